This design comes from an exercise in tuning for small area and a short achievable clock period on the open sky130 flow, not from production work. RTL that was checked went through simulation tests only; none was proved equivalent to the original. Runs are listed by start time; runs that overlapped did not see each other's results, and the first one shown may already differ from the original design. Not every run is shown, and edits may drop behaviour that the tests do not exercise. The RTL of runs 2, 3, 6 and 8 to 10 was laid out without a check of its function. Power is estimated from default activity; no workload was simulated.

`flow/design.v`:
```
`timescale 1ns / 1ps
module ID(
    input [31:0] instr,
    output reg [6:0] op,
    output reg [2:0] fun,
    output reg [4:0] rs2,
    output reg [4:0] rs1,
    output reg [4:0] rd,
    output reg [31:0] outIns  
    );
always @(*)
begin
    op <= {instr[6:0]};
    fun <= {instr[14:12]};
    rs2 <= {instr[24:20]};
    rs1 <= {instr[19:15]};
    rd <= {instr[11:7]};
    outIns <= instr;
end
endmodule
`timescale 1ns / 1ps
module controller(
    input [6:0] op,   
    input [2:0] fun,   
    output reg Branch,
    output reg Jump,
    output reg ALUAsrc,
    output reg[1:0] ALUBsrc,
    output reg[3:0] ALUctr,
    output reg MemtoReg,
    output reg RegWr,
    output reg MemWr,
    output reg[2:0] ExtOp
    );
    reg Rtype;
    reg Itype;
    reg lui;
    reg load;
    reg store;
    reg Btype;
    reg Jtype;
always @ (*)
begin
    Rtype = ~op[6] && op[5] && op[4] && ~op[3] && ~op[2] && op[1] && op[0];
    Itype = ~op[6] && ~op[5] && op[4] && ~op[3] && ~op[2] && op[1] && op[0];
    lui = ~op[6] && op[5] && op[4] && ~op[3] && op[2] && op[1] && op[0];
    load = ~op[6] && ~op[5] && ~op[4] && ~op[3] && ~op[2] && op[1] && op[0];
    store = ~op[6] && op[5] && ~op[4] && ~op[3] && ~op[2] && op[1] && op[0];
    Btype = op[6] && op[5] && ~op[4] && ~op[3] && ~op[2] && op[1] && op[0];
    Jtype = op[6] && op[5] && ~op[4] && op[3] && op[2] && op[1] && op[0];
end
always @ (*)
begin
    RegWr <= Rtype || Itype || lui || load || Jtype;
    MemWr <= store;
    MemtoReg <= load;
    ALUctr <= {{lui || Btype}, {((Rtype || Itype) && fun[2]) || lui}, {((Rtype || Itype) && fun[1]) || lui}, {((Rtype || Itype) && fun[0]) || lui}};
    ALUBsrc <= {{Itype || lui || load || store}, {Jtype}};
    ExtOp <= {{Jtype}, {store || Btype}, {lui || Btype}};
    Branch <= Btype;
    Jump <= Jtype;
    ALUAsrc <= Jtype;
end
endmodule
`timescale 1ns / 1ps
module extender(
    input [31:0] instr,
    input [2:0] ExtOp,
    output reg[31:0] imm
    );
reg[31:0] imms[0:4];   
always @ (*)
begin
    imms[0] <= {{20{instr[31]}}, instr[31:20]};   
    imms[1] <= {instr[31:12], 12'b0};   
    imms[2] <= {{20{instr[31]}}, instr[31:25], instr[11:7]};   
    imms[3] <= {{20{instr[31]}}, instr[7], instr[30:25], instr[11:8], 1'b0};   
    imms[4] <= {{12{instr[31]}}, instr[19:12], instr[20], instr[30:21], 1'b0};   
end
always @ (*)
begin
    if(ExtOp <= 4 )
        imm <= imms[ExtOp]; 
    else
        imm <= 32'b0;
end
endmodule
`timescale 1ns / 1ps
module register_set_32(
    input rst_n,   
    input clk,   
    input [4:0] waddr,   
    input [31:0] wdata,   
    input we,   
    input [4:0] raddr1,   
    output reg[31:0] rdata1,   
    input [4:0] raddr2,   
    output reg[31:0] rdata2   
    );
reg[31:0] mem_r[0:31];   
always @ (posedge clk) 
begin
    if(rst_n)   
       begin
            if((waddr != 5'b0) && (we))   
                mem_r[waddr] <= wdata;    
       end
end
always @(*)      
begin   
    if(~rst_n)   
        rdata1 <= 32'b0;
    else
        if(raddr1 == 5'b0)   
            rdata1 <= 32'b0;
        else
            rdata1 <= mem_r[raddr1];
end
always @(*)
begin
    if(~rst_n)   
        rdata2 <= 32'b0;
    else
        if(raddr2 == 5'b0)   
            rdata2 <= 32'b0;
        else
            rdata2 <= mem_r[raddr2];
end
endmodule
`timescale 1ns / 1ps
module MUX2in(
        input  select,   
        input [31:0] in0,
        input [31:0] in1,
        output reg[31:0] out
        );
    always @(*) begin
        if(select == 1'b0)
            out <= in0;
        else
            out <= in1;
    end
endmodule
`timescale 1ns / 1ps
module MUX(
    input [1:0] select,   
    input [31:0] in0,
    input [31:0] in1,
    input [31:0] in2,
    input [31:0] in3,
    output reg[31:0] out
    );
always @(*) begin
    if(select == 2'b00)
        out = in0;
    else
        if(select == 2'b01)
            out = 32'h00000004;   
        else
            if(select == 2'b10)
                out = in2;
            else
                out = in3;
end
endmodule
`timescale 1ns / 1ps
module ALU(
    input [31:0] in_A,
    input [31:0] in_B,
    input [3:0] ALUctr,
    output reg ZERO,   
    output reg[31:0]Result
    );
reg [32:0] temp_add;
reg [32:0] temp_sub;
reg AltB;    
reg overflow;
reg AltuB;   
always @ (*)
begin
    temp_sub = in_A + ((~in_B)+1'b1);
    temp_add = in_A + in_B;
    overflow = (temp_sub[32]^((in_A[31]^in_B[31]) != temp_sub[31]));   
    AltB = (overflow^temp_sub[31]);  
    AltuB = (in_A < in_B);  
    if(ALUctr == 4'b0000)   
        Result = temp_add[31:0];
    else 
        if(ALUctr == 4'b0010)   
            Result = {31'b0, {AltB}};
        else
            if(ALUctr == 4'b0011)   
                Result = {31'b0, {AltuB}};
            else
                if(ALUctr == 4'b0110)   
                    Result = in_A | in_B;
                else
                    if(ALUctr == 4'b1000)   
                        Result = temp_sub[31:0];
                    else
                        if(ALUctr == 4'b1111)   
                            Result = in_B;
                        else
                            Result = 32'h00000000;   
    if(Result == 32'h00000000)
        ZERO = 1;
    else
        ZERO = 0;
end
endmodule
`timescale 1ns / 1ps
module next_addr(
    input [31:0]imm,
    input [31:0]addr,
    input ZERO,
    input Branch,
    input Jump,
    output reg [31:0]next_addr
    );
    reg [31:0] offset;
always @(*)
begin
    if((ZERO && Branch) || Jump)
        offset = imm;
    else
        offset = 32'h00000004;
    next_addr = addr + offset;
end
endmodule
`timescale 1ns / 1ps
module pc(
    input clk,
    input rst_n,   
    input [31:0]next_addr,
    output reg[31:0] addr
    );
always @(posedge clk)
begin
    if(~rst_n)
        addr <= 32'h00000000;
    else
        addr <= next_addr;
end
endmodule
`timescale 1ns / 1ps
module rv_core(
    input clk,
    input rst_n,                 
    output [31:0] imem_addr,     
    input  [31:0] imem_rdata,    
    output [31:0] dmem_addr,     
    output [31:0] dmem_wdata,    
    output        dmem_we,       
    input  [31:0] dmem_rdata     
    );
wire [31:0] addr;
wire [31:0] next;
wire [6:0]  op;
wire [2:0]  fun;
wire [4:0]  rs1, rs2, rd;
wire [31:0] instr;
wire Branch, Jump, ALUAsrc, MemtoReg, RegWr, MemWr;
wire [1:0] ALUBsrc;
wire [3:0] ALUctr;
wire [2:0] ExtOp;
wire [31:0] imm;
wire [31:0] rdata1, rdata2;
wire [31:0] in_A, in_B;
wire [31:0] Result;
wire ZERO;
wire [31:0] wdata;
pc pc_0(.clk(clk), .rst_n(rst_n), .next_addr(next), .addr(addr));
next_addr next_addr_0(.imm(imm), .addr(addr), .ZERO(ZERO), .Branch(Branch),
                      .Jump(Jump), .next_addr(next));
ID ID_0(.instr(imem_rdata), .op(op), .fun(fun), .rs2(rs2), .rs1(rs1), .rd(rd),
        .outIns(instr));
controller controller_0(.op(op), .fun(fun), .Branch(Branch), .Jump(Jump),
                        .ALUAsrc(ALUAsrc), .ALUBsrc(ALUBsrc), .ALUctr(ALUctr),
                        .MemtoReg(MemtoReg), .RegWr(RegWr), .MemWr(MemWr),
                        .ExtOp(ExtOp));
extender extender_0(.instr(instr), .ExtOp(ExtOp), .imm(imm));
register_set_32 register_set_32_0(.rst_n(rst_n), .clk(clk), .waddr(rd),
                                  .wdata(wdata), .we(RegWr), .raddr1(rs1),
                                  .rdata1(rdata1), .raddr2(rs2), .rdata2(rdata2));
MUX2in MUX2in_1(.select(ALUAsrc), .in0(rdata1), .in1(addr), .out(in_A));
MUX MUX_0(.select(ALUBsrc), .in0(rdata2), .in1(32'h00000000), .in2(imm),
          .in3(32'h00000000), .out(in_B));
ALU ALU_0(.in_A(in_A), .in_B(in_B), .ALUctr(ALUctr), .ZERO(ZERO), .Result(Result));
MUX2in MUX2in_0(.select(MemtoReg), .in0(Result), .in1(dmem_rdata), .out(wdata));
assign imem_addr  = addr;
assign dmem_addr  = Result;
assign dmem_wdata = rdata2;
assign dmem_we    = MemWr & rst_n;
endmodule
```
`flow/run.sh`:
```
#!/bin/bash
# synth_recipe.tcl (not shown) runs the flow's synth.tcl, then flattens the netlist and writes it again
# the make line also repeats each setting of config.mk as NAME=value (left out here)
make -C /OpenROAD-flow-scripts/flow DESIGN_CONFIG=/design/flow/config.mk WORK_HOME=/design/flow/orfs CLKGATE_MAP_FILE= SYNTH_SCRIPT=/design/flow/synth_recipe.tcl finish
```
`flow/config.mk`:
```
export PLATFORM = sky130hd
export DESIGN_NAME = rv_core
export DESIGN_NICKNAME = rv_core
export VERILOG_FILES = /design/flow/design.v
export SDC_FILE = /design/flow/constraint.sdc
export NUM_CORES = 4
export LEC_CHECK = 0
export CAP_MARGIN = 20
export CORE_MARGIN = 2
export CORE_UTILIZATION = 40
export SLEW_MARGIN = 20
```
`flow/constraint.sdc`:
```
create_clock -name core_clock -period 12.5 [get_ports {clk}]
set_input_delay 2.5000 -clock core_clock [delete_from_list [all_inputs] [get_ports {clk}]]
set_output_delay 2.5000 -clock core_clock [all_outputs]
set_load 0.01 [all_outputs]
```
==> results of run 1 <==
-- cell type report --
cell class / count / area, µm² / share of cell area [%]
Clock buffer: 131 / 2810 / 4.22
Clock inverter: 66 / 552 / 0.828
Inverter: 113 / 424 / 0.636
Multi-Input combinational cell: 2209 / 23900 / 35.8
Sequential cell: 1056 / 31400 / 47.1
Tap cell: 1876 / 2350 / 3.52
Timing Repair Buffer: 602 / 5240 / 7.86
-- cells by family after synthesis --
| family | Yosys count | share of synthesized area [%] |
|---|---|---|
| AOI/OAI and AO/OA | 591 | 7.27 |
| xor gates and xnor gates | 35 | 0.570 |
| adders and majority gates | 129 | 2.91 |
| buffers and inverters | 374 | 2.54 |
| DFF | 1056 | 55.8 |
| muxes | 718 | 25.1 |
| other | 1 | 0.00667 |
| and+or+nand+nor | 703 | 5.76 |
-- worst max-delay path: cells and delay by family --
family                   cells  cell delay (ns)
adder cells (fa/ha/maj)      2             0.73
buffers and inverters        5             1.19
XOR/XNOR                     1             0.14
AO/OA/AOI/OAI               16             4.21
multiplexers                 3             1.43
AND/OR/NAND/NOR             10             2.26
-- stage by stage --
step	setup WS [ns]	total power [mW]	util (%)	hold WS [ns]
finish	0.498	8.98	47.8	0.769
global route	0.0583	9.25	47.8	0.820
CTS	0.440	8.99	47.7	0.764
detailed placement	-0.334	5.90	45.3	0.749
global placement	-0.300	5.89	45.3	0.764
floorplan	0.161	5.10	-	0.648
-- sequential cells by signal, indices dropped and copies added, names as in the netlist --
name / cells
register_set_32_0.mem_r: 1024
pc_0.addr: 32
-- worst min path at each step --
stage | from | depth (start not counted) | end
finish | pc_0.addr[1] | 3 | pc_0.addr[1]
global route | pc_0.addr[1] | 3 | pc_0.addr[1]
CTS | pc_0.addr[1] | 3 | pc_0.addr[1]
detailed placement | pc_0.addr[1] | 3 | pc_0.addr[1]
global placement | pc_0.addr[1] | 3 | pc_0.addr[1]
floorplan | pc_0.addr[0] | 2 | pc_0.addr[0]
-- power breakdown --
| group | internal (mW) | switching, mW |
|---|---|---|
| logic | 0.661 | 1.04 |
| clock network | 1.74 | 1.39 |
| registers | 4.14 | 0.0147 |
| total | 6.54 | 2.44 |
-- cell usage in the layout, fill, tap and decap left out, drive strengths merged, types with 42 or more instances in the layout --
master,instances
ha,126
inv,115
clkinv,50
o21ai,84
nand2,145
a21oi,134
clkbuf,131
buf,450
nor2,308
clkdlybuf4s50,152
nor3,42
mux4,551
mux2i,132
nand2b,43
edfxtp,1024
-- per-layer routing --
metal,wire length [µm],vias to the layer above
met4,7390,4
met5,32,-
met3,22100,328
li1,-,15700
met2,92800,2276
met1,84100,20200
==> qor.txt, run 1 <==
Slowest stage delay, CP - 0.65 ns
Highest Clock Rate - 0.0833 GHz
Max-slew violation count - 0
CTS tree - done
CP max stage cell - a311oi_1
Area growth, synth to finish - 18.5%
Worst R2R Path Depth - 36
First-pass GRT wire length - 286000 µm
Ratio of cells with drive above 1 in the final layout - 30.5%
Layout Cells excl Fill - 6053
Gr ovfl total - 0
Final Cycle Share - 96.0%
Met3 usage in global routing - 5.78%
Setup Viol. Count Final - 0
Final hold viol count - 0
Placed Cells incl. Taps - 5856
Pwr dens - 135 nW/µm²
Area leader, netlist - edfxtp_1
Seq/Total Area, Yosys - 55.8%
Static Leak - 23.0 nW
Most common cell in the netlist - edfxtp_1
CP Launch Point - imem_rdata[20]
Final Net Count - 4284
Placed Area - 63300 µm²
Worst vdd ir - 0.123 mV
Unrepaired setup endpoints after global routing - false
Final GP Congestion - 1.01
DRC violations left - 0
CTS max path bufs - 3
First DRT Iteration DRCs - 5654
R2r endpoint - pc_0.addr[30]
Buffers on Ports - 162
Routed WL per cell - 34.1 µm
CP Class - in -> reg
Post-synth top area share - 54.7%
Initial Util - 40.3%
H-tree depth - 3
Vias in the first global route - 37100
Reg2reg setup slack - 2.55 ns
Startpoint types - input pin
Netlist cell types - 88
Outcome - finished clean
Post-synth EDFFs - 1024
Post-route ant nets - 0
Number of vias per cell - 6.36
Yosys reg bits - 1056
Clk Latency, worst-skew pair - 0.74 ns
Reg-to-reg startpoint - register_set_32_0.mem_r[23][2]
CP max FO - 47
Worst Hold Class - reg -> reg
TritonCTS Sinks - 1056
Num rows - 137
Die height - 379 µm
Hold_buf cts - 0
Filler Cell Count - 12000
Core box area - 140000 µm²
Worst Max-Slew Pin Slew - 1.11 ns
Via Count - 38500
Die span in x - 379 µm
Netlist Area Pre-Place - 56200 µm²
WP data required - 13.10 ns
M1 GR Usage - 41.1%
Dpl hpwl - 133000 µm
Root buffer cell - clkbuf_16
Antenna cell count - 0
Maximum Capacitance Violations - 0
Boundary pin count - 163
End point of the critical path - pc_0.addr[30]
Initial antenna violation count - 5
Post-CTS Setup Bufs - 0
Largest net degree at the start of global routing - 76
Synth Area per Inst - 15.6 µm²
Minimum period implied by the final worst setup slack - 12.00 ns
Synth Warn # - 10
Gate Count Post-Synth - 3607
Synth async-reset ratio - 0%
Most frequent cells after synthesis - edfxtp_1, mux4_2, nor2_1
CP Capture Type - flip-flop
Relative slew slack - 25.6%
M2 GR Usage - 43.3%
Fin Setup TNS - 0 ns
Cell area after layout - 66600 µm²
Crit path DAT - 12.60 ns
Clk slew on worst S/H paths - 0.08 ns
Drt total wl - 206000 µm
Crit-path most repeated cell - o21ai_0
TritonCTS buffer count - 107
GRT busiest layer - met2
Die ar. - 144000 µm²
Gr usage total - 28.6%
Post-synth top flop - edfxtp_1
Skew final - 0.0390 ns
Synth area leaders - edfxtp_1, mux4_2, ha_1, mux2i_1, nor2_1
CTS resizes - 0
Drt pass-1 iters - 6
==> run 2: changes to the inputs <==
==> flow/design.v (replaced) <==
module xor32(input [31:0] a, input [31:0] b, output [31:0] y);
assign y = a ^ b;
endmodule
module add_ks_cy(input [31:0] a, input [31:0] b, input [31:0] p, input cin, output [31:0] c);
wire [31:0] g = a & b;
wire g_0 = g[0] | (p[0] & cin);
wire G0_1 = g[1] | (p[1] & g_0);
wire G0_2 = g[2] | (p[2] & g[1]);
wire P0_2 = p[2] & p[1];
wire G0_3 = g[3] | (p[3] & g[2]);
wire P0_3 = p[3] & p[2];
wire G0_4 = g[4] | (p[4] & g[3]);
wire P0_4 = p[4] & p[3];
wire G0_5 = g[5] | (p[5] & g[4]);
wire P0_5 = p[5] & p[4];
wire G0_6 = g[6] | (p[6] & g[5]);
wire P0_6 = p[6] & p[5];
wire G0_7 = g[7] | (p[7] & g[6]);
wire P0_7 = p[7] & p[6];
wire G0_8 = g[8] | (p[8] & g[7]);
wire P0_8 = p[8] & p[7];
wire G0_9 = g[9] | (p[9] & g[8]);
wire P0_9 = p[9] & p[8];
wire G0_10 = g[10] | (p[10] & g[9]);
wire P0_10 = p[10] & p[9];
wire G0_11 = g[11] | (p[11] & g[10]);
wire P0_11 = p[11] & p[10];
wire G0_12 = g[12] | (p[12] & g[11]);
wire P0_12 = p[12] & p[11];
wire G0_13 = g[13] | (p[13] & g[12]);
wire P0_13 = p[13] & p[12];
wire G0_14 = g[14] | (p[14] & g[13]);
wire P0_14 = p[14] & p[13];
wire G0_15 = g[15] | (p[15] & g[14]);
wire P0_15 = p[15] & p[14];
wire G0_16 = g[16] | (p[16] & g[15]);
wire P0_16 = p[16] & p[15];
wire G0_17 = g[17] | (p[17] & g[16]);
wire P0_17 = p[17] & p[16];
wire G0_18 = g[18] | (p[18] & g[17]);
wire P0_18 = p[18] & p[17];
wire G0_19 = g[19] | (p[19] & g[18]);
wire P0_19 = p[19] & p[18];
wire G0_20 = g[20] | (p[20] & g[19]);
wire P0_20 = p[20] & p[19];
wire G0_21 = g[21] | (p[21] & g[20]);
wire P0_21 = p[21] & p[20];
wire G0_22 = g[22] | (p[22] & g[21]);
wire P0_22 = p[22] & p[21];
wire G0_23 = g[23] | (p[23] & g[22]);
wire P0_23 = p[23] & p[22];
wire G0_24 = g[24] | (p[24] & g[23]);
wire P0_24 = p[24] & p[23];
wire G0_25 = g[25] | (p[25] & g[24]);
wire P0_25 = p[25] & p[24];
wire G0_26 = g[26] | (p[26] & g[25]);
wire P0_26 = p[26] & p[25];
wire G0_27 = g[27] | (p[27] & g[26]);
wire P0_27 = p[27] & p[26];
wire G0_28 = g[28] | (p[28] & g[27]);
wire P0_28 = p[28] & p[27];
wire G0_29 = g[29] | (p[29] & g[28]);
wire P0_29 = p[29] & p[28];
wire G0_30 = g[30] | (p[30] & g[29]);
wire P0_30 = p[30] & p[29];
wire G0_31 = g[31] | (p[31] & g[30]);
wire P0_31 = p[31] & p[30];
wire G1_2 = G0_2 | (P0_2 & g_0);
wire G1_3 = G0_3 | (P0_3 & G0_1);
wire G1_4 = G0_4 | (P0_4 & G0_2);
wire P1_4 = P0_4 & P0_2;
wire G1_5 = G0_5 | (P0_5 & G0_3);
wire P1_5 = P0_5 & P0_3;
wire G1_6 = G0_6 | (P0_6 & G0_4);
wire P1_6 = P0_6 & P0_4;
wire G1_7 = G0_7 | (P0_7 & G0_5);
wire P1_7 = P0_7 & P0_5;
wire G1_8 = G0_8 | (P0_8 & G0_6);
wire P1_8 = P0_8 & P0_6;
wire G1_9 = G0_9 | (P0_9 & G0_7);
wire P1_9 = P0_9 & P0_7;
wire G1_10 = G0_10 | (P0_10 & G0_8);
wire P1_10 = P0_10 & P0_8;
wire G1_11 = G0_11 | (P0_11 & G0_9);
wire P1_11 = P0_11 & P0_9;
wire G1_12 = G0_12 | (P0_12 & G0_10);
wire P1_12 = P0_12 & P0_10;
wire G1_13 = G0_13 | (P0_13 & G0_11);
wire P1_13 = P0_13 & P0_11;
wire G1_14 = G0_14 | (P0_14 & G0_12);
wire P1_14 = P0_14 & P0_12;
wire G1_15 = G0_15 | (P0_15 & G0_13);
wire P1_15 = P0_15 & P0_13;
wire G1_16 = G0_16 | (P0_16 & G0_14);
wire P1_16 = P0_16 & P0_14;
wire G1_17 = G0_17 | (P0_17 & G0_15);
wire P1_17 = P0_17 & P0_15;
wire G1_18 = G0_18 | (P0_18 & G0_16);
wire P1_18 = P0_18 & P0_16;
wire G1_19 = G0_19 | (P0_19 & G0_17);
wire P1_19 = P0_19 & P0_17;
wire G1_20 = G0_20 | (P0_20 & G0_18);
wire P1_20 = P0_20 & P0_18;
wire G1_21 = G0_21 | (P0_21 & G0_19);
wire P1_21 = P0_21 & P0_19;
wire G1_22 = G0_22 | (P0_22 & G0_20);
wire P1_22 = P0_22 & P0_20;
wire G1_23 = G0_23 | (P0_23 & G0_21);
wire P1_23 = P0_23 & P0_21;
wire G1_24 = G0_24 | (P0_24 & G0_22);
wire P1_24 = P0_24 & P0_22;
wire G1_25 = G0_25 | (P0_25 & G0_23);
wire P1_25 = P0_25 & P0_23;
wire G1_26 = G0_26 | (P0_26 & G0_24);
wire P1_26 = P0_26 & P0_24;
wire G1_27 = G0_27 | (P0_27 & G0_25);
wire P1_27 = P0_27 & P0_25;
wire G1_28 = G0_28 | (P0_28 & G0_26);
wire P1_28 = P0_28 & P0_26;
wire G1_29 = G0_29 | (P0_29 & G0_27);
wire P1_29 = P0_29 & P0_27;
wire G1_30 = G0_30 | (P0_30 & G0_28);
wire P1_30 = P0_30 & P0_28;
wire G1_31 = G0_31 | (P0_31 & G0_29);
wire P1_31 = P0_31 & P0_29;
wire G2_4 = G1_4 | (P1_4 & g_0);
wire G2_5 = G1_5 | (P1_5 & G0_1);
wire G2_6 = G1_6 | (P1_6 & G1_2);
wire G2_7 = G1_7 | (P1_7 & G1_3);
wire G2_8 = G1_8 | (P1_8 & G1_4);
wire P2_8 = P1_8 & P1_4;
wire G2_9 = G1_9 | (P1_9 & G1_5);
wire P2_9 = P1_9 & P1_5;
wire G2_10 = G1_10 | (P1_10 & G1_6);
wire P2_10 = P1_10 & P1_6;
wire G2_11 = G1_11 | (P1_11 & G1_7);
wire P2_11 = P1_11 & P1_7;
wire G2_12 = G1_12 | (P1_12 & G1_8);
wire P2_12 = P1_12 & P1_8;
wire G2_13 = G1_13 | (P1_13 & G1_9);
wire P2_13 = P1_13 & P1_9;
wire G2_14 = G1_14 | (P1_14 & G1_10);
wire P2_14 = P1_14 & P1_10;
wire G2_15 = G1_15 | (P1_15 & G1_11);
wire P2_15 = P1_15 & P1_11;
wire G2_16 = G1_16 | (P1_16 & G1_12);
wire P2_16 = P1_16 & P1_12;
wire G2_17 = G1_17 | (P1_17 & G1_13);
wire P2_17 = P1_17 & P1_13;
wire G2_18 = G1_18 | (P1_18 & G1_14);
wire P2_18 = P1_18 & P1_14;
wire G2_19 = G1_19 | (P1_19 & G1_15);
wire P2_19 = P1_19 & P1_15;
wire G2_20 = G1_20 | (P1_20 & G1_16);
wire P2_20 = P1_20 & P1_16;
wire G2_21 = G1_21 | (P1_21 & G1_17);
wire P2_21 = P1_21 & P1_17;
wire G2_22 = G1_22 | (P1_22 & G1_18);
wire P2_22 = P1_22 & P1_18;
wire G2_23 = G1_23 | (P1_23 & G1_19);
wire P2_23 = P1_23 & P1_19;
wire G2_24 = G1_24 | (P1_24 & G1_20);
wire P2_24 = P1_24 & P1_20;
wire G2_25 = G1_25 | (P1_25 & G1_21);
wire P2_25 = P1_25 & P1_21;
wire G2_26 = G1_26 | (P1_26 & G1_22);
wire P2_26 = P1_26 & P1_22;
wire G2_27 = G1_27 | (P1_27 & G1_23);
wire P2_27 = P1_27 & P1_23;
wire G2_28 = G1_28 | (P1_28 & G1_24);
wire P2_28 = P1_28 & P1_24;
wire G2_29 = G1_29 | (P1_29 & G1_25);
wire P2_29 = P1_29 & P1_25;
wire G2_30 = G1_30 | (P1_30 & G1_26);
wire P2_30 = P1_30 & P1_26;
wire G2_31 = G1_31 | (P1_31 & G1_27);
wire P2_31 = P1_31 & P1_27;
wire G3_8 = G2_8 | (P2_8 & g_0);
wire G3_9 = G2_9 | (P2_9 & G0_1);
wire G3_10 = G2_10 | (P2_10 & G1_2);
wire G3_11 = G2_11 | (P2_11 & G1_3);
wire G3_12 = G2_12 | (P2_12 & G2_4);
wire G3_13 = G2_13 | (P2_13 & G2_5);
wire G3_14 = G2_14 | (P2_14 & G2_6);
wire G3_15 = G2_15 | (P2_15 & G2_7);
wire G3_16 = G2_16 | (P2_16 & G2_8);
wire P3_16 = P2_16 & P2_8;
wire G3_17 = G2_17 | (P2_17 & G2_9);
wire P3_17 = P2_17 & P2_9;
wire G3_18 = G2_18 | (P2_18 & G2_10);
wire P3_18 = P2_18 & P2_10;
wire G3_19 = G2_19 | (P2_19 & G2_11);
wire P3_19 = P2_19 & P2_11;
wire G3_20 = G2_20 | (P2_20 & G2_12);
wire P3_20 = P2_20 & P2_12;
wire G3_21 = G2_21 | (P2_21 & G2_13);
wire P3_21 = P2_21 & P2_13;
wire G3_22 = G2_22 | (P2_22 & G2_14);
wire P3_22 = P2_22 & P2_14;
wire G3_23 = G2_23 | (P2_23 & G2_15);
wire P3_23 = P2_23 & P2_15;
wire G3_24 = G2_24 | (P2_24 & G2_16);
wire P3_24 = P2_24 & P2_16;
wire G3_25 = G2_25 | (P2_25 & G2_17);
wire P3_25 = P2_25 & P2_17;
wire G3_26 = G2_26 | (P2_26 & G2_18);
wire P3_26 = P2_26 & P2_18;
wire G3_27 = G2_27 | (P2_27 & G2_19);
wire P3_27 = P2_27 & P2_19;
wire G3_28 = G2_28 | (P2_28 & G2_20);
wire P3_28 = P2_28 & P2_20;
wire G3_29 = G2_29 | (P2_29 & G2_21);
wire P3_29 = P2_29 & P2_21;
wire G3_30 = G2_30 | (P2_30 & G2_22);
wire P3_30 = P2_30 & P2_22;
wire G3_31 = G2_31 | (P2_31 & G2_23);
wire P3_31 = P2_31 & P2_23;
wire G4_16 = G3_16 | (P3_16 & g_0);
wire G4_17 = G3_17 | (P3_17 & G0_1);
wire G4_18 = G3_18 | (P3_18 & G1_2);
wire G4_19 = G3_19 | (P3_19 & G1_3);
wire G4_20 = G3_20 | (P3_20 & G2_4);
wire G4_21 = G3_21 | (P3_21 & G2_5);
wire G4_22 = G3_22 | (P3_22 & G2_6);
wire G4_23 = G3_23 | (P3_23 & G2_7);
wire G4_24 = G3_24 | (P3_24 & G3_8);
wire G4_25 = G3_25 | (P3_25 & G3_9);
wire G4_26 = G3_26 | (P3_26 & G3_10);
wire G4_27 = G3_27 | (P3_27 & G3_11);
wire G4_28 = G3_28 | (P3_28 & G3_12);
wire G4_29 = G3_29 | (P3_29 & G3_13);
wire G4_30 = G3_30 | (P3_30 & G3_14);
wire G4_31 = G3_31 | (P3_31 & G3_15);
assign c[0] = g_0;
assign c[1] = G0_1;
assign c[2] = G1_2;
assign c[3] = G1_3;
assign c[4] = G2_4;
assign c[5] = G2_5;
assign c[6] = G2_6;
assign c[7] = G2_7;
assign c[8] = G3_8;
assign c[9] = G3_9;
assign c[10] = G3_10;
assign c[11] = G3_11;
assign c[12] = G3_12;
assign c[13] = G3_13;
assign c[14] = G3_14;
assign c[15] = G3_15;
assign c[16] = G4_16;
assign c[17] = G4_17;
assign c[18] = G4_18;
assign c[19] = G4_19;
assign c[20] = G4_20;
assign c[21] = G4_21;
assign c[22] = G4_22;
assign c[23] = G4_23;
assign c[24] = G4_24;
assign c[25] = G4_25;
assign c[26] = G4_26;
assign c[27] = G4_27;
assign c[28] = G4_28;
assign c[29] = G4_29;
assign c[30] = G4_30;
assign c[31] = G4_31;
endmodule
module add_ks(input [31:0] a, input [31:0] b, input cin, output [31:0] s, output [31:0] p, output cout);
wire [31:0] c;
xor32 u_p(.a(a), .b(b), .y(p));
add_ks_cy u_c(.a(a), .b(b), .p(p), .cin(cin), .c(c));
xor32 u_s(.a(p), .b({c[30:0], cin}), .y(s));
assign cout = c[31];
endmodule
module add_sk_cy(input [31:0] a, input [31:0] b, input [31:0] p, input cin, output [31:0] c);
wire [31:0] g = a & b;
wire g_0 = g[0] | (p[0] & cin);
wire G0_1 = g[1] | (p[1] & g_0);
wire G0_3 = g[3] | (p[3] & g[2]);
wire P0_3 = p[3] & p[2];
wire G0_5 = g[5] | (p[5] & g[4]);
wire P0_5 = p[5] & p[4];
wire G0_7 = g[7] | (p[7] & g[6]);
wire P0_7 = p[7] & p[6];
wire G0_9 = g[9] | (p[9] & g[8]);
wire P0_9 = p[9] & p[8];
wire G0_11 = g[11] | (p[11] & g[10]);
wire P0_11 = p[11] & p[10];
wire G0_13 = g[13] | (p[13] & g[12]);
wire P0_13 = p[13] & p[12];
wire G0_15 = g[15] | (p[15] & g[14]);
wire P0_15 = p[15] & p[14];
wire G0_17 = g[17] | (p[17] & g[16]);
wire P0_17 = p[17] & p[16];
wire G0_19 = g[19] | (p[19] & g[18]);
wire P0_19 = p[19] & p[18];
wire G0_21 = g[21] | (p[21] & g[20]);
wire P0_21 = p[21] & p[20];
wire G0_23 = g[23] | (p[23] & g[22]);
wire P0_23 = p[23] & p[22];
wire G0_25 = g[25] | (p[25] & g[24]);
wire P0_25 = p[25] & p[24];
wire G0_27 = g[27] | (p[27] & g[26]);
wire P0_27 = p[27] & p[26];
wire G0_29 = g[29] | (p[29] & g[28]);
wire P0_29 = p[29] & p[28];
wire G0_31 = g[31] | (p[31] & g[30]);
wire P0_31 = p[31] & p[30];
wire G1_2 = g[2] | (p[2] & G0_1);
wire G1_3 = G0_3 | (P0_3 & G0_1);
wire G1_6 = g[6] | (p[6] & G0_5);
wire P1_6 = p[6] & P0_5;
wire G1_7 = G0_7 | (P0_7 & G0_5);
wire P1_7 = P0_7 & P0_5;
wire G1_10 = g[10] | (p[10] & G0_9);
wire P1_10 = p[10] & P0_9;
wire G1_11 = G0_11 | (P0_11 & G0_9);
wire P1_11 = P0_11 & P0_9;
wire G1_14 = g[14] | (p[14] & G0_13);
wire P1_14 = p[14] & P0_13;
wire G1_15 = G0_15 | (P0_15 & G0_13);
wire P1_15 = P0_15 & P0_13;
wire G1_18 = g[18] | (p[18] & G0_17);
wire P1_18 = p[18] & P0_17;
wire G1_19 = G0_19 | (P0_19 & G0_17);
wire P1_19 = P0_19 & P0_17;
wire G1_22 = g[22] | (p[22] & G0_21);
wire P1_22 = p[22] & P0_21;
wire G1_23 = G0_23 | (P0_23 & G0_21);
wire P1_23 = P0_23 & P0_21;
wire G1_26 = g[26] | (p[26] & G0_25);
wire P1_26 = p[26] & P0_25;
wire G1_27 = G0_27 | (P0_27 & G0_25);
wire P1_27 = P0_27 & P0_25;
wire G1_30 = g[30] | (p[30] & G0_29);
wire P1_30 = p[30] & P0_29;
wire G1_31 = G0_31 | (P0_31 & G0_29);
wire P1_31 = P0_31 & P0_29;
wire G2_4 = g[4] | (p[4] & G1_3);
wire G2_5 = G0_5 | (P0_5 & G1_3);
wire G2_6 = G1_6 | (P1_6 & G1_3);
wire G2_7 = G1_7 | (P1_7 & G1_3);
wire G2_12 = g[12] | (p[12] & G1_11);
wire P2_12 = p[12] & P1_11;
wire G2_13 = G0_13 | (P0_13 & G1_11);
wire P2_13 = P0_13 & P1_11;
wire G2_14 = G1_14 | (P1_14 & G1_11);
wire P2_14 = P1_14 & P1_11;
wire G2_15 = G1_15 | (P1_15 & G1_11);
wire P2_15 = P1_15 & P1_11;
wire G2_20 = g[20] | (p[20] & G1_19);
wire P2_20 = p[20] & P1_19;
wire G2_21 = G0_21 | (P0_21 & G1_19);
wire P2_21 = P0_21 & P1_19;
wire G2_22 = G1_22 | (P1_22 & G1_19);
wire P2_22 = P1_22 & P1_19;
wire G2_23 = G1_23 | (P1_23 & G1_19);
wire P2_23 = P1_23 & P1_19;
wire G2_28 = g[28] | (p[28] & G1_27);
wire P2_28 = p[28] & P1_27;
wire G2_29 = G0_29 | (P0_29 & G1_27);
wire P2_29 = P0_29 & P1_27;
wire G2_30 = G1_30 | (P1_30 & G1_27);
wire P2_30 = P1_30 & P1_27;
wire G2_31 = G1_31 | (P1_31 & G1_27);
wire P2_31 = P1_31 & P1_27;
wire G3_8 = g[8] | (p[8] & G2_7);
wire G3_9 = G0_9 | (P0_9 & G2_7);
wire G3_10 = G1_10 | (P1_10 & G2_7);
wire G3_11 = G1_11 | (P1_11 & G2_7);
wire G3_12 = G2_12 | (P2_12 & G2_7);
wire G3_13 = G2_13 | (P2_13 & G2_7);
wire G3_14 = G2_14 | (P2_14 & G2_7);
wire G3_15 = G2_15 | (P2_15 & G2_7);
wire G3_24 = g[24] | (p[24] & G2_23);
wire P3_24 = p[24] & P2_23;
wire G3_25 = G0_25 | (P0_25 & G2_23);
wire P3_25 = P0_25 & P2_23;
wire G3_26 = G1_26 | (P1_26 & G2_23);
wire P3_26 = P1_26 & P2_23;
wire G3_27 = G1_27 | (P1_27 & G2_23);
wire P3_27 = P1_27 & P2_23;
wire G3_28 = G2_28 | (P2_28 & G2_23);
wire P3_28 = P2_28 & P2_23;
wire G3_29 = G2_29 | (P2_29 & G2_23);
wire P3_29 = P2_29 & P2_23;
wire G3_30 = G2_30 | (P2_30 & G2_23);
wire P3_30 = P2_30 & P2_23;
wire G3_31 = G2_31 | (P2_31 & G2_23);
wire P3_31 = P2_31 & P2_23;
wire G4_16 = g[16] | (p[16] & G3_15);
wire G4_17 = G0_17 | (P0_17 & G3_15);
wire G4_18 = G1_18 | (P1_18 & G3_15);
wire G4_19 = G1_19 | (P1_19 & G3_15);
wire G4_20 = G2_20 | (P2_20 & G3_15);
wire G4_21 = G2_21 | (P2_21 & G3_15);
wire G4_22 = G2_22 | (P2_22 & G3_15);
wire G4_23 = G2_23 | (P2_23 & G3_15);
wire G4_24 = G3_24 | (P3_24 & G3_15);
wire G4_25 = G3_25 | (P3_25 & G3_15);
wire G4_26 = G3_26 | (P3_26 & G3_15);
wire G4_27 = G3_27 | (P3_27 & G3_15);
wire G4_28 = G3_28 | (P3_28 & G3_15);
wire G4_29 = G3_29 | (P3_29 & G3_15);
wire G4_30 = G3_30 | (P3_30 & G3_15);
wire G4_31 = G3_31 | (P3_31 & G3_15);
assign c[0] = g_0;
assign c[1] = G0_1;
assign c[2] = G1_2;
assign c[3] = G1_3;
assign c[4] = G2_4;
assign c[5] = G2_5;
assign c[6] = G2_6;
assign c[7] = G2_7;
assign c[8] = G3_8;
assign c[9] = G3_9;
assign c[10] = G3_10;
assign c[11] = G3_11;
assign c[12] = G3_12;
assign c[13] = G3_13;
assign c[14] = G3_14;
assign c[15] = G3_15;
assign c[16] = G4_16;
assign c[17] = G4_17;
assign c[18] = G4_18;
assign c[19] = G4_19;
assign c[20] = G4_20;
assign c[21] = G4_21;
assign c[22] = G4_22;
assign c[23] = G4_23;
assign c[24] = G4_24;
assign c[25] = G4_25;
assign c[26] = G4_26;
assign c[27] = G4_27;
assign c[28] = G4_28;
assign c[29] = G4_29;
assign c[30] = G4_30;
assign c[31] = G4_31;
endmodule
module add_sk(input [31:0] a, input [31:0] b, input cin, output [31:0] s, output [31:0] p, output cout);
wire [31:0] c;
xor32 u_p(.a(a), .b(b), .y(p));
add_sk_cy u_c(.a(a), .b(b), .p(p), .cin(cin), .c(c));
xor32 u_s(.a(p), .b({c[30:0], cin}), .y(s));
assign cout = c[31];
endmodule
module ltu32(input [31:0] a, input [31:0] b, input [31:0] p, output lt);
wire [31:0] g = a & ~b;
wire [31:0] q = ~p;
wire G0_0 = g[1] | (q[1] & (g[0] | q[0]));
wire G0_2 = g[3] | (q[3] & g[2]);
wire P0_2 = q[3] & q[2];
wire G0_4 = g[5] | (q[5] & g[4]);
wire P0_4 = q[5] & q[4];
wire G0_6 = g[7] | (q[7] & g[6]);
wire P0_6 = q[7] & q[6];
wire G0_8 = g[9] | (q[9] & g[8]);
wire P0_8 = q[9] & q[8];
wire G0_10 = g[11] | (q[11] & g[10]);
wire P0_10 = q[11] & q[10];
wire G0_12 = g[13] | (q[13] & g[12]);
wire P0_12 = q[13] & q[12];
wire G0_14 = g[15] | (q[15] & g[14]);
wire P0_14 = q[15] & q[14];
wire G0_16 = g[17] | (q[17] & g[16]);
wire P0_16 = q[17] & q[16];
wire G0_18 = g[19] | (q[19] & g[18]);
wire P0_18 = q[19] & q[18];
wire G0_20 = g[21] | (q[21] & g[20]);
wire P0_20 = q[21] & q[20];
wire G0_22 = g[23] | (q[23] & g[22]);
wire P0_22 = q[23] & q[22];
wire G0_24 = g[25] | (q[25] & g[24]);
wire P0_24 = q[25] & q[24];
wire G0_26 = g[27] | (q[27] & g[26]);
wire P0_26 = q[27] & q[26];
wire G0_28 = g[29] | (q[29] & g[28]);
wire P0_28 = q[29] & q[28];
wire G0_30 = g[31] | (q[31] & g[30]);
wire P0_30 = q[31] & q[30];
wire G1_0 = G0_2 | (P0_2 & G0_0);
wire G1_2 = G0_6 | (P0_6 & G0_4);
wire P1_2 = P0_6 & P0_4;
wire G1_4 = G0_10 | (P0_10 & G0_8);
wire P1_4 = P0_10 & P0_8;
wire G1_6 = G0_14 | (P0_14 & G0_12);
wire P1_6 = P0_14 & P0_12;
wire G1_8 = G0_18 | (P0_18 & G0_16);
wire P1_8 = P0_18 & P0_16;
wire G1_10 = G0_22 | (P0_22 & G0_20);
wire P1_10 = P0_22 & P0_20;
wire G1_12 = G0_26 | (P0_26 & G0_24);
wire P1_12 = P0_26 & P0_24;
wire G1_14 = G0_30 | (P0_30 & G0_28);
wire P1_14 = P0_30 & P0_28;
wire G2_0 = G1_2 | (P1_2 & G1_0);
wire G2_2 = G1_6 | (P1_6 & G1_4);
wire P2_2 = P1_6 & P1_4;
wire G2_4 = G1_10 | (P1_10 & G1_8);
wire P2_4 = P1_10 & P1_8;
wire G2_6 = G1_14 | (P1_14 & G1_12);
wire P2_6 = P1_14 & P1_12;
wire G3_0 = G2_2 | (P2_2 & G2_0);
wire G3_2 = G2_6 | (P2_6 & G2_4);
wire P3_2 = P2_6 & P2_4;
wire G4_0 = G3_2 | (P3_2 & G3_0);
assign lt = ~G4_0;
endmodule
`timescale 1ns / 1ps
module rv_core(
    input clk,
    input rst_n,                 
    output [31:0] imem_addr,
    input  [31:0] imem_rdata,
    output [31:0] dmem_addr,
    output [31:0] dmem_wdata,
    output        dmem_we,
    input  [31:0] dmem_rdata
    );
wire [31:0] ins = imem_rdata;
wire [6:0]  op  = ins[6:0];
wire [2:0]  f3  = ins[14:12];
wire [4:0]  rd  = ins[11:7];
wire [4:0]  rs1 = ins[19:15];
wire [4:0]  rs2 = ins[24:20];
wire is_op    = (op == 7'b0110011);
wire is_opimm = (op == 7'b0010011);
wire is_lui   = (op == 7'b0110111);
wire is_load  = (op == 7'b0000011);
wire is_store = (op == 7'b0100011);
wire is_br    = (op == 7'b1100011);
wire is_jal   = (op == 7'b1101111);
reg  [31:1] pc_q;
wire [31:0] pc  = {pc_q, 1'b0};
wire [31:0] pc4 = {pc[31:2] + 30'd1, pc[1:0]};
reg  [31:0] rf [1:31];
wire        wen = rst_n & (is_op | is_opimm | is_lui | is_load | is_jal);
reg  [31:0] wdata;
integer k;
always @(posedge clk)
    for (k = 1; k < 32; k = k + 1)
        if (wen && rd == k)
            rf[k] <= wdata;
reg [31:1] sel1, sel2;
always @(*)
    for (k = 1; k < 32; k = k + 1) begin
        sel1[k] = (rs1 == k);
        sel2[k] = (rs2 == k);
    end
wire [31:0] r1, r2;
genvar i, j;
generate
    for (i = 0; i < 32; i = i + 1) begin : g_rd
        wire [31:1] col;
        for (j = 1; j < 32; j = j + 1) begin : g_c
            assign col[j] = rf[j][i];
        end
        rf_rdbit u_r1(.sel(sel1), .d(col), .q(r1[i]));
        rf_rdbit u_r2(.sel(sel2), .d(col), .q(r2[i]));
    end
endgenerate
wire [31:0] imm_is = {{21{ins[31]}}, ins[30:25], (ins[5] ? ins[11:7] : ins[24:20])};
wire        b_reg  = ins[5] & (ins[4] | ins[6]);
wire [31:0] b      = b_reg ? r2 : imm_is;
wire [31:0] sum;
wire [31:0] p;               
wire        unused_cout;
add_ks u_add(.a(r1), .b(b), .cin(1'b0), .s(sum), .p(p), .cout(unused_cout));
wire        ltu;
ltu32 u_ltu(.a(r1), .b(b), .p(p), .lt(ltu));
wire        lts    = (r1[31] ^ b[31]) ? r1[31] : ltu;
wire        eq     = ~|p;        
reg [31:0] alu;
always @(*)
    case (f3)
        3'b000:  alu = sum;
        3'b010:  alu = {31'd0, lts};
        3'b011:  alu = {31'd0, ltu};
        3'b110:  alu = r1 | b;
        default: alu = 32'd0;
    endcase
always @(*)
    if (ins[2])
        wdata = ins[3] ? pc4 : {ins[31:12], 12'd0};
    else
        wdata = ins[4] ? alu : dmem_rdata;
wire [31:0] imm_bj = ins[3] ? {{12{ins[31]}}, ins[19:12], ins[20], ins[30:21], 1'b0}
                            : {{20{ins[31]}}, ins[7], ins[30:25], ins[11:8], 1'b0};
wire [31:0] target;
wire [31:0] unused_p;
wire        unused_c;
add_sk u_tgt(.a(pc), .b(imm_bj), .cin(1'b0), .s(target), .p(unused_p), .cout(unused_c));
wire        taken  = (is_br & eq) | is_jal;
always @(posedge clk)
    if (~rst_n)
        pc_q <= 31'd0;
    else
        pc_q <= taken ? target[31:1] : pc4[31:1];
assign imem_addr  = pc;
assign dmem_addr  = sum;
assign dmem_wdata = r2;
assign dmem_we    = is_store & rst_n;
endmodule
module rf_rdbit(
    input  [31:1] sel,
    input  [31:1] d,
    output        q
    );
assign q = |(sel & d);
endmodule
--- a/flow/config.mk
+++ b/flow/config.mk
@@ -8,4 +8,6 @@
 export CAP_MARGIN = 20
 export CORE_MARGIN = 2
-export CORE_UTILIZATION = 40
+export CORE_UTILIZATION = 55
+export SETUP_SLACK_MARGIN = 3
 export SLEW_MARGIN = 20
+export SYNTH_HIERARCHICAL = 1
==> qor.txt, run 2 <==
Post-route ant nets - 0
Final Net Count - 3988
CP Class - in -> out
Worst vdd ir - 0.146 mV
Switching part of the total - 26.3%
Worst Max-Slew Pin Slew - 1.21 ns
Minimum period implied by the final worst setup slack - 9.55 ns
Most frequent cells in the layout - edfxtp_1, a22oi_1, buf_4
Routed WL per cell - 38.0 µm
Seq pwr share - 46.1%
Outcome - finished clean
CP Capture Type - output pin
Drt pass-1 iters - 12
Final Cycle Share - 76.4%
Unrepaired setup endpoints after global routing - false
Die ar. - 88600 µm²
Most common cell after layout, fill and taps aside - edfxtp_1
Synth Area per Inst - 13.9 µm²
Switching pwr - 2.17 mW
Logic pwr share - 15.7%
Gr usage total - 42.5%
Vias in the first global route - 37700
CTS max path bufs - 3
CP Launch Point - imem_rdata[24]
Final hold viol count - 0
Relative slew slack - 18.7%
Pwr dens - 140 nW/µm²
First-pass GRT wire length - 270000 µm
Ratio of cells with drive above 1 in the final layout - 24.5%
Power, Total - 8.26 mW
Placed Cells incl. Taps - 4764
DRC violations left - 0
Worst Hold Class - reg -> reg
CTS tree - done
TritonCTS Sinks - 1023
Clk slew on worst S/H paths - 0.06 ns
Max FFs per register - 992
Num rows - 107
Reg2reg setup slack - 6.82 ns
HP Start - pc_q[1]
Boundary pin count - 163
Core box area - 85300 µm²
Startpoint types - input pin
TritonCTS buffer count - 105
Gr ovfl total - 0
Netlist Area Pre-Place - 47400 µm²
First DRT Iteration DRCs - 6901
Synth Warn # - 8
Skew final - 0.0593 ns
Via Count - 39700
Maximum Capacitance Violations - 0
Reg-to-reg startpoint - rf[5][8]
Die span in x - 298 µm
Clock share of power - 38.2%
Initial antenna violation count - 4
Highest Clock Rate - 0.105 GHz
WP data required - 10.00 ns
Gate Count Post-Synth - 3412
Largest net degree at the start of global routing - 34
Fin Setup TNS - 0 ns
Buffers on Ports - 161
Drt total wl - 196000 µm
H-tree depth - 3
Clk Latency, worst-skew pair - 0.72 ns
Biggest register - rf
Setup Viol. Count Final - 0
Final GP Congestion - 1.04
Cell area after layout - 59100 µm²
Top flop regs - rf x992, pc_q x31
Max-slew violation count - 0
Core Util, Final - 69.3%
Static Leak - 19.6 nW
Layout Cells excl Fill - 5150
Area growth, synth to finish - 24.7%
Int Pwr - 6.09 mW
Die height - 298 µm
Placed Area - 51900 µm²
Crit path DAT - 7.05 ns
CP max FO - 20
Number of vias per cell - 7.71
Dpl hpwl - 121000 µm
Initial Util - 55.6%
Root buffer cell - clkbuf_16
-- run 2: cell types whose count changed in the layout (fill, tap and decap cells not counted), moves of 92 or more --
cell / change
mux2i_1: -129
xor2_1: +92
buf_4: -147
ha_1: -124
mux4_2: -551
a22oi_1: +735
nor2_1: -200
nand4_1: +146
-- run 2: repair_timing --
item	4_1_cts	5_1_grt
gates cloned	8	8
hold buffers	0	0
gates resized for setup	385	106
endpoints found under the hold margin	0	0
setup endpoints to repair	32	26
setup buffers	115	60
pin swaps	124	85
-- run 2: final cells by class --
cell class,count,area [µm²]
fill,5804,26200
timing repair buffer,515,5060
inverter,38,143
antenna,1,2.50
tap,1144,1430
multi-input combinational,2237,18600
clock inverter,48,538
clock buffer,144,2920
sequential,1023,30400
-- run 2: path summary, 6_finish.rpt --
check | to | depth (start not counted)
max | dmem_addr[27] | 21
min | pc_q[1] | 2
min reg2reg | pc_q[1] | 2
max reg2reg | rf[22][27] | 18
-- run 2: critical path: stages --
cell	delay (ns)
buf_6	0.20
buf_12	0.16
buf_4	0.13
nand2_2	0.11
nor2_2	0.54
buf_4	0.53
a22oi_1	0.14
nand4_1	0.21
or4_4	0.22
a21o_1	0.27
xor2_4	0.23
inv_1	0.09
o21ai_1	0.21
a22o_1	0.19
and3_4	0.20
a31oi_4	0.05
buf_6	0.15
o31ai_4	0.30
a31o_1	0.21
xor2_1	0.20
buf_2	0.17
-- run 2: power groups by stage --
stage | sequential (mW) | combinational [mW] | clock (mW)
after detailed placement | 3.88 | 1.04 | 0
after global routing | 3.81 | 1.33 | 3.30
after global placement | 3.88 | 1.03 | 0
after floorplan | 3.88 | 0.556 | 0
final | 3.81 | 1.30 | 3.16
after CTS | 3.81 | 1.20 | 3.16
-- run 2: layer usage --
layer	track usage, %	vias to the layer above	part of all wire [%]
li1	-	15700	-
met1	55.2	19700	34
met2	63.1	3471	43
met3	9.78	814	13
met4	30.7	2	9.1
met5	0	-	0.0066
-- run 2: per-stage QoR --
step,hold slack [ns],setup WS [ns]
global route,0.634,2.96
detailed placement,0.576,1.04
CTS,0.592,3.00
floorplan,0.529,3.01
global placement,0.565,1.13
finish,0.594,2.95
==> run 3: changes to the inputs <==
--- a/flow/config.mk
+++ b/flow/config.mk
@@ -9,5 +9,5 @@
 export CORE_MARGIN = 2
 export CORE_UTILIZATION = 55
-export SETUP_SLACK_MARGIN = 3
+export SETUP_SLACK_MARGIN = 4.2
 export SLEW_MARGIN = 20
 export SYNTH_HIERARCHICAL = 1
==> qor.txt, run 3 <==
Outcome - finished clean
Placed Area - 52500 µm²
Post-route ant nets - 0
Clock share of power - 37.4%
TritonCTS Sinks - 1023
Netlist Area Pre-Place - 47400 µm²
Hold_buf cts - 0
Die ar. - 88600 µm²
Placed Cells incl. Taps - 4745
Int Pwr - 6.19 mW
CTS max path bufs - 3
Root buffer cell - clkbuf_16
Drt total wl - 194000 µm
Worst Hold Class - reg -> reg
Initial Util - 55.6%
Layout Cells excl Fill - 5145
Switching part of the total - 27.0%
Final GP Congestion - 0.976
Cell area after layout - 59600 µm²
Gate Count Post-Synth - 3412
DRC violations left - 0
Worst Max-Slew Pin Slew - 1.14 ns
Fin Setup TNS - 0 ns
Met3 WL - 26700 µm
Area growth, synth to finish - 25.6%
CTS tree - done
Final WS setup - 3.20 ns
First-pass GRT wire length - 271000 µm
Most frequent cells in the layout - edfxtp_1, a22oi_1, buf_4
Num rows - 107
Top Layer Used - met5
Ratio of cells with drive above 1 in the final layout - 26.4%
TritonCTS buffer count - 103
Metal2 WL - 84600 µm
Dpl hpwl - 125000 µm
Static Leak - 19.5 nW
WHS - 0.560 ns
First DRT Iteration DRCs - 6831
Seq pwr share - 44.9%
Gr usage total - 42.6%
Switching pwr - 2.29 mW
Pwr dens - 142 nW/µm²
Largest net degree at the start of global routing - 34
Die height - 298 µm
Gr ovfl total - 0
Core Util, Final - 69.8%
Skew final - 0.0833 ns
Number of vias per cell - 7.62
CP max FO - 5
Highest Clock Rate - 0.107 GHz
Final Cycle Share - 74.4%
Clk Latency, worst-skew pair - 0.72 ns
Die span in x - 298 µm
Worst vdd ir - 0.155 mV
Via Count - 39200
Power, Total - 8.48 mW
Setup Viol. Count Final - 0
Most common cell after layout, fill and taps aside - edfxtp_1
Vias in the first global route - 36700
Clk slew on worst S/H paths - 0.06 ns
Crit path DAT - 6.80 ns
Core box area - 85300 µm²
M1 wire length - 65500 µm
Final hold viol count - 0
Biggest register - rf
CP Capture Type - output pin
Boundary pin count - 163
Top flop regs - rf x992, pc_q x31
Filler Cell Count - 5817
Buffers on Ports - 161
Drt pass-1 iters - 10
Routed WL per cell - 37.7 µm
Final Net Count - 3967
Synth Warn # - 8
Minimum period implied by the final worst setup slack - 9.30 ns
Startpoint types - input pin
Post-place setup slack - 0.951 ns
Unrepaired setup endpoints after global routing - true
Logic pwr share - 17.7%
CP Class - in -> out
Synth Area per Inst - 13.9 µm²
Maximum Capacitance Violations - 0
Relative slew slack - 23.2%
WP data required - 10.00 ns
Initial antenna violation count - 13
Max-slew violation count - 0
Max FFs per register - 992
H-tree depth - 3
## run 3: power by group through the flow
stage               logic, mW  clock network (mW)  registers [mW]
global route             1.54                3.31            3.80
CTS                      1.36                3.18            3.81
floorplan               0.664                   0            3.88
detailed placement       1.16                   0            3.88
finish                   1.50                3.17            3.81
global placement         1.15                   0            3.88
## run 3: final cells by class
class / count / area, µm² / area share [%]
sequential: 1023 / 30400 / 51.1
inverter: 38 / 150 / 0.252
antenna: 17 / 42.5 / 0.0714
timing repair buffer: 497 / 4800 / 8.06
tap: 1144 / 1430 / 2.40
clock inverter: 72 / 793 / 1.33
multi-input combinational: 2236 / 19300 / 32.4
clock buffer: 118 / 2660 / 4.46
## run 3: metal layers
metal  vias up  track usage [%]
li1      15700                -
met1     19200             54.7
met2      3535             63.2
met3       757             11.2
met5         -                0
met4         6             30.4
## run 3: repair_timing
item / CTS / global route
buffers inserted: 142 / 40
cloned: 8 / 1
setup endpoints to repair: 715 / 30
resized for setup: 446 / 109
pin swaps: 107 / 78
## run 3: worst max-delay path, stage by stage
cell and delay (ns):
buf_16 0.12, buf_16 0.13, nand2b_4 0.12, nor3_4 0.11
buf_12 0.16, buf_16 0.14, a22o_1 0.26, a221oi_2 0.20
nand3_2 0.24, or4_4 0.62, o211a_1 0.17, or2_4 0.26
xor2_4 0.19, nand2_4 0.09, nor4_4 0.33, o21ai_2 0.13
a21oi_4 0.24, a21oi_4 0.11, buf_4 0.15, o21ai_4 0.18
xor2_4 0.18, buf_6 0.12
## run 3: worst paths after layout
check                               startpoint             to  slack [ns]  cells after the start
worst min-delay path                   pc_q[1]        pc_q[1]        0.56                      2
worst min register to register         pc_q[1]        pc_q[1]        0.56                      2
worst max register to register       rf[5][16]     rf[21][27]        7.14                     17
worst max-delay path            imem_rdata[20]  dmem_addr[30]        3.20                     22
==> run 4: changes to the inputs <==
--- a/flow/design.v
+++ b/flow/design.v
@@ -1,274 +1,730 @@
-module xor32(input [31:0] a, input [31:0] b, output [31:0] y);
+module rf_rd8(input [7:0] sel, input [7:0] d, output y);
+assign y = |(sel & d);
+endmodule
+module rf_rd7(input [6:0] sel, input [6:0] d, output y);
+assign y = |(sel & d);
+endmodule
+module rf_rdbit(input [31:1] sel, input [31:1] d, output q);
+wire n1;
+wire n2;
+wire n3;
+wire n4;
+wire n5;
+wire n6;
+rf_rd8 u1(.sel(sel[8:1]), .d(d[8:1]), .y(n1));
+rf_rd8 u2(.sel(sel[16:9]), .d(d[16:9]), .y(n2));
+rf_rd8 u3(.sel(sel[24:17]), .d(d[24:17]), .y(n3));
+rf_rd7 u4(.sel(sel[31:25]), .d(d[31:25]), .y(n4));
+g_nor2 u5(.a(n1), .b(n2), .y(n5));
+g_nor2 u6(.a(n3), .b(n4), .y(n6));
+g_nand2 u7(.a(n5), .b(n6), .y(q));
+endmodule
+module g_inv(input a, output y);
+assign y = ~a;
+endmodule
+module g_nand2(input a, b, output y);
+assign y = ~(a & b);
+endmodule
+module g_nor2(input a, b, output y);
+assign y = ~(a | b);
+endmodule
+module g_nand4(input a, b, c, d, output y);
+assign y = ~(a & b & c & d);
+endmodule
+module g_aoi21(input a, b, c, output y);
+assign y = ~((a & b) | c);
+endmodule
+module g_oai21(input a, b, c, output y);
+assign y = ~((a | b) & c);
+endmodule
+module g_aoi22(input a, b, c, d, output y);
+assign y = ~((a & b) | (c & d));
+endmodule
+module g_xor2(input a, b, output y);
 assign y = a ^ b;
 endmodule
-module add_ks_cy(input [31:0] a, input [31:0] b, input [31:0] p, input cin, output [31:0] c);
-wire [31:0] g = a & b;
-wire g_0 = g[0] | (p[0] & cin);
-wire G0_1 = g[1] | (p[1] & g_0);
-wire G0_2 = g[2] | (p[2] & g[1]);
-wire P0_2 = p[2] & p[1];
-wire G0_3 = g[3] | (p[3] & g[2]);
-wire P0_3 = p[3] & p[2];
-wire G0_4 = g[4] | (p[4] & g[3]);
-wire P0_4 = p[4] & p[3];
-wire G0_5 = g[5] | (p[5] & g[4]);
-wire P0_5 = p[5] & p[4];
-wire G0_6 = g[6] | (p[6] & g[5]);
-wire P0_6 = p[6] & p[5];
-wire G0_7 = g[7] | (p[7] & g[6]);
-wire P0_7 = p[7] & p[6];
-wire G0_8 = g[8] | (p[8] & g[7]);
-wire P0_8 = p[8] & p[7];
-wire G0_9 = g[9] | (p[9] & g[8]);
-wire P0_9 = p[9] & p[8];
-wire G0_10 = g[10] | (p[10] & g[9]);
-wire P0_10 = p[10] & p[9];
-wire G0_11 = g[11] | (p[11] & g[10]);
-wire P0_11 = p[11] & p[10];
-wire G0_12 = g[12] | (p[12] & g[11]);
-wire P0_12 = p[12] & p[11];
-wire G0_13 = g[13] | (p[13] & g[12]);
-wire P0_13 = p[13] & p[12];
-wire G0_14 = g[14] | (p[14] & g[13]);
-wire P0_14 = p[14] & p[13];
-wire G0_15 = g[15] | (p[15] & g[14]);
-wire P0_15 = p[15] & p[14];
-wire G0_16 = g[16] | (p[16] & g[15]);
-wire P0_16 = p[16] & p[15];
-wire G0_17 = g[17] | (p[17] & g[16]);
-wire P0_17 = p[17] & p[16];
-wire G0_18 = g[18] | (p[18] & g[17]);
-wire P0_18 = p[18] & p[17];
-wire G0_19 = g[19] | (p[19] & g[18]);
-wire P0_19 = p[19] & p[18];
-wire G0_20 = g[20] | (p[20] & g[19]);
-wire P0_20 = p[20] & p[19];
-wire G0_21 = g[21] | (p[21] & g[20]);
-wire P0_21 = p[21] & p[20];
-wire G0_22 = g[22] | (p[22] & g[21]);
-wire P0_22 = p[22] & p[21];
-wire G0_23 = g[23] | (p[23] & g[22]);
-wire P0_23 = p[23] & p[22];
-wire G0_24 = g[24] | (p[24] & g[23]);
-wire P0_24 = p[24] & p[23];
-wire G0_25 = g[25] | (p[25] & g[24]);
-wire P0_25 = p[25] & p[24];
-wire G0_26 = g[26] | (p[26] & g[25]);
-wire P0_26 = p[26] & p[25];
-wire G0_27 = g[27] | (p[27] & g[26]);
-wire P0_27 = p[27] & p[26];
-wire G0_28 = g[28] | (p[28] & g[27]);
-wire P0_28 = p[28] & p[27];
-wire G0_29 = g[29] | (p[29] & g[28]);
-wire P0_29 = p[29] & p[28];
-wire G0_30 = g[30] | (p[30] & g[29]);
-wire P0_30 = p[30] & p[29];
-wire G0_31 = g[31] | (p[31] & g[30]);
-wire P0_31 = p[31] & p[30];
-wire G1_2 = G0_2 | (P0_2 & g_0);
-wire G1_3 = G0_3 | (P0_3 & G0_1);
-wire G1_4 = G0_4 | (P0_4 & G0_2);
-wire P1_4 = P0_4 & P0_2;
-wire G1_5 = G0_5 | (P0_5 & G0_3);
-wire P1_5 = P0_5 & P0_3;
-wire G1_6 = G0_6 | (P0_6 & G0_4);
-wire P1_6 = P0_6 & P0_4;
-wire G1_7 = G0_7 | (P0_7 & G0_5);
-wire P1_7 = P0_7 & P0_5;
-wire G1_8 = G0_8 | (P0_8 & G0_6);
-wire P1_8 = P0_8 & P0_6;
-wire G1_9 = G0_9 | (P0_9 & G0_7);
-wire P1_9 = P0_9 & P0_7;
-wire G1_10 = G0_10 | (P0_10 & G0_8);
-wire P1_10 = P0_10 & P0_8;
-wire G1_11 = G0_11 | (P0_11 & G0_9);
-wire P1_11 = P0_11 & P0_9;
-wire G1_12 = G0_12 | (P0_12 & G0_10);
-wire P1_12 = P0_12 & P0_10;
-wire G1_13 = G0_13 | (P0_13 & G0_11);
-wire P1_13 = P0_13 & P0_11;
-wire G1_14 = G0_14 | (P0_14 & G0_12);
-wire P1_14 = P0_14 & P0_12;
-wire G1_15 = G0_15 | (P0_15 & G0_13);
-wire P1_15 = P0_15 & P0_13;
-wire G1_16 = G0_16 | (P0_16 & G0_14);
-wire P1_16 = P0_16 & P0_14;
-wire G1_17 = G0_17 | (P0_17 & G0_15);
-wire P1_17 = P0_17 & P0_15;
-wire G1_18 = G0_18 | (P0_18 & G0_16);
-wire P1_18 = P0_18 & P0_16;
-wire G1_19 = G0_19 | (P0_19 & G0_17);
-wire P1_19 = P0_19 & P0_17;
-wire G1_20 = G0_20 | (P0_20 & G0_18);
-wire P1_20 = P0_20 & P0_18;
-wire G1_21 = G0_21 | (P0_21 & G0_19);
-wire P1_21 = P0_21 & P0_19;
-wire G1_22 = G0_22 | (P0_22 & G0_20);
-wire P1_22 = P0_22 & P0_20;
-wire G1_23 = G0_23 | (P0_23 & G0_21);
-wire P1_23 = P0_23 & P0_21;
-wire G1_24 = G0_24 | (P0_24 & G0_22);
-wire P1_24 = P0_24 & P0_22;
-wire G1_25 = G0_25 | (P0_25 & G0_23);
-wire P1_25 = P0_25 & P0_23;
-wire G1_26 = G0_26 | (P0_26 & G0_24);
-wire P1_26 = P0_26 & P0_24;
-wire G1_27 = G0_27 | (P0_27 & G0_25);
-wire P1_27 = P0_27 & P0_25;
-wire G1_28 = G0_28 | (P0_28 & G0_26);
-wire P1_28 = P0_28 & P0_26;
-wire G1_29 = G0_29 | (P0_29 & G0_27);
-wire P1_29 = P0_29 & P0_27;
-wire G1_30 = G0_30 | (P0_30 & G0_28);
-wire P1_30 = P0_30 & P0_28;
-wire G1_31 = G0_31 | (P0_31 & G0_29);
-wire P1_31 = P0_31 & P0_29;
-wire G2_4 = G1_4 | (P1_4 & g_0);
-wire G2_5 = G1_5 | (P1_5 & G0_1);
-wire G2_6 = G1_6 | (P1_6 & G1_2);
-wire G2_7 = G1_7 | (P1_7 & G1_3);
-wire G2_8 = G1_8 | (P1_8 & G1_4);
-wire P2_8 = P1_8 & P1_4;
-wire G2_9 = G1_9 | (P1_9 & G1_5);
-wire P2_9 = P1_9 & P1_5;
-wire G2_10 = G1_10 | (P1_10 & G1_6);
-wire P2_10 = P1_10 & P1_6;
-wire G2_11 = G1_11 | (P1_11 & G1_7);
-wire P2_11 = P1_11 & P1_7;
-wire G2_12 = G1_12 | (P1_12 & G1_8);
-wire P2_12 = P1_12 & P1_8;
-wire G2_13 = G1_13 | (P1_13 & G1_9);
-wire P2_13 = P1_13 & P1_9;
-wire G2_14 = G1_14 | (P1_14 & G1_10);
-wire P2_14 = P1_14 & P1_10;
-wire G2_15 = G1_15 | (P1_15 & G1_11);
-wire P2_15 = P1_15 & P1_11;
-wire G2_16 = G1_16 | (P1_16 & G1_12);
-wire P2_16 = P1_16 & P1_12;
-wire G2_17 = G1_17 | (P1_17 & G1_13);
-wire P2_17 = P1_17 & P1_13;
-wire G2_18 = G1_18 | (P1_18 & G1_14);
-wire P2_18 = P1_18 & P1_14;
-wire G2_19 = G1_19 | (P1_19 & G1_15);
-wire P2_19 = P1_19 & P1_15;
-wire G2_20 = G1_20 | (P1_20 & G1_16);
-wire P2_20 = P1_20 & P1_16;
-wire G2_21 = G1_21 | (P1_21 & G1_17);
-wire P2_21 = P1_21 & P1_17;
-wire G2_22 = G1_22 | (P1_22 & G1_18);
-wire P2_22 = P1_22 & P1_18;
-wire G2_23 = G1_23 | (P1_23 & G1_19);
-wire P2_23 = P1_23 & P1_19;
-wire G2_24 = G1_24 | (P1_24 & G1_20);
-wire P2_24 = P1_24 & P1_20;
-wire G2_25 = G1_25 | (P1_25 & G1_21);
-wire P2_25 = P1_25 & P1_21;
-wire G2_26 = G1_26 | (P1_26 & G1_22);
-wire P2_26 = P1_26 & P1_22;
-wire G2_27 = G1_27 | (P1_27 & G1_23);
-wire P2_27 = P1_27 & P1_23;
-wire G2_28 = G1_28 | (P1_28 & G1_24);
-wire P2_28 = P1_28 & P1_24;
-wire G2_29 = G1_29 | (P1_29 & G1_25);
-wire P2_29 = P1_29 & P1_25;
-wire G2_30 = G1_30 | (P1_30 & G1_26);
-wire P2_30 = P1_30 & P1_26;
-wire G2_31 = G1_31 | (P1_31 & G1_27);
-wire P2_31 = P1_31 & P1_27;
-wire G3_8 = G2_8 | (P2_8 & g_0);
-wire G3_9 = G2_9 | (P2_9 & G0_1);
-wire G3_10 = G2_10 | (P2_10 & G1_2);
-wire G3_11 = G2_11 | (P2_11 & G1_3);
-wire G3_12 = G2_12 | (P2_12 & G2_4);
-wire G3_13 = G2_13 | (P2_13 & G2_5);
-wire G3_14 = G2_14 | (P2_14 & G2_6);
-wire G3_15 = G2_15 | (P2_15 & G2_7);
-wire G3_16 = G2_16 | (P2_16 & G2_8);
-wire P3_16 = P2_16 & P2_8;
-wire G3_17 = G2_17 | (P2_17 & G2_9);
-wire P3_17 = P2_17 & P2_9;
-wire G3_18 = G2_18 | (P2_18 & G2_10);
-wire P3_18 = P2_18 & P2_10;
-wire G3_19 = G2_19 | (P2_19 & G2_11);
-wire P3_19 = P2_19 & P2_11;
-wire G3_20 = G2_20 | (P2_20 & G2_12);
-wire P3_20 = P2_20 & P2_12;
-wire G3_21 = G2_21 | (P2_21 & G2_13);
-wire P3_21 = P2_21 & P2_13;
-wire G3_22 = G2_22 | (P2_22 & G2_14);
-wire P3_22 = P2_22 & P2_14;
-wire G3_23 = G2_23 | (P2_23 & G2_15);
-wire P3_23 = P2_23 & P2_15;
-wire G3_24 = G2_24 | (P2_24 & G2_16);
-wire P3_24 = P2_24 & P2_16;
-wire G3_25 = G2_25 | (P2_25 & G2_17);
-wire P3_25 = P2_25 & P2_17;
-wire G3_26 = G2_26 | (P2_26 & G2_18);
-wire P3_26 = P2_26 & P2_18;
-wire G3_27 = G2_27 | (P2_27 & G2_19);
-wire P3_27 = P2_27 & P2_19;
-wire G3_28 = G2_28 | (P2_28 & G2_20);
-wire P3_28 = P2_28 & P2_20;
-wire G3_29 = G2_29 | (P2_29 & G2_21);
-wire P3_29 = P2_29 & P2_21;
-wire G3_30 = G2_30 | (P2_30 & G2_22);
-wire P3_30 = P2_30 & P2_22;
-wire G3_31 = G2_31 | (P2_31 & G2_23);
-wire P3_31 = P2_31 & P2_23;
-wire G4_16 = G3_16 | (P3_16 & g_0);
-wire G4_17 = G3_17 | (P3_17 & G0_1);
-wire G4_18 = G3_18 | (P3_18 & G1_2);
-wire G4_19 = G3_19 | (P3_19 & G1_3);
-wire G4_20 = G3_20 | (P3_20 & G2_4);
-wire G4_21 = G3_21 | (P3_21 & G2_5);
-wire G4_22 = G3_22 | (P3_22 & G2_6);
-wire G4_23 = G3_23 | (P3_23 & G2_7);
-wire G4_24 = G3_24 | (P3_24 & G3_8);
-wire G4_25 = G3_25 | (P3_25 & G3_9);
-wire G4_26 = G3_26 | (P3_26 & G3_10);
-wire G4_27 = G3_27 | (P3_27 & G3_11);
-wire G4_28 = G3_28 | (P3_28 & G3_12);
-wire G4_29 = G3_29 | (P3_29 & G3_13);
-wire G4_30 = G3_30 | (P3_30 & G3_14);
-wire G4_31 = G3_31 | (P3_31 & G3_15);
-assign c[0] = g_0;
-assign c[1] = G0_1;
-assign c[2] = G1_2;
-assign c[3] = G1_3;
-assign c[4] = G2_4;
-assign c[5] = G2_5;
-assign c[6] = G2_6;
-assign c[7] = G2_7;
-assign c[8] = G3_8;
-assign c[9] = G3_9;
-assign c[10] = G3_10;
-assign c[11] = G3_11;
-assign c[12] = G3_12;
-assign c[13] = G3_13;
-assign c[14] = G3_14;
-assign c[15] = G3_15;
-assign c[16] = G4_16;
-assign c[17] = G4_17;
-assign c[18] = G4_18;
-assign c[19] = G4_19;
-assign c[20] = G4_20;
-assign c[21] = G4_21;
-assign c[22] = G4_22;
-assign c[23] = G4_23;
-assign c[24] = G4_24;
-assign c[25] = G4_25;
-assign c[26] = G4_26;
-assign c[27] = G4_27;
-assign c[28] = G4_28;
-assign c[29] = G4_29;
-assign c[30] = G4_30;
-assign c[31] = G4_31;
+module g_xnor2(input a, b, output y);
+assign y = ~(a ^ b);
 endmodule
-module add_ks(input [31:0] a, input [31:0] b, input cin, output [31:0] s, output [31:0] p, output cout);
-wire [31:0] c;
-xor32 u_p(.a(a), .b(b), .y(p));
-add_ks_cy u_c(.a(a), .b(b), .p(p), .cin(cin), .c(c));
-xor32 u_s(.a(p), .b({c[30:0], cin}), .y(s));
-assign cout = c[31];
+module add_ksp(input [31:0] a, input [31:0] b, output [31:0] s, output [31:0] p);
+wire n1;
+wire n2;
+wire n3;
+wire n4;
+wire n5;
+wire n6;
+wire n7;
+wire n8;
+wire n9;
+wire n10;
+wire n11;
+wire n12;
+wire n13;
+wire n14;
+wire n15;
+wire n16;
+wire n17;
+wire n18;
+wire n19;
+wire n20;
+wire n21;
+wire n22;
+wire n23;
+wire n24;
+wire n25;
+wire n26;
+wire n27;
+wire n28;
+wire n29;
+wire n30;
+wire n31;
+wire n32;
+wire n33;
+wire n34;
+wire n35;
+wire n36;
+wire n37;
+wire n38;
+wire n39;
+wire n40;
+wire n41;
+wire n42;
+wire n43;
+wire n44;
+wire n45;
+wire n46;
+wire n47;
+wire n48;
+wire n49;
+wire n50;
+wire n51;
+wire n52;
+wire n53;
+wire n54;
+wire n55;
+wire n56;
+wire n57;
+wire n58;
+wire n59;
+wire n60;
+wire n61;
+wire n62;
+wire n63;
+wire n64;
+wire n97;
+wire n98;
+wire n99;
+wire n100;
+wire n101;
+wire n102;
+wire n103;
+wire n104;
+wire n105;
+wire n106;
+wire n107;
+wire n108;
+wire n109;
+wire n110;
+wire n111;
+wire n112;
+wire n113;
+wire n114;
+wire n115;
+wire n116;
+wire n117;
+wire n118;
+wire n119;
+wire n120;
+wire n121;
+wire n122;
+wire n123;
+wire n124;
+wire n125;
+wire n126;
+wire n127;
+wire n128;
+wire n129;
+wire n130;
+wire n131;
+wire n132;
+wire n133;
+wire n134;
+wire n135;
+wire n136;
+wire n137;
+wire n138;
+wire n139;
+wire n140;
+wire n141;
+wire n142;
+wire n143;
+wire n144;
+wire n145;
+wire n146;
+wire n147;
+wire n148;
+wire n149;
+wire n150;
+wire n151;
+wire n152;
+wire n153;
+wire n154;
+wire n155;
+wire n156;
+wire n157;
+wire n158;
+wire n159;
+wire n160;
+wire n161;
+wire n162;
+wire n163;
+wire n164;
+wire n165;
+wire n166;
+wire n167;
+wire n168;
+wire n169;
+wire n170;
+wire n171;
+wire n172;
+wire n173;
+wire n174;
+wire n175;
+wire n176;
+wire n177;
+wire n178;
+wire n179;
+wire n180;
+wire n181;
+wire n182;
+wire n183;
+wire n184;
+wire n185;
+wire n186;
+wire n187;
+wire n188;
+wire n189;
+wire n190;
+wire n191;
+wire n192;
+wire n193;
+wire n194;
+wire n195;
+wire n196;
+wire n197;
+wire n198;
+wire n199;
+wire n200;
+wire n201;
+wire n202;
+wire n203;
+wire n204;
+wire n205;
+wire n206;
+wire n207;
+wire n208;
+wire n209;
+wire n210;
+wire n211;
+wire n212;
+wire n213;
+wire n214;
+wire n215;
+wire n216;
+wire n217;
+wire n218;
+wire n219;
+wire n220;
+wire n221;
+wire n222;
+wire n223;
+wire n224;
+wire n225;
+wire n226;
+wire n227;
+wire n228;
+wire n229;
+wire n230;
+wire n231;
+wire n232;
+wire n233;
+wire n234;
+wire n235;
+wire n236;
+wire n237;
+wire n238;
+wire n239;
+wire n240;
+wire n241;
+wire n242;
+wire n243;
+wire n244;
+wire n245;
+wire n246;
+wire n247;
+wire n248;
+wire n249;
+wire n250;
+wire n251;
+wire n252;
+wire n253;
+wire n254;
+wire n255;
+wire n256;
+wire n257;
+wire n258;
+wire n259;
+wire n260;
+wire n261;
+wire n262;
+wire n263;
+wire n264;
+wire n265;
+wire n266;
+wire n267;
+wire n268;
+wire n269;
+wire n270;
+wire n271;
+wire n272;
+wire n273;
+wire n274;
+wire n275;
+wire n276;
+wire n277;
+wire n278;
+wire n279;
+wire n280;
+wire n281;
+wire n282;
+wire n283;
+wire n284;
+wire n285;
+wire n286;
+wire n287;
+wire n288;
+wire n289;
+wire n290;
+wire n291;
+wire n292;
+wire n293;
+wire n294;
+wire n295;
+wire n296;
+wire n297;
+wire n298;
+wire n299;
+wire n300;
+wire n301;
+wire n302;
+wire n303;
+wire n304;
+wire n305;
+wire n306;
+wire n307;
+wire n308;
+wire n309;
+wire n310;
+wire n311;
+wire n312;
+wire n313;
+wire n314;
+wire n315;
+wire n316;
+wire n317;
+wire n318;
+wire n319;
+wire n320;
+wire n321;
+wire n322;
+wire n323;
+wire n324;
+wire n325;
+wire n326;
+wire n327;
+wire n328;
+wire n329;
+wire n330;
+wire n331;
+wire n332;
+wire n333;
+wire n334;
+wire n335;
+wire n336;
+wire n337;
+wire n338;
+g_nand2 u1(.a(a[0]), .b(b[0]), .y(n1));
+g_nor2 u2(.a(a[0]), .b(b[0]), .y(n2));
+g_nand2 u3(.a(a[1]), .b(b[1]), .y(n3));
+g_nor2 u4(.a(a[1]), .b(b[1]), .y(n4));
+g_nand2 u5(.a(a[2]), .b(b[2]), .y(n5));
+g_nor2 u6(.a(a[2]), .b(b[2]), .y(n6));
+g_nand2 u7(.a(a[3]), .b(b[3]), .y(n7));
+g_nor2 u8(.a(a[3]), .b(b[3]), .y(n8));
+g_nand2 u9(.a(a[4]), .b(b[4]), .y(n9));
+g_nor2 u10(.a(a[4]), .b(b[4]), .y(n10));
+g_nand2 u11(.a(a[5]), .b(b[5]), .y(n11));
+g_nor2 u12(.a(a[5]), .b(b[5]), .y(n12));
+g_nand2 u13(.a(a[6]), .b(b[6]), .y(n13));
+g_nor2 u14(.a(a[6]), .b(b[6]), .y(n14));
+g_nand2 u15(.a(a[7]), .b(b[7]), .y(n15));
+g_nor2 u16(.a(a[7]), .b(b[7]), .y(n16));
+g_nand2 u17(.a(a[8]), .b(b[8]), .y(n17));
+g_nor2 u18(.a(a[8]), .b(b[8]), .y(n18));
+g_nand2 u19(.a(a[9]), .b(b[9]), .y(n19));
+g_nor2 u20(.a(a[9]), .b(b[9]), .y(n20));
+g_nand2 u21(.a(a[10]), .b(b[10]), .y(n21));
+g_nor2 u22(.a(a[10]), .b(b[10]), .y(n22));
+g_nand2 u23(.a(a[11]), .b(b[11]), .y(n23));
+g_nor2 u24(.a(a[11]), .b(b[11]), .y(n24));
+g_nand2 u25(.a(a[12]), .b(b[12]), .y(n25));
+g_nor2 u26(.a(a[12]), .b(b[12]), .y(n26));
+g_nand2 u27(.a(a[13]), .b(b[13]), .y(n27));
+g_nor2 u28(.a(a[13]), .b(b[13]), .y(n28));
+g_nand2 u29(.a(a[14]), .b(b[14]), .y(n29));
+g_nor2 u30(.a(a[14]), .b(b[14]), .y(n30));
+g_nand2 u31(.a(a[15]), .b(b[15]), .y(n31));
+g_nor2 u32(.a(a[15]), .b(b[15]), .y(n32));
+g_nand2 u33(.a(a[16]), .b(b[16]), .y(n33));
+g_nor2 u34(.a(a[16]), .b(b[16]), .y(n34));
+g_nand2 u35(.a(a[17]), .b(b[17]), .y(n35));
+g_nor2 u36(.a(a[17]), .b(b[17]), .y(n36));
+g_nand2 u37(.a(a[18]), .b(b[18]), .y(n37));
+g_nor2 u38(.a(a[18]), .b(b[18]), .y(n38));
+g_nand2 u39(.a(a[19]), .b(b[19]), .y(n39));
+g_nor2 u40(.a(a[19]), .b(b[19]), .y(n40));
+g_nand2 u41(.a(a[20]), .b(b[20]), .y(n41));
+g_nor2 u42(.a(a[20]), .b(b[20]), .y(n42));
+g_nand2 u43(.a(a[21]), .b(b[21]), .y(n43));
+g_nor2 u44(.a(a[21]), .b(b[21]), .y(n44));
+g_nand2 u45(.a(a[22]), .b(b[22]), .y(n45));
+g_nor2 u46(.a(a[22]), .b(b[22]), .y(n46));
+g_nand2 u47(.a(a[23]), .b(b[23]), .y(n47));
+g_nor2 u48(.a(a[23]), .b(b[23]), .y(n48));
+g_nand2 u49(.a(a[24]), .b(b[24]), .y(n49));
+g_nor2 u50(.a(a[24]), .b(b[24]), .y(n50));
+g_nand2 u51(.a(a[25]), .b(b[25]), .y(n51));
+g_nor2 u52(.a(a[25]), .b(b[25]), .y(n52));
+g_nand2 u53(.a(a[26]), .b(b[26]), .y(n53));
+g_nor2 u54(.a(a[26]), .b(b[26]), .y(n54));
+g_nand2 u55(.a(a[27]), .b(b[27]), .y(n55));
+g_nor2 u56(.a(a[27]), .b(b[27]), .y(n56));
+g_nand2 u57(.a(a[28]), .b(b[28]), .y(n57));
+g_nor2 u58(.a(a[28]), .b(b[28]), .y(n58));
+g_nand2 u59(.a(a[29]), .b(b[29]), .y(n59));
+g_nor2 u60(.a(a[29]), .b(b[29]), .y(n60));
+g_nand2 u61(.a(a[30]), .b(b[30]), .y(n61));
+g_nor2 u62(.a(a[30]), .b(b[30]), .y(n62));
+g_nand2 u63(.a(a[31]), .b(b[31]), .y(n63));
+g_nor2 u64(.a(a[31]), .b(b[31]), .y(n64));
+g_xor2 u65(.a(a[0]), .b(b[0]), .y(p[0]));
+g_xor2 u66(.a(a[1]), .b(b[1]), .y(p[1]));
+g_xor2 u67(.a(a[2]), .b(b[2]), .y(p[2]));
+g_xor2 u68(.a(a[3]), .b(b[3]), .y(p[3]));
+g_xor2 u69(.a(a[4]), .b(b[4]), .y(p[4]));
+g_xor2 u70(.a(a[5]), .b(b[5]), .y(p[5]));
+g_xor2 u71(.a(a[6]), .b(b[6]), .y(p[6]));
+g_xor2 u72(.a(a[7]), .b(b[7]), .y(p[7]));
+g_xor2 u73(.a(a[8]), .b(b[8]), .y(p[8]));
+g_xor2 u74(.a(a[9]), .b(b[9]), .y(p[9]));
+g_xor2 u75(.a(a[10]), .b(b[10]), .y(p[10]));
+g_xor2 u76(.a(a[11]), .b(b[11]), .y(p[11]));
+g_xor2 u77(.a(a[12]), .b(b[12]), .y(p[12]));
+g_xor2 u78(.a(a[13]), .b(b[13]), .y(p[13]));
+g_xor2 u79(.a(a[14]), .b(b[14]), .y(p[14]));
+g_xor2 u80(.a(a[15]), .b(b[15]), .y(p[15]));
+g_xor2 u81(.a(a[16]), .b(b[16]), .y(p[16]));
+g_xor2 u82(.a(a[17]), .b(b[17]), .y(p[17]));
+g_xor2 u83(.a(a[18]), .b(b[18]), .y(p[18]));
+g_xor2 u84(.a(a[19]), .b(b[19]), .y(p[19]));
+g_xor2 u85(.a(a[20]), .b(b[20]), .y(p[20]));
+g_xor2 u86(.a(a[21]), .b(b[21]), .y(p[21]));
+g_xor2 u87(.a(a[22]), .b(b[22]), .y(p[22]));
+g_xor2 u88(.a(a[23]), .b(b[23]), .y(p[23]));
+g_xor2 u89(.a(a[24]), .b(b[24]), .y(p[24]));
+g_xor2 u90(.a(a[25]), .b(b[25]), .y(p[25]));
+g_xor2 u91(.a(a[26]), .b(b[26]), .y(p[26]));
+g_xor2 u92(.a(a[27]), .b(b[27]), .y(p[27]));
+g_xor2 u93(.a(a[28]), .b(b[28]), .y(p[28]));
+g_xor2 u94(.a(a[29]), .b(b[29]), .y(p[29]));
+g_xor2 u95(.a(a[30]), .b(b[30]), .y(p[30]));
+g_xor2 u96(.a(a[31]), .b(b[31]), .y(p[31]));
+g_oai21 u97(.a(n4), .b(n1), .c(n3), .y(n97));
+g_oai21 u98(.a(n6), .b(n3), .c(n5), .y(n98));
+g_nor2 u99(.a(n6), .b(n4), .y(n99));
+g_oai21 u100(.a(n8), .b(n5), .c(n7), .y(n100));
+g_nor2 u101(.a(n8), .b(n6), .y(n101));
+g_oai21 u102(.a(n10), .b(n7), .c(n9), .y(n102));
+g_nor2 u103(.a(n10), .b(n8), .y(n103));
+g_oai21 u104(.a(n12), .b(n9), .c(n11), .y(n104));
+g_nor2 u105(.a(n12), .b(n10), .y(n105));
+g_oai21 u106(.a(n14), .b(n11), .c(n13), .y(n106));
+g_nor2 u107(.a(n14), .b(n12), .y(n107));
+g_oai21 u108(.a(n16), .b(n13), .c(n15), .y(n108));
+g_nor2 u109(.a(n16), .b(n14), .y(n109));
+g_oai21 u110(.a(n18), .b(n15), .c(n17), .y(n110));
+g_nor2 u111(.a(n18), .b(n16), .y(n111));
+g_oai21 u112(.a(n20), .b(n17), .c(n19), .y(n112));
+g_nor2 u113(.a(n20), .b(n18), .y(n113));
+g_oai21 u114(.a(n22), .b(n19), .c(n21), .y(n114));
+g_nor2 u115(.a(n22), .b(n20), .y(n115));
+g_oai21 u116(.a(n24), .b(n21), .c(n23), .y(n116));
+g_nor2 u117(.a(n24), .b(n22), .y(n117));
+g_oai21 u118(.a(n26), .b(n23), .c(n25), .y(n118));
+g_nor2 u119(.a(n26), .b(n24), .y(n119));
+g_oai21 u120(.a(n28), .b(n25), .c(n27), .y(n120));
+g_nor2 u121(.a(n28), .b(n26), .y(n121));
+g_oai21 u122(.a(n30), .b(n27), .c(n29), .y(n122));
+g_nor2 u123(.a(n30), .b(n28), .y(n123));
+g_oai21 u124(.a(n32), .b(n29), .c(n31), .y(n124));
+g_nor2 u125(.a(n32), .b(n30), .y(n125));
+g_oai21 u126(.a(n34), .b(n31), .c(n33), .y(n126));
+g_nor2 u127(.a(n34), .b(n32), .y(n127));
+g_oai21 u128(.a(n36), .b(n33), .c(n35), .y(n128));
+g_nor2 u129(.a(n36), .b(n34), .y(n129));
+g_oai21 u130(.a(n38), .b(n35), .c(n37), .y(n130));
+g_nor2 u131(.a(n38), .b(n36), .y(n131));
+g_oai21 u132(.a(n40), .b(n37), .c(n39), .y(n132));
+g_nor2 u133(.a(n40), .b(n38), .y(n133));
+g_oai21 u134(.a(n42), .b(n39), .c(n41), .y(n134));
+g_nor2 u135(.a(n42), .b(n40), .y(n135));
+g_oai21 u136(.a(n44), .b(n41), .c(n43), .y(n136));
+g_nor2 u137(.a(n44), .b(n42), .y(n137));
+g_oai21 u138(.a(n46), .b(n43), .c(n45), .y(n138));
+g_nor2 u139(.a(n46), .b(n44), .y(n139));
+g_oai21 u140(.a(n48), .b(n45), .c(n47), .y(n140));
+g_nor2 u141(.a(n48), .b(n46), .y(n141));
+g_oai21 u142(.a(n50), .b(n47), .c(n49), .y(n142));
+g_nor2 u143(.a(n50), .b(n48), .y(n143));
+g_oai21 u144(.a(n52), .b(n49), .c(n51), .y(n144));
+g_nor2 u145(.a(n52), .b(n50), .y(n145));
+g_oai21 u146(.a(n54), .b(n51), .c(n53), .y(n146));
+g_nor2 u147(.a(n54), .b(n52), .y(n147));
+g_oai21 u148(.a(n56), .b(n53), .c(n55), .y(n148));
+g_nor2 u149(.a(n56), .b(n54), .y(n149));
+g_oai21 u150(.a(n58), .b(n55), .c(n57), .y(n150));
+g_nor2 u151(.a(n58), .b(n56), .y(n151));
+g_oai21 u152(.a(n60), .b(n57), .c(n59), .y(n152));
+g_nor2 u153(.a(n60), .b(n58), .y(n153));
+g_oai21 u154(.a(n62), .b(n59), .c(n61), .y(n154));
+g_nor2 u155(.a(n62), .b(n60), .y(n155));
+g_oai21 u156(.a(n64), .b(n61), .c(n63), .y(n156));
+g_nor2 u157(.a(n64), .b(n62), .y(n157));
+g_inv u158(.a(n1), .y(n158));
+g_aoi21 u159(.a(n99), .b(n158), .c(n98), .y(n159));
+g_aoi21 u160(.a(n101), .b(n97), .c(n100), .y(n160));
+g_aoi21 u161(.a(n103), .b(n98), .c(n102), .y(n161));
+g_nand2 u162(.a(n103), .b(n99), .y(n162));
+g_aoi21 u163(.a(n105), .b(n100), .c(n104), .y(n163));
+g_nand2 u164(.a(n105), .b(n101), .y(n164));
+g_aoi21 u165(.a(n107), .b(n102), .c(n106), .y(n165));
+g_nand2 u166(.a(n107), .b(n103), .y(n166));
+g_aoi21 u167(.a(n109), .b(n104), .c(n108), .y(n167));
+g_nand2 u168(.a(n109), .b(n105), .y(n168));
+g_aoi21 u169(.a(n111), .b(n106), .c(n110), .y(n169));
+g_nand2 u170(.a(n111), .b(n107), .y(n170));
+g_aoi21 u171(.a(n113), .b(n108), .c(n112), .y(n171));
+g_nand2 u172(.a(n113), .b(n109), .y(n172));
+g_aoi21 u173(.a(n115), .b(n110), .c(n114), .y(n173));
+g_nand2 u174(.a(n115), .b(n111), .y(n174));
+g_aoi21 u175(.a(n117), .b(n112), .c(n116), .y(n175));
+g_nand2 u176(.a(n117), .b(n113), .y(n176));
+g_aoi21 u177(.a(n119), .b(n114), .c(n118), .y(n177));
+g_nand2 u178(.a(n119), .b(n115), .y(n178));
+g_aoi21 u179(.a(n121), .b(n116), .c(n120), .y(n179));
+g_nand2 u180(.a(n121), .b(n117), .y(n180));
+g_aoi21 u181(.a(n123), .b(n118), .c(n122), .y(n181));
+g_nand2 u182(.a(n123), .b(n119), .y(n182));
+g_aoi21 u183(.a(n125), .b(n120), .c(n124), .y(n183));
+g_nand2 u184(.a(n125), .b(n121), .y(n184));
+g_aoi21 u185(.a(n127), .b(n122), .c(n126), .y(n185));
+g_nand2 u186(.a(n127), .b(n123), .y(n186));
+g_aoi21 u187(.a(n129), .b(n124), .c(n128), .y(n187));
+g_nand2 u188(.a(n129), .b(n125), .y(n188));
+g_aoi21 u189(.a(n131), .b(n126), .c(n130), .y(n189));
+g_nand2 u190(.a(n131), .b(n127), .y(n190));
+g_aoi21 u191(.a(n133), .b(n128), .c(n132), .y(n191));
+g_nand2 u192(.a(n133), .b(n129), .y(n192));
+g_aoi21 u193(.a(n135), .b(n130), .c(n134), .y(n193));
+g_nand2 u194(.a(n135), .b(n131), .y(n194));
+g_aoi21 u195(.a(n137), .b(n132), .c(n136), .y(n195));
+g_nand2 u196(.a(n137), .b(n133), .y(n196));
+g_aoi21 u197(.a(n139), .b(n134), .c(n138), .y(n197));
+g_nand2 u198(.a(n139), .b(n135), .y(n198));
+g_aoi21 u199(.a(n141), .b(n136), .c(n140), .y(n199));
+g_nand2 u200(.a(n141), .b(n137), .y(n200));
+g_aoi21 u201(.a(n143), .b(n138), .c(n142), .y(n201));
+g_nand2 u202(.a(n143), .b(n139), .y(n202));
+g_aoi21 u203(.a(n145), .b(n140), .c(n144), .y(n203));
+g_nand2 u204(.a(n145), .b(n141), .y(n204));
+g_aoi21 u205(.a(n147), .b(n142), .c(n146), .y(n205));
+g_nand2 u206(.a(n147), .b(n143), .y(n206));
+g_aoi21 u207(.a(n149), .b(n144), .c(n148), .y(n207));
+g_nand2 u208(.a(n149), .b(n145), .y(n208));
+g_aoi21 u209(.a(n151), .b(n146), .c(n150), .y(n209));
+g_nand2 u210(.a(n151), .b(n147), .y(n210));
+g_aoi21 u211(.a(n153), .b(n148), .c(n152), .y(n211));
+g_nand2 u212(.a(n153), .b(n149), .y(n212));
+g_aoi21 u213(.a(n155), .b(n150), .c(n154), .y(n213));
+g_nand2 u214(.a(n155), .b(n151), .y(n214));
+g_aoi21 u215(.a(n157), .b(n152), .c(n156), .y(n215));
+g_nand2 u216(.a(n157), .b(n153), .y(n216));
+g_inv u217(.a(n158), .y(n217));
+g_inv u218(.a(n97), .y(n218));
+g_oai21 u219(.a(n162), .b(n217), .c(n161), .y(n219));
+g_oai21 u220(.a(n164), .b(n218), .c(n163), .y(n220));
+g_oai21 u221(.a(n166), .b(n159), .c(n165), .y(n221));
+g_oai21 u222(.a(n168), .b(n160), .c(n167), .y(n222));
+g_oai21 u223(.a(n170), .b(n161), .c(n169), .y(n223));
+g_nor2 u224(.a(n170), .b(n162), .y(n224));
+g_oai21 u225(.a(n172), .b(n163), .c(n171), .y(n225));
+g_nor2 u226(.a(n172), .b(n164), .y(n226));
+g_oai21 u227(.a(n174), .b(n165), .c(n173), .y(n227));
+g_nor2 u228(.a(n174), .b(n166), .y(n228));
+g_oai21 u229(.a(n176), .b(n167), .c(n175), .y(n229));
+g_nor2 u230(.a(n176), .b(n168), .y(n230));
+g_oai21 u231(.a(n178), .b(n169), .c(n177), .y(n231));
+g_nor2 u232(.a(n178), .b(n170), .y(n232));
+g_oai21 u233(.a(n180), .b(n171), .c(n179), .y(n233));
+g_nor2 u234(.a(n180), .b(n172), .y(n234));
+g_oai21 u235(.a(n182), .b(n173), .c(n181), .y(n235));
+g_nor2 u236(.a(n182), .b(n174), .y(n236));
+g_oai21 u237(.a(n184), .b(n175), .c(n183), .y(n237));
+g_nor2 u238(.a(n184), .b(n176), .y(n238));
+g_oai21 u239(.a(n186), .b(n177), .c(n185), .y(n239));
+g_nor2 u240(.a(n186), .b(n178), .y(n240));
+g_oai21 u241(.a(n188), .b(n179), .c(n187), .y(n241));
+g_nor2 u242(.a(n188), .b(n180), .y(n242));
+g_oai21 u243(.a(n190), .b(n181), .c(n189), .y(n243));
+g_nor2 u244(.a(n190), .b(n182), .y(n244));
+g_oai21 u245(.a(n192), .b(n183), .c(n191), .y(n245));
+g_nor2 u246(.a(n192), .b(n184), .y(n246));
+g_oai21 u247(.a(n194), .b(n185), .c(n193), .y(n247));
+g_nor2 u248(.a(n194), .b(n186), .y(n248));
+g_oai21 u249(.a(n196), .b(n187), .c(n195), .y(n249));
+g_nor2 u250(.a(n196), .b(n188), .y(n250));
+g_oai21 u251(.a(n198), .b(n189), .c(n197), .y(n251));
+g_nor2 u252(.a(n198), .b(n190), .y(n252));
+g_oai21 u253(.a(n200), .b(n191), .c(n199), .y(n253));
+g_nor2 u254(.a(n200), .b(n192), .y(n254));
+g_oai21 u255(.a(n202), .b(n193), .c(n201), .y(n255));
+g_nor2 u256(.a(n202), .b(n194), .y(n256));
+g_oai21 u257(.a(n204), .b(n195), .c(n203), .y(n257));
+g_nor2 u258(.a(n204), .b(n196), .y(n258));
+g_oai21 u259(.a(n206), .b(n197), .c(n205), .y(n259));
+g_nor2 u260(.a(n206), .b(n198), .y(n260));
+g_oai21 u261(.a(n208), .b(n199), .c(n207), .y(n261));
+g_nor2 u262(.a(n208), .b(n200), .y(n262));
+g_oai21 u263(.a(n210), .b(n201), .c(n209), .y(n263));
+g_nor2 u264(.a(n210), .b(n202), .y(n264));
+g_oai21 u265(.a(n212), .b(n203), .c(n211), .y(n265));
+g_nor2 u266(.a(n212), .b(n204), .y(n266));
+g_oai21 u267(.a(n214), .b(n205), .c(n213), .y(n267));
+g_nor2 u268(.a(n214), .b(n206), .y(n268));
+g_oai21 u269(.a(n216), .b(n207), .c(n215), .y(n269));
+g_nor2 u270(.a(n216), .b(n208), .y(n270));
+g_inv u271(.a(n217), .y(n271));
+g_inv u272(.a(n218), .y(n272));
+g_inv u273(.a(n159), .y(n273));
+g_inv u274(.a(n160), .y(n274));
+g_aoi21 u275(.a(n224), .b(n271), .c(n223), .y(n275));
+g_aoi21 u276(.a(n226), .b(n272), .c(n225), .y(n276));
+g_aoi21 u277(.a(n228), .b(n273), .c(n227), .y(n277));
+g_aoi21 u278(.a(n230), .b(n274), .c(n229), .y(n278));
+g_aoi21 u279(.a(n232), .b(n219), .c(n231), .y(n279));
+g_aoi21 u280(.a(n234), .b(n220), .c(n233), .y(n280));
+g_aoi21 u281(.a(n236), .b(n221), .c(n235), .y(n281));
+g_aoi21 u282(.a(n238), .b(n222), .c(n237), .y(n282));
+g_aoi21 u283(.a(n240), .b(n223), .c(n239), .y(n283));
+g_nand2 u284(.a(n240), .b(n224), .y(n284));
+g_aoi21 u285(.a(n242), .b(n225), .c(n241), .y(n285));
+g_nand2 u286(.a(n242), .b(n226), .y(n286));
+g_aoi21 u287(.a(n244), .b(n227), .c(n243), .y(n287));
+g_nand2 u288(.a(n244), .b(n228), .y(n288));
+g_aoi21 u289(.a(n246), .b(n229), .c(n245), .y(n289));
+g_nand2 u290(.a(n246), .b(n230), .y(n290));
+g_aoi21 u291(.a(n248), .b(n231), .c(n247), .y(n291));
+g_nand2 u292(.a(n248), .b(n232), .y(n292));
+g_aoi21 u293(.a(n250), .b(n233), .c(n249), .y(n293));
+g_nand2 u294(.a(n250), .b(n234), .y(n294));
+g_aoi21 u295(.a(n252), .b(n235), .c(n251), .y(n295));
+g_nand2 u296(.a(n252), .b(n236), .y(n296));
+g_aoi21 u297(.a(n254), .b(n237), .c(n253), .y(n297));
+g_nand2 u298(.a(n254), .b(n238), .y(n298));
+g_aoi21 u299(.a(n256), .b(n239), .c(n255), .y(n299));
+g_nand2 u300(.a(n256), .b(n240), .y(n300));
+g_aoi21 u301(.a(n258), .b(n241), .c(n257), .y(n301));
+g_nand2 u302(.a(n258), .b(n242), .y(n302));
+g_aoi21 u303(.a(n260), .b(n243), .c(n259), .y(n303));
+g_nand2 u304(.a(n260), .b(n244), .y(n304));
+g_aoi21 u305(.a(n262), .b(n245), .c(n261), .y(n305));
+g_nand2 u306(.a(n262), .b(n246), .y(n306));
+g_aoi21 u307(.a(n264), .b(n247), .c(n263), .y(n307));
+g_nand2 u308(.a(n264), .b(n248), .y(n308));
+g_aoi21 u309(.a(n266), .b(n249), .c(n265), .y(n309));
+g_nand2 u310(.a(n266), .b(n250), .y(n310));
+g_aoi21 u311(.a(n268), .b(n251), .c(n267), .y(n311));
+g_nand2 u312(.a(n268), .b(n252), .y(n312));
+g_aoi21 u313(.a(n270), .b(n253), .c(n269), .y(n313));
+g_nand2 u314(.a(n270), .b(n254), .y(n314));
+g_inv u315(.a(n271), .y(n315));
+g_inv u316(.a(n272), .y(n316));
+g_inv u317(.a(n273), .y(n317));
+g_inv u318(.a(n274), .y(n318));
+g_inv u319(.a(n219), .y(n319));
+g_inv u320(.a(n220), .y(n320));
+g_inv u321(.a(n221), .y(n321));
+g_inv u322(.a(n222), .y(n322));
+g_oai21 u323(.a(n284), .b(n315), .c(n283), .y(n323));
+g_oai21 u324(.a(n286), .b(n316), .c(n285), .y(n324));
+g_oai21 u325(.a(n288), .b(n317), .c(n287), .y(n325));
+g_oai21 u326(.a(n290), .b(n318), .c(n289), .y(n326));
+g_oai21 u327(.a(n292), .b(n319), .c(n291), .y(n327));
+g_oai21 u328(.a(n294), .b(n320), .c(n293), .y(n328));
+g_oai21 u329(.a(n296), .b(n321), .c(n295), .y(n329));
+g_oai21 u330(.a(n298), .b(n322), .c(n297), .y(n330));
+g_oai21 u331(.a(n300), .b(n275), .c(n299), .y(n331));
+g_oai21 u332(.a(n302), .b(n276), .c(n301), .y(n332));
+g_oai21 u333(.a(n304), .b(n277), .c(n303), .y(n333));
+g_oai21 u334(.a(n306), .b(n278), .c(n305), .y(n334));
+g_oai21 u335(.a(n308), .b(n279), .c(n307), .y(n335));
+g_oai21 u336(.a(n310), .b(n280), .c(n309), .y(n336));
+g_oai21 u337(.a(n312), .b(n281), .c(n311), .y(n337));
+g_oai21 u338(.a(n314), .b(n282), .c(n313), .y(n338));
+g_xnor2 u339(.a(p[1]), .b(n315), .y(s[1]));
+g_xnor2 u340(.a(p[2]), .b(n316), .y(s[2]));
+g_xnor2 u341(.a(p[3]), .b(n317), .y(s[3]));
+g_xnor2 u342(.a(p[4]), .b(n318), .y(s[4]));
+g_xnor2 u343(.a(p[5]), .b(n319), .y(s[5]));
+g_xnor2 u344(.a(p[6]), .b(n320), .y(s[6]));
+g_xnor2 u345(.a(p[7]), .b(n321), .y(s[7]));
+g_xnor2 u346(.a(p[8]), .b(n322), .y(s[8]));
+g_xnor2 u347(.a(p[9]), .b(n275), .y(s[9]));
+g_xnor2 u348(.a(p[10]), .b(n276), .y(s[10]));
+g_xnor2 u349(.a(p[11]), .b(n277), .y(s[11]));
+g_xnor2 u350(.a(p[12]), .b(n278), .y(s[12]));
+g_xnor2 u351(.a(p[13]), .b(n279), .y(s[13]));
+g_xnor2 u352(.a(p[14]), .b(n280), .y(s[14]));
+g_xnor2 u353(.a(p[15]), .b(n281), .y(s[15]));
+g_xnor2 u354(.a(p[16]), .b(n282), .y(s[16]));
+g_xor2 u355(.a(p[17]), .b(n323), .y(s[17]));
+g_xor2 u356(.a(p[18]), .b(n324), .y(s[18]));
+g_xor2 u357(.a(p[19]), .b(n325), .y(s[19]));
+g_xor2 u358(.a(p[20]), .b(n326), .y(s[20]));
+g_xor2 u359(.a(p[21]), .b(n327), .y(s[21]));
+g_xor2 u360(.a(p[22]), .b(n328), .y(s[22]));
+g_xor2 u361(.a(p[23]), .b(n329), .y(s[23]));
+g_xor2 u362(.a(p[24]), .b(n330), .y(s[24]));
+g_xor2 u363(.a(p[25]), .b(n331), .y(s[25]));
+g_xor2 u364(.a(p[26]), .b(n332), .y(s[26]));
+g_xor2 u365(.a(p[27]), .b(n333), .y(s[27]));
+g_xor2 u366(.a(p[28]), .b(n334), .y(s[28]));
+g_xor2 u367(.a(p[29]), .b(n335), .y(s[29]));
+g_xor2 u368(.a(p[30]), .b(n336), .y(s[30]));
+g_xor2 u369(.a(p[31]), .b(n337), .y(s[31]));
+assign s[0] = p[0];
+endmodule
+module xor32(input [31:0] a, input [31:0] b, output [31:0] y);
+assign y = a ^ b;
 endmodule
 module add_sk_cy(input [31:0] a, input [31:0] b, input [31:0] p, input cin, output [31:0] c);
@@ -564,6 +1020,5 @@
 wire [31:0] sum;
 wire [31:0] p;               
-wire        unused_cout;
-add_ks u_add(.a(r1), .b(b), .cin(1'b0), .s(sum), .p(p), .cout(unused_cout));
+add_ksp u_add(.a(r1), .b(b), .s(sum), .p(p));
 wire        ltu;
 ltu32 u_ltu(.a(r1), .b(b), .p(p), .lt(ltu));
@@ -601,9 +1056,2 @@
 assign dmem_we    = is_store & rst_n;
 endmodule
-module rf_rdbit(
-    input  [31:1] sel,
-    input  [31:1] d,
-    output        q
-    );
-assign q = |(sel & d);
-endmodule
--- a/flow/config.mk
+++ b/flow/config.mk
@@ -9,5 +9,6 @@
 export CORE_MARGIN = 2
 export CORE_UTILIZATION = 55
-export SETUP_SLACK_MARGIN = 4.2
+export CTS_BUF_LIST = sky130_fd_sc_hd__clkbuf_4 sky130_fd_sc_hd__clkbuf_8
+export SETUP_SLACK_MARGIN = 3.5
 export SLEW_MARGIN = 20
 export SYNTH_HIERARCHICAL = 1
==> qor.txt, run 4 <==
Outcome - finished clean
Num rows - 107
Vias in the first global route - 39800
Worst Hold Class - reg -> reg
CTS tree - done
Initial Util - 55.6%
Relative slew slack - 21.7%
Gate Count Post-Synth - 3662
Initial antenna violation count - 8
HP Start - pc_q[1]
Final Net Count - 4306
CP max FO - 32
First-pass GRT wire length - 283000 µm
Pwr dens - 138 nW/µm²
R2r endpoint - rf[11][0]
Reg2reg setup slack - 7.48 ns
CTS max path bufs - 3
Ratio of cells with drive above 1 in the final layout - 25.8%
Worst vdd ir - 0.113 mV
Post-route ant nets - 0
Number of vias per cell - 7.59
TritonCTS buffer count - 162
Minimum period implied by the final worst setup slack - 9.22 ns
Top flop regs - rf x992, pc_q x31
Routed WL per cell - 37.7 µm
Placed Cells incl. Taps - 5049
Die span in x - 298 µm
Unrepaired setup endpoints after global routing - true
CP Class - in -> out
Via Count - 41800
Hold Path Sink - pc_q[1]
CP Capture Type - output pin
Final hold viol count - 0
Setup Viol. Count Final - 0
Core Util, Final - 68.9%
Biggest register - rf
Clk Latency, worst-skew pair - 0.89 ns
Max-slew violation count - 0
Synth Area per Inst - 13.0 µm²
Boundary pin count - 163
Layout Cells excl Fill - 5506
First DRT Iteration DRCs - 7968
Hold Path Stages - 2
Root buffer cell - clkbuf_8
Placed Area - 52100 µm²
Gr ovfl total - 0
Highest Clock Rate - 0.108 GHz
Maximum Capacitance Violations - 0
Startpoint types - input pin
Die ar. - 88700 µm²
Dpl hpwl - 126000 µm
Fin Setup TNS - 0 ns
Netlist Area Pre-Place - 47500 µm²
WP data required - 10.00 ns
TritonCTS Sinks - 1023
DRC violations left - 0
Synth Warn # - 8
Final GP Congestion - 1.12
Most frequent cells in the layout - edfxtp_1, a22oi_1, buf_4
Clk slew on worst S/H paths - 0.06 ns
Drt total wl - 208000 µm
Largest net degree at the start of global routing - 34
Final Cycle Share - 73.7%
Crit path DAT - 6.72 ns
Core box area - 85400 µm²
Skew final - 0.0563 ns
Static Leak - 19.2 nW
Filler Cell Count - 6138
H-tree depth - 4
Reg-to-reg startpoint - rf[6][25]
Worst Max-Slew Pin Slew - 1.18 ns
Post-place setup slack - 1.74 ns
Final WS setup - 3.28 ns
Drt pass-1 iters - 8
Hold_buf cts - 0
Gr usage total - 44.8%
Max FFs per register - 992
Power, Total - 8.10 mW
Buffers on Ports - 161
Area growth, synth to finish - 23.8%
Most common cell after layout, fill and taps aside - edfxtp_1
Die height - 298 µm
Worst R2R Path Depth - 16
Cell area after layout - 58800 µm²
WHS - 0.580 ns
## run 4: cell type report
type	instances	area, µm²	share of cell area [%]
Inverter	42	158	0.268
Antenna cell	5	12.5	0.0213
Multi-Input combinational cell	2513	19000	32.3
Timing Repair Buffer	496	4740	8.06
Clock buffer	211	2630	4.47
Tap cell	1144	1430	2.43
Clock inverter	72	454	0.772
Sequential cell	1023	30400	51.7
## run 4: what timing repair did
action / in CTS / in global routing
gates resized for setup: 377 / 232
setup buffers: 104 / 51
cloned: 6 / 8
pin swaps: 78 / 109
endpoints found under the setup margin: 32 / 28
## run 4: worst max-delay path by stage
stage	from	end	slack, ns	cells past startpoint
finish	imem_rdata[19]	dmem_addr[29]	3.28	19
floorplan	imem_rdata[24]	dmem_addr[27]	3.57	17
CTS	imem_rdata[22]	dmem_addr[24]	3.39	21
detailed placement	imem_rdata[20]	dmem_addr[24]	1.74	18
global placement	imem_rdata[20]	dmem_addr[24]	1.73	18
global route	imem_rdata[23]	dmem_addr[24]	3.37	21
## run 4: power by group
part	leakage [nW]	total [mW]	internal (mW)	switching [mW]
clock network	1.61	2.78	1.44	1.34
logic	8.24	1.51	0.490	1.02
registers	9.32	3.81	3.80	0.00464
## run 4: worst max-delay path, cell delays in order
cell             delay (ns)
clkdlybuf4s15_2        0.49
nand3b_1               0.18
buf_4                  0.19
buf_4                  0.13
nor2_2                 0.03
buf_4                  0.31
a22oi_1                0.25
nand4_1                0.11
nor2_1                 0.45
nand2_1                0.32
nor2_4                 0.29
nor2_4                 0.10
a21oi_4                0.23
o21ai_2                0.10
buf_4                  0.14
a21oi_2                0.22
o21ai_1                0.13
xor2_1                 0.30
buf_2                  0.20
## run 4: metal layers
layer / up-vias / global-route usage (%) / share of wire (%)
met1: 20300 / 54.8 / 33
met2: 3998 / 68.0 / 43
met5: - / 0 / 0.010
met3: 1014 / 17.2 / 16
li1: 16500 / - / -
met4: 4 / 26.0 / 7.9
==> run 5: changes to the inputs <==
--- a/flow/config.mk
+++ b/flow/config.mk
@@ -8,7 +8,7 @@
 export CAP_MARGIN = 20
 export CORE_MARGIN = 2
-export CORE_UTILIZATION = 55
+export CORE_UTILIZATION = 65
 export CTS_BUF_LIST = sky130_fd_sc_hd__clkbuf_4 sky130_fd_sc_hd__clkbuf_8
-export SETUP_SLACK_MARGIN = 3.5
+export SETUP_SLACK_MARGIN = 4
 export SLEW_MARGIN = 20
 export SYNTH_HIERARCHICAL = 1
==> qor.txt, run 5 <==
Outcome - finished clean
Hold Path Stages - 2
Startpoint types - input pin
Filler Cell Count - 3929
Most frequent cells in the layout - edfxtp_1, a22oi_1, nand4_1
Multi-input gate area - 19300 µm²
Worst path bufs/invs - 4
Area growth, synth to finish - 23.3%
H-tree depth - 4
Maximum Capacitance Violations - 0
Drt total wl - 203000 µm
Worst path depth - 17
Minimum period implied by the final worst setup slack - 8.69 ns
Relative slew slack - 17.7%
Post-place setup slack - 1.74 ns
Root buffer cell - clkbuf_8
Number of vias per cell - 8.16
Unrepaired setup endpoints after global routing - true
Pwr dens - 139 nW/µm²
Slowest stage delay, CP - 0.46 ns
Reg2reg setup slack - 7.60 ns
Die span in x - 274 µm
Post-route ant nets - 0
CP delay by family, top - simple AND/OR/NAND/NOR gates
Via Count - 43000
Initial antenna violation count - 7
Worst R2R Path Depth - 18
WP data required - 10.00 ns
HP Start - pc_q[1]
End point of the critical path - dmem_addr[30]
Boundary pin count - 163
First-pass GRT wire length - 280000 µm
CP Capture Type - output pin
Core box area - 72700 µm²
Num rows - 99
Power, Total - 8.14 mW
Final Net Count - 4247
Skew final - 0.0654 ns
Initial Util - 65.3%
Biggest register - rf
Highest Clock Rate - 0.115 GHz
Cell area after layout - 58600 µm²
Worst Hold Class - reg -> reg
Routed WL per cell - 38.6 µm
Worst vdd ir - 0.128 mV
Hold_buf cts - 0
First DRT Iteration DRCs - 9950
Worst Max-Slew Pin Slew - 1.23 ns
Critical-path cell list - buf_2 > nand2b_4 > buf_12 > nor2_4 > buf_6 > a22oi_1 > nand4_1 > nor2_1 > nand2_1 > nor2_1 > nor2_1 > a21oi_2 > o21ai_1 > a21oi_2 > o21ai_2 > xor2_2 > buf_2
CP Class - in -> out
CP max FO - 24
CP Launch Point - imem_rdata[18]
Netlist Area Pre-Place - 47500 µm²
Clk slew on worst S/H paths - 0.06 ns
Vias in the first global route - 41300
Reg-to-reg startpoint - rf[25][1]
Buffers on Ports - 161
Max-slew violation count - 0
Setup Viol. Count Final - 0
CTS tree - done
TritonCTS buffer count - 158
Ratio of cells with drive above 1 in the final layout - 26.1%
Drt pass-1 iters - 14
Final hold viol count - 0
TritonCTS Sinks - 1023
Placed Area - 51800 µm²
Top flop regs - rf x992, pc_q x31
CTS max path bufs - 3
Static Leak - 19.0 nW
Most common cell after layout, fill and taps aside - edfxtp_1
Crit path DAT - 6.19 ns
Dpl hpwl - 120000 µm
CP max stage cell - nor2_1
Die height - 274 µm
Gate Count Post-Synth - 3662
R2r endpoint - rf[31][0]
Gr usage total - 52.8%
Crit-path most repeated cell - nor2_1
Final GP Congestion - 1.07
Fin Setup TNS - 0 ns
DRC violations left - 0
Largest net degree at the start of global routing - 34
Final WS setup - 3.81 ns
Final Cycle Share - 69.6%
Sequential Area - 30400 µm²
Synth Area per Inst - 13.0 µm²
Synth Warn # - 8
Die ar. - 75300 µm²
Clk Latency, worst-skew pair - 0.92 ns
Max FFs per register - 992
Gr ovfl total - 0
[run 5: layout make-up]
class                   count  share of cell area [%]
clock inverters            68                   0.887
multi-input cells        2511                    33.0
clock buffers             212                    4.42
repair buffers            443                    7.40
well taps                 959                    2.05
flip-flops and latches   1023                    51.9
diodes                      6                  0.0256
inverters                  42                   0.269
[run 5: what timing repair did]
item	4_1_cts	5_1_grt
cloned	4	1
setup endpoints to repair	64	30
endpoints found under the hold margin	0	0
gates resized for setup	484	247
pin swaps	77	117
buffers inserted	93	39
[run 5: how the worst min path moves through the flow]
stage	slack (ns)	end
CTS	0.55	pc_q[1]
finish	0.55	pc_q[1]
global placement	0.53	pc_q[1]
floorplan	0.53	pc_q[1]
global route	0.58	pc_q[1]
detailed placement	0.54	pc_q[1]
[run 5: stage by stage]
stage	hold WS (ns)	util, %	cells
final	0.553	80.5	5264
after global placement	0.530	71.1	4836
after global routing	0.582	80.5	5259
after CTS	0.551	78.5	5216
after detailed placement	0.543	71.2	4839
after floorplan	0.529	-	3667
[run 5: power breakdown]
| part | total (mW) | switching (mW) | internal (mW) | leakage, nW |
|---|---|---|---|---|
| Sequential | 3.81 | 0.00456 | 3.80 | 9.32 |
| Combinational | 1.51 | 1.03 | 0.485 | 8.07 |
| Clock | 2.83 | 1.39 | 1.43 | 1.64 |
[run 5: worst min-delay path, delay by kind of cell, from the launching register on]
family	cells	cell delay (ns)
simple gates	1	0.08
flops	1	0.37
mux	1	0.06
[run 5: per-layer routing]
metal / part of all wire [%] / up-vias / GRT usage (%)
met5: 0.089 / - / 0
met4: 10 / 10 / 41.4
met3: 18 / 1457 / 25.0
met2: 42 / 5028 / 75.7
met1: 30 / 20100 / 61.0
li1: - / 16400 / -
==> run 6: changes to the inputs <==
--- a/flow/design.v
+++ b/flow/design.v
@@ -5,4 +5,7 @@
 assign y = |(sel & d);
 endmodule
+module rf_rd4(input [3:0] sel, input [3:0] d, output y);
+assign y = |(sel & d);
+endmodule
 module rf_rdbit(input [31:1] sel, input [31:1] d, output q);
 wire n1;
@@ -20,4 +23,15 @@
 g_nand2 u7(.a(n5), .b(n6), .y(q));
 endmodule
+module rf_rdbit_pd(input [7:0] lo, input [3:0] hi, input [31:1] d, output q);
+wire n1;
+wire n2;
+wire n3;
+wire n4;
+rf_rd7 u1(.sel(lo[7:1]), .d(d[7:1]), .y(n1));
+rf_rd8 u2(.sel(lo), .d(d[15:8]), .y(n2));
+rf_rd8 u3(.sel(lo), .d(d[23:16]), .y(n3));
+rf_rd8 u4(.sel(lo), .d(d[31:24]), .y(n4));
+rf_rd4 u5(.sel(hi), .d({n4, n3, n2, n1}), .y(q));
+endmodule
 module g_inv(input a, output y);
 assign y = ~a;
@@ -997,10 +1011,16 @@
         if (wen && rd == k)
             rf[k] <= wdata;
-reg [31:1] sel1, sel2;
-always @(*)
-    for (k = 1; k < 32; k = k + 1) begin
-        sel1[k] = (rs1 == k);
-        sel2[k] = (rs2 == k);
+reg [7:0] lo1, lo2;
+reg [3:0] hi1, hi2;
+always @(*) begin
+    for (k = 0; k < 8; k = k + 1) begin
+        lo1[k] = (rs1[2:0] == k);
+        lo2[k] = (rs2[2:0] == k);
+    end
+    for (k = 0; k < 4; k = k + 1) begin
+        hi1[k] = (rs1[4:3] == k);
+        hi2[k] = (rs2[4:3] == k);
     end
+end
 wire [31:0] r1, r2;
 genvar i, j;
@@ -1011,6 +1031,6 @@
             assign col[j] = rf[j][i];
         end
-        rf_rdbit u_r1(.sel(sel1), .d(col), .q(r1[i]));
-        rf_rdbit u_r2(.sel(sel2), .d(col), .q(r2[i]));
+        rf_rdbit_pd u_r1(.lo(lo1), .hi(hi1), .d(col), .q(r1[i]));
+        rf_rdbit_pd u_r2(.lo(lo2), .hi(hi2), .d(col), .q(r2[i]));
     end
 endgenerate
==> flow/flow/run.sh (new file) <==
#!/bin/bash
# Layout flow: the standard layout (standard.sh: ORFS synthesis to final
# layout), run unchanged for synthesis, then with these differences:
#  * port buffers are buf_2 cells instead of ORFS's default choice (a
#    clkdlybuf4s50_1 delay cell); every port still gets its buffer;
#  * CTS builds its tree from clkbuf_8/clkbuf_16 with larger sink clusters and
#    no dummy loads.
# Each tool's full output goes to a log in this folder (and ORFS's own per-step
# logs under orfs/logs/).
set -euo pipefail
bash standard.sh synth > synth.log 2>&1
export BUFFER_PORTS_ARGS="-buffer_cell sky130_fd_sc_hd__buf_2"
export CTS_ARGS="-sink_clustering_enable -repair_clock_nets -dont_use_dummy_load -sink_clustering_size 20 -sink_clustering_max_diameter 80 -buf_list {sky130_fd_sc_hd__clkbuf_8 sky130_fd_sc_hd__clkbuf_16}"
bash standard.sh > layout.log 2>&1
==> flow/standard.sh (new file) <==
#!/bin/bash
# synth_recipe.tcl (not shown) runs the flow's synth.tcl, then flattens the netlist and writes it again
# the make line also repeats each setting of config.mk as NAME=value (left out here)
make -C /OpenROAD-flow-scripts/flow DESIGN_CONFIG=/design/flow/config.mk WORK_HOME=/design/flow/orfs CLKGATE_MAP_FILE= SYNTH_SCRIPT=/design/flow/synth_recipe.tcl "${@:-finish}"
--- a/flow/config.mk
+++ b/flow/config.mk
@@ -9,5 +9,4 @@
 export CORE_MARGIN = 2
 export CORE_UTILIZATION = 65
-export CTS_BUF_LIST = sky130_fd_sc_hd__clkbuf_4 sky130_fd_sc_hd__clkbuf_8
 export SETUP_SLACK_MARGIN = 4
 export SLEW_MARGIN = 20
removed: flow/run.sh
==> qor.txt, run 6 <==
Cell area after layout - 55300 µm²
Boundary pin count - 163
Gr ovfl total - 0
Max-slew violation count - 0
Num rows - 99
Startpoint types - input pin
Dpl hpwl - 108000 µm
CP Class - in -> out
Drt pass-1 iters - 14
Highest Clock Rate - 0.115 GHz
Gate Count Post-Synth - 3599
Minimum period implied by the final worst setup slack - 8.66 ns
Buffers on Ports - 161
Die span in x - 275 µm
Synth Area per Inst - 13.3 µm²
Ratio of cells with drive above 1 in the final layout - 20.1%
Most frequent cells in the layout - a22oi_1, edfxtp_1, nand4_1
Relative slew slack - 5.61%
Initial antenna violation count - 6
Post-place setup slack - 2.84 ns
Largest net degree at the start of global routing - 97
First DRT Iteration DRCs - 10000
WP data required - 10.00 ns
Placed Cells incl. Taps - 4729
Clk Latency, worst-skew pair - 0.69 ns
Netlist Area Pre-Place - 47800 µm²
Die height - 275 µm
Routed WL per cell - 44.2 µm
Final Cycle Share - 69.3%
Root buffer cell - clkbuf_16
Unrepaired setup endpoints after global routing - true
Biggest register - rf
Setup Viol. Count Final - 0
Post-route ant nets - 0
H-tree depth - 2
CP Capture Type - output pin
Skew final - 0.107 ns
Hold_buf cts - 0
Worst Hold Class - reg -> reg
Core box area - 73000 µm²
TritonCTS buffer count - 58
Layout Cells excl Fill - 4898
Crit path DAT - 6.16 ns
Vias in the first global route - 40200
Drt total wl - 217000 µm
DRC violations left - 0
TritonCTS Sinks - 1023
Placed Area - 51000 µm²
Area growth, synth to finish - 15.5%
CTS tree - done
Worst vdd ir - 0.147 mV
Gr usage total - 54.3%
Synth Warn # - 8
Pwr dens - 129 nW/µm²
Maximum Capacitance Violations - 0
CP max FO - 32
Max FFs per register - 992
First-pass GRT wire length - 286000 µm
Final GP Congestion - 1.01
Via Count - 42900
Static Leak - 17.7 nW
Clk slew on worst S/H paths - 0.05 ns
Power, Total - 7.14 mW
Die ar. - 75800 µm²
Final hold viol count - 0
CTS max path bufs - 3
Most common cell after layout, fill and taps aside - a22oi_1
Final Net Count - 3998
Worst Max-Slew Pin Slew - 1.42 ns
Final WS setup - 3.84 ns
Fin Setup TNS - 0 ns
Initial Util - 65.5%
Outcome - finished clean
Number of vias per cell - 8.75
Filler Cell Count - 4449
Top flop regs - rf x992, pc_q x31
-- run 6: what timing repair did --
action,4_1_cts,5_1_grt
endpoints found under the setup margin,30,26
setup buffers,44,16
pin swaps,31,36
gates resized for setup,132,148
gates cloned,22,14
-- run 6: metal layers --
layer	vias to the layer above	track usage, %	share of wire (%)
met4	8	41.4	11
met2	5293	75.7	40
met1	19900	64.6	29
li1	16000	-	-
met3	1641	26.9	21
met5	-	0.125	0.058
-- run 6: report_power, final --
group / switching, mW / leakage (nW) / internal (mW) / total, mW
clock: 1.06 / 0.715 / 0.819 / 1.88
sequential: 0.00534 / 9.32 / 3.79 / 3.80
combinational: 1.03 / 7.68 / 0.434 / 1.46
-- run 6: worst paths after layout --
check | startpoint | endpoint | slack, ns | depth (start not counted)
setup / recovery | imem_rdata[19] | dmem_addr[13] | 3.84 | 12
hold / removal | pc_q[1] | pc_q[1] | 0.61 | 2
setup reg to reg | rf[1][0] | rf[2][0] | 7.13 | 17
hold reg to reg | pc_q[1] | pc_q[1] | 0.61 | 2
-- run 6: cell type report --
class	instances	area, µm²	area share (%)
antenna	11	27.5	0.0498
inverter	45	169	0.306
multi-input combinational	2459	18600	33.6
clock buffer	58	1450	2.63
timing repair buffer	343	3410	6.16
tap	959	1200	2.17
sequential	1023	30400	55.0
-- run 6: critical path, stage by stage --
cell and delay [ns]:
buf_2 0.38, nor2b_4 0.23, buf_4 0.73, a22oi_1 0.36, nand2_1 0.33, nand2_1 0.19, o21ai_4 0.25, a21oi_4 0.07
o21ai_2 0.22, a21oi_4 0.10, xnor2_1 0.54, buf_2 0.24
-- run 6: stage by stage --
step / hold slack, ns / util, %
after floorplan: 0.529 / -
after global placement: 0.525 / 69.9
after detailed placement: 0.574 / 69.9
after CTS: 0.591 / 74.0
after global routing: 0.612 / 75.7
final: 0.611 / 75.7
==> run 7: changes to the inputs <==
--- a/flow/design.v
+++ b/flow/design.v
@@ -5,7 +5,4 @@
 assign y = |(sel & d);
 endmodule
-module rf_rd4(input [3:0] sel, input [3:0] d, output y);
-assign y = |(sel & d);
-endmodule
 module rf_rdbit(input [31:1] sel, input [31:1] d, output q);
 wire n1;
@@ -23,15 +20,4 @@
 g_nand2 u7(.a(n5), .b(n6), .y(q));
 endmodule
-module rf_rdbit_pd(input [7:0] lo, input [3:0] hi, input [31:1] d, output q);
-wire n1;
-wire n2;
-wire n3;
-wire n4;
-rf_rd7 u1(.sel(lo[7:1]), .d(d[7:1]), .y(n1));
-rf_rd8 u2(.sel(lo), .d(d[15:8]), .y(n2));
-rf_rd8 u3(.sel(lo), .d(d[23:16]), .y(n3));
-rf_rd8 u4(.sel(lo), .d(d[31:24]), .y(n4));
-rf_rd4 u5(.sel(hi), .d({n4, n3, n2, n1}), .y(q));
-endmodule
 module g_inv(input a, output y);
 assign y = ~a;
@@ -1011,16 +997,10 @@
         if (wen && rd == k)
             rf[k] <= wdata;
-reg [7:0] lo1, lo2;
-reg [3:0] hi1, hi2;
-always @(*) begin
-    for (k = 0; k < 8; k = k + 1) begin
-        lo1[k] = (rs1[2:0] == k);
-        lo2[k] = (rs2[2:0] == k);
-    end
-    for (k = 0; k < 4; k = k + 1) begin
-        hi1[k] = (rs1[4:3] == k);
-        hi2[k] = (rs2[4:3] == k);
+reg [31:1] sel1, sel2;
+always @(*)
+    for (k = 1; k < 32; k = k + 1) begin
+        sel1[k] = (rs1 == k);
+        sel2[k] = (rs2 == k);
     end
-end
 wire [31:0] r1, r2;
 genvar i, j;
@@ -1031,6 +1011,6 @@
             assign col[j] = rf[j][i];
         end
-        rf_rdbit_pd u_r1(.lo(lo1), .hi(hi1), .d(col), .q(r1[i]));
-        rf_rdbit_pd u_r2(.lo(lo2), .hi(hi2), .d(col), .q(r2[i]));
+        rf_rdbit u_r1(.sel(sel1), .d(col), .q(r1[i]));
+        rf_rdbit u_r2(.sel(sel2), .d(col), .q(r2[i]));
     end
 endgenerate
==> qor.txt, run 7 <==
Clk slew on worst S/H paths - 0.08 ns
Slowest stage delay, CP - 0.50 ns
Maximum Capacitance Violations - 0
Netlist Area Pre-Place - 47500 µm²
Post-route ant nets - 0
Drt total wl - 201000 µm
Clk Latency, worst-skew pair - 0.71 ns
Gate Count Post-Synth - 3662
CP max FO - 16
Worst vdd ir - 0.124 mV
Biggest register - rf
Initial antenna violation count - 8
Num rows - 99
Max FFs per register - 992
Worst Hold Class - reg -> reg
Largest net degree at the start of global routing - 34
Critical-path cell list - buf_12 > nand2b_4 > buf_12 > buf_12 > nor3_4 > buf_4 > clkbuf_16 > a22oi_1 > nand4_1 > nor2_2 > nand2_1 > a21oi_1 > inv_1 > xor2_2 > xor2_1 > buf_4 > buf_2
Drt pass-1 iters - 13
Area growth, synth to finish - 17.1%
TritonCTS buffer count - 60
Filler Cell Count - 4305
Hold Path Sink - pc_q[1]
Static Leak - 17.9 nW
Top flop regs - rf x992, pc_q x31
DRC violations left - 0
Most frequent cells in the layout - edfxtp_1, a22oi_1, nand4_1
Die span in x - 274 µm
Outcome - finished clean
Worst Max-Slew Pin Slew - 1.17 ns
Final Net Count - 4124
Core Util, Final - 76.5%
Crit-path most repeated cell - buf_12
H-tree depth - 2
Routed WL per cell - 40.0 µm
CTS tree - done
Setup Viol. Count Final - 0
Gr usage total - 52.0%
Final Cycle Share - 68.8%
Final GP Congestion - 1.08
Die ar. - 75300 µm²
Pwr dens - 127 nW/µm²
Die height - 274 µm
Reg2reg setup slack - 7.05 ns
Via Count - 41600
Reg-to-reg startpoint - rf[25][0]
Vias in the first global route - 39100
First DRT Iteration DRCs - 8979
Hold_buf cts - 0
HP Start - pc_q[1]
Highest Clock Rate - 0.116 GHz
Max-slew violation count - 0
Fin Setup TNS - 0 ns
Initial Util - 65.3%
Number of vias per cell - 8.30
First-pass GRT wire length - 275000 µm
Root buffer cell - clkbuf_16
Gr ovfl total - 0
Boundary pin count - 163
Ratio of cells with drive above 1 in the final layout - 24.3%
Post-place setup slack - 2.41 ns
Synth Area per Inst - 13.0 µm²
Synth Warn # - 8
Relative slew slack - 22.1%
CP Capture Type - output pin
CP max stage cell - a21oi_1
Startpoint types - input pin
WHS - 0.562 ns
CP Class - in -> out
CTS max path bufs - 3
WP data required - 10.00 ns
Dpl hpwl - 118000 µm
Most common cell after layout, fill and taps aside - edfxtp_1
TritonCTS Sinks - 1023
Buffers on Ports - 161
Minimum period implied by the final worst setup slack - 8.59 ns
Final WS setup - 3.91 ns
Skew final - 0.116 ns
Worst R2R Path Depth - 16
Hold Path Stages - 2
Unrepaired setup endpoints after global routing - true
Core box area - 72700 µm²
Crit path DAT - 6.09 ns
Final hold viol count - 0
R2r endpoint - rf[28][0]
## run 7: per-layer routing
| layer | global-route usage (%) | share of wire (%) |
|---|---|---|
| met1 | 61.7 | 29 |
| met2 | 77.4 | 43 |
| met3 | 23.1 | 19 |
| met4 | 32.8 | 9.6 |
| met5 | 0 | 0.096 |
## run 7: through the flow
step                      instance area, µm²  cells  total power, mW
after detailed placement               50800   4827             4.97
final                                  55600   5017             7.06
after global routing                   55600   5013             7.17
after CTS                              54200   4965             6.84
after global placement                 50800   4825             4.96
after floorplan                        47800   3667             4.47
## run 7: timing repair
action                     in CTS  in global routing
setup endpoints to repair      32                 29
gates resized for setup       249                252
pin swaps                      52                 93
gates cloned                   10                  2
buffers inserted               68                 45
## run 7: area by class of cell
type                            count  area, µm²  area share, %
Sequential cell                  1023      30400           54.7
Multi-Input combinational cell   2515      18800           33.8
Timing Repair Buffer              414       3550           6.38
Clock buffer                       60       1500           2.70
Tap cell                          959       1200           2.16
Inverter                           42        158          0.283
Antenna cell                        4       10.0         0.0180
## run 7: how the worst max path moves through the flow
stage	to	from	depth (start not counted)	slack, ns
after floorplan	dmem_addr[27]	imem_rdata[23]	17	4.03
after global placement	dmem_addr[22]	imem_rdata[24]	17	2.28
after detailed placement	dmem_addr[22]	imem_rdata[24]	17	2.41
after CTS	dmem_addr[30]	imem_rdata[24]	18	3.97
after global routing	dmem_addr[26]	imem_rdata[20]	19	3.82
final	dmem_addr[31]	imem_rdata[22]	17	3.91
## run 7: power by group
part	leakage (nW)	total (mW)	switching, mW	internal [mW]
Combinational	7.88	1.38	0.976	0.402
Sequential	9.32	3.80	0.00449	3.80
Clock	0.739	1.89	1.04	0.844
## run 7: worst max-delay path: cells and delay by family
kind | cells | cell delay, ns
xor+xnor | 2 | 0.56
buf+inv | 8 | 1.24
compound gates | 2 | 0.69
simple gates | 5 | 1.07
==> run 8: changes to the inputs <==
--- a/flow/design.v
+++ b/flow/design.v
@@ -5,4 +5,7 @@
 assign y = |(sel & d);
 endmodule
+module rf_rd4(input [3:0] sel, input [3:0] d, output y);
+assign y = |(sel & d);
+endmodule
 module rf_rdbit(input [31:1] sel, input [31:1] d, output q);
 wire n1;
@@ -20,4 +23,15 @@
 g_nand2 u7(.a(n5), .b(n6), .y(q));
 endmodule
+module rf_rdbit_pd(input [7:0] lo, input [3:0] hi, input [31:1] d, output q);
+wire n1;
+wire n2;
+wire n3;
+wire n4;
+rf_rd7 u1(.sel(lo[7:1]), .d(d[7:1]), .y(n1));
+rf_rd8 u2(.sel(lo), .d(d[15:8]), .y(n2));
+rf_rd8 u3(.sel(lo), .d(d[23:16]), .y(n3));
+rf_rd8 u4(.sel(lo), .d(d[31:24]), .y(n4));
+rf_rd4 u5(.sel(hi), .d({n4, n3, n2, n1}), .y(q));
+endmodule
 module g_inv(input a, output y);
 assign y = ~a;
@@ -997,10 +1011,16 @@
         if (wen && rd == k)
             rf[k] <= wdata;
-reg [31:1] sel1, sel2;
-always @(*)
-    for (k = 1; k < 32; k = k + 1) begin
-        sel1[k] = (rs1 == k);
-        sel2[k] = (rs2 == k);
+reg [7:0] lo1, lo2;
+reg [3:0] hi1, hi2;
+always @(*) begin
+    for (k = 0; k < 8; k = k + 1) begin
+        lo1[k] = (rs1[2:0] == k);
+        lo2[k] = (rs2[2:0] == k);
+    end
+    for (k = 0; k < 4; k = k + 1) begin
+        hi1[k] = (rs1[4:3] == k);
+        hi2[k] = (rs2[4:3] == k);
     end
+end
 wire [31:0] r1, r2;
 genvar i, j;
@@ -1011,6 +1031,6 @@
             assign col[j] = rf[j][i];
         end
-        rf_rdbit u_r1(.sel(sel1), .d(col), .q(r1[i]));
-        rf_rdbit u_r2(.sel(sel2), .d(col), .q(r2[i]));
+        rf_rdbit_pd u_r1(.lo(lo1), .hi(hi1), .d(col), .q(r1[i]));
+        rf_rdbit_pd u_r2(.lo(lo2), .hi(hi2), .d(col), .q(r2[i]));
     end
 endgenerate
--- a/flow/config.mk
+++ b/flow/config.mk
@@ -8,5 +8,6 @@
 export CAP_MARGIN = 20
 export CORE_MARGIN = 2
-export CORE_UTILIZATION = 65
+export CORE_UTILIZATION = 75
+export PLACE_DENSITY = 0.85
 export SETUP_SLACK_MARGIN = 4
 export SLEW_MARGIN = 20
==> qor.txt, run 8 <==
Outcome - stopped before the end
Failing step - global routing (5_1_grt)
Err - [ERROR GRT-0232] Routing congestion too high. Check the congestion heatmap in the GUI.
Final GP Congestion - 1.12
Initial Util - 75.8%
Synth Area per Inst - 13.3 µm²
Gate Count Post-Synth - 3599
TritonCTS Sinks - 1023
Synth Warn # - 8
Placed Cells incl. Taps - 4611
Dpl hpwl - 116000 µm
CTS max path bufs - 3
Gr usage total - 87.9%
Root buffer cell - clkbuf_16
Num rows - 92
Die height - 257 µm
Netlist Area Pre-Place - 47800 µm²
Die span in x - 257 µm
Gr ovfl total - 211
Boundary pin count - 163
H-tree depth - 2
TritonCTS buffer count - 58
Hold_buf cts - 0
Largest net degree at the start of global routing - 65
Buffers on Ports - 161
==> run 8: metal layers <==
| metal | GRT usage (%) | overflow |
|---|---|---|
| met5 | 65.8 | 4 |
| met4 | 84.8 | 94 |
| met3 | 82.1 | 10 |
| met2 | 95.9 | 93 |
| met1 | 88.1 | 10 |
==> run 8: worst max path at each step <==
stage / from / end / slack (ns) / cells past startpoint
detailed placement: imem_rdata[20] / dmem_addr[24] / 2.72 / 16
global placement: imem_rdata[20] / dmem_addr[24] / 2.72 / 16
floorplan: imem_rdata[21] / dmem_addr[28] / 2.80 / 15
CTS: imem_rdata[15] / dmem_addr[24] / 3.99 / 15
==> run 8: metrics by stage <==
step / total power [mW] / cell area (µm²) / hold slack, ns / worst slack [ns]
after floorplan: 4.55 / 48300 / 0.529 / 2.80
after global placement: 5.00 / 50900 / 0.527 / 2.72
after detailed placement: 5.03 / 50900 / 0.570 / 2.72
after CTS: 6.98 / 54500 / 0.580 / 3.99
==> run 8: repair_timing <==
action	CTS
gates resized for setup	201
cloned	39
setup endpoints to repair	32
setup buffers	50
pin swaps	63
hold endpoints to repair	0
==> run 8: power groups by stage <==
stage / Combinational (mW) / Clock, mW / Sequential, mW
after detailed placement: 1.15 / 0 / 3.88
after global placement: 1.12 / 0 / 3.88
after CTS: 1.32 / 1.86 / 3.80
after floorplan: 0.667 / 0 / 3.88
==> run 9: changes to the inputs <==
--- a/flow/design.v
+++ b/flow/design.v
@@ -1011,16 +1011,13 @@
         if (wen && rd == k)
             rf[k] <= wdata;
-reg [7:0] lo1, lo2;
-reg [3:0] hi1, hi2;
-always @(*) begin
-    for (k = 0; k < 8; k = k + 1) begin
-        lo1[k] = (rs1[2:0] == k);
-        lo2[k] = (rs2[2:0] == k);
-    end
-    for (k = 0; k < 4; k = k + 1) begin
-        hi1[k] = (rs1[4:3] == k);
-        hi2[k] = (rs2[4:3] == k);
+wire [31:0] lo1, lo2;        
+wire [15:0] hi1, hi2;        
+genvar c;
+generate
+    for (c = 0; c < 4; c = c + 1) begin : g_dec
+        rf_dec u_d1(.rs(rs1), .lo(lo1[8*c +: 8]), .hi(hi1[4*c +: 4]));
+        rf_dec u_d2(.rs(rs2), .lo(lo2[8*c +: 8]), .hi(hi2[4*c +: 4]));
     end
-end
+endgenerate
 wire [31:0] r1, r2;
 genvar i, j;
@@ -1031,6 +1028,6 @@
             assign col[j] = rf[j][i];
         end
-        rf_rdbit_pd u_r1(.lo(lo1), .hi(hi1), .d(col), .q(r1[i]));
-        rf_rdbit_pd u_r2(.lo(lo2), .hi(hi2), .d(col), .q(r2[i]));
+        rf_rdbit_pd u_r1(.lo(lo1[8*(i/8) +: 8]), .hi(hi1[4*(i/8) +: 4]), .d(col), .q(r1[i]));
+        rf_rdbit_pd u_r2(.lo(lo2[8*(i/8) +: 8]), .hi(hi2[4*(i/8) +: 4]), .d(col), .q(r2[i]));
     end
 endgenerate
@@ -1076,2 +1073,17 @@
 assign dmem_we    = is_store & rst_n;
 endmodule
+module rf_dec(
+    input  [4:0] rs,
+    output [7:0] lo,
+    output [3:0] hi
+    );
+genvar k;
+generate
+    for (k = 0; k < 8; k = k + 1) begin : g_lo
+        assign lo[k] = (rs[2:0] == k);
+    end
+    for (k = 0; k < 4; k = k + 1) begin : g_hi
+        assign hi[k] = (rs[4:3] == k);
+    end
+endgenerate
+endmodule
--- a/flow/config.mk
+++ b/flow/config.mk
@@ -8,6 +8,5 @@
 export CAP_MARGIN = 20
 export CORE_MARGIN = 2
-export CORE_UTILIZATION = 75
-export PLACE_DENSITY = 0.85
+export CORE_UTILIZATION = 65
 export SETUP_SLACK_MARGIN = 4
 export SLEW_MARGIN = 20
==> qor.txt, run 9 <==
Synth Warn # - 8
Initial antenna violation count - 8
Biggest register - rf
Top flop regs - rf x992, pc_q x31
Final GP Congestion - 1.05
Filler Cell Count - 4775
Area growth, synth to finish - 13.7%
Final Net Count - 4093
Maximum Capacitance Violations - 0
Fin Setup TNS - 0 ns
Drt pass-1 iters - 13
Startpoint types - input pin
Most common cell after layout, fill and taps aside - a22oi_1
CP Class - in -> out
Placed Cells incl. Taps - 4834
Switching pwr - 2.00 mW
CTS tree - done
Logic pwr share - 19.2%
Switching part of the total - 28.5%
CP max FO - 24
Num rows - 100
Vias in the first global route - 39800
Gate Count Post-Synth - 3684
Cell area after layout - 55000 µm²
Via Count - 43000
Post-place setup slack - 3.03 ns
Layout Cells excl Fill - 5004
CP Capture Type - output pin
H-tree depth - 2
First DRT Iteration DRCs - 9391
Initial Util - 65.4%
Highest Clock Rate - 0.115 GHz
Final Cycle Share - 69.4%
Clock share of power - 26.6%
Post-route ant nets - 0
Die height - 277 µm
Drt total wl - 201000 µm
Root buffer cell - clkbuf_16
Core box area - 74100 µm²
Crit path DAT - 6.18 ns
Unrepaired setup endpoints after global routing - true
Ratio of cells with drive above 1 in the final layout - 19.1%
Die ar. - 76700 µm²
DRC violations left - 0
Die span in x - 277 µm
Int Pwr - 5.01 mW
Seq pwr share - 54.2%
Routed WL per cell - 40.1 µm
Pwr dens - 127 nW/µm²
Dpl hpwl - 111000 µm
Skew final - 0.0571 ns
Worst Hold Class - reg -> reg
Gr usage total - 49.2%
Relative slew slack - 21.1%
Outcome - finished clean
TritonCTS Sinks - 1023
Worst Max-Slew Pin Slew - 1.18 ns
Hold_buf cts - 0
TritonCTS buffer count - 58
Setup Viol. Count Final - 0
Synth Area per Inst - 13.1 µm²
WHS - 0.652 ns
Slowest stage delay, CP - 0.35 ns
Max FFs per register - 992
Largest net degree at the start of global routing - 59
Boundary pin count - 163
Placed Area - 51300 µm²
Gr ovfl total - 0
CP max stage cell - mux2_4
Buffers on Ports - 161
First-pass GRT wire length - 272000 µm
Static Leak - 17.7 nW
Minimum period implied by the final worst setup slack - 8.68 ns
Clk Latency, worst-skew pair - 0.68 ns
Most frequent cells in the layout - a22oi_1, edfxtp_1, nand4_1
Netlist Area Pre-Place - 48400 µm²
CTS max path bufs - 3
Crit-path most repeated cell - o21ai_1
Worst vdd ir - 0.123 mV
Critical-path cell list - buf_6 > clkbuf_16 > nor3_2 > buf_4 > a22oi_1 > nand4_1 > a22oi_2 > nand2_1 > mux2_4 > nor2_4 > o21ai_1 > a21oi_2 > o21ai_4 > a21oi_4 > o21ai_1 > xor2_2 > buf_2
Max-slew violation count - 0
WP data required - 10.00 ns
Final hold viol count - 0
Clk slew on worst S/H paths - 0.08 ns
Final WS setup - 3.82 ns
Number of vias per cell - 8.58
## run 9: path summary, 6_finish.rpt
check	startpoint	to	slack (ns)	depth (start not counted)
worst max-delay path	imem_rdata[20]	dmem_addr[27]	3.82	17
worst min-delay path	pc_q[1]	pc_q[1]	0.65	2
worst max register to register	rf[1][0]	rf[6][0]	7.61	15
worst min register to register	pc_q[1]	pc_q[1]	0.65	2
## run 9: power by group through the flow
stage          Sequential (mW)  Combinational (mW)  Clock [mW]
2_1_floorplan             3.88               0.638           0
3_3_place_gp              3.88                1.09           0
3_5_place_dp              3.88                1.11           0
4_1_cts                   3.80                1.17        1.84
5_1_grt                   3.80                1.36        1.95
6_report                  3.80                1.35        1.86
## run 9: layout make-up
cell class | count | area [µm²] | area share [%]
Inverter | 44 | 165 | 0.300
Tap cell | 969 | 1210 | 2.20
Multi-Input combinational cell | 2578 | 19200 | 34.8
Antenna cell | 12 | 30.0 | 0.0546
Sequential cell | 1023 | 30400 | 55.3
Clock buffer | 58 | 1450 | 2.64
Timing Repair Buffer | 320 | 2620 | 4.75
## run 9: routing by layer
layer / track usage (%) / part of all wire [%] / vias up
met5: 0 / 0.013 / -
met4: 33.8 / 9.7 / 4
met3: 18.6 / 19 / 1353
met2: 69.8 / 40 / 5218
met1: 63.0 / 30 / 20100
li1: - / - / 16300
## run 9: timing repair
| item | 4_1_cts | 5_1_grt |
|---|---|---|
| resized for setup | 164 | 158 |
| setup buffers | 18 | 35 |
| cloned | 31 | 16 |
| pin swaps | 23 | 21 |
| hold endpoints to repair | 0 | 0 |
| endpoints found under the setup margin | 31 | 27 |
## run 9: stage by stage
stage	total power [mW]	utilization, %
after floorplan	4.52	-
after global placement	4.97	69.3
after detailed placement	4.99	69.3
after CTS	6.81	72.6
after global routing	7.11	74.3
final	7.01	74.3
## run 9: worst max-delay path, delay by kind of cell
family | cells | cell delay, ns
buffers and inverters | 4 | 0.91
AOI/OAI and AO/OA | 7 | 1.50
xor gates and xnor gates | 1 | 0.32
and+or+nand+nor | 4 | 0.55
muxes | 1 | 0.35
==> run 10: changes to the inputs <==
--- a/flow/design.v
+++ b/flow/design.v
@@ -61,5 +61,5 @@
 assign y = ~(a ^ b);
 endmodule
-module add_ksp(input [31:0] a, input [31:0] b, output [31:0] s, output [31:0] p);
+module add_ksp(input [31:0] a, input [31:0] b, output [31:0] s, output [31:0] s2, output [31:0] p);
 wire n1;
 wire n2;
@@ -707,35 +707,67 @@
 g_oai21 u338(.a(n314), .b(n282), .c(n313), .y(n338));
 g_xnor2 u339(.a(p[1]), .b(n315), .y(s[1]));
-g_xnor2 u340(.a(p[2]), .b(n316), .y(s[2]));
-g_xnor2 u341(.a(p[3]), .b(n317), .y(s[3]));
-g_xnor2 u342(.a(p[4]), .b(n318), .y(s[4]));
-g_xnor2 u343(.a(p[5]), .b(n319), .y(s[5]));
-g_xnor2 u344(.a(p[6]), .b(n320), .y(s[6]));
-g_xnor2 u345(.a(p[7]), .b(n321), .y(s[7]));
-g_xnor2 u346(.a(p[8]), .b(n322), .y(s[8]));
-g_xnor2 u347(.a(p[9]), .b(n275), .y(s[9]));
-g_xnor2 u348(.a(p[10]), .b(n276), .y(s[10]));
-g_xnor2 u349(.a(p[11]), .b(n277), .y(s[11]));
-g_xnor2 u350(.a(p[12]), .b(n278), .y(s[12]));
-g_xnor2 u351(.a(p[13]), .b(n279), .y(s[13]));
-g_xnor2 u352(.a(p[14]), .b(n280), .y(s[14]));
-g_xnor2 u353(.a(p[15]), .b(n281), .y(s[15]));
-g_xnor2 u354(.a(p[16]), .b(n282), .y(s[16]));
-g_xor2 u355(.a(p[17]), .b(n323), .y(s[17]));
-g_xor2 u356(.a(p[18]), .b(n324), .y(s[18]));
-g_xor2 u357(.a(p[19]), .b(n325), .y(s[19]));
-g_xor2 u358(.a(p[20]), .b(n326), .y(s[20]));
-g_xor2 u359(.a(p[21]), .b(n327), .y(s[21]));
-g_xor2 u360(.a(p[22]), .b(n328), .y(s[22]));
-g_xor2 u361(.a(p[23]), .b(n329), .y(s[23]));
-g_xor2 u362(.a(p[24]), .b(n330), .y(s[24]));
-g_xor2 u363(.a(p[25]), .b(n331), .y(s[25]));
-g_xor2 u364(.a(p[26]), .b(n332), .y(s[26]));
-g_xor2 u365(.a(p[27]), .b(n333), .y(s[27]));
-g_xor2 u366(.a(p[28]), .b(n334), .y(s[28]));
-g_xor2 u367(.a(p[29]), .b(n335), .y(s[29]));
-g_xor2 u368(.a(p[30]), .b(n336), .y(s[30]));
-g_xor2 u369(.a(p[31]), .b(n337), .y(s[31]));
+g_xnor2 u340(.a(p[1]), .b(n315), .y(s2[1]));
+g_xnor2 u341(.a(p[2]), .b(n316), .y(s[2]));
+g_xnor2 u342(.a(p[2]), .b(n316), .y(s2[2]));
+g_xnor2 u343(.a(p[3]), .b(n317), .y(s[3]));
+g_xnor2 u344(.a(p[3]), .b(n317), .y(s2[3]));
+g_xnor2 u345(.a(p[4]), .b(n318), .y(s[4]));
+g_xnor2 u346(.a(p[4]), .b(n318), .y(s2[4]));
+g_xnor2 u347(.a(p[5]), .b(n319), .y(s[5]));
+g_xnor2 u348(.a(p[5]), .b(n319), .y(s2[5]));
+g_xnor2 u349(.a(p[6]), .b(n320), .y(s[6]));
+g_xnor2 u350(.a(p[6]), .b(n320), .y(s2[6]));
+g_xnor2 u351(.a(p[7]), .b(n321), .y(s[7]));
+g_xnor2 u352(.a(p[7]), .b(n321), .y(s2[7]));
+g_xnor2 u353(.a(p[8]), .b(n322), .y(s[8]));
+g_xnor2 u354(.a(p[8]), .b(n322), .y(s2[8]));
+g_xnor2 u355(.a(p[9]), .b(n275), .y(s[9]));
+g_xnor2 u356(.a(p[9]), .b(n275), .y(s2[9]));
+g_xnor2 u357(.a(p[10]), .b(n276), .y(s[10]));
+g_xnor2 u358(.a(p[10]), .b(n276), .y(s2[10]));
+g_xnor2 u359(.a(p[11]), .b(n277), .y(s[11]));
+g_xnor2 u360(.a(p[11]), .b(n277), .y(s2[11]));
+g_xnor2 u361(.a(p[12]), .b(n278), .y(s[12]));
+g_xnor2 u362(.a(p[12]), .b(n278), .y(s2[12]));
+g_xnor2 u363(.a(p[13]), .b(n279), .y(s[13]));
+g_xnor2 u364(.a(p[13]), .b(n279), .y(s2[13]));
+g_xnor2 u365(.a(p[14]), .b(n280), .y(s[14]));
+g_xnor2 u366(.a(p[14]), .b(n280), .y(s2[14]));
+g_xnor2 u367(.a(p[15]), .b(n281), .y(s[15]));
+g_xnor2 u368(.a(p[15]), .b(n281), .y(s2[15]));
+g_xnor2 u369(.a(p[16]), .b(n282), .y(s[16]));
+g_xnor2 u370(.a(p[16]), .b(n282), .y(s2[16]));
+g_xor2 u371(.a(p[17]), .b(n323), .y(s[17]));
+g_xor2 u372(.a(p[17]), .b(n323), .y(s2[17]));
+g_xor2 u373(.a(p[18]), .b(n324), .y(s[18]));
+g_xor2 u374(.a(p[18]), .b(n324), .y(s2[18]));
+g_xor2 u375(.a(p[19]), .b(n325), .y(s[19]));
+g_xor2 u376(.a(p[19]), .b(n325), .y(s2[19]));
+g_xor2 u377(.a(p[20]), .b(n326), .y(s[20]));
+g_xor2 u378(.a(p[20]), .b(n326), .y(s2[20]));
+g_xor2 u379(.a(p[21]), .b(n327), .y(s[21]));
+g_xor2 u380(.a(p[21]), .b(n327), .y(s2[21]));
+g_xor2 u381(.a(p[22]), .b(n328), .y(s[22]));
+g_xor2 u382(.a(p[22]), .b(n328), .y(s2[22]));
+g_xor2 u383(.a(p[23]), .b(n329), .y(s[23]));
+g_xor2 u384(.a(p[23]), .b(n329), .y(s2[23]));
+g_xor2 u385(.a(p[24]), .b(n330), .y(s[24]));
+g_xor2 u386(.a(p[24]), .b(n330), .y(s2[24]));
+g_xor2 u387(.a(p[25]), .b(n331), .y(s[25]));
+g_xor2 u388(.a(p[25]), .b(n331), .y(s2[25]));
+g_xor2 u389(.a(p[26]), .b(n332), .y(s[26]));
+g_xor2 u390(.a(p[26]), .b(n332), .y(s2[26]));
+g_xor2 u391(.a(p[27]), .b(n333), .y(s[27]));
+g_xor2 u392(.a(p[27]), .b(n333), .y(s2[27]));
+g_xor2 u393(.a(p[28]), .b(n334), .y(s[28]));
+g_xor2 u394(.a(p[28]), .b(n334), .y(s2[28]));
+g_xor2 u395(.a(p[29]), .b(n335), .y(s[29]));
+g_xor2 u396(.a(p[29]), .b(n335), .y(s2[29]));
+g_xor2 u397(.a(p[30]), .b(n336), .y(s[30]));
+g_xor2 u398(.a(p[30]), .b(n336), .y(s2[30]));
+g_xor2 u399(.a(p[31]), .b(n337), .y(s[31]));
+g_xor2 u400(.a(p[31]), .b(n337), .y(s2[31]));
 assign s[0] = p[0];
+assign s2[0] = p[0];
 endmodule
 module xor32(input [31:0] a, input [31:0] b, output [31:0] y);
@@ -1035,7 +1067,8 @@
 wire        b_reg  = ins[5] & (ins[4] | ins[6]);
 wire [31:0] b      = b_reg ? r2 : imm_is;
-wire [31:0] sum;
+wire [31:0] sum;             
+wire [31:0] sum_o;           
 wire [31:0] p;               
-add_ksp u_add(.a(r1), .b(b), .s(sum), .p(p));
+add_ksp u_add(.a(r1), .b(b), .s(sum_o), .s2(sum), .p(p));
 wire        ltu;
 ltu32 u_ltu(.a(r1), .b(b), .p(p), .lt(ltu));
@@ -1069,5 +1102,5 @@
         pc_q <= taken ? target[31:1] : pc4[31:1];
 assign imem_addr  = pc;
-assign dmem_addr  = sum;
+assign dmem_addr  = sum_o;
 assign dmem_wdata = r2;
 assign dmem_we    = is_store & rst_n;
==> flow/flow/run.sh (replaced) <==
#!/bin/bash
# Layout flow: the standard layout (standard.sh: ORFS synthesis to final
# layout), run unchanged for synthesis, then with these differences:
#  * port buffers are buf_2 cells instead of ORFS's default choice (a
#    clkdlybuf4s50_1 delay cell); every port still gets its buffer;
#  * CTS builds its tree from clkbuf_16 with larger sink clusters and
#    no dummy loads.
# Each tool's full output goes to a log in this folder (and ORFS's own per-step
# logs under orfs/logs/).
set -euo pipefail
bash standard.sh synth > synth.log 2>&1
export BUFFER_PORTS_ARGS="-buffer_cell sky130_fd_sc_hd__buf_2"
export CTS_ARGS="-sink_clustering_enable -repair_clock_nets -dont_use_dummy_load -sink_clustering_size 30 -sink_clustering_max_diameter 100 -buf_list {sky130_fd_sc_hd__clkbuf_16}"
bash standard.sh > layout.log 2>&1
==> qor.txt, run 10 <==
Switching part of the total - 29.0%
Setup Viol. Count Final - 0
Netlist Area Pre-Place - 48700 µm²
Reg2reg setup slack - 7.82 ns
Initial Util - 65.5%
Largest net degree at the start of global routing - 59
First DRT Iteration DRCs - 9345
Worst Hold Class - reg -> reg
CP delay by family, top - simple AND/OR/NAND/NOR gates
TritonCTS Sinks - 1023
Ratio of cells with drive above 1 in the final layout - 19.5%
Drt pass-1 iters - 13
Num rows - 100
Hold Path Stages - 2
Routed WL per cell - 40.0 µm
Initial antenna violation count - 7
Most frequent cells in the layout - a22oi_1, edfxtp_1, nand4_1
R2r endpoint - rf[4][0]
Via Count - 42500
Int Pwr - 4.82 mW
Clk Latency, worst-skew pair - 0.65 ns
Pwr dens - 123 nW/µm²
Gr ovfl total - 0
Final Cycle Share - 69.4%
Met3 usage in global routing - 18.4%
Most common cell after layout, fill and taps aside - a22oi_1
CP max FO - 16
Startpoint types - input pin
Dpl hpwl - 113000 µm
Final GP Congestion - 0.986
Seq pwr share - 56.0%
Drt total wl - 200000 µm
Biggest register - rf
Final hold viol count - 0
Relative slew slack - 13.2%
DRC violations left - 0
CTS tree - done
TritonCTS buffer count - 41
Max-slew violation count - 0
Highest Clock Rate - 0.115 GHz
GRT busiest layer - met2
M2 GR Usage - 70.7%
Cell area after layout - 55100 µm²
Filler Cell Count - 4746
Vias in the first global route - 40500
HP Start - pc_q[1]
Gr usage total - 49.6%
Boundary pin count - 163
Top flop regs - rf x992, pc_q x31
CP max stage cell - and3_2
Unrepaired setup endpoints after global routing - true
Skew final - 0.0759 ns
Clock share of power - 23.3%
Area growth, synth to finish - 13.2%
Worst Max-Slew Pin Slew - 1.29 ns
Buffers on Ports - 161
Slowest stage delay, CP - 0.65 ns
Reg-to-reg startpoint - rf[1][31]
Core Util, Final - 74.2%
H-tree depth - 2
Clk slew on worst S/H paths - 0.11 ns
Hold_buf cts - 0
CTS max path bufs - 3
Power, Total - 6.79 mW
Placed Area - 51700 µm²
Core box area - 74300 µm²
Switching pwr - 1.97 mW
Number of vias per cell - 8.49
Crit path DAT - 6.17 ns
Gate Count Post-Synth - 3716
Root buffer cell - clkbuf_16
WP data required - 10.00 ns
Maximum Capacitance Violations - 0
Outcome - finished clean
Worst path bufs/invs - 3
Worst vdd ir - 0.188 mV
Die height - 278 µm
Die span in x - 278 µm
M1 GR Usage - 63.2%
Synth Area per Inst - 13.1 µm²
Static Leak - 17.6 nW
Fin Setup TNS - 0 ns
Antenna cell count - 0
Max FFs per register - 992
Minimum period implied by the final worst setup slack - 8.67 ns
First-pass GRT wire length - 276000 µm
Critical-path cell list - clkbuf_4 > buf_6 > and3_2 > a22oi_1 > nand4_1 > a22oi_1 > nand2_2 > a21o_1 > nor2_2 > nor2_1 > nand2_1 > nor2_1 > nand2_1 > o21ai_2 > xor2_2 > buf_2
Sequential Area - 30400 µm²
Worst R2R Path Depth - 16
Final Net Count - 4109
Post-route ant nets - 0
CP Capture Type - output pin
Hold Path Sink - pc_q[1]
CP Class - in -> out
Synth Warn # - 8
Logic pwr share - 20.7%
Die ar. - 77100 µm²
Multi-input gate area - 19700 µm²
[run 10: changes by cell type in the layout (fill, tap and decap cells not counted), moves of 7 or more]
| cell | delta |
|---|---|
| nor2_1 | -7 |
| diode_2 | -12 |
| xnor2_1 | +19 |
| o21ai_2 | +16 |
| clkbuf_16 | -22 |
| xor2_1 | +10 |
| o21ai_1 | -20 |
[run 10: what timing repair did]
action	CTS	global route
pin swaps	20	28
gates resized for setup	178	195
setup buffers	25	29
setup endpoints to repair	31	25
gates cloned	27	13
[run 10: worst max-delay path by stage]
stage / startpoint / end / slack, ns / cells after the start
CTS: imem_rdata[16] / dmem_addr[23] / 3.93 / 15
detailed placement: imem_rdata[21] / dmem_addr[21] / 2.68 / 17
global placement: imem_rdata[20] / dmem_addr[23] / 2.77 / 16
global route: imem_rdata[23] / dmem_addr[28] / 3.92 / 13
finish: imem_rdata[22] / dmem_addr[30] / 3.83 / 16
floorplan: imem_rdata[17] / dmem_addr[31] / 4.00 / 12
[run 10: worst reg2reg max path: stages, from the launching register on]
cell and delay, ns:
edfxtp_1 0.40, a222oi_1 0.32, nand3_1 0.15, a22oi_1 0.22, nand2_1 0.23, a21oi_1 0.39, inv_1 0.16, xor2_2 0.26
nor4_2 0.42, nand2_1 0.18, or4_1 0.63, a21oi_1 0.23, a2111oi_2 0.06, a31oi_1 0.24, o211a_1 0.18, nor3_2 0.05
buf_4 0.25
[run 10: layout make-up]
cell class | instances | area share, %
multi-input combinational | 2611 | 35.7
inverter | 44 | 0.300
sequential | 1023 | 55.2
timing repair buffer | 320 | 4.73
clock buffer | 41 | 1.86
tap | 969 | 2.20
[run 10: power by group through the flow]
stage / Sequential [mW] / Clock [mW] / Combinational (mW)
4_1_cts: 3.80 / 1.56 / 1.24
2_1_floorplan: 3.88 / 0 / 0.680
5_1_grt: 3.80 / 1.67 / 1.44
6_report: 3.80 / 1.58 / 1.41
3_3_place_gp: 3.88 / 0 / 1.15
3_5_place_dp: 3.88 / 0 / 1.17
[run 10: stage by stage]
step / std cells / setup slack, ns / hold slack (ns)
floorplan: 3721 / 4.00 / 0.583
global placement: 4872 / 2.77 / 0.598
detailed placement: 4872 / 2.68 / 0.620
CTS: 4965 / 3.93 / 0.639
global route: 5008 / 3.92 / 0.681
finish: 5008 / 3.83 / 0.643
[run 10: layer usage]
| layer | vias to the layer above | part of all wire [%] |
|---|---|---|
| li1 | 16400 | - |
| met1 | 19800 | 30 |
| met2 | 4992 | 41 |
| met3 | 1356 | 19 |
| met4 | 6 | 9.7 |
| met5 | - | 0.034 |
==> run 11: changes to the inputs <==
--- a/flow/design.v
+++ b/flow/design.v
@@ -34,4 +34,37 @@
 rf_rd4 u5(.sel(hi), .d({n4, n3, n2, n1}), .y(q));
 endmodule
+module rf_rdbit3(input [31:1] sel, input [31:1] d, output q);
+wire n1;
+wire n2;
+wire n3;
+wire n4;
+wire n5;
+wire n6;
+wire n7;
+wire n8;
+wire n9;
+wire n10;
+wire n11;
+wire n12;
+wire n13;
+wire n14;
+wire n15;
+g_aoi222 u1(.a(sel[1]), .b(d[1]), .c(sel[2]), .d(d[2]), .e(sel[3]), .f(d[3]), .y(n1));
+g_aoi222 u2(.a(sel[4]), .b(d[4]), .c(sel[5]), .d(d[5]), .e(sel[6]), .f(d[6]), .y(n2));
+g_aoi222 u3(.a(sel[7]), .b(d[7]), .c(sel[8]), .d(d[8]), .e(sel[9]), .f(d[9]), .y(n3));
+g_aoi222 u4(.a(sel[10]), .b(d[10]), .c(sel[11]), .d(d[11]), .e(sel[12]), .f(d[12]), .y(n4));
+g_aoi222 u5(.a(sel[13]), .b(d[13]), .c(sel[14]), .d(d[14]), .e(sel[15]), .f(d[15]), .y(n5));
+g_aoi222 u6(.a(sel[16]), .b(d[16]), .c(sel[17]), .d(d[17]), .e(sel[18]), .f(d[18]), .y(n6));
+g_aoi222 u7(.a(sel[19]), .b(d[19]), .c(sel[20]), .d(d[20]), .e(sel[21]), .f(d[21]), .y(n7));
+g_aoi222 u8(.a(sel[22]), .b(d[22]), .c(sel[23]), .d(d[23]), .e(sel[24]), .f(d[24]), .y(n8));
+g_aoi222 u9(.a(sel[25]), .b(d[25]), .c(sel[26]), .d(d[26]), .e(sel[27]), .f(d[27]), .y(n9));
+g_aoi222 u10(.a(sel[28]), .b(d[28]), .c(sel[29]), .d(d[29]), .e(sel[30]), .f(d[30]), .y(n10));
+g_nand2 u11(.a(sel[31]), .b(d[31]), .y(n11));
+g_nand4 u12(.a(n1), .b(n2), .c(n3), .d(n4), .y(n12));
+g_nand4 u13(.a(n5), .b(n6), .c(n7), .d(n8), .y(n13));
+g_and3 u14(.a(n9), .b(n10), .c(n11), .y(n14));
+g_nor2 u15(.a(n12), .b(n13), .y(n15));
+g_nand2 u16(.a(n15), .b(n14), .y(q));
+endmodule
 module g_inv(input a, output y);
 assign y = ~a;
@@ -55,4 +88,16 @@
 assign y = ~((a & b) | (c & d));
 endmodule
+module g_aoi222(input a, b, c, d, e, f, output y);
+assign y = ~((a & b) | (c & d) | (e & f));
+endmodule
+module g_nand3(input a, b, c, output y);
+assign y = ~(a & b & c);
+endmodule
+module g_nor3(input a, b, c, output y);
+assign y = ~(a | b | c);
+endmodule
+module g_and3(input a, b, c, output y);
+assign y = a & b & c;
+endmodule
 module g_xor2(input a, b, output y);
 assign y = a ^ b;
@@ -1043,11 +1088,10 @@
         if (wen && rd == k)
             rf[k] <= wdata;
-wire [31:0] lo1, lo2;        
-wire [15:0] hi1, hi2;        
+wire [61:0] sel1, sel2;      
 genvar c;
 generate
-    for (c = 0; c < 4; c = c + 1) begin : g_dec
-        rf_dec u_d1(.rs(rs1), .lo(lo1[8*c +: 8]), .hi(hi1[4*c +: 4]));
-        rf_dec u_d2(.rs(rs2), .lo(lo2[8*c +: 8]), .hi(hi2[4*c +: 4]));
+    for (c = 0; c < 2; c = c + 1) begin : g_dec
+        rf_dec u_d1(.rs(rs1), .sel(sel1[31*c +: 31]));
+        rf_dec u_d2(.rs(rs2), .sel(sel2[31*c +: 31]));
     end
 endgenerate
@@ -1060,6 +1104,6 @@
             assign col[j] = rf[j][i];
         end
-        rf_rdbit_pd u_r1(.lo(lo1[8*(i/8) +: 8]), .hi(hi1[4*(i/8) +: 4]), .d(col), .q(r1[i]));
-        rf_rdbit_pd u_r2(.lo(lo2[8*(i/8) +: 8]), .hi(hi2[4*(i/8) +: 4]), .d(col), .q(r2[i]));
+        rf_rdbit3 u_r1(.sel(sel1[31*(i/16) +: 31]), .d(col), .q(r1[i]));
+        rf_rdbit3 u_r2(.sel(sel2[31*(i/16) +: 31]), .d(col), .q(r2[i]));
     end
 endgenerate
@@ -1107,15 +1151,11 @@
 endmodule
 module rf_dec(
-    input  [4:0] rs,
-    output [7:0] lo,
-    output [3:0] hi
+    input  [4:0]  rs,
+    output [30:0] sel
     );
 genvar k;
 generate
-    for (k = 0; k < 8; k = k + 1) begin : g_lo
-        assign lo[k] = (rs[2:0] == k);
-    end
-    for (k = 0; k < 4; k = k + 1) begin : g_hi
-        assign hi[k] = (rs[4:3] == k);
+    for (k = 1; k < 32; k = k + 1) begin : g_sel
+        assign sel[k-1] = (rs == k);
     end
 endgenerate
==> flow/flow/run.sh (replaced) <==
#!/bin/bash
# Layout flow: the standard layout (standard.sh: ORFS synthesis to final
# layout), run unchanged for synthesis, then with these differences:
#  * port buffers are buf_4 cells instead of ORFS's default choice (a
#    clkdlybuf4s50_1 delay cell); every port still gets its buffer;
#  * CTS builds its tree from clkbuf_16 with larger sink clusters and
#    no dummy loads.
# Each tool's full output goes to a log in this folder (and ORFS's own per-step
# logs under orfs/logs/).
set -euo pipefail
bash standard.sh synth > synth.log 2>&1
export BUFFER_PORTS_ARGS="-buffer_cell sky130_fd_sc_hd__buf_4"
export CTS_ARGS="-sink_clustering_enable -repair_clock_nets -dont_use_dummy_load -sink_clustering_size 30 -sink_clustering_max_diameter 100 -buf_list {sky130_fd_sc_hd__clkbuf_16}"
bash standard.sh > layout.log 2>&1
==> qor.txt, run 11 <==
Fin Setup TNS - 0 ns
Startpoint types - input pin
Unrepaired setup endpoints after global routing - true
Largest net degree at the start of global routing - 59
TritonCTS Sinks - 1023
Buffers on Ports - 161
Cell area after layout - 54400 µm²
Filler Cell Count - 4333
Die height - 273 µm
Switching part of the total - 28.6%
Worst vdd ir - 0.160 mV
Via Count - 40200
Seq pwr share - 55.5%
Most common cell after layout, fill and taps aside - edfxtp_1
First DRT Iteration DRCs - 11100
Top flop regs - rf x992, pc_q x31
Core box area - 71600 µm²
R2r endpoint - rf[5][0]
Max FFs per register - 992
Most frequent cells in the layout - edfxtp_1, a222oi_1, buf_4
Sequential Area - 30400 µm²
CP Capture Type - output pin
Clock share of power - 23.3%
CP max FO - 19
DRC violations left - 0
Die ar. - 74600 µm²
CTS max path bufs - 3
Hold Path Sink - pc_q[1]
Routed WL per cell - 38.4 µm
Clk slew on worst S/H paths - 0.06 ns
Logic pwr share - 21.2%
Netlist Area Pre-Place - 47100 µm²
Vias in the first global route - 37900
Final Net Count - 3879
Hold Path Stages - 2
Setup Viol. Count Final - 0
CP Class - in -> out
Synth Area per Inst - 13.8 µm²
Post-route ant nets - 0
Root buffer cell - clkbuf_16
Drt pass-1 iters - 15
WP data required - 10.00 ns
Worst Hold Class - reg -> reg
First-pass GRT wire length - 254000 µm
Initial Util - 65.8%
Reg2reg setup slack - 7.12 ns
Final Cycle Share - 69.9%
Placed Area - 50600 µm²
HP Start - pc_q[1]
H-tree depth - 2
Multi-input gate area - 17900 µm²
CTS tree - done
Final hold viol count - 0
Highest Clock Rate - 0.114 GHz
Num rows - 98
Ratio of cells with drive above 1 in the final layout - 24.5%
Clk Latency, worst-skew pair - 0.68 ns
Int Pwr - 4.89 mW
Gate Count Post-Synth - 3420
Drt total wl - 183000 µm
Maximum Capacitance Violations - 0
Crit path DAT - 6.24 ns
Pwr dens - 126 nW/µm²
Minimum period implied by the final worst setup slack - 8.74 ns
Reg-to-reg startpoint - rf[1][1]
Skew final - 0.171 ns
CP Launch Point - imem_rdata[21]
Relative slew slack - 32.7%
Dpl hpwl - 114000 µm
Biggest register - rf
Boundary pin count - 163
Die span in x - 273 µm
TritonCTS buffer count - 42
Power, Total - 6.85 mW
Max-slew violation count - 0
Gr usage total - 47.0%
Worst Max-Slew Pin Slew - 0.999 ns
Static Leak - 17.5 nW
Gr ovfl total - 0
Outcome - finished clean
Worst R2R Path Depth - 15
Final GP Congestion - 1.05
Area growth, synth to finish - 15.4%
Hold_buf cts - 0
Switching pwr - 1.96 mW
Synth Warn # - 8
Initial antenna violation count - 3
Number of vias per cell - 8.43
run 11: power groups by stage:
stage                     sequential (mW)  clock (mW)  combinational [mW]
after floorplan                      3.88           0               0.651
after CTS                            3.80        1.57                1.30
after detailed placement             3.88           0                1.20
after global placement               3.88           0                1.18
final                                3.80        1.60                1.45
after global routing                 3.80        1.68                1.49
run 11: worst max-delay path, stage by stage:
cell and delay (ns):
buf_12 0.16, nand3b_1 0.15, buf_4 0.13, buf_4 0.15, nor2_4 0.10, a222oi_1 0.38, nand4_1 0.17, nor2_1 0.62
nand2_1 0.21, a21o_1 0.25, nor2_2 0.20, o21ai_1 0.13, a21oi_2 0.20, o21ai_1 0.14, a21oi_2 0.15, o21ai_2 0.09
xor2_1 0.27, buf_4 0.18
run 11: layout make-up:
class / instances / area share, %
Antenna cell: 2 / 0.00920
Sequential cell: 1023 / 55.9
Multi-Input combinational cell: 2269 / 32.9
Tap cell: 950 / 2.19
Inverter: 44 / 0.304
Clock buffer: 42 / 1.93
Timing Repair Buffer: 431 / 6.72
run 11: how the worst max path moves through the flow:
stage	end	cells after the start
2_1_floorplan	dmem_addr[30]	15
3_3_place_gp	dmem_addr[18]	15
3_5_place_dp	dmem_addr[18]	15
4_1_cts	dmem_addr[30]	17
5_1_grt	dmem_addr[19]	18
6_report	dmem_addr[19]	18
run 11: metal layers:
metal  global-route usage [%]  share of wire (%)  up-vias
met3                     14.6                 18     1102
met5                        0             0.0060        -
met4                     29.2                8.9        2
met1                     59.8                 30    18800
met2                     71.0                 43     4603
li1                         -                  -    15700
run 11: what timing repair did:
item | CTS | global route
pin swaps | 64 | 119
resized for setup | 220 | 175
setup endpoints to repair | 29 | 30
hold endpoints to repair | 0 | 0
cloned | 0 | 2
setup buffers | 53 | 72
run 11: stage by stage:
stage / setup slack, ns / hold WS (ns) / utilization (%) / cells
after floorplan: 4.71 / 0.583 / - / 3425
after global routing: 3.67 / 0.667 / 75.9 / 4759
after detailed placement: 3.14 / 0.637 / 70.7 / 4588
after global placement: 3.15 / 0.622 / 70.6 / 4586
after CTS: 3.98 / 0.646 / 74.1 / 4683
final: 3.76 / 0.644 / 75.9 / 4761
==> run 12: changes to the inputs <==
==> flow/flow/run.sh (replaced) <==
#!/bin/bash
# Layout flow: the standard layout (standard.sh: ORFS synthesis to final
# layout), run unchanged for synthesis, then with these differences:
#  * port buffers are buf_2 cells instead of ORFS's default choice (a
#    clkdlybuf4s50_1 delay cell); every port still gets its buffer;
#  * CTS builds its tree from clkbuf_8/clkbuf_16 with larger sink clusters and
#    no dummy loads.
# Each tool's full output goes to a log in this folder (and ORFS's own per-step
# logs under orfs/logs/).
set -euo pipefail
bash standard.sh synth > synth.log 2>&1
export BUFFER_PORTS_ARGS="-buffer_cell sky130_fd_sc_hd__buf_2"
export CTS_ARGS="-sink_clustering_enable -repair_clock_nets -dont_use_dummy_load -sink_clustering_size 20 -sink_clustering_max_diameter 80 -buf_list {sky130_fd_sc_hd__clkbuf_8 sky130_fd_sc_hd__clkbuf_16}"
bash standard.sh > layout.log 2>&1
==> qor.txt, run 12 <==
Setup Viol. Count Final - 0
Outcome - finished clean
Antenna cell count - 0
Via Count - 40700
Worst vdd ir - 0.154 mV
Die span in x - 273 µm
Clk Latency, worst-skew pair - 0.71 ns
Final GP Congestion - 1.08
Initial antenna violation count - 0
DRC violations left - 0
M2 GR Usage - 69.9%
Maximum Capacitance Violations - 0
CTS max path bufs - 3
Pwr dens - 130 nW/µm²
M1 GR Usage - 60.9%
Final hold viol count - 0
CP Class - in -> out
TritonCTS Sinks - 1023
Ratio of cells with drive above 1 in the final layout - 26.0%
Buffers on Ports - 161
Clk slew on worst S/H paths - 0.08 ns
Most common cell after layout, fill and taps aside - edfxtp_1
CP max FO - 16
Final Cycle Share - 70.1%
WP data required - 10.00 ns
Unrepaired setup endpoints after global routing - true
Drt total wl - 186000 µm
Post-route ant nets - 0
CP Capture Type - output pin
Core Util, Final - 77.2%
TritonCTS buffer count - 60
Dpl hpwl - 115000 µm
Root buffer cell - clkbuf_16
Startpoint types - input pin
Largest net degree at the start of global routing - 59
Core box area - 71600 µm²
Die height - 273 µm
Crit path DAT - 6.26 ns
Final Net Count - 3923
Cell area after layout - 55300 µm²
Highest Clock Rate - 0.114 GHz
Fin Setup TNS - 0 ns
Max-slew violation count - 0
Most frequent cells in the layout - edfxtp_1, a222oi_1, buf_4
Top flop regs - rf x992, pc_q x31
First-pass GRT wire length - 256000 µm
Worst Max-Slew Pin Slew - 0.993 ns
Routed WL per cell - 38.8 µm
Skew final - 0.148 ns
Post-place setup slack - 2.90 ns
Area growth, synth to finish - 17.3%
Vias in the first global route - 37900
GRT busiest layer - met2
Gr usage total - 47.3%
H-tree depth - 2
Synth Area per Inst - 13.8 µm²
Num rows - 98
Minimum period implied by the final worst setup slack - 8.76 ns
Netlist Area Pre-Place - 47100 µm²
Relative slew slack - 33.1%
Static Leak - 18.0 nW
CTS tree - done
First DRT Iteration DRCs - 12300
Worst Hold Class - reg -> reg
Met3 usage in global routing - 15.1%
Hold_buf cts - 0
Drt pass-1 iters - 15
Synth Warn # - 8
Biggest register - rf
Initial Util - 65.8%
Max FFs per register - 992
Number of vias per cell - 8.46
Boundary pin count - 163
Gate Count Post-Synth - 3420
Final WS setup - 3.74 ns
Gr ovfl total - 0
Placed Area - 50200 µm²
Die ar. - 74600 µm²
-- run 12: path summary, 6_finish.rpt --
kind,startpoint,endpoint,slack [ns],depth (start not counted)
max,imem_rdata[21],dmem_addr[31],3.74,17
min,pc_q[1],pc_q[1],0.68,2
max reg2reg,rf[10][26],rf[23][0],7.09,15
min reg2reg,pc_q[1],pc_q[1],0.68,2
-- run 12: timing repair --
| action | 4_1_cts | 5_1_grt |
|---|---|---|
| resized for setup | 289 | 176 |
| setup endpoints to repair | 32 | 29 |
| gates cloned | 0 | 9 |
| pin swaps | 98 | 152 |
| buffers inserted | 48 | 108 |
-- run 12: layer usage --
| layer | wire length, µm | vias to the layer above |
|---|---|---|
| li1 | - | 15700 |
| met1 | 57200 | 19100 |
| met2 | 78800 | 4733 |
| met3 | 32800 | 1120 |
| met4 | 17500 | 2 |
| met5 | 89 | - |
-- run 12: final cells by class --
cell class	count	area (µm²)
Clock buffer	60	1500
Sequential cell	1023	30400
Timing Repair Buffer	457	3730
Inverter	44	165
Fill cell	4331	16400
Tap cell	950	1190
Multi-Input combinational cell	2269	18300
-- run 12: power by group --
| part | switching [mW] | internal (mW) | leakage [nW] | total, mW |
|---|---|---|---|---|
| logic | 1.01 | 0.484 | 7.93 | 1.49 |
| clock network | 1.05 | 0.844 | 0.739 | 1.89 |
| registers | 0.00537 | 3.80 | 9.31 | 3.80 |
| total | 2.06 | 5.12 | 18.0 | 7.19 |
-- run 12: critical path, stage by stage --
cell and delay, ns:
buf_16 0.14, or3b_4 0.29, nor2_1 0.07, buf_4 0.24, a222oi_1 0.39, nand4_1 0.39, nor2_2 0.45, nand2_1 0.21
a21o_1 0.25, nor2_1 0.22, nor2_1 0.12, a21oi_2 0.21, o21ai_1 0.11, a21oi_2 0.17, o21ai_4 0.10, xor2_2 0.22
buf_2 0.17
-- run 12: through the flow --
stage | std cells | hold WS (ns) | total power [mW]
2_1_floorplan | 3425 | 0.583 | 4.53
3_3_place_gp | 4575 | 0.607 | 5.01
3_5_place_dp | 4578 | 0.635 | 5.02
4_1_cts | 4686 | 0.651 | 6.94
5_1_grt | 4803 | 0.719 | 7.31
6_report | 4803 | 0.680 | 7.19
==> run 13: changes to the inputs <==
--- a/flow/design.v
+++ b/flow/design.v
@@ -67,4 +67,38 @@
 g_nand2 u16(.a(n15), .b(n14), .y(q));
 endmodule
+module rf_rdbit3d(input [31:1] sel, input [31:1] d, output q, output q2);
+wire n1;
+wire n2;
+wire n3;
+wire n4;
+wire n5;
+wire n6;
+wire n7;
+wire n8;
+wire n9;
+wire n10;
+wire n11;
+wire n12;
+wire n13;
+wire n14;
+wire n15;
+g_aoi222 u1(.a(sel[1]), .b(d[1]), .c(sel[2]), .d(d[2]), .e(sel[3]), .f(d[3]), .y(n1));
+g_aoi222 u2(.a(sel[4]), .b(d[4]), .c(sel[5]), .d(d[5]), .e(sel[6]), .f(d[6]), .y(n2));
+g_aoi222 u3(.a(sel[7]), .b(d[7]), .c(sel[8]), .d(d[8]), .e(sel[9]), .f(d[9]), .y(n3));
+g_aoi222 u4(.a(sel[10]), .b(d[10]), .c(sel[11]), .d(d[11]), .e(sel[12]), .f(d[12]), .y(n4));
+g_aoi222 u5(.a(sel[13]), .b(d[13]), .c(sel[14]), .d(d[14]), .e(sel[15]), .f(d[15]), .y(n5));
+g_aoi222 u6(.a(sel[16]), .b(d[16]), .c(sel[17]), .d(d[17]), .e(sel[18]), .f(d[18]), .y(n6));
+g_aoi222 u7(.a(sel[19]), .b(d[19]), .c(sel[20]), .d(d[20]), .e(sel[21]), .f(d[21]), .y(n7));
+g_aoi222 u8(.a(sel[22]), .b(d[22]), .c(sel[23]), .d(d[23]), .e(sel[24]), .f(d[24]), .y(n8));
+g_aoi222 u9(.a(sel[25]), .b(d[25]), .c(sel[26]), .d(d[26]), .e(sel[27]), .f(d[27]), .y(n9));
+g_aoi222 u10(.a(sel[28]), .b(d[28]), .c(sel[29]), .d(d[29]), .e(sel[30]), .f(d[30]), .y(n10));
+g_nand2 u11(.a(sel[31]), .b(d[31]), .y(n11));
+g_nand4 u12(.a(n1), .b(n2), .c(n3), .d(n4), .y(n12));
+g_nand4 u13(.a(n5), .b(n6), .c(n7), .d(n8), .y(n13));
+g_and3 u14(.a(n9), .b(n10), .c(n11), .y(n14));
+g_nor2 u15(.a(n12), .b(n13), .y(n15));
+g_nand2 u16(.a(n15), .b(n14), .y(q));
+g_nand2 u17(.a(n15), .b(n14), .y(q2));
+endmodule
 module g_inv(input a, output y);
 assign y = ~a;
@@ -1097,4 +1131,5 @@
 endgenerate
 wire [31:0] r1, r2;
+wire [31:0] r1x;             
 genvar i, j;
 generate
@@ -1104,5 +1139,5 @@
             assign col[j] = rf[j][i];
         end
-        rf_rdbit3 u_r1(.sel(sel1[31*(i/16) +: 31]), .d(col), .q(r1[i]));
+        rf_rdbit3d u_r1(.sel(sel1[31*(i/16) +: 31]), .d(col), .q(r1[i]), .q2(r1x[i]));
         rf_rdbit3 u_r2(.sel(sel2[31*(i/16) +: 31]), .d(col), .q(r2[i]));
     end
@@ -1116,6 +1151,6 @@
 add_ksp u_add(.a(r1), .b(b), .s(sum_o), .s2(sum), .p(p));
 wire        ltu;
-ltu32 u_ltu(.a(r1), .b(b), .p(p), .lt(ltu));
-wire        lts    = (r1[31] ^ b[31]) ? r1[31] : ltu;
+ltu32 u_ltu(.a(r1x), .b(b), .p(p), .lt(ltu));
+wire        lts    = (r1x[31] ^ b[31]) ? r1x[31] : ltu;
 wire        eq     = ~|p;        
 reg [31:0] alu;
@@ -1125,5 +1160,5 @@
         3'b010:  alu = {31'd0, lts};
         3'b011:  alu = {31'd0, ltu};
-        3'b110:  alu = r1 | b;
+        3'b110:  alu = r1x | b;
         default: alu = 32'd0;
     endcase
==> qor.txt, run 13 <==
Largest net degree at the start of global routing - 59
Setup Viol. Count Final - 0
First DRT Iteration DRCs - 11100
Worst Max-Slew Pin Slew - 1.15 ns
Synth Area per Inst - 13.7 µm²
WHS - 0.689 ns
Outcome - finished clean
Post-place setup slack - 3.14 ns
Die height - 274 µm
Final Net Count - 3918
First-pass GRT wire length - 261000 µm
Most frequent cells in the layout - edfxtp_1, a222oi_1, nand2_1
Gr usage total - 48.4%
Startpoint types - input pin
Minimum period implied by the final worst setup slack - 8.79 ns
Gr ovfl total - 0
Unrepaired setup endpoints after global routing - true
Buffers on Ports - 161
Clk slew on worst S/H paths - 0.09 ns
CTS tree - done
Ratio of cells with drive above 1 in the final layout - 22.5%
Drt total wl - 187000 µm
H-tree depth - 2
Hold_buf cts - 0
CTS max path bufs - 3
CP max stage cell - a222oi_1
Dpl hpwl - 118000 µm
Synth Warn # - 8
Via Count - 40500
Top flop regs - rf x992, pc_q x31
Final WS setup - 3.71 ns
Gate Count Post-Synth - 3452
Die ar. - 74800 µm²
Filler Cell Count - 4397
CP Capture Type - output pin
Number of vias per cell - 8.44
WP data required - 10.00 ns
TritonCTS buffer count - 60
Fin Setup TNS - 0 ns
Highest Clock Rate - 0.114 GHz
Boundary pin count - 163
Biggest register - rf
Final hold viol count - 0
Clk Latency, worst-skew pair - 0.72 ns
Slowest stage delay, CP - 0.46 ns
Relative slew slack - 22.7%
Core box area - 71700 µm²
Maximum Capacitance Violations - 0
Critical-path cell list - buf_4 > or3b_4 > nor2_1 > buf_4 > a222oi_1 > nand4_1 > nor2_1 > nand2_1 > nor2_2 > o21ai_1 > a21oi_2 > o21ai_2 > a21oi_2 > o21ai_2 > xor2_1 > buf_2
Placed Area - 50400 µm²
Initial Util - 65.8%
Vias in the first global route - 37900
Crit path DAT - 6.29 ns
Most common cell after layout, fill and taps aside - edfxtp_1
Final Cycle Share - 70.3%
Worst vdd ir - 0.130 mV
Max FFs per register - 992
Num rows - 98
TritonCTS Sinks - 1023
DRC violations left - 0
Drt pass-1 iters - 22
Cell area after layout - 54200 µm²
Worst Hold Class - reg -> reg
Final GP Congestion - 1.10
Root buffer cell - clkbuf_16
CP Class - in -> out
Die span in x - 274 µm
Pwr dens - 131 nW/µm²
Skew final - 0.169 ns
Post-route ant nets - 0
Netlist Area Pre-Place - 47200 µm²
Area growth, synth to finish - 14.8%
Initial antenna violation count - 1
Routed WL per cell - 38.9 µm
Static Leak - 17.8 nW
CP max FO - 18
Max-slew violation count - 0
==> run 13: routing by layer <==
metal | track usage, % | part of all wire (%) | vias up
li1 | - | - | 15800
met1 | 62.2 | 30 | 19000
met2 | 71.4 | 42 | 4717
met3 | 15.8 | 18 | 1060
met4 | 30.7 | 9.2 | 6
met5 | 1.03 | 0.071 | -
==> run 13: path summary, 6_finish.rpt <==
path | from | to | slack (ns) | cells past startpoint
hold reg to reg | pc_q[1] | pc_q[1] | 0.69 | 2
setup reg to reg | rf[10][1] | rf[26][0] | 6.99 | 15
setup / recovery | imem_rdata[17] | dmem_addr[29] | 3.71 | 16
hold / removal | pc_q[1] | pc_q[1] | 0.69 | 2
==> run 13: cell type report <==
class | instances | area (µm²) | area share (%)
sequential | 1023 | 30400 | 56.1
multi-input combinational | 2299 | 17700 | 32.7
timing repair buffer | 422 | 3230 | 5.95
clock buffer | 60 | 1500 | 2.77
tap | 950 | 1190 | 2.19
inverter | 44 | 165 | 0.305
antenna | 1 | 2.50 | 0.00462
==> run 13: through the flow <==
| step | util, % | power [mW] | instances |
|---|---|---|---|
| 2_1_floorplan | - | 4.54 | 3457 |
| 3_5_place_dp | 70.3 | 5.04 | 4638 |
| 5_1_grt | 75.6 | 7.23 | 4798 |
| 3_3_place_gp | 70.3 | 5.02 | 4638 |
| 4_1_cts | 74.3 | 6.91 | 4764 |
| 6_report | 75.6 | 7.11 | 4799 |
==> run 13: power breakdown <==
part	internal (mW)	leakage [nW]	switching (mW)
combinational	0.441	7.72	0.969
sequential	3.80	9.31	0.00573
clock	0.844	0.739	1.06
total	5.08	17.8	2.03
==> run 13: critical path: cells and delay by family <==
family                    cells  cell delay [ns]
xor gates and xnor gates      1             0.28
buffers and inverters         3             0.63
and+or+nand+nor               6             1.49
AOI/OAI and AO/OA             6             1.36
==> run 13: repair_timing <==
item | CTS | global route
resized for setup | 158 | 139
cloned | 0 | 1
buffers inserted | 66 | 33
pin swaps | 84 | 75
endpoints found under the setup margin | 31 | 27
==> run 14: changes to the inputs <==
==> flow/design.v: back to that of run 11 <==
==> flow/flow/run.sh (replaced) <==
#!/bin/bash
# Layout flow: the standard layout (standard.sh: ORFS synthesis to final
# layout), run unchanged for synthesis, then with these differences:
#  * port buffers are buf_2 cells instead of ORFS's default choice (a
#    clkdlybuf4s50_1 delay cell); every port still gets its buffer;
#  * CTS builds its tree from clkbuf_16 with larger sink clusters and
#    no dummy loads.
# Each tool's full output goes to a log in this folder (and ORFS's own per-step
# logs under orfs/logs/).
set -euo pipefail
bash standard.sh synth > synth.log 2>&1
export BUFFER_PORTS_ARGS="-buffer_cell sky130_fd_sc_hd__buf_2"
export CTS_ARGS="-sink_clustering_enable -repair_clock_nets -dont_use_dummy_load -sink_clustering_size 30 -sink_clustering_max_diameter 100 -buf_list {sky130_fd_sc_hd__clkbuf_16}"
bash standard.sh > layout.log 2>&1
==> qor.txt, run 14 <==
Outcome - finished clean
Buffers on Ports - 161
Hold_buf cts - 0
Clk slew on worst S/H paths - 0.08 ns
Final Net Count - 3868
Worst Max-Slew Pin Slew - 0.990 ns
Die height - 273 µm
DRC violations left - 0
Highest Clock Rate - 0.115 GHz
Most common cell after layout, fill and taps aside - edfxtp_1
Seq pwr share - 55.6%
Post-place setup slack - 2.90 ns
Post-route ant nets - 0
Placed Cells incl. Taps - 4578
Worst Hold Class - reg -> reg
Layout Cells excl Fill - 4749
WP data required - 10.00 ns
CTS tree - done
HP Start - pc_q[1]
Crit path DAT - 6.23 ns
Gr usage total - 46.9%
Setup Viol. Count Final - 0
Initial antenna violation count - 1
M1 GR Usage - 60.7%
First-pass GRT wire length - 254000 µm
Initial Util - 65.8%
Clock share of power - 23.4%
Top flop regs - rf x992, pc_q x31
Drt total wl - 182000 µm
Int Pwr - 4.86 mW
Final GP Congestion - 1.08
Unrepaired setup endpoints after global routing - true
Netlist Area Pre-Place - 47100 µm²
Number of vias per cell - 8.44
TritonCTS Sinks - 1023
Final Cycle Share - 69.8%
CP Capture Type - output pin
Filler Cell Count - 4421
Largest net degree at the start of global routing - 59
CP max FO - 19
Maximum Capacitance Violations - 0
Fin Setup TNS - 0 ns
Dpl hpwl - 115000 µm
Max-slew violation count - 0
TritonCTS buffer count - 42
First DRT Iteration DRCs - 11000
M2 GR Usage - 69.9%
Final hold viol count - 0
Ratio of cells with drive above 1 in the final layout - 24.9%
H-tree depth - 2
Routed WL per cell - 38.4 µm
Minimum period implied by the final worst setup slack - 8.73 ns
Max FFs per register - 992
Via Count - 40100
Die ar. - 74600 µm²
Final WS setup - 3.77 ns
Gr ovfl total - 0
Static Leak - 17.4 nW
Gate Count Post-Synth - 3420
Drt pass-1 iters - 22
Vias in the first global route - 37400
Boundary pin count - 163
Synth Warn # - 8
CP Launch Point - imem_rdata[22]
Biggest register - rf
CTS max path bufs - 3
Die span in x - 273 µm
Synth Area per Inst - 13.8 µm²
CP Class - in -> out
GRT busiest layer - met2
Worst vdd ir - 0.167 mV
Logic pwr share - 21.0%
Sequential Area - 30400 µm²
Switching part of the total - 28.9%
Area growth, synth to finish - 15.2%
Startpoint types - input pin
Pwr dens - 126 nW/µm²
Skew final - 0.102 ns
Multi-input gate area - 18200 µm²
Reg-to-reg startpoint - rf[10][0]
Relative slew slack - 34.0%
Num rows - 98
Switching pwr - 1.98 mW
Core box area - 71600 µm²
Most frequent cells in the layout - edfxtp_1, a222oi_1, nand2_1
Met3 usage in global routing - 14.0%
Clk Latency, worst-skew pair - 0.67 ns
Core Util, Final - 75.7%
Root buffer cell - clkbuf_16
[run 14: final cells by class]
type,instances,share of cell area (%)
Inverter,44,0.304
Multi-Input combinational cell,2270,33.5
Clock buffer,42,1.94
Timing Repair Buffer,419,6.03
Sequential cell,1023,56.1
Tap cell,950,2.19
Antenna cell,1,0.00461
[run 14: layer usage]
layer	part of all wire (%)	up-vias
met2	43	4586
li1	-	15600
met5	0	-
met1	31	18800
met4	9.2	0
met3	17	1061
[run 14: metrics by stage]
step / power [mW] / instance area, µm² / hold WS, ns
final: 6.83 / 54200 / 0.665
after global routing: 6.96 / 54200 / 0.692
after CTS: 6.65 / 52800 / 0.651
after detailed placement: 5.02 / 50200 / 0.635
after global placement: 5.01 / 50100 / 0.607
after floorplan: 4.53 / 47100 / 0.583
[run 14: what timing repair did]
item,in CTS,in global routing
buffers inserted,48,76
pin swaps,86,115
cloned,0,4
endpoints found under the setup margin,32,27
gates resized for setup,277,166
endpoints found under the hold margin,0,0
[run 14: power groups by stage]
stage	Sequential (mW)	Clock, mW	Combinational [mW]
after floorplan	3.88	0	0.651
after global placement	3.88	0	1.13
after detailed placement	3.88	0	1.14
after CTS	3.80	1.57	1.27
after global routing	3.80	1.69	1.47
final	3.80	1.60	1.44
[run 14: worst paths after layout]
kind | endpoint | cells after the start | slack [ns]
max reg2reg | rf[10][0] | 16 | 7.04
min | pc_q[1] | 2 | 0.67
min reg2reg | pc_q[1] | 2 | 0.67
max | dmem_addr[24] | 17 | 3.77
[run 14: critical path: stages]
cell and delay [ns]:
buf_12 0.15, or3b_4 0.33, nor2_4 0.08, buf_12 0.16, a222oi_1 0.37, nand4_1 0.44
nor2_2 0.33, nand2_2 0.12, mux2_4 0.33, nor2_4 0.17, nor2_2 0.10, a21oi_4 0.23
o21ai_2 0.13, a21oi_2 0.16, o21ai_2 0.11, xor2_1 0.28, buf_2 0.19
==> run 15: changes to the inputs <==
==> flow/design.v: back to that of run 13 <==
==> qor.txt, run 15 <==
Outcome - finished clean
Post-place setup slack - 3.14 ns
Maximum Capacitance Violations - 0
Pwr dens - 127 nW/µm²
H-tree depth - 2
Multi-input gate area - 17900 µm²
Synth Area per Inst - 13.7 µm²
CTS max path bufs - 3
DRC violations left - 0
Die span in x - 274 µm
Skew final - 0.118 ns
Highest Clock Rate - 0.115 GHz
Final Cycle Share - 69.6%
Final GP Congestion - 1.10
CP Class - in -> out
Minimum period implied by the final worst setup slack - 8.70 ns
CP max FO - 19
Top flop regs - rf x992, pc_q x31
CP max stage cell - a222oi_1
Buffers on Ports - 161
TritonCTS buffer count - 43
Gr usage total - 47.5%
Drt total wl - 184000 µm
Most common cell after layout, fill and taps aside - edfxtp_1
Core box area - 71700 µm²
Die ar. - 74800 µm²
Netlist Area Pre-Place - 47200 µm²
Unrepaired setup endpoints after global routing - true
Critical-path cell list - buf_8 > or3b_4 > nor2_4 > buf_4 > a222oi_1 > nand4_1 > nor2_1 > nand2_1 > mux2_4 > nor2_4 > o21ai_1 > a21oi_2 > o21ai_2 > a21oi_2 > buf_4 > xnor2_2 > buf_2
Worst Max-Slew Pin Slew - 1.16 ns
Final hold viol count - 0
Biggest register - rf
Drt pass-1 iters - 14
Final Net Count - 3879
Power, Total - 6.81 mW
CP Capture Type - output pin
TritonCTS Sinks - 1023
First-pass GRT wire length - 255000 µm
Num rows - 98
Vias in the first global route - 37200
Worst Hold Class - reg -> reg
Number of vias per cell - 8.42
Initial Util - 65.8%
First DRT Iteration DRCs - 10600
Sequential Area - 30400 µm²
Max-slew violation count - 0
Synth Warn # - 8
Dpl hpwl - 118000 µm
WP data required - 10.00 ns
Crit path DAT - 6.20 ns
Startpoint types - input pin
Clk Latency, worst-skew pair - 0.67 ns
Area growth, synth to finish - 13.8%
Largest net degree at the start of global routing - 59
Relative slew slack - 21.7%
Routed WL per cell - 38.6 µm
Gate Count Post-Synth - 3452
Static Leak - 17.5 nW
Root buffer cell - clkbuf_16
CTS tree - done
Gr ovfl total - 0
Worst vdd ir - 0.124 mV
Slowest stage delay, CP - 0.45 ns
Hold_buf cts - 0
Via Count - 40100
Fin Setup TNS - 0 ns
Ratio of cells with drive above 1 in the final layout - 22.6%
Core Util, Final - 74.9%
Filler Cell Count - 4482
Most frequent cells in the layout - edfxtp_1, a222oi_1, nand2_1
Max FFs per register - 992
Setup Viol. Count Final - 0
Die height - 274 µm
Final WS setup - 3.80 ns
Clk slew on worst S/H paths - 0.08 ns
Initial antenna violation count - 1
Boundary pin count - 163
Post-route ant nets - 0
[run 15: layout make-up]
class	count	share of cell area, %
Antenna cell	1	0.00466
Clock buffer	43	2.00
Inverter	44	0.307
Multi-Input combinational cell	2299	33.3
Sequential cell	1023	56.6
Tap cell	950	2.21
Timing Repair Buffer	400	5.56
[run 15: power breakdown]
group	internal, mW	leakage [nW]	total (mW)	switching [mW]
logic	0.434	7.62	1.40	0.967
registers	3.80	9.31	3.80	0.00562
clock network	0.620	0.530	1.61	0.990
total	4.85	17.5	6.81	1.96
[run 15: worst paths after layout]
check / startpoint / to / slack [ns] / cells after the start
min reg2reg: pc_q[1] / pc_q[1] / 0.70 / 2
min: pc_q[1] / pc_q[1] / 0.70 / 2
max reg2reg: rf[10][1] / rf[8][0] / 7.05 / 15
max: imem_rdata[21] / dmem_addr[15] / 3.80 / 17
[run 15: per-layer routing]
| layer | up-vias | share of wire [%] | global-route usage (%) |
|---|---|---|---|
| li1 | 15700 | - | - |
| met1 | 18800 | 31 | 60.9 |
| met2 | 4544 | 42 | 69.6 |
| met3 | 1041 | 17 | 15.6 |
| met4 | 0 | 9.5 | 31.5 |
| met5 | - | 0 | 0 |
[run 15: through the flow]
stage	hold slack, ns	instance area [µm²]	cells
finish	0.698	53700	4760
global route	0.703	53700	4759
CTS	0.676	52600	4731
detailed placement	0.666	50400	4638
global placement	0.619	50400	4638
floorplan	0.583	47200	3457
[run 15: timing repair]
item                       in CTS  in global routing
pin swaps                      75                132
gates resized for setup       156                202
gates cloned                    0                  2
setup buffers                  50                 26
setup endpoints to repair      31                 23
[run 15: critical path: cells and delay by family]
| kind | cells | cell delay (ns) |
|---|---|---|
| AND/OR/NAND/NOR | 6 | 1.32 |
| AO/OA/AOI/OAI | 5 | 1.12 |
| buffers and inverters | 4 | 0.73 |
| multiplexers | 1 | 0.33 |
| XOR/XNOR | 1 | 0.19 |
==> run 16: changes to the inputs <==
--- a/flow/config.mk
+++ b/flow/config.mk
@@ -9,5 +9,5 @@
 export CORE_MARGIN = 2
 export CORE_UTILIZATION = 65
-export SETUP_SLACK_MARGIN = 4
+export SETUP_SLACK_MARGIN = 4.2
 export SLEW_MARGIN = 20
 export SYNTH_HIERARCHICAL = 1
==> qor.txt, run 16 <==
Highest Clock Rate - 0.116 GHz
Pwr dens - 127 nW/µm²
Relative slew slack - 23.0%
Static Leak - 17.7 nW
Fin Setup TNS - 0 ns
Netlist Area Pre-Place - 47200 µm²
CP Class - in -> out
Maximum Capacitance Violations - 0
Max-slew violation count - 0
H-tree depth - 2
Ratio of cells with drive above 1 in the final layout - 23.5%
Clk Latency, worst-skew pair - 0.67 ns
Worst vdd ir - 0.123 mV
WP data required - 10.00 ns
CP max FO - 16
Vias in the first global route - 37600
DRC violations left - 0
WHS - 0.698 ns
Max FFs per register - 992
Worst Hold Class - reg -> reg
Drt pass-1 iters - 14
Minimum period implied by the final worst setup slack - 8.59 ns
Final WS setup - 3.91 ns
Initial antenna violation count - 2
Core box area - 71700 µm²
Sequential Area - 30400 µm²
Post-place setup slack - 3.14 ns
Final hold viol count - 0
Top flop regs - rf x992, pc_q x31
CTS tree - done
Largest net degree at the start of global routing - 59
Gr ovfl total - 0
Routed WL per cell - 38.5 µm
Biggest register - rf
TritonCTS Sinks - 1023
Clk slew on worst S/H paths - 0.08 ns
Most frequent cells in the layout - edfxtp_1, a222oi_1, nand2_1
Antenna cell count - 0
Crit path DAT - 6.09 ns
Num rows - 98
Startpoint types - input pin
Synth Warn # - 8
Die height - 274 µm
Dpl hpwl - 118000 µm
Gr usage total - 48.0%
Setup Viol. Count Final - 0
Boundary pin count - 163
Filler Cell Count - 4430
First-pass GRT wire length - 258000 µm
Initial Util - 65.8%
Drt total wl - 184000 µm
TritonCTS buffer count - 43
Unrepaired setup endpoints after global routing - true
Worst Max-Slew Pin Slew - 1.14 ns
Gate Count Post-Synth - 3452
Outcome - finished clean
Buffers on Ports - 161
Die ar. - 74800 µm²
Via Count - 40100
Final Cycle Share - 68.7%
Die span in x - 274 µm
Final GP Congestion - 1.10
Hold_buf cts - 0
Root buffer cell - clkbuf_16
Power, Total - 6.86 mW
Synth Area per Inst - 13.7 µm²
Final Net Count - 3906
Most common cell after layout, fill and taps aside - edfxtp_1
Number of vias per cell - 8.37
CP Capture Type - output pin
Post-route ant nets - 0
First DRT Iteration DRCs - 11200
Skew final - 0.119 ns
Multi-input gate area - 18000 µm²
CTS max path bufs - 3
Area growth, synth to finish - 14.5%
## run 16: changes by cell type in the layout (fill, tap and decap cells not counted), moves of 3 or more
cell     delta
xnor2_1     -3
o21ai_4     +3
xnor2_2     +3
buf_4      +23
o21ai_1     -3
buf_6       +5
nand2_1     -3
## run 16: per-layer routing
metal  vias up  track usage, %  routed length, µm
met5         -               0                 30
met4         4            32.0              17300
met3      1031            15.8              32300
met2      4564            70.5              78200
met1     18700            61.3              56600
li1      15700               -                  -
## run 16: layout make-up
| cell class | count | area share [%] |
|---|---|---|
| Clock buffer | 43 | 1.99 |
| Sequential cell | 1023 | 56.2 |
| Timing Repair Buffer | 427 | 6.00 |
| Inverter | 44 | 0.305 |
| Tap cell | 950 | 2.20 |
| Multi-Input combinational cell | 2299 | 33.3 |
## run 16: worst max-delay path: stages
cell      delay [ns]
buf_6           0.18
nand2b_4        0.25
nor2_1          0.10
buf_4           0.22
a222oi_1        0.36
nand4_1         0.43
nor2_2          0.31
nand2_2         0.14
a21o_4          0.25
nor2_4          0.18
nor2_1          0.11
a21oi_2         0.19
o21ai_1         0.13
a21oi_2         0.29
xnor2_2         0.21
buf_2           0.20
## run 16: power breakdown
group,total [mW],internal [mW],switching (mW)
Combinational,1.44,0.462,0.979
Clock,1.61,0.620,0.994
Sequential,3.80,3.80,0.00540
## run 16: stage by stage
| stage | std cells | utilization, % | area [µm²] |
|---|---|---|---|
| finish | 4786 | 75.4 | 54100 |
| global route | 4786 | 75.4 | 54100 |
| CTS | 4758 | 74.5 | 53400 |
| detailed placement | 4638 | 70.3 | 50400 |
| global placement | 4638 | 70.3 | 50400 |
| floorplan | 3457 | - | 47200 |
## run 16: what timing repair did
action / in CTS / in global routing
endpoints found under the setup margin: 32 / 30
pin swaps: 139 / 89
buffers inserted: 75 / 28
cloned: 2 / 0
resized for setup: 297 / 92
## run 16: final timing paths
check                      start  cells after the start            end  slack (ns)
hold / removal           pc_q[1]                      2        pc_q[1]        0.70
hold reg to reg          pc_q[1]                      2        pc_q[1]        0.70
setup / recovery  imem_rdata[24]                     16  dmem_addr[16]        3.91
setup reg to reg       rf[10][1]                     15       rf[3][0]        7.02
==> run 17: changes to the inputs <==
==> flow/flow/run.sh (replaced) <==
#!/bin/bash
# Layout flow: the standard layout (standard.sh: ORFS synthesis to final
# layout), run unchanged for synthesis, then with these differences:
#  * port buffers are buf_4 cells instead of ORFS's default choice (a
#    clkdlybuf4s50_1 delay cell); every port still gets its buffer;
#  * CTS builds its tree from clkbuf_16 with larger sink clusters and
#    no dummy loads.
# Each tool's full output goes to a log in this folder (and ORFS's own per-step
# logs under orfs/logs/).
set -euo pipefail
bash standard.sh synth > synth.log 2>&1
export BUFFER_PORTS_ARGS="-buffer_cell sky130_fd_sc_hd__buf_4"
export CTS_ARGS="-sink_clustering_enable -repair_clock_nets -dont_use_dummy_load -sink_clustering_size 30 -sink_clustering_max_diameter 100 -buf_list {sky130_fd_sc_hd__clkbuf_16}"
bash standard.sh > layout.log 2>&1
--- a/flow/config.mk
+++ b/flow/config.mk
@@ -9,5 +9,5 @@
 export CORE_MARGIN = 2
 export CORE_UTILIZATION = 65
-export SETUP_SLACK_MARGIN = 4.2
+export SETUP_SLACK_MARGIN = 4
 export SLEW_MARGIN = 20
 export SYNTH_HIERARCHICAL = 1
==> qor.txt, run 17 <==
CP max stage cell - a222oi_1
Metal2 WL - 79400 µm
R2r endpoint - rf[4][0]
Ratio of cells with drive above 1 in the final layout - 23.2%
Most frequent cells in the layout - edfxtp_1, a222oi_1, buf_4
Worst Max-Slew Pin Slew - 1.14 ns
Switching pwr - 1.96 mW
Max FFs per register - 992
Cell area after layout - 54200 µm²
DRC violations left - 0
Final Cycle Share - 69.3%
Top Layer Used - met4
CP Class - in -> out
Gate Count Post-Synth - 3452
Die height - 274 µm
CTS max path bufs - 3
Minimum period implied by the final worst setup slack - 8.66 ns
Critical-path cell list - buf_6 > nand3b_1 > buf_4 > nor2_1 > buf_4 > a222oi_1 > nand4_1 > nor2_2 > nand2_1 > a21o_1 > nor2_2 > nor2_1 > a21oi_2 > o21ai_1 > a21oi_2 > o21ai_2 > xor2_2 > buf_4
Final GP Congestion - 1.12
First-pass GRT wire length - 258000 µm
Drt total wl - 186000 µm
Power, Total - 6.84 mW
Buffers on Ports - 161
Number of vias per cell - 8.42
Vias in the first global route - 37100
Slowest stage delay, CP - 0.41 ns
Netlist Area Pre-Place - 47200 µm²
Initial antenna violation count - 1
Met3 WL - 33400 µm
Drt pass-1 iters - 17
Core box area - 71700 µm²
Area growth, synth to finish - 14.7%
Skew final - 0.152 ns
Largest net degree at the start of global routing - 59
Die ar. - 74800 µm²
Switching part of the total - 28.6%
Gr usage total - 47.9%
Outcome - finished clean
Maximum Capacitance Violations - 0
Worst vdd ir - 0.131 mV
WP data required - 10.00 ns
Static Leak - 17.6 nW
Final Net Count - 3894
Dpl hpwl - 118000 µm
TritonCTS buffer count - 42
Synth Area per Inst - 13.7 µm²
Max-slew violation count - 0
Clock share of power - 23.3%
Seq pwr share - 55.6%
Fin Setup TNS - 0 ns
M1 wire length - 57400 µm
Crit path DAT - 6.16 ns
Initial Util - 65.8%
Top flop regs - rf x992, pc_q x31
End point of the critical path - dmem_addr[20]
Setup Viol. Count Final - 0
Post-route ant nets - 0
Unrepaired setup endpoints after global routing - true
Hold Path Stages - 2
CTS tree - done
Via Count - 40200
Placed Area - 50700 µm²
Worst Hold Class - reg -> reg
Clk Latency, worst-skew pair - 0.67 ns
Relative slew slack - 23.2%
Biggest register - rf
Clk slew on worst S/H paths - 0.11 ns
Boundary pin count - 163
H-tree depth - 2
Synth Warn # - 8
Pwr dens - 126 nW/µm²
TritonCTS Sinks - 1023
Int Pwr - 4.88 mW
Crit-path most repeated cell - buf_4
Root buffer cell - clkbuf_16
Routed WL per cell - 38.9 µm
Reg-to-reg startpoint - rf[7][1]
Die span in x - 274 µm
Worst path depth - 18
Gr ovfl total - 0
Filler Cell Count - 4376
Startpoint types - input pin
Reg2reg setup slack - 7.19 ns
Highest Clock Rate - 0.116 GHz
CP Capture Type - output pin
CP max FO - 19
CP delay by family, top - simple AND/OR/NAND/NOR gates
Worst R2R Path Depth - 16
Worst path bufs/invs - 4
Most common cell after layout, fill and taps aside - edfxtp_1
Logic pwr share - 21.2%
Final hold viol count - 0
CP Launch Point - imem_rdata[21]
First DRT Iteration DRCs - 11500
Num rows - 98
run 17: layout make-up:
type / count / area [µm²] / area share, %
Antenna cell: 1 / 2.50 / 0.00462
Clock buffer: 42 / 1050 / 1.94
Inverter: 44 / 168 / 0.310
Multi-Input combinational cell: 2301 / 17900 / 33.0
Sequential cell: 1023 / 30400 / 56.1
Tap cell: 950 / 1190 / 2.19
Timing Repair Buffer: 414 / 3490 / 6.45
run 17: how the worst min path moves through the flow:
stage,from,end,slack (ns)
6_report,pc_q[1],pc_q[1],0.70
5_1_grt,pc_q[1],pc_q[1],0.73
4_1_cts,pc_q[1],pc_q[1],0.68
3_5_place_dp,pc_q[1],pc_q[1],0.67
3_3_place_gp,pc_q[1],pc_q[1],0.64
2_1_floorplan,pc_q[1],pc_q[1],0.58
run 17: routing by layer:
layer	global-route usage [%]	up-vias
met5	0.257	-
met4	25.5	0
met3	15.6	1042
met2	72.0	4597
met1	62.3	18900
li1	-	15700
run 17: metrics by stage:
stage	util (%)	hold slack, ns	cells	setup WS (ns)
after floorplan	-	0.583	3457	4.71
after global placement	70.7	0.636	4628	3.40
after detailed placement	70.7	0.668	4628	3.31
after CTS	73.5	0.684	4696	3.96
after global routing	75.5	0.730	4774	3.86
final	75.5	0.696	4775	3.84
run 17: worst min-delay path, cell delays in order, from the launching register on:
cell and delay (ns):
dfxtp_1 0.43, mux2i_1 0.18, nor2_1 0.05
run 17: what timing repair did:
item | CTS | global route
gates cloned | 2 | 2
pin swaps | 67 | 119
buffers inserted | 24 | 75
resized for setup | 175 | 179
hold buffers | 0 | 0
endpoints found under the setup margin | 29 | 26
run 17: power groups by stage:
| stage | logic, mW | clock network, mW | registers, mW |
|---|---|---|---|
| 2_1_floorplan | 0.658 | 0 | 3.88 |
| 3_3_place_gp | 1.19 | 0 | 3.88 |
| 3_5_place_dp | 1.20 | 0 | 3.88 |
| 4_1_cts | 1.28 | 1.57 | 3.80 |
| 5_1_grt | 1.48 | 1.68 | 3.80 |
| 6_report | 1.45 | 1.59 | 3.80 |
==> run 18: changes to the inputs <==
--- a/flow/config.mk
+++ b/flow/config.mk
@@ -9,5 +9,5 @@
 export CORE_MARGIN = 2
 export CORE_UTILIZATION = 65
-export SETUP_SLACK_MARGIN = 4
+export SETUP_SLACK_MARGIN = 4.2
 export SLEW_MARGIN = 20
 export SYNTH_HIERARCHICAL = 1
==> qor.txt, run 18 <==
Placed Area - 50700 µm²
Boundary pin count - 163
Relative slew slack - 24.8%
H-tree depth - 2
Static Leak - 17.8 nW
CTS tree - done
Initial antenna violation count - 4
Setup Viol. Count Final - 0
Largest net degree at the start of global routing - 59
Clk Latency, worst-skew pair - 0.67 ns
Maximum Capacitance Violations - 0
Dpl hpwl - 118000 µm
CP Capture Type - output pin
Final WS setup - 3.90 ns
Die ar. - 74800 µm²
Buffers on Ports - 161
Hold_buf cts - 0
Drt total wl - 186000 µm
Initial Util - 65.8%
CP max FO - 19
Crit path DAT - 6.10 ns
Minimum period implied by the final worst setup slack - 8.60 ns
First DRT Iteration DRCs - 11900
Area growth, synth to finish - 15.4%
Fin Setup TNS - 0 ns
Worst vdd ir - 0.125 mV
TritonCTS buffer count - 42
Final GP Congestion - 1.12
Synth Warn # - 8
Root buffer cell - clkbuf_16
Pwr dens - 126 nW/µm²
Cell area after layout - 54500 µm²
Top flop regs - rf x992, pc_q x31
Power, Total - 6.88 mW
WP data required - 10.00 ns
Filler Cell Count - 4328
Gate Count Post-Synth - 3452
CP Class - in -> out
Worst Hold Class - reg -> reg
TritonCTS Sinks - 1023
Max-slew violation count - 0
Number of vias per cell - 8.43
Ratio of cells with drive above 1 in the final layout - 23.9%
Outcome - finished clean
Final Net Count - 3910
First-pass GRT wire length - 259000 µm
Gr ovfl total - 0
Worst Max-Slew Pin Slew - 1.12 ns
Num rows - 98
Skew final - 0.147 ns
Vias in the first global route - 37600
Unrepaired setup endpoints after global routing - true
Die span in x - 274 µm
CTS max path bufs - 3
Post-place setup slack - 3.31 ns
Post-route ant nets - 0
Startpoint types - input pin
Biggest register - rf
Final Cycle Share - 68.8%
Highest Clock Rate - 0.116 GHz
Most common cell after layout, fill and taps aside - edfxtp_1
Most frequent cells in the layout - edfxtp_1, a222oi_1, buf_4
Die height - 274 µm
Netlist Area Pre-Place - 47200 µm²
Core box area - 71700 µm²
Gr usage total - 48.4%
Drt pass-1 iters - 15
DRC violations left - 0
Max FFs per register - 992
Placed Cells incl. Taps - 4628
Routed WL per cell - 38.9 µm
Clk slew on worst S/H paths - 0.11 ns
Layout Cells excl Fill - 4791
Via Count - 40400
Synth Area per Inst - 13.7 µm²
Final hold viol count - 0
==> run 18: final cells by class <==
type / count / area (µm²) / share of cell area, %
sequential: 1023 / 30400 / 55.8
multi-input combinational: 2301 / 18000 / 33.0
timing repair buffer: 430 / 3670 / 6.73
tap: 950 / 1190 / 2.18
clock buffer: 42 / 1050 / 1.93
inverter: 44 / 168 / 0.308
antenna: 1 / 2.50 / 0.00459
==> run 18: path summary, 6_finish.rpt <==
kind	startpoint	to	slack [ns]	cells past startpoint
setup / recovery	imem_rdata[22]	dmem_addr[31]	3.90	18
hold / removal	pc_q[1]	pc_q[1]	0.71	2
setup reg to reg	rf[4][1]	rf[4][0]	7.18	16
hold reg to reg	pc_q[1]	pc_q[1]	0.71	2
==> run 18: timing repair <==
item                                    CTS  global route
endpoints found under the setup margin   31            29
gates resized for setup                 285           116
endpoints found under the hold margin     0             0
buffers inserted                         61            50
pin swaps                               109           124
cloned                                    7             1
==> run 18: routing by layer <==
layer,routed length (µm),global-route usage [%]
met5,73,0
met4,16300,27.5
met3,34200,16.4
met2,79000,71.9
met1,56900,62.5
==> run 18: power breakdown <==
part | internal, mW | switching [mW] | leakage (nW) | total, mW
combinational | 0.503 | 0.981 | 7.93 | 1.48
clock | 0.606 | 0.989 | 0.518 | 1.59
sequential | 3.80 | 0.00565 | 9.31 | 3.80
==> run 18: critical path: stages <==
cell	delay (ns)
buf_8	0.14
nand3b_1	0.31
buf_4	0.18
nor2_1	0.05
buf_4	0.24
a222oi_1	0.30
nand4_1	0.30
nor2_1	0.32
nand2_1	0.15
a21o_1	0.23
nor2_1	0.26
o21ai_1	0.18
a21oi_2	0.20
o21ai_1	0.12
a21oi_2	0.12
o21ai_2	0.10
xor2_2	0.20
buf_4	0.18
==> run 18: through the flow <==
| stage | hold slack, ns | utilization, % |
|---|---|---|
| after global placement | 0.636 | 70.7 |
| after detailed placement | 0.668 | 70.7 |
| after floorplan | 0.583 | - |
| after global routing | 0.730 | 76.0 |
| after CTS | 0.684 | 74.6 |
| final | 0.708 | 76.0 |
==> run 19: changes to the inputs <==
==> flow/flow/run.sh (replaced) <==
#!/bin/bash
# Layout flow: the standard layout (standard.sh: ORFS synthesis to final
# layout), run unchanged for synthesis, then with these differences:
#  * port buffers are buf_2 cells instead of ORFS's default choice (a
#    clkdlybuf4s50_1 delay cell); every port still gets its buffer;
#  * CTS builds its tree from clkbuf_16 with larger sink clusters and
#    no dummy loads.
# Each tool's full output goes to a log in this folder (and ORFS's own per-step
# logs under orfs/logs/).
set -euo pipefail
bash standard.sh synth > synth.log 2>&1
export BUFFER_PORTS_ARGS="-buffer_cell sky130_fd_sc_hd__buf_2"
export CTS_ARGS="-sink_clustering_enable -repair_clock_nets -dont_use_dummy_load -sink_clustering_size 30 -sink_clustering_max_diameter 100 -buf_list {sky130_fd_sc_hd__clkbuf_16}"
bash standard.sh > layout.log 2>&1
--- a/flow/config.mk
+++ b/flow/config.mk
@@ -9,5 +9,5 @@
 export CORE_MARGIN = 2
 export CORE_UTILIZATION = 65
-export SETUP_SLACK_MARGIN = 4.2
+export SETUP_SLACK_MARGIN = 4.4
 export SLEW_MARGIN = 20
 export SYNTH_HIERARCHICAL = 1
==> qor.txt, run 19 <==
Drt pass-1 iters - 14
Final WS setup - 3.94 ns
CP Class - in -> out
Worst R2R Path Depth - 16
WP data required - 10.00 ns
Post-place setup slack - 3.14 ns
Root buffer cell - clkbuf_16
Max-slew violation count - 0
Biggest register - rf
Unrepaired setup endpoints after global routing - true
Pwr dens - 127 nW/µm²
Highest Clock Rate - 0.117 GHz
Crit path DAT - 6.06 ns
Synth Warn # - 8
Boundary pin count - 163
CTS tree - done
Reg2reg setup slack - 7.00 ns
Worst vdd ir - 0.123 mV
Core box area - 71700 µm²
Antenna cell count - 0
Core Util, Final - 76.2%
Critical-path cell list - buf_16 > or3b_4 > nor2_4 > buf_8 > a222oi_1 > nand4_1 > nor2_2 > nand2_2 > mux2_4 > nor2_4 > nor2_2 > a21oi_2 > o21ai_2 > a21oi_2 > o21ai_2 > xor2_2 > buf_2
Top flop regs - rf x992, pc_q x31
CTS max path bufs - 3
Worst path bufs/invs - 3
Ratio of cells with drive above 1 in the final layout - 24.7%
WHS - 0.703 ns
Setup Viol. Count Final - 0
Clk slew on worst S/H paths - 0.07 ns
TritonCTS Sinks - 1023
Fin Setup TNS - 0 ns
CP delay by family, top - simple AND/OR/NAND/NOR gates
TritonCTS buffer count - 43
CP max stage cell - a222oi_1
Clk Latency, worst-skew pair - 0.67 ns
Reg-to-reg startpoint - rf[10][1]
Initial Util - 65.8%
First-pass GRT wire length - 259000 µm
Gr usage total - 48.1%
CP max FO - 9
Via Count - 40600
Worst Hold Class - reg -> reg
Minimum period implied by the final worst setup slack - 8.56 ns
Post-route ant nets - 0
Final Net Count - 3925
Buffers on Ports - 161
Outcome - finished clean
Area growth, synth to finish - 15.7%
Gr ovfl total - 0
Initial antenna violation count - 1
Gate Count Post-Synth - 3452
Startpoint types - input pin
Most frequent cells in the layout - edfxtp_1, a222oi_1, nand2_1
Synth Area per Inst - 13.7 µm²
Filler Cell Count - 4371
Die ar. - 74800 µm²
Maximum Capacitance Violations - 0
Max FFs per register - 992
Skew final - 0.119 ns
First DRT Iteration DRCs - 11400
CP Capture Type - output pin
DRC violations left - 0
Most common cell after layout, fill and taps aside - edfxtp_1
Worst Max-Slew Pin Slew - 1.18 ns
Hold Path Stages - 2
Power, Total - 6.92 mW
Final Cycle Share - 68.5%
Hold Path Sink - pc_q[1]
Dpl hpwl - 118000 µm
HP Start - pc_q[1]
Slowest stage delay, CP - 0.49 ns
Vias in the first global route - 37700
Drt total wl - 187000 µm
Num rows - 98
Relative slew slack - 20.6%
Largest net degree at the start of global routing - 59
Static Leak - 17.9 nW
Routed WL per cell - 38.9 µm
Number of vias per cell - 8.45
Final GP Congestion - 1.10
Die height - 274 µm
Netlist Area Pre-Place - 47200 µm²
Die span in x - 274 µm
R2r endpoint - rf[2][0]
Final hold viol count - 0
H-tree depth - 2
==> run 19: worst min-delay path: cells and delay by family (launching register included) <==
kind	cells	cell delay, ns
muxes	1	0.19
DFF	1	0.42
and+or+nand+nor	1	0.05
==> run 19: worst max path at each step <==
stage | start | endpoint | slack, ns | depth (start not counted)
after floorplan | imem_rdata[24] | dmem_addr[30] | 4.71 | 15
after CTS | imem_rdata[21] | dmem_addr[30] | 4.16 | 17
after global placement | imem_rdata[20] | dmem_addr[18] | 3.19 | 16
final | imem_rdata[22] | dmem_addr[29] | 3.94 | 17
after global routing | imem_rdata[20] | dmem_addr[29] | 3.96 | 18
after detailed placement | imem_rdata[22] | dmem_addr[19] | 3.14 | 15
==> run 19: layout make-up <==
type,instances,area (µm²),area share [%]
clock buffer,43,1080,1.97
timing repair buffer,446,3550,6.51
multi-input combinational,2299,18200,33.4
tap,950,1190,2.18
sequential,1023,30400,55.7
inverter,44,168,0.307
==> run 19: power breakdown <==
group	switching (mW)	total (mW)	internal, mW
logic	1.01	1.51	0.500
clock network	0.994	1.61	0.620
registers	0.00553	3.80	3.80
==> run 19: what timing repair did <==
item	in CTS	in global routing
endpoints found under the setup margin	32	31
pin swaps	140	108
buffers inserted	80	36
hold buffers	0	0
cloned	4	4
gates resized for setup	321	139
==> run 19: metrics by stage <==
stage	cell area, µm²	std cells
finish	54600	4805
global placement	50400	4638
floorplan	47200	3457
detailed placement	50400	4638
global route	54600	4805
CTS	53600	4765
==> run 19: routing by layer <==
| metal | routed length, µm | GRT usage [%] |
|---|---|---|
| met1 | 56400 | 61.4 |
| met2 | 79400 | 70.8 |
| met3 | 33500 | 15.7 |
| met4 | 17700 | 31.6 |
| met5 | 13 | 0 |

## re-timing with driven ports
No port has a modelled driver above. Below, the same layouts with a new extraction and two added sets of constraints.
Step 1 sets driving cells, clkbuf_16 on the clock port and buf_2 on the other inputs (assumed; they add their load-dependent delay and slew).
Step 2 adds t to the input delays and takes it off the output delays; t is the mean of the earliest and latest rising clock arrival at the registers after step 1. Input paths then give back, and output paths get back, about the clock's delay inside the block.
a / b / c = ideal / step 1 / step 2; a / b = the first two.
| run | shift t [ns] | setup WS [ns] | worst slew at a driven data input, ns |
|---|---|---|---|
| run 1 | 0.810 | 0.498 / 0.445 / -0.365 | 0.14 |
| run 2 | 0.772 | 2.946 / 2.894 / 2.894 | 0.05 |
| run 3 | 0.744 | 3.197 / 3.094 / 3.094 | 0.11 |
| run 4 | 0.928 | 3.283 / 3.258 / 3.258 | 0.05 |
| run 5 | 0.954 | 3.806 / 3.774 / 3.774 | 0.07 |
| run 6 | 0.709 | 3.835 / 3.810 / 3.810 | 0.09 |
| run 7 | 0.722 | 3.905 / 3.821 / 3.821 | 0.10 |
| run 9 | 0.726 | 3.821 / 3.772 / 3.772 | 0.13 |
| run 10 | 0.681 | 3.826 / 3.778 / 3.778 | 0.09 |
| run 11 | 0.664 | 3.764 / 3.683 / 3.683 | 0.08 |
| run 12 | 0.705 | 3.741 / 3.489 / 3.489 | 0.30 |
| run 13 | 0.704 | 3.707 / 3.684 / 3.684 | 0.07 |
| run 14 | 0.691 | 3.772 / 3.726 / 3.726 | 0.07 |
| run 15 | 0.682 | 3.796 / 3.753 / 3.753 | 0.07 |
| run 16 | 0.681 | 3.910 / 3.826 / 3.826 | 0.09 |
| run 17 | 0.671 | 3.844 / 3.804 / 3.804 | 0.06 |
| run 18 | 0.671 | 3.904 / 3.764 / 3.764 | 0.17 |
| run 19 | 0.676 | 3.936 / 3.692 / 3.692 | 0.30 |
With both steps, setup timing fails in run 1, where it was met with ideal ports. For run 1, which loses most, drivers alone change the setup slack by -0.053 ns; drivers and shift together by -0.863 ns.
